This design comes from an exercise in tuning for small area on the open sky130 flow, not from production work. RTL that was checked went through simulation tests only; none was proved equivalent to the original. The runs stand in the order in which they began. Some may have run side by side, so a run need not build on the results above it, and the first need not be the original design. Some runs may be left out. An edit can pass the tests and still lose a function that they never use. Only the layout flow was run in runs 7 to 10; the RTL was not checked for function there. In runs 5 to 15 the design's own scripts or RTL, not TritonCTS, make the clock network. The clock port is modelled as an ideal driver, which makes a skipped or thinned clock tree look cheaper than it is; a real chip needs a root buffer or a tree. Power and IR drop assume default switching activity.

### design/flow/design.v
 `timescale 1ns / 1ps
module i2c_sniffer (
    input wire clk,
    input wire rst,
    input wire i2c_sda,
    input wire i2c_scl,
    output reg debug_led,
    output reg [7:0] address,
    output reg [7:0] reg_address,
    output reg [7:0] reg_data,
    output reg       address_ready,
    output reg       reg_address_ready,
    output reg       reg_data_ready,   
    output reg       sniff_success
);
    reg [1:0] scl_sync, sda_sync;
    reg scl_clean, sda_clean;
    reg scl_prev_clean, sda_prev_clean;   
    reg [4:0] wait_counter;   
    reg [25:0] led_counter;   
    wire i2c_scl_in = i2c_scl;
    wire i2c_sda_in = i2c_sda;
    reg stop_flag;
    always @(posedge clk) begin
        scl_sync <= {scl_sync[0], i2c_scl_in};
        sda_sync <= {sda_sync[0], i2c_sda_in};
        scl_prev_clean <= scl_clean;
        sda_prev_clean <= sda_clean;
        scl_clean <= scl_sync[1];
        sda_clean <= sda_sync[1];
    end
        wire start_cond = scl_clean && scl_prev_clean && sda_prev_clean && !sda_clean;
        wire stop_cond  = scl_clean && scl_prev_clean && !sda_prev_clean && sda_clean;
        localparam IDLE         = 0;
        localparam RECV_ADDR    = 1;
        localparam RECV_REG     = 2;
        localparam WAIT_NEXT    = 3;
        localparam RECV_WRITE   = 4;
        localparam RECV_READ    = 5;
        localparam ACK_ADDR     = 6;
        localparam ACK_REG      = 7;
        localparam WAIT_RESTART = 8;
        localparam REPEATED_START=9;
        localparam ACK_DATA     = 10;
        localparam ACK_RDATA    =11;
        localparam STATE_STOP =12;
        reg [3:0] state;
        reg [7:0] captured_data;
        reg [2:0] bit_counter;
        wire sda_posedge = sda_clean & !sda_prev_clean;
        wire sda_negedge = !sda_clean & sda_prev_clean;
        wire scl_posedge = scl_clean & !scl_prev_clean;
        wire scl_negedge = !scl_clean & scl_prev_clean;
        always @(posedge clk or posedge rst) begin
            if (rst) begin
                state <= IDLE;
                bit_counter <= 0;
                captured_data <= 0;
                address <= 0;
                reg_address <= 0;
                reg_data <= 0;
                address_ready <= 0;
                reg_address_ready <= 0;
                reg_data_ready <= 0;
                wait_counter <= 0;         
                sniff_success <= 0;
                stop_flag <= 1;   
                led_counter <= 0;
                debug_led <= 0;
            end else begin
                address_ready <= 0;
                reg_address_ready <= 0;
                reg_data_ready <= 0;
                    if (start_cond && !stop_flag && state != IDLE) begin    
                      bit_counter <=0;                
                        state <= RECV_ADDR;   
                    end
                    if (stop_cond)
                        stop_flag <= 1;        
                    else if (start_cond)
                        stop_flag <= 0;        
                case (state)
                    IDLE: begin
                        if (start_cond && stop_flag) begin
                            state <= RECV_ADDR;
                            bit_counter <= 0;
                        end
                    end
                    RECV_ADDR: begin
                        if (scl_posedge) begin
                            if (bit_counter == 0)
                                captured_data <= 8'b0;
                            captured_data[7 - bit_counter] <= sda_clean;
                            if (bit_counter == 7) begin
                                bit_counter <= 0;
                                address <= {captured_data[7:1], sda_clean};
                                address_ready <= 1;
                                state <= ACK_ADDR;
                            end else begin
                                bit_counter <= bit_counter + 1;
                            end
                        end
                    end
                       ACK_ADDR: begin
                         address_ready <= 0;     
                        if (scl_posedge) begin   
                            if (address[0] == 0) begin
                                state <= RECV_REG;
                            end else begin
                                state <= RECV_READ;
                            end
                        end
                    end
                   RECV_REG: begin               
                        if (scl_posedge) begin
                            if (bit_counter == 0)
                                captured_data <= 8'b0;
                            captured_data[7 - bit_counter] <= sda_clean;
                            if (bit_counter == 7) begin
                                reg_address <= {captured_data[7:1], sda_clean};
                                reg_address_ready <= 1;  
                                bit_counter <= 0;
                                state <= ACK_REG;
                            end else begin
                                bit_counter <= bit_counter + 1;
                            end
                        end
                    end
                   ACK_REG: begin
                  reg_address_ready <= 0;
                if (scl_posedge) begin
                    if (sda_clean == 1'b0) begin
                         state <= RECV_WRITE;
                    end
                  end
                end
            RECV_WRITE: begin    
                if (scl_clean && !scl_prev_clean) begin
                    if (bit_counter == 0)
                        captured_data <= 8'b0;
                        captured_data[7 - bit_counter] <= sda_clean;
                            if (bit_counter == 7) begin
                                reg_data <=  {captured_data[7:1], sda_clean};    
                                reg_data_ready <= 1;
                                bit_counter <= 0;
                                state <= ACK_DATA;
                            end else begin
                                bit_counter <= bit_counter + 1;
                                end
                    end
                end
            ACK_DATA: begin
                reg_data_ready <= 0;   
                if (scl_clean && !scl_prev_clean) begin
                    state <= IDLE;
                end
            end
            RECV_READ: begin
                if (scl_clean && !scl_prev_clean) begin
                    if (bit_counter == 0)
                        captured_data <= 8'b0;
                    captured_data[7 - bit_counter] <= sda_clean;
                    if (bit_counter == 7) begin
                        reg_data <= {captured_data[7:1], sda_clean};
                        reg_data_ready<=1;
                        bit_counter <= 0;
                        state <= ACK_RDATA;
                    end else begin
                        bit_counter <= bit_counter + 1;
                    end
                end
            end
            ACK_RDATA: begin
             sniff_success <= 1;
                reg_data_ready <= 0;   
                if (scl_clean && !scl_prev_clean) begin
                    if (stop_cond) begin
                        state <= STATE_STOP;
                    end else begin
                    sniff_success <= 1;
                        state <= RECV_READ;
                    end
                end
            end
        endcase
         if (stop_cond) begin
            state <= IDLE;
        end
                if (sniff_success) begin
                    led_counter <= 26'd50_000_000;  
                    debug_led <= 1;
                end else if (led_counter != 0) begin
                    led_counter <= led_counter - 1;
                    if (led_counter == 1)
                        debug_led <= 0;
                end
    end
end
endmodule
`timescale 1ns / 1ps
    module uart_send_sequencer (
        input        clk,
        input        rst,
        input        address_ready,
        input        reg_address_ready,
        input        reg_data_ready,
        input  [7:0] address,
        input  [7:0] reg_address,
        input  [7:0] reg_data,
         output reg        uart_tx_en,
        input  wire      uart_tx_done,
        output reg [7:0] uart_tx_data,
        input tx_busy,
        output reg      sniff_success,
         output reg debug_led
    );
    reg [4:0] wait_counter;   
    reg [25:0] led_counter;   
        localparam UART_IDLE       = 4'd0;
        localparam UART_SEND_ADDR  = 4'd1;
        localparam UART_WAIT_ADDR  = 4'd2;
        localparam UART_IDLE_ADDR  = 4'd3;
        localparam UART_SEND_REG   = 4'd4;
        localparam UART_WAIT_REG   = 4'd5;
        localparam UART_IDLE_REG   = 4'd6;
        localparam UART_SEND_DATA  = 4'd7;
        localparam UART_WAIT_DATA  = 4'd8;
        reg [3:0] uart_state;
        always @(posedge clk or posedge rst) begin
            if (rst) begin
                uart_state       <= UART_IDLE;
         sniff_success <= 0;
                uart_tx_en  <= 0;
                uart_tx_data     <= 0;
            end else begin
           uart_tx_en  <= 0;
            case (uart_state)
              UART_IDLE: begin
                 if (address_ready) begin
                         uart_state <= UART_SEND_ADDR;
                    end else if (reg_address_ready) begin
                         uart_state <= UART_SEND_REG;
                    end else if (reg_data_ready) begin
                         uart_state <= UART_SEND_DATA;
                    end
            end
           UART_SEND_ADDR: begin
            uart_tx_data <= address;          
            uart_state <= UART_WAIT_ADDR;     
            end
        UART_WAIT_ADDR: begin
            uart_tx_en  <= 1;
            if (uart_tx_done)begin
            uart_tx_en  <= 0;
                uart_state <= UART_IDLE_ADDR;  
        end 
        end
          UART_IDLE_ADDR: begin       
                     if (address_ready) begin
                         uart_state <= UART_SEND_ADDR;
                    end else if (reg_address_ready) begin
                         uart_state <= UART_SEND_REG;
                    end else if (reg_data_ready) begin
                         uart_state <= UART_SEND_DATA;
                    end
                end
        UART_SEND_REG: begin    
                    uart_tx_data <= reg_address;              
                    uart_state <= UART_WAIT_REG;              
                end
           UART_WAIT_REG: begin
                  uart_tx_en  <= 1;
                    if (uart_tx_done)begin    
                        uart_tx_en  <= 0;            
                        uart_state <= UART_IDLE_REG;          
                end
                end
                UART_IDLE_REG: begin
                    if (address_ready) begin
                         uart_state <= UART_SEND_ADDR;                      
                    end else if (reg_address_ready) begin
                         uart_state <= UART_SEND_REG;
                    end else if (reg_data_ready) begin
                         uart_state <= UART_SEND_DATA;
                    end
                 end
                UART_SEND_DATA: begin
                    uart_tx_data <= reg_data;
                    uart_state <= UART_WAIT_DATA;
                end
                UART_WAIT_DATA: begin
                   uart_tx_en  <= 1;
                    if (uart_tx_done) begin
                        uart_tx_en  <= 0;
                        uart_state <= UART_IDLE;
                end
                end
            endcase
        end
    end
    endmodule
`timescale 1ns / 1ps
module uart_tx #(
    parameter BAUD_RATE  = 115200,
    parameter CLK_FREQ   =100_000_000
)(
    input        clk,
    input        rst,
    input  [7:0] tx_data,
    input        tx_start,
    output reg      tx_busy,
    output reg   tx_serial,
    output reg   tx_done,
     output reg      sniff_success,
     output reg debug_led
);
    localparam CLOCK_DIV = 868; 
    localparam STATE_IDLE   = 3'b000;
    localparam STATE_START  = 3'b001;
    localparam STATE_DATA   = 3'b010;
    localparam STATE_STOP   = 3'b011;
    localparam STATE_DONE   = 3'b100;
    reg [2:0]  state;
    reg [15:0]  baud_counter;     
    reg [2:0]  bit_index;
    reg [4:0] wait_counter;   
reg [25:0] led_counter;   
    always @(posedge clk or posedge rst) begin
        if (rst) begin
            state        <= STATE_IDLE;
            baud_counter <= 0;
            bit_index    <= 0;
            tx_serial    <= 1'b1;
            tx_done      <= 1'b0;
            tx_busy      <= 1'b0;
        end else begin
        case (state)
            STATE_IDLE: begin
                baud_counter <= 0;
                bit_index    <= 0;
                tx_serial    <= 1'b1;   
                tx_done      <= 1'b0;
                if (tx_start) begin
                    tx_busy      <= 1'b1;
                    state     <= STATE_START;
                end
            end
            STATE_START: begin
                tx_serial <= 1'b0;   
                if (baud_counter < CLOCK_DIV - 1) begin
                    baud_counter <= baud_counter + 1;
               end else begin
                    baud_counter <= 0;
                    state        <= STATE_DATA;
                end
            end
            STATE_DATA: begin
                tx_serial <= tx_data[bit_index];
                if (baud_counter < CLOCK_DIV - 1)
                    baud_counter <= baud_counter + 1;
                else begin
                    baud_counter <= 0;
                    if (bit_index == 7)begin
                        state <= STATE_STOP;
                  end  else
                        bit_index <= bit_index + 1;
                end
            end
            STATE_STOP: begin
                tx_serial <= 1'b1;
                if (baud_counter < CLOCK_DIV - 1)
                    baud_counter <= baud_counter + 1;
                else begin
                    baud_counter <= 0;
                   tx_busy         <= 0;
                    tx_done         <= 1;
                    state        <= STATE_DONE;
                end
            end
            STATE_DONE: begin
                tx_done <= 1;
                state   <= STATE_IDLE;
            end
            default: state <= STATE_IDLE;
        endcase
        end
    end
endmodule
`timescale 1ns / 1ps
module top (
    input        clk,           
    input        rst,           
    input        i2c_sda,       
    input        i2c_scl,       
    output  debug_led,
    output       tx             
);
    wire [7:0] address;
    wire [7:0] reg_address;
    wire [7:0] reg_data;
    wire       address_ready;
    wire       reg_address_ready;
    wire       reg_data_ready;
    wire sda_clean_dbg, scl_clean_dbg;
    wire [7:0] uart_tx_data;
    wire       tx_start;
    wire       tx_done;
    wire       tx_busy;
    i2c_sniffer i2c_sniffer_inst (
        .clk(clk),
        .rst(rst),
        .i2c_sda(i2c_sda),
        .i2c_scl(i2c_scl),
        .address(address),
        .reg_address(reg_address),
        .reg_data(reg_data),
        .address_ready(address_ready),
        .reg_address_ready(reg_address_ready),
        .reg_data_ready(reg_data_ready),
        .sniff_success(),
        .debug_led(debug_led)
    );
    uart_send_sequencer sequencer (
        .clk(clk),
        .rst(rst),
        .address_ready(address_ready),
        .reg_address_ready(reg_address_ready),
        .reg_data_ready(reg_data_ready),
        .address(address),
        .reg_address(reg_address),
        .reg_data(reg_data),
        .uart_tx_data(uart_tx_data),
        .uart_tx_en(tx_start),
        .uart_tx_done(tx_done),
        .tx_busy(tx_busy),
        .sniff_success(),
        .debug_led()
    );
    uart_tx #(
        .BAUD_RATE(115200),
        .CLK_FREQ(100_000_000)
    ) uart_tx_inst (
        .clk(clk),
        .rst(rst),
        .tx_data(uart_tx_data),
        .tx_start(tx_start),
        .tx_busy(tx_busy),
        .tx_serial(tx),
        .sniff_success(),
        .debug_led(),
        .tx_done(tx_done)
    );
endmodule
### design/flow/config.mk
export PLATFORM = sky130hd
export DESIGN_NAME = top
export DESIGN_NICKNAME = top
export VERILOG_FILES = /design/flow/design.v
export SDC_FILE = /design/flow/constraint.sdc
export NUM_CORES = 4
export LEC_CHECK = 0
export CAP_MARGIN = 20
export CORE_MARGIN = 2
export CORE_UTILIZATION = 40
export SLEW_MARGIN = 20
### design/flow/constraint.sdc
create_clock -name core_clock -period 10.0 [get_ports {clk}]
set_input_delay 2.0000 -clock core_clock [delete_from_list [all_inputs] [get_ports {clk}]]
set_output_delay 2.0000 -clock core_clock [all_outputs]
set_load 0.01 [all_outputs]
### design/flow/run.sh
#!/bin/bash
# synth_recipe.tcl (not shown) runs the flow's synth.tcl, then flattens the netlist and writes it again
# the make line also repeats each setting of config.mk as NAME=value (left out here)
make -C /OpenROAD-flow-scripts/flow DESIGN_CONFIG=/design/flow/config.mk WORK_HOME=/design/flow/orfs CLKGATE_MAP_FILE= SYNTH_SCRIPT=/design/flow/synth_recipe.tcl finish
==> results of run 1 <==
flip-flops by register name (all words and copies together) (netlist names), 2 cells and up:
signal                          count
i2c_sniffer_inst.captured_data      7
i2c_sniffer_inst.reg_address        8
i2c_sniffer_inst.led_counter       26
i2c_sniffer_inst.scl_sync           2
uart_tx_inst.bit_index              3
sequencer.uart_state                4
i2c_sniffer_inst.bit_counter        3
sequencer.uart_tx_data              8
i2c_sniffer_inst.reg_data           8
i2c_sniffer_inst.address            8
i2c_sniffer_inst.sda_sync           2
uart_tx_inst.state                  3
uart_tx_inst.baud_counter          16
i2c_sniffer_inst.state              4
cells in the final DEF, fill, tap and decap left out, types with 16 or more instances in the layout:
master / Yosys / routed
dfrtp_1: 105 / 105
nor2_1: 65 / 65
nand2_1: 42 / 42
o21ai_0: 42 / 42
a21oi_1: 25 / 25
mux2_2: 24 / 24
inv_1: 21 / 20
clkbuf_16: 0 / 20
nor3_1: 18 / 18
xor2_1: 18 / 18
nand3_1: 16 / 16
metal layers:
| layer | track usage | vias up | part of all wire |
|---|---|---|---|
| met2 | 0.251 | 83 | 0.47 |
| met3 | 0.0440 | 12 | 0.039 |
| li1 | - | 2266 | - |
| met5 | 0 | - | 0 |
| met4 | 0.0537 | 0 | 0.014 |
| met1 | 0.222 | 2299 | 0.48 |
power breakdown:
group | internal (mW) | total, mW | switching (mW)
sequential | 0.516 | 0.589 | 0.0731
combinational | 0.123 | 0.278 | 0.155
clock | 0.400 | 0.613 | 0.213
total | 1.04 | 1.48 | 0.441
layout make-up:
cell class	count	area [µm²]
Fill cell	1381	7780
Multi-Input combinational cell	457	3020
Sequential cell	115	2840
Clock buffer	23	532
Tap cell	184	230
Clock inverter	9	88.8
Inverter	21	81.3
Timing Repair Buffer	7	65.1
cells by family after synthesis:
family,after synthesis
flip-flops,115
multiplexers,31
XOR/XNOR,30
AO/OA/AOI/OAI,138
adder cells (fa/ha/maj),11
buffers and inverters,47
AND/OR/NAND/NOR,247
path summary, 6_finish.rpt:
check / start / end / depth (start not counted)
max in group asynchronous: rst / i2c_sniffer_inst.led_counter[4] / 3
worst max register to register: i2c_sniffer_inst.bit_counter[0] / i2c_sniffer_inst.state[0] / 6
worst min-delay path: i2c_sniffer_inst.sda_sync[1] / i2c_sniffer_inst.sda_clean / 0
min in group asynchronous: rst / i2c_sniffer_inst.debug_led / 2
worst min register to register: i2c_sniffer_inst.sda_sync[1] / i2c_sniffer_inst.sda_clean / 0
worst max-delay path: uart_tx_inst.tx_serial / tx / 1
==> impl_results.md, run 1 <==
* Crit-path max FO at 2
* Crit. End Element: output port
* Pin count of the biggest net entering global routing at 69
* Core box area at 0.0146 mm²
* Post-synth top area cell: dfrtp_1
* Non-Filler Instances at 816
* CTS tree: done
* Number of antenna violations at the first check in global routing at 0
* Number of failing setup endpoints in the final timing report at 0
* Worst Skew at about 0.0086 ns
* Type of origin of the critical path: flop
* Effective utilization at floorplan at 0.414
* Area share of xor/xnor cells in the synthesized design at 0.0434
* Port bufs at 5
* Gpl congestion at 0.825
* Post-CTS Setup Bufs at 0
* Mean number of vias per cell at roughly 5.7
* Synth async-reset ratio at 0.930
* CP Data Required Time at 8.00 ns
* # diodes at 0
* Global-route wire length before repair at 21.5 mm
* Complex-gate fraction of the synthesized area at 0.147
* Max-slew violation count at 0
* Layout cell share with drive strength beyond 1 at 0.123
* Maximum root-to-sink buffer count at 2
* Number of buffer and inverter stages on the critical path at 1
* Clock latency reported for the late side of the worst-skew pair at 0.41 ns
* Remaining antenna violation count at 0
* Overall routing resource usage at 0.162
* Final routed wirelength across all metal layers at 12.2 mm
* Chip Width at roughly 130 µm
* Hold WS at ~0.33 ns
* Sequential-to-total area share from yosys stat at 0.469
* Final net count at 634
* Min Tclk post-route at 3.45 ns
* Detailed-placement wirelength estimate at 8.17 mm
* Total non-filler cell area in the finished layout at 0.00686 mm²
* Avg Synthesized Cell Area at 9.79 µm²
* Netlist area before placement at 0.00606 mm²
* Boundary pin count at 6
* Seq cells post-synth at 115
* Peak supply drop at 0.000158 V
* Placed Cells at ~800
* Overall die area at 0.0161 mm²
* Crit path max-delay family: flip-flops
* TritonCTS sink count at 115
* Clock slew seen by the registers of the worst setup and hold paths at 0.05 ns
* Cell type of the slowest stage on the worst timing path: dfstp_2
* Synthesized netlist cell count at 619
* Predominant post-synthesis flop cell: dfrtp_1
* Hold buffer count at CTS at 0
* LEAKAGE at 3.06 nW
* Net count of the mapped netlist at 634
* First-iteration detailed-routing DRC count at 322
* Most numerous cell in the Yosys netlist: dfrtp_1
* Clock H-tree levels at 4
* Period Utilization, post-route at 0.345
* Total CTS buffers at 17
* Vias in the first global route at 4502
* PD cells at roughly 220 mW/mm²
* Fraction of synthesized cell area taken by the top area cell type at 0.434
* Worst hold-check path type: reg2reg
* Number of failing hold endpoints at the final stage at 0
* Pin slew with the least headroom to its limit at approximately 0.94 ns
* Post-synthesis share of cell area spent on and, or, nand and nor gates at 0.225
* Overall via count from detail_route at 4660
* Area share of fa/ha/maj cells after synthesis at 0.0227
* Placement Rows at 44
* Post-place setup slack at around 6.2 ns
* Arrival time at the worst endpoint at 1.45 ns
* First-pass iteration count of the detailed router at 4
* Top cells by area, synth: dfrtp_1, mux2_2, nor2_1, o21ai_0, dfxtp_1
* Multiplexer area fraction after synthesis at 0.0603
* Largest family of logic cells by synthesized area: simple AND/OR/NAND/NOR gates
* Die span in y at 127 µm
* Achievable Freq at 290 MHz
* Setup slack of the most critical reg-to-reg path at 7.69 ns
* Number of distinct library cells after synthesis at 67
* Post-CTS resize count at 0
* Number of max-capacitance violations reported at 0
* Post-synth EDFFs at 0
* Unrepaired setup endpoints after global routing: no
* Crit path cell chain: clkdlybuf4s50_1
* Placed instance area at 0.00624 mm²
* Worst rel slew slack at 0.373
* Kind of critical path: reg2out
* Warnings from Yosys at 3
* Area growth from synthesis to layout at 13.2%
* Smallest setup slack after layout at 6.55 ns
* Tot Pwr at 1.48 mW
* Remaining Overflow, GRT at 0
* Highest cell delay on the worst timing path at 0.53 ns
* Number of remaining DRC errors at 0
* Total negative setup slack at 0 ns
* Synth top cells by count: dfrtp_1, nor2_1, nand2_1, o21ai_0, a21oi_1
* Mean routed wirelength per cell at 14.9 µm
* Result of the run: no timing/DRC/antenna violations
* Final core utilization at 0.468
* CTS Root Cell: clkbuf_16
==> run 2, diff against run 1 <==
==> design/flow/design.v (replaced) <==
`timescale 1ns / 1ps
module i2c_sniffer (
    input  wire       clk,
    input  wire       rst,
    input  wire       i2c_sda,
    input  wire       i2c_scl,
    output reg        debug_led,
    output wire       byte_valid,    
    output wire [7:0] byte_data
);
    reg [1:0] scl_sync, sda_sync;
    reg scl_clean, sda_clean, scl_prev_clean, sda_prev_clean;
    always @(posedge clk) begin
        scl_sync <= {scl_sync[0], i2c_scl};
        sda_sync <= {sda_sync[0], i2c_sda};
        scl_clean <= scl_sync[1];
        sda_clean <= sda_sync[1];
        scl_prev_clean <= scl_clean;
        sda_prev_clean <= sda_clean;
    end
    wire start_cond  = scl_clean & scl_prev_clean & sda_prev_clean & ~sda_clean;
    wire stop_cond   = scl_clean & scl_prev_clean & ~sda_prev_clean & sda_clean;
    wire scl_posedge = scl_clean & ~scl_prev_clean;
    localparam [2:0] IDLE_STOP = 3'b000,   
                     IDLE_DATA = 3'b001,   
                     ADDR      = 3'b100,
                     REG       = 3'b101,
                     WRITE     = 3'b110,
                     READ      = 3'b111;
    reg [2:0] phase;
    reg [8:0] cap;
    reg       sniff_success;
    wire active = phase[2];
    wire ack    = cap[8];
    assign byte_valid = active & scl_posedge & ~ack & cap[7];
    assign byte_data  = {cap[6:0], sda_clean};
    always @(posedge clk) begin
        if (start_cond | (scl_posedge & ack & ~(phase == REG & sda_clean)))
            cap <= 9'd1;
        else if (scl_posedge & ~ack)
            cap <= {cap[7:0], sda_clean};
    end
    always @(posedge clk or posedge rst) begin
        if (rst) begin
            phase <= IDLE_STOP;
        end else if (stop_cond) begin
            phase <= IDLE_STOP;
        end else if (start_cond) begin
            if (phase != IDLE_DATA)
                phase <= ADDR;
        end else if (scl_posedge & ack & active) begin
            case (phase)
                ADDR:    phase <= cap[0] ? READ : REG;
                REG:     if (~sda_clean) phase <= WRITE;
                WRITE:   phase <= IDLE_DATA;
                default: phase <= READ;
            endcase
        end
    end
    always @(posedge clk or posedge rst) begin
        if (rst) begin
            sniff_success <= 1'b0;
            debug_led <= 1'b0;
        end else begin
            if (phase == READ & ack)
                sniff_success <= 1'b1;
            debug_led <= sniff_success;
        end
    end
endmodule
`timescale 1ns / 1ps
`timescale 1ns / 1ps
module uart_tx (
    input        clk,
    input        rst,
    input        tx_start,
    input  [7:0] tx_data,
    output       tx_serial
);
    reg [10:0] shreg;
    reg [1:0]  cj;
    reg [2:0]  ca;
    reg [4:0]  cb;
    wire tick = ~|{cj, ca[1:0], cb[3:0]};      
    wire idle = ~|shreg[10:1];
    wire load = tx_start & idle & (~shreg[0] | tick);
    assign tx_serial = shreg[0] | idle;
    always @(posedge clk or posedge rst) begin
        if (rst)
            shreg <= 11'd0;
        else
            shreg <= (tick ? {1'b0, shreg[10:1]} : shreg)
                   | ({11{load}} & {1'b1, tx_data, 1'b0, 1'b1});
    end
    always @(posedge clk) begin
        if (load) begin
            cj <= 2'b00;
            ca <= 3'b101;
            cb <= 5'b10101;
        end else begin
            cj <= {cj[0], ~cj[1]};
            ca <= {ca[1:0], ca[2] ^ ca[1]};
            cb <= {cb[3:0], cb[4] ^ cb[2]};
        end
    end
endmodule
`timescale 1ns / 1ps
module top (
    input  clk,         
    input  rst,         
    input  i2c_sda,     
    input  i2c_scl,     
    output debug_led,   
    output tx           
);
    wire       byte_valid;
    wire [7:0] byte_data;
    i2c_sniffer i2c_sniffer_inst (
        .clk(clk),
        .rst(rst),
        .i2c_sda(i2c_sda),
        .i2c_scl(i2c_scl),
        .debug_led(debug_led),
        .byte_valid(byte_valid),
        .byte_data(byte_data)
    );
    uart_tx uart_tx_inst (
        .clk(clk),
        .rst(rst),
        .tx_start(byte_valid),
        .tx_data(byte_data),
        .tx_serial(tx)
    );
endmodule
==> impl_results.md, run 2 <==
* Instance count along the most critical hold path at 0 (unchanged)
* Number of failing setup endpoints in the final timing report at 0 (unchanged)
* Seq cells post-synth at 43 (-63%)
* Port bufs at 5 (unchanged)
* Total non-filler cell area in the finished layout at 0.00191 mm² (-72%)
* Top library cells by usage in the layout, fill and taps aside: dfxtp_1, nor2_1, nand2_1, dfrtp_1
* Netlist area before placement at 0.00170 mm² (-72%)
* Crit path cell chain: nor4_1 > a31o_2 > clkdlybuf4s50_1
* TritonCTS sink count at 43 (-63%)
* Hold buffer count at CTS at 0 (unchanged)
* Number of distinct library cells after synthesis at 40 (-40%)
* Highest cell delay on the worst timing path at 0.52 ns (about the same)
* Area share of fa/ha/maj cells after synthesis at 0 (-0.0227)
* Maximum root-to-sink buffer count at 2 (unchanged)
* First-iteration detailed-routing DRC count at 65 (-80%)
* Largest family of logic cells by synthesized area: simple AND/OR/NAND/NOR gates
* Layout cell share with drive strength beyond 1 at 0.0936 (-0.0299)
* Worst Skew at 0.00646 ns (-0.00215 ns)
* CTS Root Cell: clkbuf_8
* Clock latency reported for the late side of the worst-skew pair at 0.30 ns (-0.11 ns)
* Total negative setup slack at 0 ns (unchanged)
* Post-synth EDFFs at 0 (unchanged)
* Clock slew seen by the registers of the worst setup and hold paths at 0.08 ns (+0.03 ns)
* Crit-path max FO at 4 (+2)
* Total CTS buffers at 5 (-12)
* Post-synth top area cell: dfxtp_1
* Synth top cells by count: dfxtp_1, nor2_1, dfrtp_1, nand2_1
* Min Tclk post-route at 3.84 ns (+0.382 ns)
* Vias in the first global route at 1151 (-74%)
* Result of the run: no timing/DRC/antenna violations
* Worst hold-check path type: reg2reg
* Placement Rows at 23 (-48%)
* Achievable Freq at 261 MHz (-10%)
* Placed instance area at 0.00178 mm² (-72%)
* Period Utilization, post-route at 0.384 (+0.0382)
* Core box area at 0.00403 mm² (-72%)
* Final net count at 174 (-73%)
* Biggest registers after layout: uart_tx_inst.shreg: 11 flops, i2c_sniffer_inst.cap: 9 flops, uart_tx_inst.cb: 5 flops
* Top cells by area, synth: dfxtp_1, dfrtp_1, mux2i_1, nor2_1, a21oi_1
* Placed Cells at 213 (-73%)
* Post-CTS resize count at 0 (unchanged)
* Mean routed wirelength per cell at 13.9 µm (-6.8%)
* CP Data Required Time at 8.00 ns (about the same)
* Detailed-placement wirelength estimate at 2.16 mm (-74%)
* Kind of critical path: reg2out
* Peak supply drop at 0.000162 V (+2.0%)
* Pin slew with the least headroom to its limit at 0.871 ns (-0.0695 ns)
* Boundary pin count at 6 (unchanged)
* Number of max-capacitance violations reported at 0 (unchanged)
* Multiplexer area fraction after synthesis at 0.0834 (+0.0231)
* Avg Synthesized Cell Area at 10.5 µm² (+6.9%)
* Overall die area at 0.00478 mm² (-70%)
* Final routed wirelength across all metal layers at 3.08 mm (-75%)
* Arrival time at the worst endpoint at 1.84 ns (+0.39 ns)
* Net count of the mapped netlist at 166 (-74%)
* Most common library cell in the layout ignoring fill and taps: dfxtp_1
* Flip-flop count of the largest register after layout at 11 (-58%)
* Crit. End Element: output port
* Warnings from Yosys at 2 (-1)
* LEAKAGE at 0.862 nW (-72%)
* Number of antenna violations at the first check in global routing at 0 (unchanged)
* Sequential-to-total area share from yosys stat at 0.555 (+0.0863)
* Fraction of synthesized cell area taken by the top area cell type at 0.319 (-0.115)
* Layout filler cell count at 392 (-72%)
* CTS tree: done
* First-pass iteration count of the detailed router at 4 (unchanged)
* Type of origin of the critical path: flop
* Setup slack of the most critical reg-to-reg path at 7.84 ns (+0.15 ns)
* Depth of the worst register-to-register path at 4 (-2)
* PD cells at 295 mW/mm² (+37%)
* Area growth from synthesis to layout at 12.8%
* Cell type of the slowest stage on the worst timing path: clkdlybuf4s50_1
* Predominant post-synthesis flop cell: dfxtp_1
* Die span in y at 69.1 µm (-46%)
* Most numerous cell in the Yosys netlist: dfxtp_1
* Pin count of the biggest net entering global routing at 17 (-75%)
* Worst rel slew slack at 0.417 (+0.0438)
* Post-synthesis share of cell area spent on and, or, nand and nor gates at 0.202 (-0.0229)
* Complex-gate fraction of the synthesized area at 0.120 (-0.0277)
* Remaining antenna violation count at 0 (unchanged)
* Number of remaining DRC errors at 0 (unchanged)
* Mean number of vias per cell at 5.25 (-8.1%)
* Post-CTS Setup Bufs at 0 (unchanged)
* Global-route wire length before repair at 5.26 mm (-76%)
* Overall via count from detail_route at 1160 (-75%)
* Synth async-reset ratio at 0.372 (-0.558)
* Area share of xor/xnor cells in the synthesized design at 0.0103 (-0.0330)
* Gpl congestion at 0.757 (-8.2%)
* Largest Register: uart_tx_inst.shreg
* Chip Width at 69.1 µm (-46%)
* Unrepaired setup endpoints after global routing: no
* Clock H-tree levels at 2 (-2)
* Number of failing hold endpoints at the final stage at 0 (unchanged)
* # diodes at 0 (unchanged)
* Effective utilization at floorplan at 0.421 (+0.00702)
* Area occupied by registers at 941 µm² (-67%)
* Hold WS at 0.325 ns (-0.0000730 ns)
* Overall routing resource usage at 0.140 (-0.0222)
* Max-slew violation count at 0 (unchanged)
* Non-Filler Instances at 221 (-73%)
* Remaining Overflow, GRT at 0 (unchanged)
* Synthesized netlist cell count at 162 (-74%)
* Area occupied by multi-input gates at 704 µm² (-77%)
==> run 2: cell types whose count changed after synthesis, moves of 16 or more <==
cell,delta
nor2_1,-47
dfrtp_1,-89
nor3_1,-17
o21ai_0,-40
inv_1,-16
dfxtp_1,+19
nand2_1,-26
clkbuf_1,-16
xor2_1,-18
mux2_2,-23
==> run 2: final timing paths <==
path                                         startpoint                         end
min in group asynchronous                           rst       uart_tx_inst.shreg[1]
max in group asynchronous                           rst   i2c_sniffer_inst.phase[1]
hold / removal             i2c_sniffer_inst.sda_sync[1]  i2c_sniffer_inst.sda_clean
hold reg to reg            i2c_sniffer_inst.sda_sync[1]  i2c_sniffer_inst.sda_clean
setup reg to reg             i2c_sniffer_inst.scl_clean          uart_tx_inst.cb[1]
setup / recovery                  uart_tx_inst.shreg[6]                          tx
==> run 2: worst max-delay path: cells and delay by family, from the launching register on <==
| kind | cells | cell delay (ns) |
|---|---|---|
| buffers and inverters | 1 | 0.52 |
| flip-flops | 1 | 0.41 |
| AND/OR/NAND/NOR | 1 | 0.39 |
| AO/OA/AOI/OAI | 1 | 0.21 |
==> run 2: logic make-up (layout without fill, tap and decap cells) <==
kind of cell | after synthesis | count (layout)
muxes | 14 | 14
DFF | 43 | 43
buffers and inverters | 9 | 18
and+or+nand+nor | 64 | 64
xor gates and xnor gates | 2 | 2
AOI/OAI and AO/OA | 30 | 30
==> run 2: metal layers <==
metal | GRT usage | share of wire
met4 | 0.0588 | 0.016
met3 | 0.0482 | 0.031
met5 | 0 | 0
met2 | 0.225 | 0.48
met1 | 0.170 | 0.48
==> run 2: final cells by class <==
type	instances	area share
tap	50	0.0327
multi-input combinational	110	0.368
clock inverter	3	0.0347
inverter	5	0.00982
clock buffer	5	0.0360
sequential	43	0.492
timing repair buffer	5	0.0262
==> run 2: metrics by stage <==
stage	util	setup slack (ns)	total power, mW
after floorplan	-	7.07	0.368
final	0.475	6.16	0.564
after detailed placement	0.441	6.48	0.408
after CTS	0.475	6.15	0.569
after global placement	0.441	6.50	0.402
after global routing	0.475	6.05	0.601
==> run 2: power by group <==
part | total [mW] | internal (mW) | switching [mW]
clock network | 0.159 | 0.0997 | 0.0589
logic | 0.125 | 0.0668 | 0.0578
registers | 0.281 | 0.228 | 0.0524
total | 0.564 | 0.395 | 0.169
==> run 3, diff against run 2 <==
--- a/design/flow/config.mk
+++ b/design/flow/config.mk
@@ -8,4 +8,6 @@
 export CAP_MARGIN = 20
 export CORE_MARGIN = 2
 export CORE_UTILIZATION = 40
+export CTS_CLUSTER_DIAMETER = 500
+export CTS_CLUSTER_SIZE = 60
 export SLEW_MARGIN = 20
==> impl_results.md, run 3 <==
* CTS tree: done
* FF-to-FF Start: i2c_sniffer_inst.scl_clean
* # diodes at 0 (unchanged)
* Total CTS buffers at 5 (unchanged)
* Clock H-tree levels at 2 (unchanged)
* Hold Path Origin: i2c_sniffer_inst.sda_sync[1]
* Crit-path max FO at 4 (unchanged)
* Pin count of the biggest net entering global routing at 17 (unchanged)
* Synthesized netlist cell count at 162 (unchanged)
* Most used routing layer: met2
* Post-synth EDFFs at 0 (unchanged)
* Result of the run: no timing/DRC/antenna violations
* LEAKAGE at 0.862 nW (unchanged)
* Maximum root-to-sink buffer count at 2 (unchanged)
* Number of failing hold endpoints at the final stage at 0 (unchanged)
* Type of origin of the critical path: flop
* Peak supply drop at 0.000162 V (unchanged)
* Boundary pin count at 6 (unchanged)
* Final net count at 174 (unchanged)
* Hold buffer count at CTS at 0 (unchanged)
* Number of remaining DRC errors at 0 (unchanged)
* Netlist area before placement at 0.00170 mm² (unchanged)
* Number of antenna violations at the first check in global routing at 0 (unchanged)
* Period Utilization, post-route at 0.384 (unchanged)
* Placed instance area at 0.00178 mm² (unchanged)
* Area growth from synthesis to layout at 12.8% (unchanged)
* TritonCTS sink count at 43 (unchanged)
* PD cells at 295 mW/mm² (unchanged)
* Worst rel slew slack at 0.417 (unchanged)
* Port bufs at 5 (unchanged)
* First-iteration detailed-routing DRC count at 65 (unchanged)
* Remaining antenna violation count at 0 (unchanged)
* Unrepaired setup endpoints after global routing: no
* Net count of the mapped netlist at 166 (unchanged)
* Core box area at 0.00403 mm² (unchanged)
* Global-route wire length before repair at 5.26 mm (unchanged)
* Layout cell share with drive strength beyond 1 at 0.0936 (unchanged)
* Worst hold-check path type: reg2reg
* Number of failing setup endpoints in the final timing report at 0 (unchanged)
* Met1 global-route usage at 0.170 (unchanged)
* Number of max-capacitance violations reported at 0 (unchanged)
* Max-slew violation count at 0 (unchanged)
* Avg Synthesized Cell Area at 10.5 µm² (unchanged)
* Flip-flop count of the largest register after layout at 11 (unchanged)
* Crit. End Element: output port
* Worst Skew at 0.00646 ns (unchanged)
* Layout filler cell count at 392 (unchanged)
* GR met2 Demand/Resource at 0.225 (unchanged)
* Most common library cell in the layout ignoring fill and taps: dfxtp_1
* Total negative setup slack at 0 ns (unchanged)
* Top cells by area, synth: dfxtp_1, dfrtp_1, mux2i_1, nor2_1, a21oi_1
* Overall die area at 0.00478 mm² (unchanged)
* Kind of critical path: reg2out
* Mean routed wirelength per cell at 13.9 µm (unchanged)
* CP Data Required Time at 8.00 ns (about the same)
* Number of distinct library cells after synthesis at 40 (unchanged)
* Warnings from Yosys at 2 (unchanged)
* Post-synth top area cell: dfxtp_1
* First-pass iteration count of the detailed router at 4 (unchanged)
* Instance count along the most critical hold path at 0 (unchanged)
* Pin slew with the least headroom to its limit at 0.871 ns (unchanged)
* Depth of the worst register-to-register path at 4 (unchanged)
* Top library cells by usage in the layout, fill and taps aside: dfxtp_1, nor2_1, nand2_1, dfrtp_1
* Final routed wirelength across all metal layers at 3.08 mm (unchanged)
* Placement Rows at 23 (unchanged)
* Detailed-placement wirelength estimate at 2.16 mm (unchanged)
* Post-CTS resize count at 0 (unchanged)
* Min Tclk post-route at 3.84 ns (unchanged)
* Die span in y at 69.1 µm (unchanged)
* Clock latency reported for the late side of the worst-skew pair at 0.30 ns (about the same)
* Predominant post-synthesis flop cell: dfxtp_1
* Overall via count from detail_route at 1160 (unchanged)
* Hold endpoint: i2c_sniffer_inst.sda_clean
* Achievable Freq at 261 MHz (unchanged)
* Gpl congestion at 0.757 (unchanged)
* Vias in the first global route at 1151 (unchanged)
* Synth top cells by count: dfxtp_1, nor2_1, dfrtp_1, nand2_1
* Biggest registers after layout: uart_tx_inst.shreg: 11 flops, i2c_sniffer_inst.cap: 9 flops, uart_tx_inst.cb: 5 flops
* Post-CTS Setup Bufs at 0 (unchanged)
* Seq cells post-synth at 43 (unchanged)
* Most numerous cell in the Yosys netlist: dfxtp_1
* Total non-filler cell area in the finished layout at 0.00191 mm² (unchanged)
* Met3 track demand over resource at 0.0482 (unchanged)
* Mean number of vias per cell at 5.25 (unchanged)
* Arrival time at the worst endpoint at 1.84 ns (about the same)
* Chip Width at 69.1 µm (unchanged)
* Setup slack of the most critical reg-to-reg path at 7.84 ns (about the same)
* Synth async-reset ratio at 0.372 (unchanged)
* Clock slew seen by the registers of the worst setup and hold paths at 0.08 ns (about the same)
* CTS Root Cell: clkbuf_8
* Sequential-to-total area share from yosys stat at 0.555 (unchanged)
* Overall routing resource usage at 0.140 (unchanged)
* Effective utilization at floorplan at 0.421 (unchanged)
* Remaining Overflow, GRT at 0 (unchanged)
* Largest Register: uart_tx_inst.shreg
* Worst reg2reg endpoint: uart_tx_inst.cb[1]
* Fraction of synthesized cell area taken by the top area cell type at 0.319 (unchanged)
## run 3: metal layers
metal | wire length [µm] | share of wire
met2 | 1470 | 0.48
met1 | 1470 | 0.48
met3 | 94 | 0.031
met4 | 48 | 0.016
met5 | 0 | 0
## run 3: worst max-delay path, stage by stage (launching register included)
cell and delay [ns]:
dfrtp_1 0.41, nor4_1 0.39, a31o_2 0.21, clkdlybuf4s50_1 0.52
## run 3: power by group
part	internal, mW	switching, mW	total [mW]	leakage (nW)
Sequential	0.228	0.0524	0.281	0.438
Combinational	0.0668	0.0578	0.125	0.356
Clock	0.0997	0.0589	0.159	0.0687
## run 3: worst max-delay path by stage
| stage | startpoint | to | slack [ns] | depth (start not counted) |
|---|---|---|---|---|
| finish | uart_tx_inst.shreg[6] | tx | 6.16 | 3 |
| global route | uart_tx_inst.shreg[6] | tx | 6.05 | 3 |
| CTS | uart_tx_inst.shreg[6] | tx | 6.15 | 3 |
| detailed placement | uart_tx_inst.shreg[6] | tx | 6.48 | 3 |
| global placement | uart_tx_inst.shreg[6] | tx | 6.50 | 3 |
| floorplan | uart_tx_inst.shreg[6] | tx | 7.07 | 2 |
## run 3: final cells by class
cell class | count | area [µm²] | share of cell area
flip-flops and latches | 43 | 941 | 0.492
clock buffers | 5 | 68.8 | 0.0360
clock inverters | 3 | 66.3 | 0.0347
inverters | 5 | 18.8 | 0.00982
repair buffers | 5 | 50.0 | 0.0262
well taps | 50 | 62.6 | 0.0327
multi-input cells | 110 | 704 | 0.368
## run 3: logic make-up after synthesis
logic type,after synthesis,share of synthesized area
xor+xnor,2,0.0103
simple gates,64,0.202
buf+inv,9,0.0295
compound gates,30,0.120
mux,14,0.0834
flops,43,0.555
## run 3: per-stage QoR
step | cells | power (mW) | setup slack [ns] | hold WS, ns | utilization
6_report | 221 | 0.564 | 6.16 | 0.325 | 0.475
5_1_grt | 221 | 0.601 | 6.05 | 0.332 | 0.475
4_1_cts | 221 | 0.569 | 6.15 | 0.332 | 0.475
3_5_place_dp | 213 | 0.408 | 6.48 | 0.315 | 0.441
3_3_place_gp | 213 | 0.402 | 6.50 | 0.311 | 0.441
2_1_floorplan | 162 | 0.368 | 7.07 | 0.310 | -
==> run 4, diff against run 3 <==
==> design/flow/flow/run.sh (new file) <==
#!/bin/bash
# Own flow: the standard layout, with a smaller clock tree (one cluster,
# no dummy loads) and the smallest buffer on the ports.
set -euo pipefail
CTS="-sink_clustering_enable -sink_clustering_size 60 -sink_clustering_max_diameter 500 -root_buf sky130_fd_sc_hd__clkbuf_8 -buf_list sky130_fd_sc_hd__clkbuf_8 -dont_use_dummy_load -repair_clock_nets"
bash standard.sh "CTS_ARGS=$CTS" "BUFFER_PORTS_ARGS=-buffer_cell sky130_fd_sc_hd__buf_1" finish > standard_flow.log 2>&1
==> design/flow/standard.sh (new file) <==
#!/bin/bash
# synth_recipe.tcl (not shown) runs the flow's synth.tcl, then flattens the netlist and writes it again
# the make line also repeats each setting of config.mk as NAME=value (left out here)
make -C /OpenROAD-flow-scripts/flow DESIGN_CONFIG=/design/flow/config.mk WORK_HOME=/design/flow/orfs CLKGATE_MAP_FILE= SYNTH_SCRIPT=/design/flow/synth_recipe.tcl "${@:-finish}"
--- a/design/flow/config.mk
+++ b/design/flow/config.mk
@@ -8,6 +8,4 @@
 export CAP_MARGIN = 20
 export CORE_MARGIN = 2
 export CORE_UTILIZATION = 40
-export CTS_CLUSTER_DIAMETER = 500
-export CTS_CLUSTER_SIZE = 60
 export SLEW_MARGIN = 20
removed: design/flow/run.sh
==> impl_results.md, run 4 <==
* Result of the run: no timing/DRC/antenna violations
* Predominant post-synthesis flop cell: dfxtp_1
* Total non-filler cell area in the finished layout at 0.00181 mm² (-5.1%)
* Seq cells post-synth at 43 (unchanged)
* First-iteration detailed-routing DRC count at 52 (-20%)
* Mean number of vias per cell at 5.34 (+1.7%)
* Synthesized netlist cell count at 162 (unchanged)
* Placement Rows at 23 (unchanged)
* Area growth from synthesis to layout at 7.01%
* LEAKAGE at 0.816 nW (-5.4%)
* Number of distinct library cells after synthesis at 40 (unchanged)
* Post-CTS Setup Bufs at 0 (unchanged)
* CTS Root Cell: clkbuf_8
* Post-synth top area cell: dfxtp_1
* First-pass iteration count of the detailed router at 6 (+2)
* Worst setup endpoint: tx
* Biggest registers after layout: uart_tx_inst.shreg: 11 flops, i2c_sniffer_inst.cap: 9 flops, uart_tx_inst.cb: 5 flops
* Crit. End Element: output port
* Number of remaining DRC errors at 0 (unchanged)
* Pin count of the biggest net entering global routing at 17 (unchanged)
* Largest Register: uart_tx_inst.shreg
* Chip Width at 69.1 µm (unchanged)
* Smallest setup slack after layout at 6.54 ns (+0.376 ns)
* Vias in the first global route at 1129 (-1.9%)
* Clock H-tree levels at 2 (unchanged)
* Top cells by area, synth: dfxtp_1, dfrtp_1, mux2i_1, nor2_1, a21oi_1
* Total negative setup slack at 0 ns (unchanged)
* Min Tclk post-route at 3.46 ns (-0.376 ns)
* Gpl congestion at 0.788 (+4.0%)
* Overall die area at 0.00478 mm² (unchanged)
* Unrepaired setup endpoints after global routing: no
* Placed Cells at 213 (unchanged)
* Worst reg2reg endpoint: uart_tx_inst.cj[1]
* Area share of fa/ha/maj cells after synthesis at 0 (unchanged)
* Number of failing setup endpoints in the final timing report at 0 (unchanged)
* Port bufs at 5 (unchanged)
* Top metal layer carrying routed signals: met4
* Final core utilization at 0.450 (-0.0242)
* Global-route wire length before repair at 5.20 mm (-1.3%)
* Non-Filler Instances at 218 (-1.4%)
* Most common library cell in the layout ignoring fill and taps: dfxtp_1
* Final net count at 174 (unchanged)
* Hold WS at 0.330 ns (+0.00476 ns)
* Worst hold-check path type: reg2reg
* Top library cells by usage in the layout, fill and taps aside: dfxtp_1, nor2_1, nand2_1, dfrtp_1
* Worst Skew at 0.0132 ns (+0.00670 ns)
* Type of origin of the critical path: flop
* Clock slew seen by the registers of the worst setup and hold paths at 0.08 ns (about the same)
* Core box area at 0.00403 mm² (unchanged)
* Synth async-reset ratio at 0.372 (unchanged)
* Met3 WL post-DR at 65 µm (-31%)
* Complex-gate fraction of the synthesized area at 0.120 (unchanged)
* Most numerous cell in the Yosys netlist: dfxtp_1
* PD cells at 271 mW/mm² (-8.0%)
* Pin slew with the least headroom to its limit at 0.854 ns (-0.0169 ns)
* Netlist area before placement at 0.00170 mm² (unchanged)
* Total CTS buffers at 5 (unchanged)
* Depth of the worst register-to-register path at 4 (unchanged)
* Startpoint of the most critical setup path: uart_tx_inst.shreg[2]
* Maximum root-to-sink buffer count at 2 (unchanged)
* Detailed-placement wirelength estimate at 2.12 mm (-2.1%)
* Post-synthesis share of cell area spent on and, or, nand and nor gates at 0.202 (unchanged)
* Period Utilization, post-route at 0.346 (-0.0376)
* Number of max-capacitance violations reported at 0 (unchanged)
* Setup slack of the most critical reg-to-reg path at 7.87 ns (+0.03 ns)
* Multiplexer area fraction after synthesis at 0.0834 (unchanged)
* Effective utilization at floorplan at 0.421 (unchanged)
* Max-slew violation count at 0 (unchanged)
* Post-synth EDFFs at 0 (unchanged)
* DR WL met2 at 1.43 mm (-2.4%)
* Peak supply drop at 0.000152 V (-6.1%)
* Overall routing resource usage at 0.137 (-0.00296)
* Worst rel slew slack at 0.428 (+0.0113)
* Sequential-to-total area share from yosys stat at 0.555 (unchanged)
* Number of antenna violations at the first check in global routing at 0 (unchanged)
* Mean routed wirelength per cell at 13.6 µm (-2.5%)
* Avg Synthesized Cell Area at 10.5 µm² (unchanged)
* Clock latency reported for the late side of the worst-skew pair at 0.29 ns (about the same)
* Crit-path max FO at 4 (unchanged)
* Area share of xor/xnor cells in the synthesized design at 0.0103 (unchanged)
* Hold buffer count at CTS at 0 (unchanged)
* Largest family of logic cells by synthesized area: simple AND/OR/NAND/NOR gates
* TritonCTS sink count at 43 (unchanged)
* Placed instance area at 0.00175 mm² (-1.8%)
* Flip-flop count of the largest register after layout at 11 (unchanged)
* Number of failing hold endpoints at the final stage at 0 (unchanged)
* Boundary pin count at 6 (unchanged)
* Warnings from Yosys at 2 (unchanged)
* Achievable Freq at 289 MHz (+11%)
* Final routed wirelength across all metal layers at 2.96 mm (-3.8%)
* Tot Pwr at 0.492 mW (-13%)
* Fraction of synthesized cell area taken by the top area cell type at 0.319 (unchanged)
* Remaining Overflow, GRT at 0 (unchanged)
* Overall via count from detail_route at 1164 (+0.34%)
* Layout cell share with drive strength beyond 1 at 0.0774 (-0.0162)
* Kind of critical path: reg2out
* Remaining antenna violation count at 0 (unchanged)
* Wire length the detailed router placed on met1 at 1.40 mm (-4.6%)
* CTS tree: done
* Synth top cells by count: dfxtp_1, nor2_1, dfrtp_1, nand2_1
* Hold Path Origin: i2c_sniffer_inst.sda_sync[1]
* Arrival time at the worst endpoint at 1.46 ns (-0.38 ns)
* Post-CTS resize count at 0 (unchanged)
* CP Data Required Time at 8.00 ns (about the same)
* FF-to-FF Start: i2c_sniffer_inst.scl_clean
* # diodes at 0 (unchanged)
* Die span in y at 69.1 µm (unchanged)
* Post-place setup slack at 6.86 ns (+0.375 ns)
* Net count of the mapped netlist at 166 (unchanged)
## run 4: cell type report
class | count | area [µm²]
Multi-Input combinational cell | 110 | 704
Sequential cell | 43 | 941
Timing Repair Buffer | 5 | 18.8
Tap cell | 50 | 62.6
Inverter | 5 | 18.8
Clock buffer | 5 | 68.8
Fill cell | 410 | 2210
## run 4: cells by family (layout without fill, tap and decap cells)
logic type      after synthesis  in the layout
xor+xnor                      2              2
simple gates                 64             64
compound gates               30             30
mux                          14             14
buf+inv                       9             15
flops                        43             43
## run 4: power by group
part / total (mW) / internal [mW] / switching, mW
Sequential: 0.281 / 0.228 / 0.0531
Clock: 0.0952 / 0.0450 / 0.0503
Combinational: 0.116 / 0.0591 / 0.0566
Total: 0.492 / 0.332 / 0.160
## run 4: routing by layer
metal | up-vias | GRT usage
met5 | - | 0
met4 | 0 | 0.0545
met3 | 6 | 0.0439
met2 | 12 | 0.225
met1 | 561 | 0.166
li1 | 585 | -
## run 4: critical path: stages, from the launching register on
cell and delay, ns:
dfrtp_1 0.41, nor4_1 0.39, a31o_2 0.22, buf_1 0.15
## run 4: worst min-delay path by stage
stage / endpoint / slack [ns] / cells after the start
after floorplan: i2c_sniffer_inst.scl_clean / 0.31 / 0
after global placement: i2c_sniffer_inst.sda_clean / 0.31 / 0
after detailed placement: i2c_sniffer_inst.sda_clean / 0.31 / 0
after CTS: i2c_sniffer_inst.sda_clean / 0.33 / 0
after global routing: i2c_sniffer_inst.scl_sync[1] / 0.34 / 0
final: i2c_sniffer_inst.sda_clean / 0.33 / 0
==> run 5, diff against run 4 <==
==> design/flow/flow/run.sh (replaced) <==
#!/bin/bash
# Own flow: the standard layout (standard.sh) with two changes:
#  - the clock is buffered by a few buffers placed at register clusters
#    (flow/pre_cts.tcl) instead of TritonCTS's H-tree with dummy loads;
#  - port buffers use the smallest buffer cell.
set -euo pipefail
export CLOCK_BUFFER_CELL=${CLOCK_BUFFER_CELL:-sky130_fd_sc_hd__clkbuf_8}
export CLOCK_BUFFER_COUNT=${CLOCK_BUFFER_COUNT:-3}
bash standard.sh \
  "BUFFER_PORTS_ARGS=-buffer_cell sky130_fd_sc_hd__buf_1" \
  "PRE_CTS_TCL=$PWD/flow/pre_cts.tcl" \
  finish > standard_flow.log 2>&1
==> design/flow/flow/clock_buffers.tcl (new file) <==
# Clock buffering without a tree: the clock port drives K buffers, each
# placed at the centre of a group of nearby registers and driving that group.
proc insert_clock_buffers { cell k } {
  set block [ord::get_db_block]
  set master [[ord::get_db] findMaster $cell]
  set clknet [$block findNet clk]
  set pins {}
  foreach it [$clknet getITerms] {
    set loc [[$it getInst] getLocation]
    lappend pins [list $it [lindex $loc 0] [lindex $loc 1]]
  }
  # k-means on register locations, seeded by spreading along x
  set pins [lsort -real -index 1 $pins]
  set n [llength $pins]
  set cents {}
  for {set g 0} {$g < $k} {incr g} {
    set p [lindex $pins [expr {int(($g + 0.5) * $n / $k)}]]
    lappend cents [list [lindex $p 1] [lindex $p 2]]
  }
  for {set iter 0} {$iter < 20} {incr iter} {
    set assign {}
    foreach p $pins {
      set best 0; set bd 1e30
      for {set g 0} {$g < $k} {incr g} {
        set c [lindex $cents $g]
        set d [expr {abs([lindex $p 1] - [lindex $c 0]) + abs([lindex $p 2] - [lindex $c 1])}]
        if {$d < $bd} { set bd $d; set best $g }
      }
      lappend assign $best
    }
    set newc {}
    for {set g 0} {$g < $k} {incr g} {
      set sx 0; set sy 0; set m 0
      foreach p $pins a $assign { if {$a == $g} { set sx [expr {$sx + [lindex $p 1]}]; set sy [expr {$sy + [lindex $p 2]}]; incr m } }
      if {$m > 0} { lappend newc [list [expr {$sx / $m}] [expr {$sy / $m}]] } else { lappend newc [lindex $cents $g] }
    }
    set cents $newc
  }
  for {set g 0} {$g < $k} {incr g} {
    set net [odb::dbNet_create $block "clk_g$g"]
    $net setSigType CLOCK
    set inst [odb::dbInst_create $block $master "clkbuf_g$g"]
    set m 0
    foreach p $pins a $assign {
      if {$a == $g} { set it [lindex $p 0]; $it disconnect; $it connect $net; incr m }
    }
    [$inst findITerm A] connect $clknet
    [$inst findITerm X] connect $net
    set c [lindex $cents $g]
    $inst setLocation [expr {int([lindex $c 0])}] [expr {int([lindex $c 1])}]
    $inst setPlacementStatus PLACED
    puts "clock buffer clkbuf_g$g ($cell) drives $m register clock pins"
  }
}
==> design/flow/flow/pre_cts.tcl (new file) <==
# PRE_CTS hook: buffer the clock by hand (see clock_buffers.tcl) in place of
# TritonCTS's H-tree, then make the step's clock_tree_synthesis call only
# switch the clock to propagated mode. The rest of the CTS step
# (legalisation, hold repair) runs as usual.
source [file join [file dirname [info script]] clock_buffers.tcl]
insert_clock_buffers $::env(CLOCK_BUFFER_CELL) $::env(CLOCK_BUFFER_COUNT)
rename clock_tree_synthesis tritoncts_clock_tree_synthesis
proc clock_tree_synthesis { args } {
  puts "clock buffered by hand; TritonCTS not run"
  set_propagated_clock [all_clocks]
}
==> impl_results.md, run 5 <==
* Core box area at 0.00403 mm² (unchanged)
* Final routed wirelength across all metal layers at 2.85 mm (-3.8%)
* Placed instance area at 0.00175 mm² (unchanged)
* Clock slew seen by the registers of the worst setup and hold paths at 0.09 ns (about the same)
* Crit-path max FO at 4 (unchanged)
* Number of antenna violations at the first check in global routing at 0 (unchanged)
* Hold buffer count at CTS at 0 (unchanged)
* Min Tclk post-route at 3.31 ns (-0.150 ns)
* Netlist area before placement at 0.00170 mm² (unchanged)
* Worst rel slew slack at 0.426 (-0.00239)
* Effective utilization at floorplan at 0.421 (unchanged)
* Gpl congestion at 0.788 (unchanged)
* Global-route wire length before repair at 5.01 mm (-3.6%)
* Arrival time at the worst endpoint at 1.31 ns (-0.15 ns)
* Vias in the first global route at 1116 (-1.2%)
* Seq cells post-synth at 43 (unchanged)
* Overall via count from detail_route at 1157 (-0.60%)
* CP Data Required Time at 8.00 ns (about the same)
* First-pass iteration count of the detailed router at 4 (-2)
* Clock latency reported for the late side of the worst-skew pair at 0.15 ns (-0.14 ns)
* Top library cells by usage in the layout, fill and taps aside: dfxtp_1, nor2_1, nand2_1, dfrtp_1
* Fraction of synthesized cell area taken by the top area cell type at 0.319 (unchanged)
* Post-synth top area cell: dfxtp_1
* Pin slew with the least headroom to its limit at 0.858 ns (+0.00357 ns)
* Type of origin of the critical path: flop
* Synth async-reset ratio at 0.372 (unchanged)
* Result of the run: no timing/DRC/antenna violations
* Pin count of the biggest net entering global routing at 17 (unchanged)
* Depth of the worst register-to-register path at 4 (unchanged)
* Kind of critical path: reg2out
* LEAKAGE at 0.802 nW (-1.8%)
* Post-CTS resize count at 0 (unchanged)
* Remaining antenna violation count at 0 (unchanged)
* Hold endpoint: i2c_sniffer_inst.sda_clean
* Setup slack of the most critical reg-to-reg path at 7.87 ns (about the same)
* Crit. End Element: output port
* Biggest registers after layout: uart_tx_inst.shreg: 11 flops, i2c_sniffer_inst.cap: 9 flops, uart_tx_inst.cb: 5 flops
* Avg Synthesized Cell Area at 10.5 µm² (unchanged)
* Largest Register: uart_tx_inst.shreg
* Number of failing hold endpoints at the final stage at 0 (unchanged)
* Number of failing setup endpoints in the final timing report at 0 (unchanged)
* Post-synth EDFFs at 0 (unchanged)
* PD cells at 259 mW/mm² (-4.4%)
* Hold Path Origin: i2c_sniffer_inst.sda_sync[1]
* Number of distinct library cells after synthesis at 40 (unchanged)
* Number of remaining DRC errors at 0 (unchanged)
* Total non-filler cell area in the finished layout at 0.00179 mm² (-1.5%)
* Mean routed wirelength per cell at 13.2 µm (-2.9%)
* Die span in y at 69.1 µm (unchanged)
* Synth top cells by count: dfxtp_1, nor2_1, dfrtp_1, nand2_1
* Detailed-placement wirelength estimate at 2.12 mm (unchanged)
* Flip-flop count of the largest register after layout at 11 (unchanged)
* Post-CTS Setup Bufs at 0 (unchanged)
* # diodes at 0 (unchanged)
* Net count of the mapped netlist at 166 (unchanged)
* Synthesized netlist cell count at 162 (unchanged)
* Worst hold-check path type: reg2reg
* Overall die area at 0.00478 mm² (unchanged)
* FF-to-FF Start: i2c_sniffer_inst.scl_clean
* Layout cell share with drive strength beyond 1 at 0.0663 (-0.0111)
* Port bufs at 5 (unchanged)
* Boundary pin count at 6 (unchanged)
* Unrepaired setup endpoints after global routing: no
* Peak supply drop at 0.000147 V (-3.2%)
* Top cells by area, synth: dfxtp_1, dfrtp_1, mux2i_1, nor2_1, a21oi_1
* Area occupied by multi-input gates at 704 µm² (unchanged)
* Instance count along the most critical hold path at 0 (unchanged)
* Sequential-to-total area share from yosys stat at 0.555 (unchanged)
* Warnings from Yosys at 2 (unchanged)
* Overall routing resource usage at 0.121 (-0.0160)
* Number of max-capacitance violations reported at 0 (unchanged)
* Final net count at 172 (-1.1%)
* Worst reg2reg endpoint: uart_tx_inst.cb[3]
* Max-slew violation count at 0 (unchanged)
* Mean number of vias per cell at 5.36 (+0.32%)
* Area growth from synthesis to layout at 5.39%
* First-iteration detailed-routing DRC count at 44 (-15%)
* Most common library cell in the layout ignoring fill and taps: dfxtp_1
* Chip Width at 69.1 µm (unchanged)
* Worst Skew at 0.0121 ns (-0.00103 ns)
* Most numerous cell in the Yosys netlist: dfxtp_1
* Predominant post-synthesis flop cell: dfxtp_1
* Area occupied by registers at 941 µm² (unchanged)
* Total negative setup slack at 0 ns (unchanged)
* Period Utilization, post-route at 0.331 (-0.0150)
* Tot Pwr at 0.463 mW (-5.9%)
* Layout filler cell count at 404 (-1.5%)
* Remaining Overflow, GRT at 0 (unchanged)
* Placement Rows at 23 (unchanged)
* Achievable Freq at 302 MHz (+4.5%)
[run 5: changes by cell type in the layout (fill, tap and decap cells not counted)]
cell      change
clkbuf_8      -2
[run 5: area by class of cell]
class / instances / area share
Multi-Input combinational cell: 110 / 0.394
Sequential cell: 43 / 0.527
Inverter: 5 / 0.0105
Timing Repair Buffer: 5 / 0.0105
Buffer: 3 / 0.0231
Tap cell: 50 / 0.0350
[run 5: kinds of logic after synthesis]
logic type	synth area share
multiplexers	0.0834
XOR/XNOR	0.0103
AND/OR/NAND/NOR	0.202
flip-flops	0.555
buffers and inverters	0.0295
AO/OA/AOI/OAI	0.120
[run 5: critical path: stages (launching register included)]
cell	delay, ns
dfrtp_1	0.42
nor4_1	0.38
a31o_2	0.21
buf_1	0.15
[run 5: routing by layer]
metal | global-route usage | up-vias | share of wire
li1 | - | 580 | -
met3 | 0.0102 | 6 | 0.033
met2 | 0.218 | 17 | 0.48
met4 | 0.0240 | 0 | 0.021
met1 | 0.159 | 554 | 0.46
met5 | 0 | - | 0
[run 5: worst max-delay path by stage]
stage,from,endpoint,slack (ns),cells past startpoint
after floorplan,uart_tx_inst.shreg[6],tx,7.07,2
after global placement,uart_tx_inst.shreg[2],tx,6.88,3
after detailed placement,uart_tx_inst.shreg[6],tx,6.86,3
after CTS,uart_tx_inst.shreg[6],tx,6.68,3
after global routing,uart_tx_inst.shreg[2],tx,6.60,3
final,uart_tx_inst.shreg[5],tx,6.69,3
[run 5: power breakdown]
part           total, mW  internal, mW  switching, mW
sequential         0.279         0.228         0.0513
clock             0.0687        0.0276         0.0410
combinational      0.115        0.0592         0.0562
[run 5: stage by stage]
stage               utilization  std cells  setup slack (ns)  hold slack, ns
floorplan                     -        162              7.07           0.310
global placement          0.433        213              6.88           0.312
detailed placement        0.433        213              6.86           0.314
CTS                       0.443        216              6.68           0.334
global route              0.443        216              6.60           0.340
finish                    0.443        216              6.69           0.330
==> run 6, diff against run 5 <==
--- a/design/flow/design.v
+++ b/design/flow/design.v
@@ -75,16 +75,17 @@
     input        rst,
     input        tx_start,
     input  [7:0] tx_data,
-    output       tx_serial
+    output reg   tx_serial
 );
     reg [10:0] shreg;
     reg [1:0]  cj;
     reg [2:0]  ca;
     reg [4:0]  cb;
     wire tick = ~|{cj, ca[1:0], cb[3:0]};      
-    wire idle = ~|shreg[10:1];
-    wire load = tx_start & idle & (~shreg[0] | tick);
-    assign tx_serial = shreg[0] | idle;
+    wire idle = ~|shreg;
+    wire load = tx_start & idle;
+    always @(posedge clk)
+        tx_serial <= shreg[0] | idle;
     always @(posedge clk or posedge rst) begin
         if (rst)
             shreg <= 11'd0;
@@ -94,9 +95,9 @@
     end
     always @(posedge clk) begin
         if (load) begin
-            cj <= 2'b00;
-            ca <= 3'b101;
-            cb <= 5'b10101;
+            cj <= 2'b01;
+            ca <= 3'b011;
+            cb <= 5'b01010;
         end else begin
             cj <= {cj[0], ~cj[1]};
             ca <= {ca[1:0], ca[2] ^ ca[1]};
==> design/flow/flow/run.sh (replaced) <==
#!/bin/bash
# Own flow: the standard layout (standard.sh) with three changes:
#  - synthesis maps the logic with an area-oriented ABC script
#    (flow/synth.tcl, flow/area.abc); registers are mapped as in the
#    standard synthesis;
#  - the clock is buffered by a few buffers placed at register clusters
#    (flow/pre_cts.tcl, flow/clock_buffers.tcl) instead of TritonCTS's
#    H-tree with dummy loads;
#  - port buffers use the smallest buffer cell.
# The full output of the ORFS make run is in standard_flow.log; each step's
# log is under orfs/logs/.
set -euo pipefail
export OWN_ABC_SCRIPT=$PWD/flow/area.abc
export FLOW_SYNTH_TCL=$PWD/synth_recipe.tcl
export CLOCK_BUFFER_CELL=sky130_fd_sc_hd__clkbuf_8
export CLOCK_BUFFER_COUNT=3
bash standard.sh \
  "SYNTH_SCRIPT=$PWD/flow/synth.tcl" \
  "BUFFER_PORTS_ARGS=-buffer_cell sky130_fd_sc_hd__buf_1" \
  "PRE_CTS_TCL=$PWD/flow/pre_cts.tcl" \
  finish > standard_flow.log 2>&1
==> design/flow/flow/area.abc (new file) <==
strash
&get -n
&st
&deepsyn -T 20
&put
amap
topo
==> design/flow/flow/synth.tcl (new file) <==
# The standard synthesis (synth_recipe.tcl, which sources ORFS's
# synth.tcl) with one change: the combinational logic is mapped by ABC with
# an area-oriented script (flow/area.abc) instead of ORFS's speed script.
# Registers are mapped before ABC runs, so they are the same as in the
# standard synthesis.
proc abc { args } {
  set i [lsearch -exact $args -script]
  if { $i >= 0 } {
    lset args [expr { $i + 1 }] $::env(OWN_ABC_SCRIPT)
  }
  yosys abc {*}$args
}
source $::env(FLOW_SYNTH_TCL)
==> impl_results.md, run 6 <==
* Largest Register: uart_tx_inst.shreg
* Seq cells post-synth at 44 (+2.3%)
* Remaining Overflow, GRT at 0 (unchanged)
* Instance count along the most critical hold path at 0 (unchanged)
* Cell type of the slowest stage on the worst timing path: dfrtp_1
* Crit path max-delay family: flip-flops
* Avg Synthesized Cell Area at 10.4 µm² (-0.71%)
* Final net count at 155 (-9.9%)
* Remaining antenna violation count at 0 (unchanged)
* Port bufs at 5 (unchanged)
* Post-CTS Setup Bufs at 0 (unchanged)
* Number of failing setup endpoints in the final timing report at 0 (unchanged)
* Clock slew seen by the registers of the worst setup and hold paths at 0.10 ns (about the same)
* CP Data Required Time at 8.00 ns (about the same)
* Flip-flop count of the largest register after layout at 11 (unchanged)
* Core box area at 0.00342 mm² (-15%)
* Number of failing hold endpoints at the final stage at 0 (unchanged)
* Gpl congestion at 0.720 (-8.6%)
* Result of the run: no timing/DRC/antenna violations
* Predominant post-synthesis flop cell: dfxtp_1
* Worst hold-check path type: reg2reg
* Total non-filler cell area in the finished layout at 0.00158 mm² (-11%)
* Mean number of vias per cell at 4.97 (-7.2%)
* Overall routing resource usage at 0.109 (-0.0118)
* Boundary pin count at 6 (unchanged)
* Max-slew violation count at 0 (unchanged)
* Worst rel slew slack at 0.392 (-0.0334)
* Placed Cells at 192 (-9.9%)
* Biggest registers after layout: uart_tx_inst.shreg: 11 flops, i2c_sniffer_inst.cap: 9 flops, uart_tx_inst.cb: 5 flops
* Instance count on the critical path at 1 (-2)
* Post-synth top area cell: dfxtp_1
* Type of origin of the critical path: flop
* Warnings from Yosys at 2 (unchanged)
* Die span in y at 64.5 µm (-6.6%)
* Number of distinct library cells after synthesis at 21 (-48%)
* Most common library cell in the layout ignoring fill and taps: dfxtp_1
* Synthesized netlist cell count at 141 (-13%)
* Hold buffer count at CTS at 0 (unchanged)
* Highest cell delay on the worst timing path at 0.37 ns (-0.05 ns)
* Number of remaining DRC errors at 0 (unchanged)
* Placement Rows at 21 (-8.7%)
* Depth of the worst register-to-register path at 4 (unchanged)
* Area growth from synthesis to layout at 8.03%
* Hold endpoint: i2c_sniffer_inst.scl_sync[1]
* # diodes at 0 (unchanged)
* Post-CTS resize count at 0 (unchanged)
* Number of antenna violations at the first check in global routing at 0 (unchanged)
* Clock latency reported for the late side of the worst-skew pair at 0.16 ns (about the same)
* Netlist area before placement at 0.00147 mm² (-14%)
* Post-synth EDFFs at 0 (unchanged)
* Final routed wirelength across all metal layers at 2.16 mm (-24%)
* Detailed-placement wirelength estimate at 1.64 mm (-23%)
* Achievable Freq at 378 MHz (+25%)
* FF-to-FF Start: uart_tx_inst.ca[1]
* Mean routed wirelength per cell at 11.1 µm (-16%)
* Crit-path max FO at 1 (-3)
* Sequential-to-total area share from yosys stat at 0.656 (+0.101)
* Layout cell share with drive strength beyond 1 at 0.0201 (-0.0461)
* Top cells by area, synth: dfxtp_1, dfrtp_1, clkinv_1, o21ai_0, o22ai_1
* Synth async-reset ratio at 0.364 (-0.00846)
* Number of max-capacitance violations reported at 0 (unchanged)
* Worst Skew at 0.0272 ns (+0.0150 ns)
* Kind of critical path: reg2out
* Top library cells by usage in the layout, fill and taps aside: dfxtp_1, clkinv_1, dfrtp_1, nor2_1, o21ai_0
* Unrepaired setup endpoints after global routing: no
* Overall via count from detail_route at 969 (-16%)
* Total negative setup slack at 0 ns (unchanged)
* Net count of the mapped netlist at 145 (-13%)
* Non-Filler Instances at 195 (-9.7%)
* Placed instance area at 0.00154 mm² (-12%)
* Setup slack of the most critical reg-to-reg path at 7.65 ns (-0.22 ns)
* Effective utilization at floorplan at 0.429 (+0.00813)
* Global-route wire length before repair at 3.77 mm (-25%)
* Crit. End Element: output port
* LEAKAGE at 0.634 nW (-21%)
* Pin slew with the least headroom to its limit at 0.902 ns (+0.0444 ns)
* Chip Width at 64.5 µm (-6.6%)
* Peak supply drop at 0.000107 V (-27%)
* Worst reg2reg endpoint: uart_tx_inst.shreg[0]
* First-pass iteration count of the detailed router at 4 (unchanged)
* Hold Path Origin: i2c_sniffer_inst.scl_sync[0]
* PD cells at 212 mW/mm² (-18%)
* Min Tclk post-route at 2.65 ns (-0.665 ns)
* Overall die area at 0.00416 mm² (-13%)
* Synth top cells by count: dfxtp_1, clkinv_1, dfrtp_1
* Crit path cell chain: buf_1
* Number of buffer and inverter stages on the critical path at 1 (unchanged)
* Vias in the first global route at 860 (-23%)
* Period Utilization, post-route at 0.265 (-0.0665)
* Arrival time at the worst endpoint at 0.65 ns (-0.66 ns)
* Most numerous cell in the Yosys netlist: dfxtp_1
* First-iteration detailed-routing DRC count at 63 (+43%)
* Fraction of synthesized cell area taken by the top area cell type at 0.383 (+0.0638)
* Pin count of the biggest net entering global routing at 20 (+3)
==> run 6: cell types whose count changed in the layout (fill, tap and decap cells not counted), sizes merged, moves of 5 or more <==
cell / before / now
a22oi: 1 / 6
o21ai: 3 / 11
nand2b: 5 / 0
clkinv: 0 / 22
o22ai: 1 / 8
a21oi: 14 / 4
nor2: 18 / 12
inv: 5 / 0
nand2: 17 / 8
mux2i: 13 / 0
==> run 6: how the worst max path moves through the flow <==
stage	from	end	slack [ns]
finish	i2c_sniffer_inst.debug_led	debug_led	7.35
global route	i2c_sniffer_inst.debug_led	debug_led	7.31
CTS	i2c_sniffer_inst.debug_led	debug_led	7.35
detailed placement	i2c_sniffer_inst.debug_led	debug_led	7.55
global placement	i2c_sniffer_inst.debug_led	debug_led	7.54
floorplan	i2c_sniffer_inst.debug_led	debug_led	7.62
==> run 6: power breakdown <==
| group | total [mW] | switching [mW] | internal [mW] |
|---|---|---|---|
| Clock | 0.0666 | 0.0390 | 0.0276 |
| Combinational | 0.0463 | 0.0241 | 0.0222 |
| Sequential | 0.223 | 0.0154 | 0.208 |
| Total | 0.336 | 0.0785 | 0.257 |
==> run 6: worst reg2reg max path: stages, from the launching register on <==
cell,delay (ns)
dfxtp_1,0.33
or4_1,0.51
nor2_1,0.53
clkinv_1,0.45
a221o_1,0.41
==> run 6: cells by family after synthesis <==
family                 after synthesis  share of synthesized area
flip-flops                          44                      0.656
AND/OR/NAND/NOR                     40                      0.136
buffers and inverters               22                     0.0564
AO/OA/AOI/OAI                       35                      0.152
==> run 6: cell type report <==
cell class | count | area, µm²
Buffer | 3 | 41.3
Fill cell | 333 | 1830
Inverter | 22 | 82.6
Multi-Input combinational cell | 75 | 422
Sequential cell | 44 | 961
Tap cell | 46 | 57.6
Timing Repair Buffer | 5 | 18.8
==> run 6: stage by stage <==
| stage | setup slack, ns | hold WS (ns) | utilization | power (mW) |
|---|---|---|---|---|
| detailed placement | 7.55 | 0.313 | 0.451 | 0.274 |
| floorplan | 7.62 | 0.310 | - | 0.260 |
| finish | 7.35 | 0.336 | 0.463 | 0.336 |
| global route | 7.31 | 0.346 | 0.463 | 0.359 |
| global placement | 7.54 | 0.311 | 0.451 | 0.270 |
| CTS | 7.35 | 0.339 | 0.463 | 0.341 |
==> run 6: routing by layer <==
layer | wire [µm] | up-vias | global-route usage
met3 | 86 | 4 | 0.00868
met1 | 1130 | 444 | 0.165
met2 | 894 | 16 | 0.174
met4 | 45 | 0 | 0.0186
met5 | 0 | - | 0
li1 | - | 505 | -
==> run 7, diff against run 6 <==
--- a/design/flow/design.v
+++ b/design/flow/design.v
@@ -28,7 +28,8 @@
                      WRITE     = 3'b110,
                      READ      = 3'b111;
     reg [2:0] phase;
-    reg [8:0] cap;
+    reg [8:0] cap_n;           
+    wire [8:0] cap = ~cap_n;
     reg       sniff_success;
     wire active = phase[2];
     wire ack    = cap[8];
@@ -36,11 +37,11 @@
     assign byte_data  = {cap[6:0], sda_clean};
     always @(posedge clk) begin
         if (start_cond | (scl_posedge & ack & ~(phase == REG & sda_clean)))
-            cap <= 9'd1;
+            cap_n <= ~9'd1;
         else if (scl_posedge & ~ack)
-            cap <= {cap[7:0], sda_clean};
+            cap_n <= ~{cap[7:0], sda_clean};
     end
-    always @(posedge clk or posedge rst) begin
+    always @(posedge clk) begin
         if (rst) begin
             phase <= IDLE_STOP;
         end else if (stop_cond) begin
@@ -57,15 +58,12 @@
             endcase
         end
     end
-    always @(posedge clk or posedge rst) begin
-        if (rst) begin
+    always @(posedge clk) begin
+        if (rst)
             sniff_success <= 1'b0;
-            debug_led <= 1'b0;
-        end else begin
-            if (phase == READ & ack)
-                sniff_success <= 1'b1;
-            debug_led <= sniff_success;
-        end
+        else if (phase == READ & ack)
+            sniff_success <= 1'b1;
+        debug_led <= sniff_success;
     end
 endmodule
 `timescale 1ns / 1ps
@@ -75,18 +73,17 @@
     input        rst,
     input        tx_start,
     input  [7:0] tx_data,
-    output reg   tx_serial
+    output       tx_serial
 );
     reg [10:0] shreg;
     reg [1:0]  cj;
     reg [2:0]  ca;
     reg [4:0]  cb;
-    wire tick = ~|{cj, ca[1:0], cb[3:0]};      
-    wire idle = ~|shreg;
-    wire load = tx_start & idle;
-    always @(posedge clk)
-        tx_serial <= shreg[0] | idle;
-    always @(posedge clk or posedge rst) begin
+    wire tick = ~|{cj[0], ~cj[1], ca[0], ca[2], cb[0], cb[2], ~cb[3], cb[4]};
+    wire idle = ~|shreg[10:1];
+    wire load = tx_start & idle & (~shreg[0] | tick);
+    assign tx_serial = shreg[0] | idle;
+    always @(posedge clk) begin
         if (rst)
             shreg <= 11'd0;
         else
@@ -95,13 +92,13 @@
     end
     always @(posedge clk) begin
         if (load) begin
-            cj <= 2'b01;
-            ca <= 3'b011;
-            cb <= 5'b01010;
+            cj <= 2'b10;
+            ca <= 3'b101;
+            cb <= 5'b11110;
         end else begin
-            cj <= {cj[0], ~cj[1]};
-            ca <= {ca[1:0], ca[2] ^ ca[1]};
-            cb <= {cb[3:0], cb[4] ^ cb[2]};
+            cj <= {~cj[0], cj[1]};
+            ca <= {~ca[1], ~ca[0], ~(ca[2] ^ ca[1])};
+            cb <= {~cb[3], ~cb[2], ~cb[1], ~cb[0], cb[4] ^ cb[2]};
         end
     end
 endmodule
--- a/design/flow/flow/run.sh
+++ b/design/flow/flow/run.sh
@@ -12,8 +12,8 @@
 set -euo pipefail
 export OWN_ABC_SCRIPT=$PWD/flow/area.abc
 export FLOW_SYNTH_TCL=$PWD/synth_recipe.tcl
-export CLOCK_BUFFER_CELL=sky130_fd_sc_hd__clkbuf_8
-export CLOCK_BUFFER_COUNT=3
+export CLOCK_BUFFER_CELL=sky130_fd_sc_hd__clkbuf_4
+export CLOCK_BUFFER_COUNT=4
 bash standard.sh \
   "SYNTH_SCRIPT=$PWD/flow/synth.tcl" \
   "BUFFER_PORTS_ARGS=-buffer_cell sky130_fd_sc_hd__buf_1" \
--- a/design/flow/config.mk
+++ b/design/flow/config.mk
@@ -7,5 +7,5 @@
 export LEC_CHECK = 0
 export CAP_MARGIN = 20
 export CORE_MARGIN = 2
-export CORE_UTILIZATION = 40
+export CORE_UTILIZATION = 60
 export SLEW_MARGIN = 20
==> impl_results.md, run 7 <==
* Result of the run: no timing/DRC/antenna violations
* Boundary pin count at 6 (unchanged)
* Period Utilization, post-route at 0.374 (+0.110)
* FF-to-FF Start: uart_tx_inst.cb[4]
* Instance count along the most critical hold path at 0 (unchanged)
* Die span in y at 51.9 µm (-20%)
* Fraction of synthesized cell area taken by the top area cell type at 0.625 (+0.243)
* Crit-path max FO at 3 (+2)
* Arrival time at the worst endpoint at 1.74 ns (+1.09 ns)
* Netlist area before placement at 0.00138 mm² (-6.1%)
* Post-synth top area cell: dfxtp_1
* Pin slew with the least headroom to its limit at 0.639 ns (-0.263 ns)
* Top cells by area, synth: dfxtp_1, o22a_1, a221o_1, nor2_1, nor3_1
* Synthesized netlist cell count at 130 (-7.8%)
* Number of antenna violations at the first check in global routing at 0 (unchanged)
* Synth top cells by count: dfxtp_1, nor2_1, clkinv_1, nand2_1
* Layout filler cell count at 176 (-47%)
* Peak supply drop at 0.000159 V (+49%)
* Final routed wirelength across all metal layers at 2.34 mm (+8.3%)
* Clock latency reported for the late side of the worst-skew pair at 0.18 ns (+0.02 ns)
* Post-CTS Setup Bufs at 0 (unchanged)
* Setup slack of the most critical reg-to-reg path at 7.39 ns (-0.26 ns)
* Vias in the first global route at 899 (+4.5%)
* PD cells at 211 mW/mm² (-0.71%)
* Avg Synthesized Cell Area at 10.6 µm² (+1.9%)
* Number of max-capacitance violations reported at 0 (unchanged)
* Total negative setup slack at 0 ns (unchanged)
* Flip-flop count of the largest register after layout at 11 (unchanged)
* Highest cell delay on the worst timing path at 0.51 ns (+0.14 ns)
* LEAKAGE at 0.558 nW (-12%)
* Mean number of vias per cell at 5.81 (+17%)
* Min Tclk post-route at 3.74 ns (+1.10 ns)
* Warnings from Yosys at 2 (unchanged)
* Most frequent CP cell: or4_1
* Gpl congestion at 0.783 (+8.7%)
* Port bufs at 5 (unchanged)
* Worst hold-check path type: reg2reg
* Overall via count from detail_route at 970 (+0.10%)
* Type of origin of the critical path: flop
* Remaining Overflow, GRT at 0 (unchanged)
* Max-slew violation count at 0 (unchanged)
* Post-synth EDFFs at 0 (unchanged)
* Number of failing hold endpoints at the final stage at 0 (unchanged)
* Most common library cell in the layout ignoring fill and taps: dfxtp_1
* Sequential-to-total area share from yosys stat at 0.625 (-0.0304)
* Worst rel slew slack at 0.572 (+0.180)
* Clock slew seen by the registers of the worst setup and hold paths at 0.12 ns (+0.02 ns)
* Detailed-placement wirelength estimate at 1.80 mm (+10%)
* Post-CTS resize count at 0 (unchanged)
* First-iteration detailed-routing DRC count at 20 (-68%)
* Hold Path Origin: i2c_sniffer_inst.scl_sync[1]
* Top library cells by usage in the layout, fill and taps aside: dfxtp_1, nor2_1, clkinv_1, nand2_1
* Net count of the mapped netlist at 134 (-7.6%)
* Crit. End Element: output port
* # diodes at 0 (unchanged)
* Overall die area at 0.00269 mm² (-35%)
* Achievable Freq at 267 MHz (-29%)
* Number of distinct library cells after synthesis at 25 (+19%)
* Largest Register: uart_tx_inst.shreg
* Overall routing resource usage at 0.192 (+0.0829)
* Placed Cells at 163 (-15%)
* Seq cells post-synth at 43 (-2.3%)
* Worst reg2reg endpoint: uart_tx_inst.shreg[4]
* Non-Filler Instances at 167 (-14%)
* Worst Skew at 0.0378 ns (+0.0106 ns)
* Number of remaining DRC errors at 0 (unchanged)
* Number of failing setup endpoints in the final timing report at 0 (unchanged)
* Area growth from synthesis to layout at 6.09%
* Placement Rows at 17 (-19%)
* First-pass iteration count of the detailed router at 4 (unchanged)
* Mean routed wirelength per cell at 14.0 µm (+27%)
* Most numerous cell in the Yosys netlist: dfxtp_1
* Effective utilization at floorplan at 0.628 (+0.199)
* Cell type of the slowest stage on the worst timing path: or4_1
* Core box area at 0.00219 mm² (-36%)
* Unrepaired setup endpoints after global routing: no
* Hold endpoint: i2c_sniffer_inst.scl_clean
* Predominant post-synthesis flop cell: dfxtp_1
* CP Data Required Time at 8.00 ns (about the same)
* Crit path cell chain: or4_1 > or4_1 > nand2b_1 > buf_1
* Synth async-reset ratio at 0 (-0.364)
* Hold buffer count at CTS at 0 (unchanged)
* Pin count of the biggest net entering global routing at 15 (-25%)
* Layout cell share with drive strength beyond 1 at 0.0288 (+0.00864)
* Global-route wire length before repair at 4.04 mm (+6.9%)
* Biggest registers after layout: uart_tx_inst.shreg: 11 flops, i2c_sniffer_inst.cap_n: 9 flops, uart_tx_inst.cb: 5 flops
* Depth of the worst register-to-register path at 7 (+3)
* Chip Width at 51.9 µm (-20%)
* Final net count at 145 (-6.5%)
* Remaining antenna violation count at 0 (unchanged)
* Final core utilization at 0.666 (+0.203)
* Kind of critical path: reg2out
==> run 7: changes by cell type after synthesis, moves of 3 or more <==
cell,previous run,this run
dfrtp_1,16,0
clkinv_1,22,12
o22a_1,0,9
nand2_1,8,12
a221o_1,1,6
o22ai_1,8,1
o21ai_0,11,1
nor2b_1,4,1
a22oi_1,6,1
nor3_1,3,9
dfxtp_1,28,43
==> run 7: through the flow <==
stage                     setup slack, ns  hold WS (ns)  instance area (µm²)  power [mW]
after floorplan                      6.60         0.310                 1380       0.242
final                                6.26         0.335                 1460       0.308
after CTS                            6.25         0.345                 1460       0.309
after global placement               6.47         0.313                 1430       0.250
after global routing                 6.13         0.351                 1460       0.326
after detailed placement             6.45         0.317                 1430       0.254
==> run 7: logic make-up after synthesis <==
family	after synthesis	share of synthesized area
simple gates	46	0.161
flops	43	0.625
compound gates	28	0.175
buf+inv	12	0.0327
xor+xnor	1	0.00636
==> run 7: critical path, delay by kind of cell (launching register included) <==
family,cells,cell delay (ns)
buffers and inverters,1,0.15
DFF,1,0.34
and+or+nand+nor,3,1.08
==> run 7: per-layer routing <==
layer | wire, µm | up-vias | GRT usage | part of all wire
met3 | 64 | 2 | 0.0144 | 0.027
met5 | 0 | - | 0 | 0
met1 | 1140 | 452 | 0.284 | 0.49
li1 | - | 499 | - | -
met4 | 9 | 0 | 0.0175 | 0.0039
met2 | 1120 | 17 | 0.319 | 0.48
==> run 7: where the power goes <==
part           internal [mW]  switching (mW)  leakage, nW
Clock                 0.0192          0.0384       0.0184
Sequential             0.198          0.0164        0.356
Combinational         0.0174          0.0179        0.184
Total                  0.235          0.0727        0.558
==> run 7: area by class of cell <==
type,instances,area (µm²),share of cell area
Multi-Input combinational cell,75,470,0.322
Inverter,12,45.0,0.0308
Tap cell,28,35.0,0.0240
Buffer,4,30.0,0.0206
Timing Repair Buffer,5,18.8,0.0129
Sequential cell,43,861,0.590
==> run 7: worst max path at each step <==
stage | start | end | slack, ns | cells past startpoint
global placement | uart_tx_inst.shreg[4] | tx | 6.47 | 4
global route | uart_tx_inst.shreg[3] | tx | 6.13 | 4
floorplan | uart_tx_inst.shreg[4] | tx | 6.60 | 3
finish | uart_tx_inst.shreg[3] | tx | 6.26 | 4
detailed placement | uart_tx_inst.shreg[4] | tx | 6.45 | 4
CTS | uart_tx_inst.shreg[3] | tx | 6.25 | 4
==> run 8, diff against run 7 <==
--- a/design/flow/flow/run.sh
+++ b/design/flow/flow/run.sh
@@ -12,8 +12,8 @@
 set -euo pipefail
 export OWN_ABC_SCRIPT=$PWD/flow/area.abc
 export FLOW_SYNTH_TCL=$PWD/synth_recipe.tcl
-export CLOCK_BUFFER_CELL=sky130_fd_sc_hd__clkbuf_4
-export CLOCK_BUFFER_COUNT=4
+export CLOCK_BUFFER_CELL=sky130_fd_sc_hd__clkbuf_8
+export CLOCK_BUFFER_COUNT=3
 bash standard.sh \
   "SYNTH_SCRIPT=$PWD/flow/synth.tcl" \
   "BUFFER_PORTS_ARGS=-buffer_cell sky130_fd_sc_hd__buf_1" \
--- a/design/flow/config.mk
+++ b/design/flow/config.mk
@@ -7,5 +7,5 @@
 export LEC_CHECK = 0
 export CAP_MARGIN = 20
 export CORE_MARGIN = 2
-export CORE_UTILIZATION = 60
+export CORE_UTILIZATION = 40
 export SLEW_MARGIN = 20
==> impl_results.md, run 8 <==
* Remaining Overflow, GRT at 0 (unchanged)
* Remaining antenna violation count at 0 (unchanged)
* Hold endpoint: i2c_sniffer_inst.scl_sync[1]
* Unrepaired setup endpoints after global routing: no
* Global-route wire length before repair at 4.11 mm (+1.7%)
* Post-CTS Setup Bufs at 0 (unchanged)
* Most common library cell in the layout ignoring fill and taps: dfxtp_1
* LEAKAGE at 0.561 nW (+0.57%)
* Predominant post-synthesis flop cell: dfxtp_1
* Clock slew seen by the registers of the worst setup and hold paths at 0.13 ns (about the same)
* Detailed-placement wirelength estimate at 1.60 mm (-11%)
* Number of failing setup endpoints in the final timing report at 0 (unchanged)
* Largest Register: uart_tx_inst.shreg
* Area growth from synthesis to layout at 8.55%
* Number of distinct library cells after synthesis at 25 (unchanged)
* Internal Power at 0.243 mW (+3.7%)
* Port bufs at 5 (unchanged)
* Worst hold-check path type: reg2reg
* Final routed wirelength across all metal layers at 2.28 mm (-2.6%)
* Placed Cells at 181 (+11%)
* Sequential-to-total area share from yosys stat at 0.625 (unchanged)
* Post-synth EDFFs at 0 (unchanged)
* Worst rel slew slack at 0.545 (-0.0276)
* Net count of the mapped netlist at 134 (unchanged)
* Proportion of power drawn by flip-flops and latches at 0.678 (-0.020)
* Synth async-reset ratio at 0 (unchanged)
* Vias in the first global route at 926 (+3.0%)
* Pin slew with the least headroom to its limit at 0.674 ns (+0.0342 ns)
* Synth top cells by count: dfxtp_1, nor2_1, clkinv_1, nand2_1
* Overall via count from detail_route at 951 (-2.0%)
* Min Tclk post-route at 3.77 ns (+0.0224 ns)
* Post-CTS resize count at 0 (unchanged)
* Proportion of power drawn by the clock network at 0.212 (+0.025)
* Biggest registers after layout: uart_tx_inst.shreg: 11 flops, i2c_sniffer_inst.cap_n: 9 flops, uart_tx_inst.cb: 5 flops
* Mean number of vias per cell at 5.17 (-11%)
* Achievable Freq at 266 MHz (-0.59%)
* FF-to-FF Start: uart_tx_inst.cb[4]
* Comb pwr share at 0.110 (-0.005)
* Crit-path max FO at 3 (unchanged)
* PD cells at 212 mW/mm² (+0.43%)
* Total negative setup slack at 0 ns (unchanged)
* Chip Width at 62.7 µm (+21%)
* Max-slew violation count at 0 (unchanged)
* Number of max-capacitance violations reported at 0 (unchanged)
* Seq cells post-synth at 43 (unchanged)
* Clock latency reported for the late side of the worst-skew pair at 0.18 ns (about the same)
* Depth of the worst register-to-register path at 8 (+1)
* Final net count at 144 (-0.69%)
* Avg Synthesized Cell Area at 10.6 µm² (unchanged)
* Synthesized netlist cell count at 130 (unchanged)
* Layout cell share with drive strength beyond 1 at 0.0217 (-0.00704)
* Netlist area before placement at 0.00138 mm² (unchanged)
* Period Utilization, post-route at 0.377 (+0.00224)
* Peak supply drop at 0.0000780 V (-51%)
* Number of antenna violations at the first check in global routing at 0 (unchanged)
* Core box area at 0.00331 mm² (+51%)
* Pin count of the biggest net entering global routing at 24 (+9)
* Mean routed wirelength per cell at 12.4 µm (-12%)
* Hold Path Origin: i2c_sniffer_inst.scl_sync[0]
* Overall routing resource usage at 0.122 (-0.0703)
* Top cells by area, synth: dfxtp_1, o22a_1, a221o_1, nor2_1, nor3_1
* Setup slack of the most critical reg-to-reg path at 7.38 ns (about the same)
* Kind of critical path: reg2out
* Die span in y at 62.7 µm (+21%)
* Placement Rows at 21 (+4)
* Number of failing hold endpoints at the final stage at 0 (unchanged)
* Worst Skew at 0.0516 ns (+0.0138 ns)
* Instance count along the most critical hold path at 0 (unchanged)
* Post-synth top area cell: dfxtp_1
* Warnings from Yosys at 2 (unchanged)
* Worst reg2reg endpoint: uart_tx_inst.shreg[2]
* # diodes at 0 (unchanged)
* Number of remaining DRC errors at 0 (unchanged)
* Type of origin of the critical path: flop
* Gpl congestion at 0.800 (+2.2%)
* First-iteration detailed-routing DRC count at 44 (+120%)
* Most numerous cell in the Yosys netlist: dfxtp_1
* Result of the run: no timing/DRC/antenna violations
* First-pass iteration count of the detailed router at 6 (+2)
* Crit. End Element: output port
* Top library cells by usage in the layout, fill and taps aside: dfxtp_1, nor2_1, clkinv_1, nand2_1
* Overall die area at 0.00393 mm² (+46%)
* Hold buffer count at CTS at 0 (unchanged)
* Net switching power figure at 0.0726 mW (-0.18%)
* Effective utilization at floorplan at 0.416 (-0.212)
* Boundary pin count at 6 (unchanged)
* Non-Filler Instances at 184 (+10%)
* Switching portion of total power at 0.230 (-0.00676)
* Fraction of synthesized cell area taken by the top area cell type at 0.625 (unchanged)
* Arrival time at the worst endpoint at 1.77 ns (+0.03 ns)
* Flip-flop count of the largest register after layout at 11 (unchanged)
* CP Data Required Time at 8.00 ns (about the same)
[run 8: cell counts after synthesis]
No cell type changed its count.
[run 8: power groups by stage]
stage	Sequential (mW)	Combinational, mW	Clock [mW]
after global routing	0.219	0.0409	0.0782
final	0.214	0.0346	0.0672
after CTS	0.214	0.0352	0.0693
after global placement	0.216	0.0337	0
after floorplan	0.213	0.0288	0
after detailed placement	0.217	0.0353	0
[run 8: cell families after synthesis]
logic type,share of synthesized area
AOI/OAI and AO/OA,0.175
buffers and inverters,0.0327
DFF,0.625
and+or+nand+nor,0.161
xor gates and xnor gates,0.00636
[run 8: worst max-delay path by stage]
| stage | from | endpoint | slack, ns | cells after the start |
|---|---|---|---|---|
| after floorplan | uart_tx_inst.shreg[4] | tx | 6.60 | 3 |
| after global placement | uart_tx_inst.shreg[4] | tx | 6.48 | 4 |
| after detailed placement | uart_tx_inst.shreg[4] | tx | 6.46 | 4 |
| after CTS | uart_tx_inst.shreg[4] | tx | 6.23 | 4 |
| after global routing | uart_tx_inst.shreg[4] | tx | 6.13 | 4 |
| final | uart_tx_inst.shreg[4] | tx | 6.23 | 4 |
[run 8: final cells by class]
cell class	instances	area, µm²
well taps	46	57.6
flip-flops and latches	43	861
multi-input cells	75	470
plain buffers	3	41.3
inverters	12	45.0
fillers	330	1820
repair buffers	5	18.8
[run 8: metrics by stage]
step / setup slack (ns) / power, mW / hold WS (ns) / util / cell area [µm²]
global route: 6.13 / 0.338 / 0.356 / 0.451 / 1490
floorplan: 6.60 / 0.242 / 0.310 / - / 1380
finish: 6.23 / 0.316 / 0.343 / 0.451 / 1490
detailed placement: 6.46 / 0.253 / 0.312 / 0.439 / 1450
global placement: 6.48 / 0.250 / 0.311 / 0.439 / 1450
CTS: 6.23 / 0.319 / 0.343 / 0.451 / 1490
[run 8: routing by layer]
layer / up-vias / part of all wire / GRT usage
li1: 488 / - / -
met1: 444 / 0.53 / 0.186
met2: 16 / 0.42 / 0.194
met3: 3 / 0.040 / 0.0108
met4: 0 / 0.015 / 0.0139
met5: - / 0 / 0
[run 8: critical path, stage by stage, from the launching register on]
cell and delay, ns:
dfxtp_1 0.35, or4_1 0.50, or4_1 0.51, nand2b_1 0.09, buf_1 0.15
==> run 9, diff against run 8 <==
==> design/flow/flow/clock_buffers.tcl (replaced) <==
# Clock buffering without a tree: the clock port drives K buffers, each
# placed at the centre of a group of nearby registers and driving that
# group. Groups are found by k-means on the placed register locations,
# with each group holding at most ceil(N/K) registers.
proc insert_clock_buffers { cell k } {
  set block [ord::get_db_block]
  set master [[ord::get_db] findMaster $cell]
  set clknet [$block findNet clk]
  set pins {}
  foreach it [$clknet getITerms] {
    set loc [[$it getInst] getLocation]
    lappend pins [list $it [lindex $loc 0] [lindex $loc 1]]
  }
  set n [llength $pins]
  set cap [expr { ($n + $k - 1) / $k }]
  # seed the centres along x
  set sorted [lsort -real -index 1 $pins]
  set cents {}
  for { set g 0 } { $g < $k } { incr g } {
    set p [lindex $sorted [expr { int(($g + 0.5) * $n / $k) }]]
    lappend cents [list [lindex $p 1] [lindex $p 2]]
  }
  for { set iter 0 } { $iter < 30 } { incr iter } {
    # capacity-limited assignment: closest (pin, centre) pairs first
    set pairs {}
    for { set i 0 } { $i < $n } { incr i } {
      set p [lindex $pins $i]
      for { set g 0 } { $g < $k } { incr g } {
        set c [lindex $cents $g]
        set d [expr { abs([lindex $p 1] - [lindex $c 0]) + abs([lindex $p 2] - [lindex $c 1]) }]
        lappend pairs [list $d $i $g]
      }
    }
    set assign [lrepeat $n -1]
    set fill [lrepeat $k 0]
    foreach pr [lsort -real -index 0 $pairs] {
      lassign $pr d i g
      if { [lindex $assign $i] >= 0 || [lindex $fill $g] >= $cap } { continue }
      lset assign $i $g
      lset fill $g [expr { [lindex $fill $g] + 1 }]
    }
    set newc {}
    for { set g 0 } { $g < $k } { incr g } {
      set sx 0.0; set sy 0.0; set m 0
      foreach p $pins a $assign {
        if { $a == $g } {
          set sx [expr { $sx + [lindex $p 1] }]
          set sy [expr { $sy + [lindex $p 2] }]
          incr m
        }
      }
      if { $m > 0 } {
        lappend newc [list [expr { $sx / $m }] [expr { $sy / $m }]]
      } else {
        lappend newc [lindex $cents $g]
      }
    }
    set cents $newc
  }
  for { set g 0 } { $g < $k } { incr g } {
    set net [odb::dbNet_create $block "clk_g$g"]
    $net setSigType CLOCK
    set inst [odb::dbInst_create $block $master "clkbuf_g$g"]
    set m 0
    foreach p $pins a $assign {
      if { $a == $g } {
        set it [lindex $p 0]
        $it disconnect
        $it connect $net
        incr m
      }
    }
    [$inst findITerm A] connect $clknet
    [$inst findITerm X] connect $net
    set c [lindex $cents $g]
    $inst setLocation [expr { int([lindex $c 0]) }] [expr { int([lindex $c 1]) }]
    $inst setPlacementStatus PLACED
    puts "clock buffer clkbuf_g$g ($cell) drives $m register clock pins"
  }
}
==> impl_results.md, run 9 <==
* Number of remaining DRC errors at 0 (unchanged)
* Net count of the mapped netlist at 134 (unchanged)
* Die span in y at 62.7 µm (unchanged)
* Worst reg2reg endpoint: uart_tx_inst.shreg[2]
* Kind of critical path: reg2out
* Net switching power figure at 0.0729 mW (+0.42%)
* Proportion of power drawn by the clock network at 0.214 (+0.002)
* Number of failing hold endpoints at the final stage at 0 (unchanged)
* Largest Register: uart_tx_inst.shreg
* Highest cell delay on the worst timing path at 0.51 ns (about the same)
* Result of the run: no timing/DRC/antenna violations
* Post-synth top area cell: dfxtp_1
* Port bufs at 5 (unchanged)
* Met3 WL post-DR at 85 µm (-7.6%)
* Placed instance area at 0.00145 mm² (unchanged)
* Number of antenna violations at the first check in global routing at 0 (unchanged)
* Switching portion of total power at 0.231 (+0.000906)
* Setup slack of the most critical reg-to-reg path at 7.35 ns (-0.03 ns)
* Hold WS at 0.332 ns (-0.0104 ns)
* Crit. End Element: output port
* Overall routing resource usage at 0.119 (-0.00269)
* Most numerous cell in the Yosys netlist: dfxtp_1
* PD cells at 212 mW/mm² (about the same)
* Core box area at 0.00331 mm² (unchanged)
* Wire length the detailed router placed on met1 at 1.17 mm (-2.6%)
* Worst hold-check path type: reg2reg
* Achievable Freq at 269 MHz (+1.2%)
* FF-to-FF Start: uart_tx_inst.cb[4]
* Type of origin of the critical path: flop
* Placed Cells at 181 (unchanged)
* Cell type of the slowest stage on the worst timing path: or4_1
* Hold endpoint: i2c_sniffer_inst.scl_clean
* Synth async-reset ratio at 0 (unchanged)
* Hold Path Origin: i2c_sniffer_inst.scl_sync[1]
* First-iteration detailed-routing DRC count at 51 (+16%)
* Proportion of power drawn by flip-flops and latches at 0.677 (about the same)
* Overall via count from detail_route at 966 (+1.6%)
* Layout filler cell count at 328 (-0.61%)
* Number of max-capacitance violations reported at 0 (unchanged)
* Depth of the worst register-to-register path at 8 (unchanged)
* Predominant post-synthesis flop cell: dfxtp_1
* Internal Power at 0.243 mW (about the same)
* Synth top cells by count: dfxtp_1, nor2_1, clkinv_1, nand2_1
* Seq cells post-synth at 43 (unchanged)
* Most frequent CP cell: or4_1
* Number of failing setup endpoints in the final timing report at 0 (unchanged)
* Smallest setup slack after layout at 6.28 ns (+0.0447 ns)
* Overall die area at 0.00393 mm² (unchanged)
* Biggest registers after layout: uart_tx_inst.shreg: 11 flops, i2c_sniffer_inst.cap_n: 9 flops, uart_tx_inst.cb: 5 flops
* Startpoint of the most critical setup path: uart_tx_inst.shreg[4]
* Global-route wire length before repair at 4.05 mm (-1.3%)
* Peak supply drop at 0.0000919 V (+18%)
* Total negative setup slack at 0 ns (unchanged)
* Comb pwr share at 0.109 (about the same)
* Most common library cell in the layout ignoring fill and taps: dfxtp_1
* Max-slew violation count at 0 (unchanged)
* Vias in the first global route at 919 (-0.76%)
* Total non-filler cell area in the finished layout at 0.00149 mm² (unchanged)
* Area occupied by multi-input gates at 470 µm² (unchanged)
* Top metal layer carrying routed signals: met4
* Detailed-placement wirelength estimate at 1.60 mm (unchanged)
* Top library cells by usage in the layout, fill and taps aside: dfxtp_1, nor2_1, clkinv_1, nand2_1
* Crit-path max FO at 3 (unchanged)
* Flip-flop count of the largest register after layout at 11 (unchanged)
* Pin count of the biggest net entering global routing at 16 (-33%)
* DR WL met2 at 946 µm (-0.53%)
* Post-CTS Setup Bufs at 0 (unchanged)
* Mean number of vias per cell at 5.25 (+1.6%)
* Mean routed wirelength per cell at 12.1 µm (-2.4%)
* Netlist area before placement at 0.00138 mm² (unchanged)
* Area occupied by registers at 861 µm² (unchanged)
* Hold buffer count at CTS at 0 (unchanged)
* Pin slew with the least headroom to its limit at 0.658 ns (-0.0162 ns)
* Number of buffer and inverter stages on the critical path at 1 (unchanged)
* LEAKAGE at 0.561 nW (unchanged)
* First-pass iteration count of the detailed router at 5 (-1)
* # diodes at 0 (unchanged)
* Crit path max-delay family: simple AND/OR/NAND/NOR gates
* Area growth from synthesis to layout at 8.55% (unchanged)
* Number of distinct library cells after synthesis at 25 (unchanged)
* Effective utilization at floorplan at 0.416 (unchanged)
* Sequential-to-total area share from yosys stat at 0.625 (unchanged)
* Final net count at 144 (unchanged)
* Min Tclk post-route at 3.72 ns (-0.0447 ns)
* Top cells by area, synth: dfxtp_1, o22a_1, a221o_1, nor2_1, nor3_1
* Layout cell share with drive strength beyond 1 at 0.0217 (unchanged)
* Synthesized netlist cell count at 130 (unchanged)
* Non-Filler Instances at 184 (unchanged)
* Clock latency reported for the late side of the worst-skew pair at 0.15 ns (-0.03 ns)
* Clock slew seen by the registers of the worst setup and hold paths at 0.09 ns (-0.04 ns)
* Chip Width at 62.7 µm (unchanged)
* Period Utilization, post-route at 0.372 (-0.00447)
* Warnings from Yosys at 2 (unchanged)
* Crit path cell chain: or4_1 > or4_1 > nand2b_1 > buf_1
* Tot Pwr at 0.316 mW (about the same)
* CP Data Required Time at 8.00 ns (about the same)
* Remaining antenna violation count at 0 (unchanged)
* Worst rel slew slack at 0.555 (+0.0109)
* Arrival time at the worst endpoint at 1.72 ns (-0.05 ns)
* Final core utilization at 0.451 (unchanged)
* Worst Skew at 0.00610 ns (-0.0455 ns)
* Gpl congestion at 0.800 (unchanged)
* Avg Synthesized Cell Area at 10.6 µm² (unchanged)
* Boundary pin count at 6 (unchanged)
* Remaining Overflow, GRT at 0 (unchanged)
* Unrepaired setup endpoints after global routing: no
* Post-synth EDFFs at 0 (unchanged)
* Post-place setup slack at 6.46 ns (unchanged)
* Fraction of synthesized cell area taken by the top area cell type at 0.625 (unchanged)
* Post-CTS resize count at 0 (unchanged)
* Final routed wirelength across all metal layers at 2.22 mm (-2.4%)
* Placement Rows at 21 (unchanged)
* Instance count along the most critical hold path at 0 (unchanged)
==> run 9: cell counts in the layout (fill, tap and decap cells not counted) <==
No cell type changed its count.
==> run 9: power groups by stage <==
stage               Clock (mW)  Combinational (mW)  Sequential, mW
detailed placement           0              0.0353           0.217
CTS                     0.0710              0.0351           0.214
floorplan                    0              0.0288           0.213
global placement             0              0.0337           0.216
finish                  0.0677              0.0345           0.214
global route            0.0775              0.0409           0.218
==> run 9: cell type report <==
cell class | instances | area share
timing repair buffer | 5 | 0.0126
buffer | 3 | 0.0276
tap | 46 | 0.0385
multi-input combinational | 75 | 0.315
sequential | 43 | 0.576
inverter | 12 | 0.0302
==> run 9: kinds of logic (layout without fill, tap and decap cells) <==
logic type | after synthesis | count (layout) | synth area share
and+or+nand+nor | 46 | 46 | 0.161
DFF | 43 | 43 | 0.625
AOI/OAI and AO/OA | 28 | 28 | 0.175
buffers and inverters | 12 | 20 | 0.0327
xor gates and xnor gates | 1 | 1 | 0.00636
==> run 9: worst max-delay path by stage <==
stage	endpoint	slack (ns)	cells past startpoint
5_1_grt	tx	6.18	4
4_1_cts	tx	6.27	4
6_report	tx	6.28	4
3_5_place_dp	tx	6.46	4
2_1_floorplan	tx	6.60	3
3_3_place_gp	tx	6.48	4
==> run 9: routing by layer <==
layer,global-route usage,vias up
met5,0,-
met4,0.0111,0
met3,0.0108,2
met2,0.187,17
met1,0.184,461
li1,-,486
==> run 10, diff against run 9 <==
--- a/design/flow/flow/run.sh
+++ b/design/flow/flow/run.sh
@@ -12,8 +12,8 @@
 set -euo pipefail
 export OWN_ABC_SCRIPT=$PWD/flow/area.abc
 export FLOW_SYNTH_TCL=$PWD/synth_recipe.tcl
-export CLOCK_BUFFER_CELL=sky130_fd_sc_hd__clkbuf_8
-export CLOCK_BUFFER_COUNT=3
+export CLOCK_BUFFER_CELL=sky130_fd_sc_hd__clkbuf_4
+export CLOCK_BUFFER_COUNT=4
 bash standard.sh \
   "SYNTH_SCRIPT=$PWD/flow/synth.tcl" \
   "BUFFER_PORTS_ARGS=-buffer_cell sky130_fd_sc_hd__buf_1" \
--- a/design/flow/config.mk
+++ b/design/flow/config.mk
@@ -7,5 +7,5 @@
 export LEC_CHECK = 0
 export CAP_MARGIN = 20
 export CORE_MARGIN = 2
-export CORE_UTILIZATION = 40
+export CORE_UTILIZATION = 60
 export SLEW_MARGIN = 20
==> impl_results.md, run 10 <==
* Pin count of the biggest net entering global routing at 15 (-1)
* Fraction of synthesized cell area taken by the top area cell type at 0.625 (unchanged)
* Avg Synthesized Cell Area at 10.6 µm² (unchanged)
* Global-route wire length before repair at 4.11 mm (+1.5%)
* Arrival time at the worst endpoint at 1.75 ns (+0.03 ns)
* Mean routed wirelength per cell at 14.3 µm (+18%)
* Number of antenna violations at the first check in global routing at 0 (unchanged)
* Sequential-to-total area share from yosys stat at 0.625 (unchanged)
* Worst hold-check path type: reg2reg
* Remaining antenna violation count at 0 (unchanged)
* Detailed-placement wirelength estimate at 1.80 mm (+12%)
* Mean number of vias per cell at 5.84 (+11%)
* Synth top cells by count: dfxtp_1, nor2_1, clkinv_1, nand2_1
* Crit-path max FO at 3 (unchanged)
* Synth async-reset ratio at 0 (unchanged)
* Clock latency reported for the late side of the worst-skew pair at 0.17 ns (+0.02 ns)
* Chip Width at 51.9 µm (-17%)
* Flip-flop count of the largest register after layout at 11 (unchanged)
* Number of max-capacitance violations reported at 0 (unchanged)
* Biggest registers after layout: uart_tx_inst.shreg: 11 flops, i2c_sniffer_inst.cap_n: 9 flops, uart_tx_inst.cb: 5 flops
* Depth of the worst register-to-register path at 7 (-1)
* Result of the run: no timing/DRC/antenna violations
* Worst rel slew slack at 0.565 (+0.00906)
* Placed Cells at 163 (-9.9%)
* Number of failing setup endpoints in the final timing report at 0 (unchanged)
* Type of origin of the critical path: flop
* Total negative setup slack at 0 ns (unchanged)
* Worst Skew at 0.0123 ns (+0.00623 ns)
* Placed instance area at 0.00143 mm² (-1.6%)
* Post-synth EDFFs at 0 (unchanged)
* Post-synth top area cell: dfxtp_1
* Number of distinct library cells after synthesis at 25 (unchanged)
* Seq cells post-synth at 43 (unchanged)
* PD cells at 212 mW/mm² (about the same)
* Final net count at 145 (+0.69%)
* Peak supply drop at 0.000168 V (+83%)
* Pin slew with the least headroom to its limit at 0.651 ns (-0.00672 ns)
* Boundary pin count at 6 (unchanged)
* Hold buffer count at CTS at 0 (unchanged)
* Number of failing hold endpoints at the final stage at 0 (unchanged)
* Predominant post-synthesis flop cell: dfxtp_1
* Post-CTS Setup Bufs at 0 (unchanged)
* Number of remaining DRC errors at 0 (unchanged)
* Kind of critical path: reg2out
* Layout filler cell count at 180 (-45%)
* Synthesized netlist cell count at 130 (unchanged)
* Core box area at 0.00219 mm² (-34%)
* Smallest setup slack after layout at 6.25 ns (-0.0302 ns)
* Post-CTS resize count at 0 (unchanged)
* Placement Rows at 17 (-19%)
* Effective utilization at floorplan at 0.628 (+0.212)
* Min Tclk post-route at 3.75 ns (+0.0302 ns)
* Net count of the mapped netlist at 134 (unchanged)
* Total non-filler cell area in the finished layout at 0.00146 mm² (-2.3%)
* Gpl congestion at 0.783 (-2.1%)
* Max-slew violation count at 0 (unchanged)
* Remaining Overflow, GRT at 0 (unchanged)
* LEAKAGE at 0.558 nW (-0.56%)
* Achievable Freq at 267 MHz (-0.80%)
* # diodes at 0 (unchanged)
* Instance count along the most critical hold path at 0 (unchanged)
* Netlist area before placement at 0.00138 mm² (unchanged)
* Overall via count from detail_route at 975 (+0.93%)
* Layout cell share with drive strength beyond 1 at 0.0288 (+0.00704)
* Area growth from synthesis to layout at 6.09%
* Unrepaired setup endpoints after global routing: no
* Most numerous cell in the Yosys netlist: dfxtp_1
* Overall routing resource usage at 0.197 (+0.0779)
* Overall die area at 0.00269 mm² (-31%)
* Warnings from Yosys at 2 (unchanged)
* Non-Filler Instances at 167 (-9.2%)
* Final routed wirelength across all metal layers at 2.38 mm (+7.2%)
* Period Utilization, post-route at 0.375 (+0.00302)
* First-iteration detailed-routing DRC count at 18 (-65%)
* Final core utilization at 0.666 (+0.215)
* Crit. End Element: output port
* First-pass iteration count of the detailed router at 6 (+1)
* Most common library cell in the layout ignoring fill and taps: dfxtp_1
* Largest Register: uart_tx_inst.shreg
* Clock slew seen by the registers of the worst setup and hold paths at 0.11 ns (+0.02 ns)
* Port bufs at 5 (unchanged)
* Top cells by area, synth: dfxtp_1, o22a_1, a221o_1, nor2_1, nor3_1
* Die span in y at 51.9 µm (-17%)
* CP Data Required Time at 8.00 ns (about the same)
* Post-place setup slack at 6.45 ns (-0.00931 ns)
* Vias in the first global route at 908 (-1.2%)
* Top library cells by usage in the layout, fill and taps aside: dfxtp_1, nor2_1, clkinv_1, nand2_1
run 10: cell counts after synthesis:
No cell type changed its count.
run 10: worst max-delay path, stage by stage, from the launching register on:
cell      delay (ns)
dfxtp_1         0.34
or4_1           0.50
or4_1           0.51
nand2b_1        0.09
buf_1           0.15
run 10: where the power goes:
part           leakage (nW)  switching, mW  internal [mW]
combinational         0.184         0.0179         0.0174
clock                0.0184         0.0400         0.0192
sequential            0.356         0.0162          0.198
total                 0.558         0.0741          0.235
run 10: kinds of logic after synthesis:
| family | Yosys count | synth area share |
|---|---|---|
| DFF | 43 | 0.625 |
| and+or+nand+nor | 46 | 0.161 |
| buffers and inverters | 12 | 0.0327 |
| xor gates and xnor gates | 1 | 0.00636 |
| AOI/OAI and AO/OA | 28 | 0.175 |
run 10: per-stage QoR:
stage / power, mW / hold WS (ns)
finish: 0.309 / 0.325
global placement: 0.250 / 0.313
floorplan: 0.242 / 0.310
detailed placement: 0.254 / 0.317
CTS: 0.311 / 0.338
global route: 0.329 / 0.344
run 10: area by class of cell:
class | instances | area [µm²] | area share
Buffer | 4 | 30.0 | 0.0206
Inverter | 12 | 45.0 | 0.0308
Multi-Input combinational cell | 75 | 470 | 0.322
Tap cell | 28 | 35.0 | 0.0240
Sequential cell | 43 | 861 | 0.590
Timing Repair Buffer | 5 | 18.8 | 0.0129
run 10: routing by layer:
layer,track usage,vias to the layer above,share of wire
met2,0.327,19,0.48
li1,-,501,-
met3,0.0144,4,0.033
met4,0.0175,0,0.012
met5,0,-,0
met1,0.292,451,0.47
run 10: final timing paths:
| path | from | to | slack (ns) |
|---|---|---|---|
| hold reg to reg | i2c_sniffer_inst.scl_sync[1] | i2c_sniffer_inst.scl_clean | 0.32 |
| setup reg to reg | uart_tx_inst.cb[4] | uart_tx_inst.shreg[4] | 7.42 |
| hold / removal | i2c_sniffer_inst.scl_sync[1] | i2c_sniffer_inst.scl_clean | 0.32 |
| setup / recovery | uart_tx_inst.shreg[4] | tx | 6.25 |
==> run 11, diff against run 10 <==
--- a/design/flow/design.v
+++ b/design/flow/design.v
@@ -23,10 +23,10 @@
     wire scl_posedge = scl_clean & ~scl_prev_clean;
     localparam [2:0] IDLE_STOP = 3'b000,   
                      IDLE_DATA = 3'b001,   
-                     ADDR      = 3'b100,
-                     REG       = 3'b101,
-                     WRITE     = 3'b110,
-                     READ      = 3'b111;
+                     ADDR      = 3'b111,
+                     REG       = 3'b100,
+                     WRITE     = 3'b101,
+                     READ      = 3'b110;
     reg [2:0] phase;
     reg [8:0] cap_n;           
     wire [8:0] cap = ~cap_n;
--- a/design/flow/config.mk
+++ b/design/flow/config.mk
@@ -7,5 +7,5 @@
 export LEC_CHECK = 0
 export CAP_MARGIN = 20
 export CORE_MARGIN = 2
-export CORE_UTILIZATION = 60
+export CORE_UTILIZATION = 75
 export SLEW_MARGIN = 20
==> impl_results.md, run 11 <==
* Result of the run: no timing/DRC/antenna violations
* Number of distinct library cells after synthesis at 24 (-4.0%)
* LEAKAGE at 0.546 nW (-2.1%)
* Net switching power figure at 0.0867 mW (+17%)
* Vias in the first global route at 923 (+1.7%)
* Overall via count from detail_route at 963 (-1.2%)
* Min Tclk post-route at 3.77 ns (+0.0183 ns)
* Die span in y at 46.5 µm (-10%)
* Comb pwr share at 0.146 (+0.032)
* Period Utilization, post-route at 0.377 (+0.00183)
* Tot Pwr at 0.338 mW (+9.2%)
* Arrival time at the worst endpoint at 1.77 ns (+0.02 ns)
* Seq cells post-synth at 43 (unchanged)
* Crit. End Element: output port
* Number of antenna violations at the first check in global routing at 0 (unchanged)
* Remaining antenna violation count at 0 (unchanged)
* Largest Register: uart_tx_inst.shreg
* PD cells at 235 mW/mm² (+11%)
* Proportion of power drawn by flip-flops and latches at 0.687 (-0.007)
* Number of failing setup endpoints in the final timing report at 0 (unchanged)
* Most numerous cell in the Yosys netlist: dfxtp_1
* Layout cell share with drive strength beyond 1 at 0.0280 (-0.000805)
* Final net count at 149 (+2.8%)
* Crit path cell chain: or4_1 > or4_1 > nand2b_1 > buf_1
* Number of buffer and inverter stages on the critical path at 1 (unchanged)
* Post-CTS Setup Bufs at 0 (unchanged)
* Post-CTS resize count at 0 (unchanged)
* Chip Width at 46.5 µm (-10%)
* Area growth from synthesis to layout at 5.90%
* Sequential-to-total area share from yosys stat at 0.634 (+0.00865)
* Worst Skew at 0.0156 ns (+0.00329 ns)
* Kind of critical path: reg2out
* Effective utilization at floorplan at 0.795 (+0.167)
* Top cells by area, synth: dfxtp_1, a22oi_1, nand2_1, o21ai_0, nor2_1
* Clock latency reported for the late side of the worst-skew pair at 0.17 ns (about the same)
* Number of remaining DRC errors at 0 (unchanged)
* Pin slew with the least headroom to its limit at 0.637 ns (-0.0140 ns)
* Final core utilization at 0.842 (+0.175)
* Post-synth EDFFs at 0 (unchanged)
* Worst rel slew slack at 0.569 (+0.00495)
* Fraction of synthesized cell area taken by the top area cell type at 0.634 (+0.00865)
* Biggest registers after layout: uart_tx_inst.shreg: 11 flops, i2c_sniffer_inst.cap_n: 9 flops, uart_tx_inst.cb: 5 flops
* Port bufs at 5 (unchanged)
* Global-route wire length before repair at 3.84 mm (-6.5%)
* Post-synth top area cell: dfxtp_1
* Overall routing resource usage at 0.239 (+0.0423)
* Core box area at 0.00171 mm² (-22%)
* Hold WS at 0.316 ns (-0.00855 ns)
* Predominant post-synthesis flop cell: dfxtp_1
* First-iteration detailed-routing DRC count at 17 (-1)
* Synth top cells by count: dfxtp_1, nand2_1, nor2_1
* Number of max-capacitance violations reported at 0 (unchanged)
* Placement Rows at 15 (-2)
* Flip-flop count of the largest register after layout at 11 (unchanged)
* Gpl congestion at 0.769 (-1.7%)
* Cell type of the slowest stage on the worst timing path: or4_1
* Netlist area before placement at 0.00136 mm² (-1.4%)
* Remaining Overflow, GRT at 0 (unchanged)
* Total negative setup slack at 0 ns (unchanged)
* Most common library cell in the layout ignoring fill and taps: dfxtp_1
* Avg Synthesized Cell Area at 10.1 µm² (-4.3%)
* First-pass iteration count of the detailed router at 4 (-2)
* Clock slew seen by the registers of the worst setup and hold paths at 0.11 ns (about the same)
* Hold buffer count at CTS at 0 (unchanged)
* Peak supply drop at 0.000207 V (+23%)
* Mean number of vias per cell at 5.73 (-1.8%)
* Most frequent CP cell: or4_1
* Worst hold-check path type: reg2reg
* Warnings from Yosys at 2 (unchanged)
* Internal Power at 0.251 mW (+6.8%)
* Switching portion of total power at 0.257 (+0.0170)
* Synth async-reset ratio at 0 (unchanged)
* Mean routed wirelength per cell at 13.6 µm (-4.3%)
* Pin count of the biggest net entering global routing at 12 (-3)
* Overall die area at 0.00217 mm² (-20%)
* Type of origin of the critical path: flop
* Proportion of power drawn by the clock network at 0.167 (-0.025)
* Highest cell delay on the worst timing path at 0.52 ns (about the same)
* Net count of the mapped netlist at 138 (+3.0%)
* Number of failing hold endpoints at the final stage at 0 (unchanged)
* CP Data Required Time at 8.00 ns (about the same)
* Max-slew violation count at 0 (unchanged)
* Boundary pin count at 6 (unchanged)
* Crit path max-delay family: simple AND/OR/NAND/NOR gates
* Unrepaired setup endpoints after global routing: no
* Synthesized netlist cell count at 134 (+3.1%)
* # diodes at 0 (unchanged)
* Top library cells by usage in the layout, fill and taps aside: dfxtp_1, nand2_1, nor2_1, o21ai_0, clkinv_1
* Crit-path max FO at 3 (unchanged)
* Detailed-placement wirelength estimate at 1.77 mm (-1.8%)
* Final routed wirelength across all metal layers at 2.29 mm (-3.7%)
* Achievable Freq at 265 MHz (-0.48%)
[run 11: cell families after synthesis]
kind of cell	Yosys count	synth area share
buf+inv	10	0.0277
xor+xnor	1	0.00645
simple gates	43	0.147
compound gates	37	0.184
flops	43	0.634
[run 11: final timing paths]
path	startpoint	to	slack, ns	depth (start not counted)
setup / recovery	uart_tx_inst.shreg[4]	tx	6.23	4
hold / removal	i2c_sniffer_inst.sda_sync[1]	i2c_sniffer_inst.sda_clean	0.32	0
setup reg to reg	uart_tx_inst.ca[0]	uart_tx_inst.shreg[8]	7.29	7
hold reg to reg	i2c_sniffer_inst.sda_sync[1]	i2c_sniffer_inst.sda_clean	0.32	0
[run 11: power by group through the flow]
stage | Sequential, mW | Clock [mW] | Combinational [mW]
detailed placement | 0.235 | 0 | 0.0503
global route | 0.236 | 0.0635 | 0.0580
finish | 0.232 | 0.0563 | 0.0494
floorplan | 0.228 | 0 | 0.0403
global placement | 0.233 | 0 | 0.0452
CTS | 0.232 | 0.0576 | 0.0504
[run 11: through the flow]
step                      instances  setup slack (ns)  instance area (µm²)
after floorplan                 134              6.60                 1360
after global placement          164              6.46                 1410
after detailed placement        164              6.44                 1410
after CTS                       168              6.23                 1440
after global routing            168              6.15                 1440
final                           168              6.23                 1440
[run 11: layer usage]
layer	track usage	wire length (µm)	vias up
li1	-	-	492
met1	0.277	975	435
met2	0.472	1200	32
met3	0.0275	106	4
met4	0.0286	12	0
met5	0	0	-
[run 11: area by class of cell]
class                           instances  area (µm²)
Inverter                               10        37.5
Tap cell                               25        31.3
Buffer                                  4        30.0
Timing Repair Buffer                    5        18.8
Sequential cell                        43         861
Multi-Input combinational cell         81         459
Fill cell                             105         270
==> run 12, diff against run 11 <==
==> design/flow/flow/area.abc (replaced) <==
strash
&get -n
&st
&deepsyn -T 20
&put
amap -F 4 -A 8
topo
--- a/design/flow/config.mk
+++ b/design/flow/config.mk
@@ -6,6 +6,6 @@
 export NUM_CORES = 4
 export LEC_CHECK = 0
 export CAP_MARGIN = 20
-export CORE_MARGIN = 2
-export CORE_UTILIZATION = 75
+export CORE_AREA = 2 2 60 60
+export DIE_AREA = 0 0 62 62
 export SLEW_MARGIN = 20
==> impl_results.md, run 12 <==
* Fraction of synthesized cell area taken by the top area cell type at 0.632 (-0.00233)
* Post-place setup slack at 6.45 ns (+0.00798 ns)
* Internal Power at 0.247 mW (-1.4%)
* Number of distinct library cells after synthesis at 24 (unchanged)
* Mean number of vias per cell at 4.98 (-13%)
* Placement Rows at 21 (+6)
* Most numerous cell in the Yosys netlist: dfxtp_1
* Total negative setup slack at 0 ns (unchanged)
* Achievable Freq at 268 MHz (+0.84%)
* Sequential-to-total area share from yosys stat at 0.632 (-0.00233)
* Proportion of power drawn by the clock network at 0.181 (+0.014)
* Unrepaired setup endpoints after global routing: no
* Pin slew with the least headroom to its limit at 0.594 ns (-0.0432 ns)
* Net switching power figure at 0.0779 mW (-10%)
* # diodes at 0 (unchanged)
* Type of origin of the critical path: flop
* Clock latency reported for the late side of the worst-skew pair at 0.17 ns (about the same)
* Global-route wire length before repair at 3.52 mm (-8.4%)
* Gpl congestion at 0.823 (+7.0%)
* Post-synth top area cell: dfxtp_1
* Number of failing hold endpoints at the final stage at 0 (unchanged)
* Number of remaining DRC errors at 0 (unchanged)
* Mean routed wirelength per cell at 11.4 µm (-16%)
* Number of antenna violations at the first check in global routing at 0 (unchanged)
* Worst hold-check path type: reg2reg
* Vias in the first global route at 809 (-12%)
* Detailed-placement wirelength estimate at 1.57 mm (-11%)
* Effective utilization at floorplan at 0.415 (-0.380)
* Worst Skew at 0.0142 ns (-0.00139 ns)
* Synth async-reset ratio at 0 (unchanged)
* Overall via count from detail_route at 926 (-3.8%)
* Seq cells post-synth at 43 (unchanged)
* Total non-filler cell area in the finished layout at 0.00147 mm² (+2.2%)
* Pin count of the biggest net entering global routing at 12 (unchanged)
* Placed instance area at 0.00144 mm² (+2.2%)
* Kind of critical path: reg2out
* Avg Synthesized Cell Area at 10.4 µm² (+2.7%)
* Core box area at 0.00328 mm² (+92%)
* Largest Register: uart_tx_inst.shreg
* Chip Width at 62 µm (+33%)
* Die span in y at 62 µm (+33%)
* Predominant post-synthesis flop cell: dfxtp_1
* Most frequent CP cell: or4_1
* Final net count at 146 (-2.0%)
* Synthesized netlist cell count at 131 (-2.2%)
* LEAKAGE at 0.540 nW (-1.1%)
* Post-CTS Setup Bufs at 0 (unchanged)
* Tot Pwr at 0.325 mW (-3.6%)
* Proportion of power drawn by flip-flops and latches at 0.700 (+0.013)
* Min Tclk post-route at 3.74 ns (-0.0314 ns)
* PD cells at 221 mW/mm² (-5.7%)
* Netlist area before placement at 0.00136 mm² (+0.37%)
* Worst rel slew slack at 0.603 (+0.0333)
* Cell type of the slowest stage on the worst timing path: or4_1
* Comb pwr share at 0.119 (-0.027)
* Flip-flop count of the largest register after layout at 11 (unchanged)
* Remaining antenna violation count at 0 (unchanged)
* Remaining Overflow, GRT at 0 (unchanged)
* First-pass iteration count of the detailed router at 4 (unchanged)
* Top cells by area, synth: dfxtp_1, a22oi_1, o22a_1, o21ai_0, clkinv_1
* Synth top cells by count: dfxtp_1, clkinv_1, nand2_1
* Switching portion of total power at 0.240 (-0.0172)
* Result of the run: no timing/DRC/antenna violations
* Overall routing resource usage at 0.117 (-0.122)
* Smallest setup slack after layout at 6.26 ns (+0.0314 ns)
* Peak supply drop at 0.000108 V (-48%)
* Overall die area at 0.00384 mm² (+77%)
* Final routed wirelength across all metal layers at 2.12 mm (-7.4%)
* Setup slack of the most critical reg-to-reg path at 7.52 ns (+0.23 ns)
* Clock slew seen by the registers of the worst setup and hold paths at 0.11 ns (about the same)
* CP Data Required Time at 8.00 ns (about the same)
* Period Utilization, post-route at 0.374 (-0.00314)
* Top library cells by usage in the layout, fill and taps aside: dfxtp_1, clkinv_1, nand2_1, nor2_1, o21ai_0
* Highest cell delay on the worst timing path at 0.50 ns (-0.02 ns)
* Boundary pin count at 6 (unchanged)
* Net count of the mapped netlist at 135 (-2.2%)
* Crit-path max FO at 3 (unchanged)
* First-iteration detailed-routing DRC count at 89 (+72)
* Area growth from synthesis to layout at 7.81%
* Number of failing setup endpoints in the final timing report at 0 (unchanged)
* Max-slew violation count at 0 (unchanged)
* Post-CTS resize count at 0 (unchanged)
* Port bufs at 5 (unchanged)
* Crit. End Element: output port
* Most common library cell in the layout ignoring fill and taps: dfxtp_1
* Biggest registers after layout: uart_tx_inst.shreg: 11 flops, i2c_sniffer_inst.cap_n: 9 flops, uart_tx_inst.cb: 5 flops
* Hold buffer count at CTS at 0 (unchanged)
* Crit path cell chain: or4_1 > or4_1 > nand2b_1 > buf_1
* Arrival time at the worst endpoint at 1.74 ns (-0.03 ns)
* Warnings from Yosys at 2 (unchanged)
* Number of max-capacitance violations reported at 0 (unchanged)
* Post-synth EDFFs at 0 (unchanged)
* Layout cell share with drive strength beyond 1 at 0.0286 (+0.000599)
==> run 12: cell families after synthesis <==
family,Yosys count,synth area share
AOI/OAI and AO/OA,38,0.195
DFF,43,0.632
buffers and inverters,12,0.0331
and+or+nand+nor,36,0.128
xor gates and xnor gates,2,0.0129
==> run 12: cell type report <==
type,count,area (µm²)
Buffer,4,30.0
Multi-Input combinational cell,76,457
Inverter,12,45.0
Sequential cell,43,861
Timing Repair Buffer,5,18.8
Fill cell,325,1820
Tap cell,46,57.6
==> run 12: path summary, 6_finish.rpt <==
kind,startpoint,cells past startpoint,to
setup / recovery,uart_tx_inst.shreg[4],4,tx
hold / removal,i2c_sniffer_inst.sda_sync[1],0,i2c_sniffer_inst.sda_clean
setup reg to reg,uart_tx_inst.shreg[4],6,uart_tx_inst.shreg[4]
hold reg to reg,i2c_sniffer_inst.sda_sync[1],0,i2c_sniffer_inst.sda_clean
==> run 12: power by group through the flow <==
stage | clock [mW] | combinational, mW | sequential (mW)
4_1_cts | 0.0620 | 0.0393 | 0.228
5_1_grt | 0.0694 | 0.0441 | 0.232
2_1_floorplan | 0 | 0.0331 | 0.226
6_report | 0.0590 | 0.0386 | 0.228
3_5_place_dp | 0 | 0.0390 | 0.232
3_3_place_gp | 0 | 0.0378 | 0.231
==> run 12: critical path: cells and delay by family (launching register included) <==
| family | cells | cell delay, ns |
|---|---|---|
| buf+inv | 1 | 0.15 |
| flops | 1 | 0.33 |
| simple gates | 3 | 1.09 |
==> run 12: routing by layer <==
layer	wire, µm	vias to the layer above	GRT usage
met2	931	12	0.195
met1	1060	416	0.161
li1	-	491	-
met3	86	7	0.0186
met4	50	0	0.0213
met5	0	-	0
==> run 12: metrics by stage <==
stage           util  hold slack (ns)  std cells
3_3_place_gp   0.438            0.313        182
6_report       0.447            0.333        186
2_1_floorplan      -            0.310        131
3_5_place_dp   0.438            0.315        182
5_1_grt        0.447            0.340        186
4_1_cts        0.447            0.333        186
==> run 13, diff against run 12 <==
--- a/design/flow/config.mk
+++ b/design/flow/config.mk
@@ -6,6 +6,6 @@
 export NUM_CORES = 4
 export LEC_CHECK = 0
 export CAP_MARGIN = 20
-export CORE_AREA = 2 2 60 60
-export DIE_AREA = 0 0 62 62
+export CORE_MARGIN = 2
+export CORE_UTILIZATION = 40
 export SLEW_MARGIN = 20
==> impl_results.md, run 13 <==
* Top cells by area, synth: dfxtp_1, a22oi_1, o22a_1, o21ai_0, clkinv_1
* Hold buffer count at CTS at 0 (unchanged)
* Worst Skew at 0.0223 ns (+0.00806 ns)
* Proportion of power drawn by the clock network at 0.183 (+0.002)
* Final routed wirelength across all metal layers at 2.18 mm (+2.6%)
* Number of failing hold endpoints at the final stage at 0 (unchanged)
* Gpl congestion at 0.823 (about the same)
* Placement Rows at 21 (unchanged)
* Total non-filler cell area in the finished layout at 0.00147 mm² (unchanged)
* Number of max-capacitance violations reported at 0 (unchanged)
* Internal Power at 0.247 mW (about the same)
* Result of the run: no timing/DRC/antenna violations
* Clock latency reported for the late side of the worst-skew pair at 0.17 ns (about the same)
* CP Data Required Time at 8.00 ns (about the same)
* Avg Synthesized Cell Area at 10.4 µm² (unchanged)
* LEAKAGE at 0.540 nW (unchanged)
* Chip Width at 62.4 µm (+0.59%)
* Total negative setup slack at 0 ns (unchanged)
* Achievable Freq at 267 MHz (-0.34%)
* Area occupied by multi-input gates at 457 µm² (unchanged)
* Pin count of the biggest net entering global routing at 12 (unchanged)
* Overall via count from detail_route at 948 (+2.4%)
* Seq cells post-synth at 43 (unchanged)
* Largest Register: uart_tx_inst.shreg
* Netlist area before placement at 0.00136 mm² (unchanged)
* Number of failing setup endpoints in the final timing report at 0 (unchanged)
* Crit. End Element: output port
* First-iteration detailed-routing DRC count at 63 (-29%)
* # diodes at 0 (unchanged)
* Worst hold-check path type: reg2reg
* Final net count at 146 (unchanged)
* Detailed-placement wirelength estimate at 1.65 mm (+5.1%)
* Type of origin of the critical path: flop
* First-pass iteration count of the detailed router at 4 (unchanged)
* Biggest registers after layout: uart_tx_inst.shreg: 11 flops, i2c_sniffer_inst.cap_n: 9 flops, uart_tx_inst.cb: 5 flops
* Tot Pwr at 0.326 mW (+0.28%)
* Clock slew seen by the registers of the worst setup and hold paths at 0.12 ns (about the same)
* Number of remaining DRC errors at 0 (unchanged)
* Warnings from Yosys at 2 (unchanged)
* Switching portion of total power at 0.242 (+0.00210)
* Net switching power figure at 0.0788 mW (+1.2%)
* Pin slew with the least headroom to its limit at 0.636 ns (+0.0425 ns)
* Flip-flop count of the largest register after layout at 11 (unchanged)
* Placed instance area at 0.00144 mm² (unchanged)
* Number of distinct library cells after synthesis at 24 (unchanged)
* Fraction of synthesized cell area taken by the top area cell type at 0.632 (unchanged)
* Min Tclk post-route at 3.75 ns (+0.0127 ns)
* Worst rel slew slack at 0.572 (-0.0308)
* Period Utilization, post-route at 0.375 (+0.00127)
* Post-CTS Setup Bufs at 0 (unchanged)
* Mean routed wirelength per cell at 11.7 µm (+2.6%)
* Overall die area at 0.00389 mm² (+1.2%)
* PD cells at 222 mW/mm² (+0.28%)
* Boundary pin count at 6 (unchanged)
* Overall routing resource usage at 0.114 (-0.00292)
* Vias in the first global route at 913 (+13%)
* Unrepaired setup endpoints after global routing: no
* Layout cell share with drive strength beyond 1 at 0.0286 (unchanged)
* Post-synth top area cell: dfxtp_1
* Net count of the mapped netlist at 135 (unchanged)
* Layout filler cell count at 319 (-1.8%)
* Arrival time at the worst endpoint at 1.75 ns (about the same)
* Most common library cell in the layout ignoring fill and taps: dfxtp_1
* Post-CTS resize count at 0 (unchanged)
* Core box area at 0.00331 mm² (+0.80%)
* Comb pwr share at 0.118 (about the same)
* Most numerous cell in the Yosys netlist: dfxtp_1
* Die span in y at 62.4 µm (+0.59%)
* Crit-path max FO at 3 (unchanged)
* Mean number of vias per cell at 5.10 (+2.4%)
* Global-route wire length before repair at 3.80 mm (+8.0%)
* Port bufs at 5 (unchanged)
* Max-slew violation count at 0 (unchanged)
* Kind of critical path: reg2out
* Effective utilization at floorplan at 0.412 (-0.00329)
* Post-synth EDFFs at 0 (unchanged)
* Area occupied by registers at 861 µm² (unchanged)
* Synthesized netlist cell count at 131 (unchanged)
* Remaining antenna violation count at 0 (unchanged)
* Proportion of power drawn by flip-flops and latches at 0.699 (about the same)
* Sequential-to-total area share from yosys stat at 0.632 (unchanged)
* Number of antenna violations at the first check in global routing at 0 (unchanged)
* Area growth from synthesis to layout at 7.81% (unchanged)
* Synth top cells by count: dfxtp_1, clkinv_1, nand2_1
* Peak supply drop at 0.000105 V (-3.1%)
* Synth async-reset ratio at 0 (unchanged)
* Remaining Overflow, GRT at 0 (unchanged)
* Predominant post-synthesis flop cell: dfxtp_1
* Top library cells by usage in the layout, fill and taps aside: dfxtp_1, clkinv_1, nand2_1, nor2_1, o21ai_0
## run 13: cell counts in the layout (fill, tap and decap cells not counted)
Identical to the previous run, type by type.
## run 13: metal layers
layer	vias to the layer above	global-route usage	part of all wire
li1	493	-	-
met1	432	0.148	0.45
met2	18	0.208	0.49
met3	5	0.0127	0.037
met4	0	0.0167	0.018
met5	-	0	0
## run 13: area by class of cell
type                       instances  share of cell area
buffer                             4              0.0204
inverter                          12              0.0307
timing repair buffer               5              0.0128
sequential                        43               0.586
tap                               46              0.0392
multi-input combinational         76               0.311
## run 13: power groups by stage
| stage | clock, mW | sequential, mW | combinational [mW] |
|---|---|---|---|
| 2_1_floorplan | 0 | 0.226 | 0.0331 |
| 3_3_place_gp | 0 | 0.231 | 0.0377 |
| 3_5_place_dp | 0 | 0.232 | 0.0395 |
| 4_1_cts | 0.0620 | 0.228 | 0.0396 |
| 5_1_grt | 0.0702 | 0.232 | 0.0449 |
| 6_report | 0.0596 | 0.228 | 0.0386 |
## run 13: critical path, cell delays in order (launching register included)
cell and delay [ns]:
dfxtp_1 0.34, or4_1 0.50, or4_1 0.50, nand2b_1 0.09
buf_1 0.14
## run 13: kinds of logic (layout without fill, tap and decap cells)
logic type	after synthesis	in the layout	synth area share
buf+inv	12	21	0.0331
xor+xnor	2	2	0.0129
simple gates	36	36	0.128
flops	43	43	0.632
compound gates	38	38	0.195
## run 13: per-stage QoR
step | hold WS [ns] | utilization | instances | setup slack [ns]
6_report | 0.309 | 0.444 | 186 | 6.25
5_1_grt | 0.337 | 0.444 | 186 | 6.23
4_1_cts | 0.310 | 0.444 | 186 | 6.24
3_5_place_dp | 0.312 | 0.435 | 182 | 6.46
3_3_place_gp | 0.311 | 0.435 | 182 | 6.46
2_1_floorplan | 0.310 | - | 131 | 6.60
## run 13: worst paths after layout
kind | start | end | slack, ns | depth (start not counted)
worst max-delay path | uart_tx_inst.shreg[4] | tx | 6.25 | 4
worst min-delay path | i2c_sniffer_inst.scl_sync[0] | i2c_sniffer_inst.scl_sync[1] | 0.31 | 0
worst min register to register | i2c_sniffer_inst.scl_sync[0] | i2c_sniffer_inst.scl_sync[1] | 0.31 | 0
worst max register to register | uart_tx_inst.ca[0] | uart_tx_inst.shreg[8] | 7.47 | 7
==> run 14, diff against run 13 <==
==> design/flow/flow/area.abc (replaced) <==
strash
&get -n
&st
&deepsyn -T 20
&put
amap
topo
--- a/design/flow/config.mk
+++ b/design/flow/config.mk
@@ -6,6 +6,6 @@
 export NUM_CORES = 4
 export LEC_CHECK = 0
 export CAP_MARGIN = 20
-export CORE_MARGIN = 2
-export CORE_UTILIZATION = 40
+export CORE_AREA = 2 2 60 60
+export DIE_AREA = 0 0 62 62
 export SLEW_MARGIN = 20
==> impl_results.md, run 14 <==
* Result of the run: no timing/DRC/antenna violations
* Predominant post-synthesis flop cell: dfxtp_1
* Pin slew with the least headroom to its limit at 0.616 ns (-0.0198 ns)
* Warnings from Yosys at 2 (unchanged)
* Vias in the first global route at 876 (-4.1%)
* Post-synth top area cell: dfxtp_1
* Crit. End Element: output port
* Wire length the detailed router placed on met1 at 1.06 mm (+7.5%)
* Clock slew seen by the registers of the worst setup and hold paths at 0.10 ns (-0.02 ns)
* Unrepaired setup endpoints after global routing: no
* Hold buffer count at CTS at 0 (unchanged)
* First-iteration detailed-routing DRC count at 60 (-4.8%)
* Overall via count from detail_route at 943 (-0.53%)
* Port bufs at 5 (unchanged)
* Mean routed wirelength per cell at 11.5 µm (-2.3%)
* CP Data Required Time at 8.00 ns (about the same)
* Clock latency reported for the late side of the worst-skew pair at 0.17 ns (about the same)
* Crit-path max FO at 3 (unchanged)
* Area growth from synthesis to layout at 7.83% (about the same)
* DR WL met2 at 1.01 mm (-6.6%)
* Number of distinct library cells after synthesis at 24 (unchanged)
* Worst hold-check path type: reg2reg
* Synthesized netlist cell count at 134 (+2.3%)
* Remaining Overflow, GRT at 0 (unchanged)
* Gpl congestion at 0.718 (-13%)
* Core box area at 0.00328 mm² (-0.79%)
* Period Utilization, post-route at 0.375 (about the same)
* Synth top cells by count: dfxtp_1, nand2_1, nor2_1
* Met3 WL post-DR at 58 µm (-28%)
* Number of antenna violations at the first check in global routing at 0 (unchanged)
* Sequential-to-total area share from yosys stat at 0.634 (+0.00233)
* Kind of critical path: reg2out
* Top metal layer carrying routed signals: met4
* Post-place setup slack at 6.44 ns (-0.0163 ns)
* Final routed wirelength across all metal layers at 2.17 mm (-0.69%)
* Post-CTS Setup Bufs at 0 (unchanged)
* Number of remaining DRC errors at 0 (unchanged)
* Fraction of synthesized cell area taken by the top area cell type at 0.634 (+0.00233)
* Most common library cell in the layout ignoring fill and taps: dfxtp_1
* Seq cells post-synth at 43 (unchanged)
* Number of failing hold endpoints at the final stage at 0 (unchanged)
* Remaining antenna violation count at 0 (unchanged)
* Netlist area before placement at 0.00136 mm² (-0.37%)
* First-pass iteration count of the detailed router at 4 (unchanged)
* Total negative setup slack at 0 ns (unchanged)
* Effective utilization at floorplan at 0.413 (+0.00177)
* Top cells by area, synth: dfxtp_1, a22oi_1, nand2_1, o21ai_0, nor2_1
* # diodes at 0 (unchanged)
* Flip-flop count of the largest register after layout at 11 (unchanged)
* Largest Register: uart_tx_inst.shreg
* Layout filler cell count at 330 (+3.4%)
* Boundary pin count at 6 (unchanged)
* Layout cell share with drive strength beyond 1 at 0.0280 (-0.000599)
* Min Tclk post-route at 3.75 ns (-0.00304 ns)
* Die span in y at 62 µm (-0.59%)
* Biggest registers after layout: uart_tx_inst.shreg: 11 flops, i2c_sniffer_inst.cap_n: 9 flops, uart_tx_inst.cb: 5 flops
* Worst rel slew slack at 0.588 (+0.0156)
* Achievable Freq at 267 MHz (about the same)
* Final core utilization at 0.446 (+0.00202)
* Most numerous cell in the Yosys netlist: dfxtp_1
* Top library cells by usage in the layout, fill and taps aside: dfxtp_1, nand2_1, nor2_1, o21ai_0, clkinv_1
* Max-slew violation count at 0 (unchanged)
* Total non-filler cell area in the finished layout at 0.00146 mm² (-0.34%)
* Type of origin of the critical path: flop
* Overall routing resource usage at 0.126 (+0.0116)
* Placement Rows at 21 (unchanged)
* Post-synth EDFFs at 0 (unchanged)
* Pin count of the biggest net entering global routing at 12 (unchanged)
* Number of max-capacitance violations reported at 0 (unchanged)
* Mean number of vias per cell at 4.99 (-2.1%)
* Final net count at 149 (+2.1%)
* Arrival time at the worst endpoint at 1.75 ns (about the same)
* PD cells at 231 mW/mm² (+4.0%)
* Placed instance area at 0.00143 mm² (-0.35%)
* Synth async-reset ratio at 0 (unchanged)
* Chip Width at 62 µm (-0.59%)
* Post-CTS resize count at 0 (unchanged)
* Overall die area at 0.00384 mm² (-1.2%)
* Detailed-placement wirelength estimate at 1.63 mm (-0.87%)
* Number of failing setup endpoints in the final timing report at 0 (unchanged)
* LEAKAGE at 0.546 nW (+1.1%)
* Peak supply drop at 0.000102 V (-2.6%)
* Worst Skew at 0.00739 ns (-0.0149 ns)
* Smallest setup slack after layout at 6.25 ns (+0.00304 ns)
* Global-route wire length before repair at 3.82 mm (+0.55%)
* Avg Synthesized Cell Area at 10.1 µm² (-2.6%)
* Net count of the mapped netlist at 138 (+2.2%)
-- run 14: cell types whose count changed in the layout (fill, tap and decap cells not counted), sizes merged, moves of 2 or more --
cell / change
o31ai: -2
a21oi: +2
nor2: +4
nand2: +4
clkinv: -2
nand2b: -2
nor2b: +2
-- run 14: worst paths after layout --
path                                                    from                          to  slack (ns)  cells after the start
worst max-delay path                   uart_tx_inst.shreg[4]                          tx        6.25                      4
worst min-delay path            i2c_sniffer_inst.scl_sync[1]  i2c_sniffer_inst.scl_clean        0.33                      0
worst max register to register         uart_tx_inst.shreg[4]       uart_tx_inst.shreg[2]        7.41                      6
worst min register to register  i2c_sniffer_inst.scl_sync[1]  i2c_sniffer_inst.scl_clean        0.33                      0
-- run 14: power by group --
| part | switching (mW) | leakage [nW] | internal, mW |
|---|---|---|---|
| clock network | 0.0397 | 0.0184 | 0.0192 |
| registers | 0.0228 | 0.356 | 0.208 |
| logic | 0.0247 | 0.172 | 0.0237 |
-- run 14: final cells by class --
cell class,instances,area (µm²),area share
plain buffers,4,30.0,0.0205
well taps,46,57.6,0.0393
flip-flops and latches,43,861,0.588
multi-input cells,81,459,0.314
inverters,10,37.5,0.0256
repair buffers,5,18.8,0.0128
-- run 14: through the flow --
step,hold WS [ns],power [mW],instances
after floorplan,0.310,0.268,134
after global placement,0.311,0.279,185
after detailed placement,0.314,0.283,185
after CTS,0.338,0.341,189
after global routing,0.349,0.364,189
final,0.332,0.338,189
-- run 14: kinds of logic after synthesis --
| kind of cell | share of synthesized area |
|---|---|
| and+or+nand+nor | 0.147 |
| buffers and inverters | 0.0277 |
| AOI/OAI and AO/OA | 0.184 |
| DFF | 0.634 |
| xor gates and xnor gates | 0.00645 |
-- run 14: critical path: stages, from the launching register on --
cell,delay [ns]
dfxtp_1,0.33
or4_1,0.51
or4_1,0.50
nand2b_1,0.09
buf_1,0.15
-- run 14: metal layers --
layer	GRT usage	vias up
met5	0	-
met4	0.0243	0
met3	0.0145	6
met2	0.219	9
met1	0.168	433
li1	-	495
==> run 15, diff against run 14 <==
--- a/design/flow/design.v
+++ b/design/flow/design.v
@@ -22,11 +22,11 @@
     wire stop_cond   = scl_clean & scl_prev_clean & ~sda_prev_clean & sda_clean;
     wire scl_posedge = scl_clean & ~scl_prev_clean;
     localparam [2:0] IDLE_STOP = 3'b000,   
-                     IDLE_DATA = 3'b001,   
-                     ADDR      = 3'b111,
-                     REG       = 3'b100,
-                     WRITE     = 3'b101,
-                     READ      = 3'b110;
+                     IDLE_DATA = 3'b010,   
+                     ADDR      = 3'b100,
+                     REG       = 3'b111,
+                     WRITE     = 3'b110,
+                     READ      = 3'b101;
     reg [2:0] phase;
     reg [8:0] cap_n;           
     wire [8:0] cap = ~cap_n;
==> design/flow/flow/area.abc (replaced) <==
strash
&get -n
&st
&deepsyn -T 20
&nf -a -A 8 -R 1000 -C 32
&put
topo
==> impl_results.md, run 15 <==
* Most numerous cell in the Yosys netlist: dfxtp_1
* Fraction of synthesized cell area taken by the top area cell type at 0.644 (+0.00949)
* Crit-path max FO at 3 (unchanged)
* First-pass iteration count of the detailed router at 6 (+2)
* Worst rel slew slack at 0.540 (-0.0480)
* Placed Cells at 179 (-3.2%)
* Biggest registers after layout: uart_tx_inst.shreg: 11 flops, i2c_sniffer_inst.cap_n: 9 flops, uart_tx_inst.cb: 5 flops
* Number of failing setup endpoints in the final timing report at 0 (unchanged)
* CP Data Required Time at 8.00 ns (about the same)
* Detailed-placement wirelength estimate at 1.56 mm (-4.5%)
* Avg Synthesized Cell Area at 10.4 µm² (+3.1%)
* Effective utilization at floorplan at 0.407 (-0.00610)
* Post-synth top area cell: dfxtp_1
* Core box area at 0.00328 mm² (unchanged)
* Die span in y at 62 µm (unchanged)
* Number of max-capacitance violations reported at 0 (unchanged)
* Result of the run: no timing/DRC/antenna violations
* Depth of the worst register-to-register path at 6 (unchanged)
* Total negative setup slack at 0 ns (unchanged)
* Min Tclk post-route at 3.26 ns (-0.490 ns)
* Final net count at 143 (-4.0%)
* Synthesized netlist cell count at 128 (-4.5%)
* Crit path cell chain: nor4_1 > nand3_1 > nand2b_1 > buf_1
* Synth top cells by count: dfxtp_1, nand2_1, o21ai_0
* Non-Filler Instances at 183 (-3.2%)
* Overall via count from detail_route at 932 (-1.2%)
* Worst Skew at 0.00804 ns (+0.000647 ns)
* Instance count along the most critical hold path at 0 (unchanged)
* Number of distinct library cells after synthesis at 25 (+4.2%)
* Unrepaired setup endpoints after global routing: no
* Hold buffer count at CTS at 0 (unchanged)
* Predominant post-synthesis flop cell: dfxtp_1
* Layout cell share with drive strength beyond 1 at 0.0292 (+0.00123)
* Vias in the first global route at 839 (-4.2%)
* Number of antenna violations at the first check in global routing at 0 (unchanged)
* Highest cell delay on the worst timing path at 0.34 ns (-0.17 ns)
* Placement Rows at 21 (unchanged)
* Worst reg2reg endpoint: uart_tx_inst.shreg[2]
* Arrival time at the worst endpoint at 1.26 ns (-0.49 ns)
* # diodes at 0 (unchanged)
* Pin slew with the least headroom to its limit at 0.691 ns (+0.0742 ns)
* Hold Path Origin: i2c_sniffer_inst.sda_sync[1]
* Type of origin of the critical path: flop
* Top library cells by usage in the layout, fill and taps aside: dfxtp_1, nand2_1, o21ai_0, nor2_1, a22oi_1
* Pin count of the biggest net entering global routing at 12 (unchanged)
* Achievable Freq at 307 MHz (+15%)
* Port bufs at 5 (unchanged)
* Max-slew violation count at 0 (unchanged)
* Cell type of the slowest stage on the worst timing path: dfxtp_1
* Warnings from Yosys at 2 (unchanged)
* Boundary pin count at 6 (unchanged)
* Overall die area at 0.00384 mm² (unchanged)
* Number of remaining DRC errors at 0 (unchanged)
* PD cells at 229 mW/mm² (-0.84%)
* Remaining antenna violation count at 0 (unchanged)
* Remaining Overflow, GRT at 0 (unchanged)
* Largest Register: uart_tx_inst.shreg
* Clock latency reported for the late side of the worst-skew pair at 0.17 ns (about the same)
* First-iteration detailed-routing DRC count at 44 (-27%)
* Clock slew seen by the registers of the worst setup and hold paths at 0.11 ns (about the same)
* Post-CTS resize count at 0 (unchanged)
* Chip Width at 62 µm (unchanged)
* Flip-flop count of the largest register after layout at 11 (unchanged)
* Number of buffer and inverter stages on the critical path at 1 (unchanged)
* Net count of the mapped netlist at 132 (-4.3%)
* Setup slack of the most critical reg-to-reg path at 7.55 ns (+0.14 ns)
* Top cells by area, synth: dfxtp_1, nand2_1, o22a_1, o21ai_0, a22oi_1
* Number of failing hold endpoints at the final stage at 0 (unchanged)
* Area growth from synthesis to layout at 7.95%
* FF-to-FF Start: uart_tx_inst.shreg[8]
* Seq cells post-synth at 43 (unchanged)
* Most common library cell in the layout ignoring fill and taps: dfxtp_1
* Mean routed wirelength per cell at 11.6 µm (+1.4%)
* Overall routing resource usage at 0.116 (-0.00920)
* Worst hold-check path type: reg2reg
* Post-synth EDFFs at 0 (unchanged)
* Period Utilization, post-route at 0.326 (-0.0490)
* Crit path max-delay family: simple AND/OR/NAND/NOR gates
* Post-CTS Setup Bufs at 0 (unchanged)
* Peak supply drop at 0.0000918 V (-9.9%)
* Final core utilization at 0.440 (-0.00610)
* Mean number of vias per cell at 5.09 (+2.1%)
* Sequential-to-total area share from yosys stat at 0.644 (+0.00949)
* Synth async-reset ratio at 0 (unchanged)
* Gpl congestion at 0.742 (+3.4%)
* Global-route wire length before repair at 3.57 mm (-6.5%)
* Netlist area before placement at 0.00134 mm² (-1.5%)
* Hold endpoint: i2c_sniffer_inst.sda_clean
* Final routed wirelength across all metal layers at 2.13 mm (-1.8%)
* LEAKAGE at 0.531 nW (-2.7%)
* Kind of critical path: reg2out
* Crit. End Element: output port
## run 15: how the worst max path moves through the flow
| stage | start | to | slack (ns) | cells past startpoint |
|---|---|---|---|---|
| floorplan | uart_tx_inst.shreg[4] | tx | 7.21 | 3 |
| global placement | uart_tx_inst.shreg[8] | tx | 6.95 | 4 |
| detailed placement | rst | uart_tx_inst.shreg[4] | 6.92 | 4 |
| CTS | uart_tx_inst.shreg[8] | tx | 6.72 | 4 |
| global route | uart_tx_inst.shreg[8] | tx | 6.62 | 4 |
| finish | uart_tx_inst.shreg[8] | tx | 6.74 | 4 |
## run 15: worst register-to-register path, stage by stage, from the launching register on
cell	delay, ns
dfxtp_1	0.34
nor4_1	0.31
nand3_1	0.18
nor4_1	0.60
nand2_1	0.33
or2_0	0.42
o21ai_0	0.21
## run 15: final cells by class
type / instances / area (µm²)
plain buffers: 4 / 30.0
fillers: 330 / 1840
inverters: 4 / 15.0
multi-input cells: 81 / 462
flip-flops and latches: 43 / 861
well taps: 46 / 57.6
repair buffers: 5 / 18.8
## run 15: cell families after synthesis
family / Yosys count / share of synthesized area
AOI/OAI and AO/OA: 38 / 0.188
xor gates and xnor gates: 2 / 0.0131
buffers and inverters: 4 / 0.0112
DFF: 43 / 0.644
and+or+nand+nor: 41 / 0.144
## run 15: routing by layer
layer / share of wire / vias up / wire, µm / track usage
met2: 0.48 / 19 / 1010 / 0.213
li1: - / 485 / - / -
met4: 0.017 / 0 / 36 / 0.0182
met3: 0.039 / 5 / 83 / 0.0145
met5: 0 / - / 0 / 0
met1: 0.47 / 423 / 994 / 0.148
## run 15: through the flow
| step | hold slack [ns] | area [µm²] | power, mW | worst slack (ns) |
|---|---|---|---|---|
| finish | 0.339 | 1440 | 0.331 | 6.74 |
| global route | 0.345 | 1440 | 0.350 | 6.62 |
| CTS | 0.342 | 1440 | 0.333 | 6.72 |
| detailed placement | 0.313 | 1410 | 0.275 | 6.92 |
| global placement | 0.312 | 1410 | 0.272 | 6.95 |
| floorplan | 0.310 | 1340 | 0.260 | 7.21 |
## run 15: power breakdown
part / switching, mW / total, mW / internal (mW)
Combinational: 0.0190 / 0.0399 / 0.0209
Clock: 0.0417 / 0.0609 / 0.0192
Sequential: 0.0237 / 0.230 / 0.206
Total: 0.0844 / 0.331 / 0.246

-- separate check: timing with driven ports --
In the flow no input, the clock included, has a driving cell. The finished layouts below were timed again as built, in two steps.
Step 1, drivers: a clkbuf_16 drives clk and a buf_2 each remaining input, both assumed.
Step 2 times the ports against the registers' clock, not the clock port: input delays grow and output delays shrink by t, the midpoint of the rising clock arrivals with the driver on.
Slacks: ideal ports / drivers / drivers and shift; pairs: ideal ports / drivers.
run	t, ns	setup WS [ns]	latest minus earliest clock arrival (ns)
run 1	0.449	6.546 / 6.505 / 6.366	0.009 / 0.009
run 2	0.318	6.164 / 6.139 / 6.457	0.007 / 0.007
run 3	0.318	6.164 / 6.139 / 6.457	0.007 / 0.007
run 4	0.306	6.540 / 6.513 / 6.819	0.014 / 0.014
run 5	0.188	6.690 / 6.645 / 6.833	0.012 / 0.013
run 6	0.189	7.355 / 7.310 / 7.499	0.027 / 0.028
run 7	0.196	6.257 / 6.222 / 6.418	0.038 / 0.038
run 8	0.193	6.235 / 6.192 / 6.385	0.052 / 0.051
run 9	0.184	6.279 / 6.239 / 6.423	0.006 / 0.006
run 10	0.198	6.249 / 6.212 / 6.410	0.012 / 0.012
run 11	0.195	6.231 / 6.195 / 6.390	0.016 / 0.015
run 12	0.205	6.262 / 6.219 / 6.424	0.014 / 0.014
run 13	0.200	6.250 / 6.211 / 6.411	0.022 / 0.022
run 14	0.202	6.253 / 6.213 / 6.415	0.008 / 0.007
run 15	0.208	6.742 / 6.700 / 6.908	0.008 / 0.009
After both steps setup and hold are still met in every run listed. The setup slack of run 1, which loses most, moves by -0.041 ns with the drivers and by -0.180 ns with both steps. Setup slack includes reset recovery checks.
